From an optimization exercise on the open Yosys and OpenROAD flow, aimed at small area, a short achievable clock period and few clock cycles per item; shortcuts taken in it are not production practice.
Function was checked by simulation only, so behaviour that the tests miss may differ from the original.
Runs are listed by start time; runs that overlapped did not see each other's results, and the first one shown may already differ from the original design.
The series may have gaps, and a smaller design here may also do less where the tests do not look.

## design/flow/design.v

```verilog
`timescale 1ns/1ps
module not_gate (input logic a, output logic y); assign y = ~a; endmodule
module and_gate_2 (input logic a,b, output logic y); assign y = a & b; endmodule
module or_gate_2 (input logic a,b, output logic y); assign y = a | b; endmodule
module xor_gate_2 (input logic a,b, output logic y); assign y = a ^ b; endmodule
module and_gate_3 (input logic a,b,c, output logic y); assign y = a & b & c; endmodule
module or_gate_3 (input logic a,b,c, output logic y); assign y = a | b | c; endmodule
module mux2 #(parameter int N = 1) (
    input  logic [N-1:0] d0, d1,
    input  logic         sel,
    output logic [N-1:0] y
);
    assign y = sel ? d1 : d0; 
endmodule
module zero_detect #(parameter int N = 8) (input logic [N-1:0] a, output logic is_zero);
    assign is_zero = ~(|a);
endmodule
module or_reduction_8  (input logic [7:0] a, output logic y); assign y = |a; endmodule
module or_reduction_23 (input logic [22:0] a, output logic y); assign y = |a; endmodule
module and_reduction_8 (input logic [7:0] a, output logic y); assign y = &a; endmodule
module cla_4bit_super (
    input  logic [3:0] a, b,
    input  logic       cin,  
    output logic [3:0] sum,
    output logic       group_p, group_g
);
    logic [3:0] p, g, c;
    assign p = a ^ b; 
    assign g = a & b;
    assign c[0] = cin;
    assign c[1] = g[0] | (p[0] & c[0]);
    assign c[2] = g[1] | (p[1] & g[0]) | (p[1] & p[0] & c[0]);
    assign c[3] = g[2] | (p[2] & g[1]) | (p[2] & p[1] & g[0]) | (p[2] & p[1] & p[0] & c[0]);
    assign sum  = p ^ c;
    assign group_p = &p; 
    assign group_g = g[3] | (p[3] & g[2]) | (p[3] & p[2] & g[1]) | (p[3] & p[2] & p[1] & g[0]);
endmodule
module lcu_7group_adder (
    input  logic [6:0] P, G,
    input  logic       cin_global,
    output logic [6:0] C
);
    assign C[0] = cin_global;
    assign C[1] = G[0] | (P[0] & cin_global);
    assign C[2] = G[1] | (P[1] & G[0]) | (P[1] & P[0] & cin_global);
    assign C[3] = G[2] | (P[2] & G[1]) | (P[2] & P[1] & G[0]) | (P[2] & P[1] & P[0] & cin_global);
    assign C[4] = G[3] | (P[3] & C[3]); 
    assign C[5] = G[4] | (P[4] & G[3]) | (P[4] & P[3] & C[3]);
    assign C[6] = G[5] | (P[5] & C[5]);
endmodule
(* flatten *)
module cla_adder_28bit_core (
    input  logic [27:0] a, b,
    input  logic        cin,  
    output logic [27:0] sum,
    output logic        cout
);
    logic [6:0] P_grp, G_grp, C_grp;
    lcu_7group_adder u_lcu (.P(P_grp), .G(G_grp), .cin_global(cin), .C(C_grp));
    cla_4bit_super u0 (a[3:0],   b[3:0],   C_grp[0], sum[3:0],   P_grp[0], G_grp[0]);
    cla_4bit_super u1 (a[7:4],   b[7:4],   C_grp[1], sum[7:4],   P_grp[1], G_grp[1]);
    cla_4bit_super u2 (a[11:8],  b[11:8],  C_grp[2], sum[11:8],  P_grp[2], G_grp[2]);
    cla_4bit_super u3 (a[15:12], b[15:12], C_grp[3], sum[15:12], P_grp[3], G_grp[3]);
    cla_4bit_super u4 (a[19:16], b[19:16], C_grp[4], sum[19:16], P_grp[4], G_grp[4]);
    cla_4bit_super u5 (a[23:20], b[23:20], C_grp[5], sum[23:20], P_grp[5], G_grp[5]);
    cla_4bit_super u6 (a[27:24], b[27:24], C_grp[6], sum[27:24], P_grp[6], G_grp[6]);
    assign cout = G_grp[6] | (P_grp[6] & C_grp[6]);
endmodule
module cla_4bit_manual (
    input  logic [3:0] a, b,
    input  logic       cin,  
    output logic [3:0] sum,
    output logic       cout
);
    logic gp, gg;
    cla_4bit_super u_core (.a(a), .b(b), .cin(cin), .sum(sum), .group_p(gp), .group_g(gg));
    assign cout = gg | (gp & cin);
endmodule
module adder_8bit_manual (
    input  logic [7:0] a, b,
    input  logic       cin,  
    output logic [7:0] sum,
    output logic       cout
);
    logic c_mid;
    logic [3:0] g0, p0, g1, p1;
    assign p0 = a[3:0] ^ b[3:0]; assign g0 = a[3:0] & b[3:0];
    assign c_mid = g0[3] | (p0[3] & g0[2]) | (p0[3] & p0[2] & g0[1]) | 
                   (p0[3] & p0[2] & p0[1] & g0[0]) | (p0[3] & p0[2] & p0[1] & p0[0] & cin);
    cla_4bit_super u0 (.a(a[3:0]), .b(b[3:0]), .cin(cin),   .sum(sum[3:0]), .group_p(), .group_g());
    cla_4bit_super u1 (.a(a[7:4]), .b(b[7:4]), .cin(c_mid), .sum(sum[7:4]), .group_p(), .group_g());
    assign p1 = a[7:4] ^ b[7:4]; assign g1 = a[7:4] & b[7:4];
    assign cout = g1[3] | 
                  (p1[3] & g1[2]) | (p1[3] & p1[2] & g1[1]) | (p1[3] & p1[2] & p1[1] & g1[0]) | 
                  (p1[3] & p1[2] & p1[1] & p1[0] & c_mid);
endmodule
module cla_adder_28bit_manual (
    input  logic [27:0] a, b,
    input  logic        cin,  
    output logic [27:0] sum,
    output logic        cout
);
    cla_adder_28bit_core u_core (.a(a), .b(b), .cin(cin), .sum(sum), .cout(cout));
endmodule
module ripple_adder_27bit (
    input  logic [26:0] a, b,
    input  logic        cin,
    output logic [26:0] s,
    output logic        cout
);
    logic [27:0] s_full;
    logic        cout_unused;
    cla_adder_28bit_core u_core (
        .a({1'b0, a}), .b({1'b0, b}), .cin(cin), 
        .sum(s_full), .cout(cout_unused)
    );
    assign s = s_full[26:0];
    assign cout = s_full[27];
endmodule
module ripple_sub_8bit (
    input  logic [7:0] a, b,
    output logic [7:0] diff,
    output logic       cout
);
    adder_8bit_manual u_core (.a(a), .b(~b), .cin(1'b1), .sum(diff), .cout(cout));
endmodule
module cmp_ge_24bit (
    input  logic [23:0] a, b,
    output logic        ge
);
    logic [27:0] s_full;
    logic        cout_full;
    cla_adder_28bit_core u_cmp (
        .a({4'd0, a}), .b({4'd0, ~b}), .cin(1'b1),
        .sum(s_full), .cout(cout_full) 
    );
    assign ge = s_full[24]; 
endmodule
(* flatten *)
module barrel_shifter_right_27 (
    input  logic [26:0] in_data,
    input  logic [4:0]  shift_amt,
    output logic [54:0] out_data
);
    logic [26:0] s0, s1, s2, s3, s4;
    assign s0 = shift_amt[0] ? {1'b0, in_data[26:1]} : in_data;
    assign s1 = shift_amt[1] ? {2'b00, s0[26:2]}     : s0;
    assign s2 = shift_amt[2] ? {4'h0, s1[26:4]}      : s1;
    assign s3 = shift_amt[3] ? {8'h00, s2[26:8]}     : s2;
    assign s4 = shift_amt[4] ? {16'h0000, s3[26:16]} : s3;
    assign out_data = {s4, 28'd0};
endmodule
(* flatten *)
module barrel_shifter_left_manual (
    input  logic [26:0] in_data,
    input  logic [4:0]  shift_amt,
    output logic [26:0] out_data
);
    logic [26:0] s0, s1, s2, s3, s4;
    assign s0 = shift_amt[0] ? {in_data[25:0], 1'b0} : in_data;
    assign s1 = shift_amt[1] ? {s0[24:0], 2'b00}     : s0;
    assign s2 = shift_amt[2] ? {s1[22:0], 4'h0}      : s1;
    assign s3 = shift_amt[3] ? {s2[18:0], 8'h00}     : s2;
    assign s4 = shift_amt[4] ? {s3[10:0], 16'h0000}  : s3;
    assign out_data = s4;
endmodule
module lzc_cell_2 (input logic [1:0] in, output logic v, p);
    assign v = in[1] | in[0]; assign p = in[1];
endmodule
module lzc_cell_4 (input logic [3:0] in, output logic v, output logic [1:0] p);
    logic v_hi, v_lo, p_hi, p_lo;
    lzc_cell_2 u_hi (.in(in[3:2]), .v(v_hi), .p(p_hi));
    lzc_cell_2 u_lo (.in(in[1:0]), .v(v_lo), .p(p_lo));
    assign v = v_hi | v_lo; assign p[1] = v_hi; assign p[0] = v_hi ? p_hi : p_lo; 
endmodule
module lzc_cell_8 (input logic [7:0] in, output logic v, output logic [2:0] p);
    logic v_hi, v_lo; logic [1:0] p_hi, p_lo;
    lzc_cell_4 u_hi (.in(in[7:4]), .v(v_hi), .p(p_hi));
    lzc_cell_4 u_lo (.in(in[3:0]), .v(v_lo), .p(p_lo));
    assign v = v_hi | v_lo; assign p[2] = v_hi; assign p[1:0] = v_hi ? p_hi : p_lo;
endmodule
module lzc_cell_16 (input logic [15:0] in, output logic v, output logic [3:0] p);
    logic v_hi, v_lo; logic [2:0] p_hi, p_lo;
    lzc_cell_8 u_hi (.in(in[15:8]), .v(v_hi), .p(p_hi));
    lzc_cell_8 u_lo (.in(in[7:0]),  .v(v_lo), .p(p_lo));
    assign v = v_hi | v_lo; assign p[3] = v_hi; assign p[2:0] = v_hi ? p_hi : p_lo;
endmodule
(* flatten *)
module lzc_32_tree (input logic [31:0] in, output logic [4:0] count);
    logic v_hi, v_lo, v_total; logic [3:0] p_hi, p_lo;
    logic [4:0] pos;
    lzc_cell_16 u_hi (.in(in[31:16]), .v(v_hi), .p(p_hi));
    lzc_cell_16 u_lo (.in(in[15:0]),  .v(v_lo), .p(p_lo));
    assign v_total = v_hi | v_lo;
    assign pos[4] = v_hi; assign pos[3:0] = v_hi ? p_hi : p_lo;
    assign count = v_total ? (~pos) : 5'b11000;
endmodule
(* flatten *)
module lzc_manual (
    input  logic [31:0] in_data,
    output logic [4:0]  count
);
    lzc_32_tree u_core (.in(in_data), .count(count));
endmodule
module incrementer_8bit (input [7:0] A, output [7:0] S, output Cout);
    assign S[0] = ~A[0];
    assign S[1] = A[1] ^ A[0];
    assign S[2] = A[2] ^ (A[1] & A[0]);
    assign S[3] = A[3] ^ (A[2] & A[1] & A[0]);
    assign S[4] = A[4] ^ (A[3] & A[2] & A[1] & A[0]);
    assign S[5] = A[5] ^ (A[4] & A[3] & A[2] & A[1] & A[0]);
    assign S[6] = A[6] ^ (A[5] & A[4] & A[3] & A[2] & A[1] & A[0]);
    assign S[7] = A[7] ^ (A[6] & A[5] & A[4] & A[3] & A[2] & A[1] & A[0]);
    assign Cout = &A;
endmodule
module incrementer_23bit (input [22:0] A, output [22:0] S);
    logic [23:0] c;
    assign c[0] = 1'b1;
    assign S[0] = A[0] ^ c[0];   assign c[1] = A[0] & c[0];
    assign S[1] = A[1] ^ c[1];   assign c[2] = A[1] & c[1];
    assign S[2] = A[2] ^ c[2];   assign c[3] = A[2] & c[2];
    assign S[3] = A[3] ^ c[3];   assign c[4] = A[3] & c[3];
    assign S[4] = A[4] ^ c[4];   assign c[5] = A[4] & c[4];
    assign S[5] = A[5] ^ c[5];   assign c[6] = A[5] & c[5];
    assign S[6] = A[6] ^ c[6];   assign c[7] = A[6] & c[6];
    assign S[7] = A[7] ^ c[7];   assign c[8] = A[7] & c[7];
    assign S[8] = A[8] ^ c[8];   assign c[9] = A[8] & c[8];
    assign S[9] = A[9] ^ c[9];   assign c[10] = A[9] & c[9];
    assign S[10] = A[10] ^ c[10]; assign c[11] = A[10] & c[10];
    assign S[11] = A[11] ^ c[11]; assign c[12] = A[11] & c[11];
    assign S[12] = A[12] ^ c[12]; assign c[13] = A[12] & c[12];
    assign S[13] = A[13] ^ c[13]; assign c[14] = A[13] & c[13];
    assign S[14] = A[14] ^ c[14]; assign c[15] = A[14] & c[14];
    assign S[15] = A[15] ^ c[15]; assign c[16] = A[15] & c[15];
    assign S[16] = A[16] ^ c[16]; assign c[17] = A[16] & c[16];
    assign S[17] = A[17] ^ c[17]; assign c[18] = A[17] & c[17];
    assign S[18] = A[18] ^ c[18]; assign c[19] = A[18] & c[18];
    assign S[19] = A[19] ^ c[19]; assign c[20] = A[19] & c[19];
    assign S[20] = A[20] ^ c[20]; assign c[21] = A[20] & c[20];
    assign S[21] = A[21] ^ c[21]; assign c[22] = A[21] & c[21];
    assign S[22] = A[22] ^ c[22]; 
endmodule
`timescale 1ns/1ps
module fpu_unpack_pretest (
    input  logic [31:0] raw_a, raw_b,
    output logic        sign_a, sign_b,
    output logic [7:0]  exp_a,  exp_b,
    output logic [22:0] frac_a, frac_b,
    output logic        is_zero_a, is_zero_b,
    output logic        is_inf_a,  is_inf_b,
    output logic        is_nan_a,  is_nan_b,
    output logic        is_subn_a, is_subn_b
);
    assign sign_a = raw_a[31];
    assign sign_b = raw_b[31];
    assign exp_a  = raw_a[30:23];
    assign exp_b  = raw_b[30:23];
    assign frac_a = raw_a[22:0];
    assign frac_b = raw_b[22:0];
    logic or_E_a, or_E_b;
    logic or_M_a, or_M_b;
    logic and_E_a, and_E_b;
    logic not_or_E_a, not_or_E_b;
    logic not_or_M_a, not_or_M_b;
    or_reduction_8  u_or_E_a (.a(exp_a),  .y(or_E_a));
    or_reduction_8  u_or_E_b (.a(exp_b),  .y(or_E_b));
    or_reduction_23 u_or_M_a (.a(frac_a), .y(or_M_a));
    or_reduction_23 u_or_M_b (.a(frac_b), .y(or_M_b));
    and_reduction_8 u_and_E_a (.a(exp_a), .y(and_E_a));
    and_reduction_8 u_and_E_b (.a(exp_b), .y(and_E_b));
    not_gate u_not_or_E_a (.a(or_E_a), .y(not_or_E_a));
    not_gate u_not_or_E_b (.a(or_E_b), .y(not_or_E_b));
    not_gate u_not_or_M_a (.a(or_M_a), .y(not_or_M_a));
    not_gate u_not_or_M_b (.a(or_M_b), .y(not_or_M_b));
    and_gate_2 u_is_zero_a (.a(not_or_E_a), .b(not_or_M_a), .y(is_zero_a));
    and_gate_2 u_is_zero_b (.a(not_or_E_b), .b(not_or_M_b), .y(is_zero_b));
    and_gate_2 u_is_subn_a (.a(not_or_E_a), .b(or_M_a), .y(is_subn_a));
    and_gate_2 u_is_subn_b (.a(not_or_E_b), .b(or_M_b), .y(is_subn_b));
    and_gate_2 u_is_inf_a (.a(and_E_a), .b(not_or_M_a), .y(is_inf_a));
    and_gate_2 u_is_inf_b (.a(and_E_b), .b(not_or_M_b), .y(is_inf_b));
    and_gate_2 u_is_nan_a (.a(and_E_a), .b(or_M_a), .y(is_nan_a));
    and_gate_2 u_is_nan_b (.a(and_E_b), .b(or_M_b), .y(is_nan_b));
endmodule
`timescale 1ns/1ps
module fpu_exponent_subtractor (
    input  logic [7:0] exp_a,
    input  logic [7:0] exp_b,
    output logic [7:0] exp_max,
    output logic [7:0] exp_min,
    output logic [4:0] exp_diff,   
    output logic       a_ge_b,
    output logic       ex_eq
);
    logic [7:0] diff_ab, diff_ba;
    logic       cout_ab, cout_ba;
    ripple_sub_8bit u_sub_ab (.a(exp_a), .b(exp_b), .diff(diff_ab), .cout(cout_ab));
    ripple_sub_8bit u_sub_ba (.a(exp_b), .b(exp_a), .diff(diff_ba), .cout(cout_ba));
    assign a_ge_b = cout_ab;
    mux2 #(.N(8)) u_mux_max (.d0(exp_b), .d1(exp_a), .sel(a_ge_b), .y(exp_max));
    mux2 #(.N(8)) u_mux_min (.d0(exp_a), .d1(exp_b), .sel(a_ge_b), .y(exp_min));
    logic [7:0] diff_abs;
    mux2 #(.N(8)) u_mux_diff (.d0(diff_ba), .d1(diff_ab), .sel(a_ge_b), .y(diff_abs));
    logic high_bits_nonzero;
    or_gate_3 u_check (.a(diff_abs[7]), .b(diff_abs[6]), .c(diff_abs[5]), .y(high_bits_nonzero));
    mux2 #(.N(5)) u_mux_sat (
        .d0 (diff_abs[4:0]),
        .d1 (5'd31),
        .sel(high_bits_nonzero),
        .y  (exp_diff)
    );
    logic diff_is_zero;
    zero_detect #(.N(8)) u_zdet (.a(diff_ab), .is_zero(diff_is_zero));
    assign ex_eq = diff_is_zero;
endmodule
`timescale 1ns/1ps
module fpu_swap_operands #(
    parameter int unsigned SIG_W = 24
) (
    input  logic [7:0]       exp_a, exp_b,
    input  logic [SIG_W-1:0] sig_a, sig_b,
    input  logic             a_ge_b_exp,
    input  logic             ex_eq,
    output logic [7:0]       exp_big, exp_small,
    output logic [SIG_W-1:0] sig_big, sig_small,
    output logic             a_is_big_mag
);
    logic sig_a_ge_b;
    cmp_ge_24bit u_cmp_sig (
        .a  (sig_a),
        .b  (sig_b),
        .ge (sig_a_ge_b)
    );
    logic a_big_final;
    mux2 #(.N(1)) u_mux_decision (
        .d0 (a_ge_b_exp),
        .d1 (sig_a_ge_b),
        .sel(ex_eq),
        .y  (a_big_final)
    );
    assign a_is_big_mag = a_big_final;
    mux2 #(.N(8))     u_mux_exp_big   (.d0(exp_b), .d1(exp_a), .sel(a_big_final), .y(exp_big));
    mux2 #(.N(8))     u_mux_exp_small (.d0(exp_a), .d1(exp_b), .sel(a_big_final), .y(exp_small));
    mux2 #(.N(SIG_W)) u_mux_sig_big   (.d0(sig_b), .d1(sig_a), .sel(a_big_final), .y(sig_big));
    mux2 #(.N(SIG_W)) u_mux_sig_small (.d0(sig_a), .d1(sig_b), .sel(a_big_final), .y(sig_small));
endmodule
`timescale 1ns/1ps
module fpu_sign_computation (
    input  logic sign_a,
    input  logic sign_b_eff, 
    input  logic a_is_big,   
    output logic sign_big,   
    output logic sign_small,   
    output logic add_path     
);
    mux2 #(.N(1)) u_mux_big (
        .d0 (sign_b_eff),
        .d1 (sign_a),
        .sel(a_is_big),
        .y  (sign_big)
    );
    mux2 #(.N(1)) u_mux_small (
        .d0 (sign_a),
        .d1 (sign_b_eff),
        .sel(a_is_big),
        .y  (sign_small)
    );
    logic xor_signs;
    xor_gate_2 u_xor (.a(sign_a), .b(sign_b_eff), .y(xor_signs));
    not_gate   u_not (.a(xor_signs), .y(add_path));
endmodule
`timescale 1ns/1ps
module fpu_align_shift_right #(
    parameter int SIG_W = 24
) (
    input  logic [SIG_W-1:0] sig_small_in,
    input  logic [4:0]       shift_amt,
    output logic [SIG_W+2:0] sig_small_out,
    output logic             guard,
    output logic             round,
    output logic             sticky
);
    logic [26:0] in_padded;
    logic [54:0] out_shifted_full;
    assign in_padded = {sig_small_in, 3'b000};
    barrel_shifter_right_27 u_shifter (
        .in_data   (in_padded),
        .shift_amt (shift_amt),
        .out_data  (out_shifted_full)
    );
    assign sig_small_out = out_shifted_full[54:28];
    assign guard = sig_small_out[2];
    assign round = sig_small_out[1];
    logic bits_shifted_out;
    or_reduction_23 u_or_sticky (.a(out_shifted_full[22:0]), .y(bits_shifted_out));
    assign sticky = sig_small_out[0] | (|out_shifted_full[27:0]);
endmodule
`timescale 1ns/1ps
module fpu_sig_add_sub (
    input  logic [26:0] mant_big,
    input  logic [26:0] mant_small,
    input  logic        add_path,  
    output logic [26:0] mant_res,
    output logic        carry_out
);
    logic [26:0] sum_add, diff_sub;
    logic        cout_add, cout_sub;
    ripple_adder_27bit u_add (
        .a   (mant_big),
        .b   (mant_small),
        .cin (1'b0),
        .s   (sum_add),
        .cout(cout_add)
    );
    ripple_adder_27bit u_sub (
        .a   (mant_big),
        .b   (~mant_small),  
        .cin (1'b1),         
        .s   (diff_sub),
        .cout(cout_sub) 
    );
    mux2 #(.N(27)) u_mux_res (
        .d0 (diff_sub),
        .d1 (sum_add),
        .sel(add_path),
        .y  (mant_res)
    );
    mux2 #(.N(1)) u_mux_cout (
        .d0 (cout_sub),
        .d1 (cout_add),
        .sel(add_path),
        .y  (carry_out)
    );
endmodule
`timescale 1ns/1ps
module fpu_normalization (
    input  logic        is_add_path,
    input  logic        carry_in,
    input  logic [26:0] mant_in,
    input  logic [7:0]  exp_in,
    output logic [7:0]  exp_out,
    output logic [22:0] frac_out,
    output logic        overflow,
    output logic        underflow,
    output logic        is_zero
);
    logic is_overflow_add;
    assign is_overflow_add = is_add_path & carry_in;
    logic [22:0] mant_right_res;
    logic [7:0]  exp_right;
    logic        ovf_right;
    logic r_guard, r_round, r_sticky, r_lsb, need_round_right;
    assign r_guard = mant_in[3]; assign r_round = mant_in[2];
    assign r_sticky = mant_in[1] | mant_in[0]; assign r_lsb = mant_in[4]; 
    assign need_round_right = r_guard & (r_round | r_sticky | r_lsb);
    logic [22:0] mant_right_rounded;
    incrementer_23bit u_round_r (.A(mant_in[26:4]), .S(mant_right_rounded));
    logic [7:0] exp_inc; logic exp_inc_ovf;
    incrementer_8bit u_exp_inc (.A(exp_in), .S(exp_inc), .Cout(exp_inc_ovf));
    logic exp_is_254; assign exp_is_254 = (exp_in == 8'hFE);
    assign ovf_right = exp_inc_ovf | (exp_inc == 8'hFF) | exp_is_254;
    assign exp_right = ovf_right ? 8'hFF : exp_inc;
    logic [22:0] mant_right_temp;
    assign mant_right_temp = need_round_right ? mant_right_rounded : mant_in[26:4];
    assign mant_right_res = ovf_right ? 23'd0 : mant_right_temp;
    logic [22:0] mant_left_res;
    logic [7:0]  exp_left;
    logic        unf_left;
    logic [23:0] mant_24_raw;
    assign mant_24_raw = mant_in[26:3];
    logic [4:0] shift_amt;
    lzc_manual u_lzc (.in_data({mant_24_raw, 8'h00}), .count(shift_amt));
    logic [26:0] shift_out_full;
    barrel_shifter_left_manual u_shifter_l (.in_data(mant_in), .shift_amt(shift_amt), .out_data(shift_out_full));
    assign mant_left_res = shift_out_full[25:3];
    logic [7:0] exp_sub_res; logic exp_sub_cout; 
    adder_8bit_manual u_exp_sub (.a(exp_in), .b(~{3'b000, shift_amt}), .cin(1'b1), .sum(exp_sub_res), .cout(exp_sub_cout));
    logic mant_is_zero_raw;
    zero_detect #(.N(24)) u_zd (.a(mant_24_raw), .is_zero(mant_is_zero_raw));
    assign unf_left = (~exp_sub_cout) & (~mant_is_zero_raw);
    assign exp_left = (exp_sub_cout) ? exp_sub_res : 8'b00;
    logic use_right_path; assign use_right_path = is_overflow_add;
    logic [7:0]  exp_pre_final; logic [22:0] frac_pre_final;
    logic        ovf_final, unf_final;
    assign exp_pre_final  = use_right_path ? exp_right : exp_left;
    assign frac_pre_final = use_right_path ? mant_right_res : mant_left_res;
    assign ovf_final      = use_right_path ? ovf_right : 1'b0;
    assign unf_final      = (!use_right_path) ? unf_left : 1'b0;
    logic frac_zero, exp_zero, result_cancellation;
    assign frac_zero = ~(|frac_pre_final);
    assign exp_zero  = ~(|exp_pre_final);
    assign result_cancellation = (!use_right_path) & mant_is_zero_raw;
    assign is_zero = (frac_zero & exp_zero) | result_cancellation;
    logic real_underflow;
    assign real_underflow = (unf_final | (exp_pre_final == 8'd0)) & (~is_zero);
    logic result_is_inf;
    assign result_is_inf = (exp_pre_final == 8'hFF);
    logic [22:0] frac_clean;
    assign frac_clean = result_is_inf ? 23'd0 : frac_pre_final;
    assign exp_out   = (is_zero | real_underflow) ? 8'b0 : exp_pre_final;
    assign frac_out  = (is_zero | real_underflow) ? 23'b0 : frac_clean;
    assign overflow  = (ovf_final | result_is_inf) & (~is_zero);
    assign underflow = real_underflow;
endmodule
`timescale 1ns/1ps
module fpu_special_case (
    input  logic        sign_a,
    input  logic        sign_b_eff,
    input  logic [7:0]  exp_a, exp_b,
    input  logic [22:0] frac_a, frac_b,
    input  logic        is_zero_a, is_zero_b,
    input  logic        is_inf_a,  is_inf_b,
    input  logic        is_nan_a,  is_nan_b,
    output logic        special_valid,
    output logic [31:0] special_res
);
    logic any_nan, inf_any, both_inf, xor_inf_sign, zero_zero;
    logic not_is_zero_a, not_is_zero_b;
    logic not_both_inf, not_xor_inf_sign, not_inf_any;
    logic a_zero_only_pre, b_zero_only_pre;
    or_gate_2  u_any_nan  (.a(is_nan_a), .b(is_nan_b), .y(any_nan));
    or_gate_2  u_inf_any  (.a(is_inf_a), .b(is_inf_b), .y(inf_any));
    and_gate_2 u_both_inf (.a(is_inf_a), .b(is_inf_b), .y(both_inf));
    xor_gate_2 u_xor_sign (.a(sign_a),   .b(sign_b_eff), .y(xor_inf_sign));
    and_gate_2 u_zero_zero(.a(is_zero_a), .b(is_zero_b),  .y(zero_zero));
    not_gate u_not_is_zero_a (.a(is_zero_a), .y(not_is_zero_a));
    not_gate u_not_is_zero_b (.a(is_zero_b), .y(not_is_zero_b));
    not_gate u_not_both_inf  (.a(both_inf),  .y(not_both_inf));
    not_gate u_not_xor_sign  (.a(xor_inf_sign), .y(not_xor_inf_sign));
    not_gate u_not_inf_any   (.a(inf_any),   .y(not_inf_any));
    and_gate_2 u_a_zero_only_pre (.a(is_zero_a),     .b(not_is_zero_b), .y(a_zero_only_pre));
    and_gate_2 u_b_zero_only_pre (.a(not_is_zero_a), .b(is_zero_b),     .y(b_zero_only_pre));
    logic cond_nan;
    logic cond_inf_pair_conflict, cond_inf_pair_same;
    logic cond_inf_a_only, cond_inf_b_only;
    logic cond_zero_zero_final, cond_a_zero_only, cond_b_zero_only;
    logic not_cond_nan;
    assign cond_nan = any_nan;
    not_gate u_not_cond_nan (.a(cond_nan), .y(not_cond_nan));
    and_gate_3 u_cond_inf_pair_conflict (
        .a(not_cond_nan), .b(both_inf),     .c(xor_inf_sign),
        .y(cond_inf_pair_conflict)
    );
    and_gate_3 u_cond_inf_pair_same (
        .a(not_cond_nan), .b(both_inf),     .c(not_xor_inf_sign),
        .y(cond_inf_pair_same)
    );
    and_gate_3 u_cond_inf_a_only (
        .a(not_cond_nan), .b(not_both_inf), .c(is_inf_a),
        .y(cond_inf_a_only)
    );
    and_gate_3 u_cond_inf_b_only (
        .a(not_cond_nan), .b(not_both_inf), .c(is_inf_b),
        .y(cond_inf_b_only)
    );
    and_gate_3 u_cond_zero_zero_final (
        .a(not_cond_nan), .b(not_inf_any), .c(zero_zero),
        .y(cond_zero_zero_final)
    );
    and_gate_3 u_cond_a_zero_only (
        .a(not_cond_nan), .b(not_inf_any), .c(a_zero_only_pre),
        .y(cond_a_zero_only)
    );
    and_gate_3 u_cond_b_zero_only (
        .a(not_cond_nan), .b(not_inf_any), .c(b_zero_only_pre),
        .y(cond_b_zero_only)
    );
    logic or1, or2, or3, or4, or5, or6;
    or_gate_2 u_or1 (.a(cond_nan),              .b(cond_inf_pair_conflict), .y(or1));
    or_gate_2 u_or2 (.a(or1),                   .b(cond_inf_pair_same),     .y(or2));
    or_gate_2 u_or3 (.a(or2),                   .b(cond_inf_a_only),        .y(or3));
    or_gate_2 u_or4 (.a(or3),                   .b(cond_inf_b_only),        .y(or4));
    or_gate_2 u_or5 (.a(or4),                   .b(cond_zero_zero_final),   .y(or5));
    or_gate_2 u_or6 (.a(or5),                   .b(cond_a_zero_only),       .y(or6));
    or_gate_2 u_or7 (.a(or6),                   .b(cond_b_zero_only),       .y(special_valid));
    logic [31:0] res_qnan, res_inf_a, res_inf_b_eff;
    logic [31:0] res_zero, res_from_b, res_from_a;
    assign res_qnan      = {1'b0, 8'hFF, 1'b1, 22'd0};    
    assign res_inf_a     = {sign_a,     8'hFF, 23'd0};
    assign res_inf_b_eff = {sign_b_eff, 8'hFF, 23'd0};
    assign res_zero      = 32'd0;
    assign res_from_b    = {sign_b_eff, exp_b, frac_b};
    assign res_from_a    = {sign_a,     exp_a, frac_a};
    assign special_res =
          ({32{cond_nan | cond_inf_pair_conflict}}   & res_qnan)
        | ({32{cond_inf_pair_same | cond_inf_a_only}} & res_inf_a)
        | ({32{cond_inf_b_only}}                      & res_inf_b_eff)
        | ({32{cond_zero_zero_final}}                 & res_zero)
        | ({32{cond_a_zero_only}}                     & res_from_b)
        | ({32{cond_b_zero_only}}                     & res_from_a);
endmodule
`timescale 1ns/1ps
module fpu_add_sub_top (
    input  logic [31:0] i_a,
    input  logic [31:0] i_b,
    input  logic        i_add_sub,    
    output logic [31:0] o_z,
    output logic        o_overflow,
    output logic        o_underflow,
    output logic        o_zero
);
    logic        sign_a, sign_b;
    logic [7:0]  exp_a_raw, exp_b_raw;
    logic [22:0] frac_a, frac_b;
    logic        is_zero_a, is_zero_b;
    logic        is_inf_a,  is_inf_b;
    logic        is_nan_a,  is_nan_b;
    logic        is_subn_a, is_subn_b;
    fpu_unpack_pretest u_unpack (
        .raw_a      (i_a),
        .raw_b      (i_b),
        .sign_a     (sign_a),
        .sign_b     (sign_b),
        .exp_a      (exp_a_raw),
        .exp_b      (exp_b_raw),
        .frac_a     (frac_a),
        .frac_b     (frac_b),
        .is_zero_a  (is_zero_a),
        .is_zero_b  (is_zero_b),
        .is_inf_a   (is_inf_a),
        .is_inf_b   (is_inf_b),
        .is_nan_a   (is_nan_a),
        .is_nan_b   (is_nan_b),
        .is_subn_a  (is_subn_a),
        .is_subn_b  (is_subn_b)
    );
    logic sign_b_eff;
    xor_gate_2 u_xor_b (
        .a (sign_b),
        .b (i_add_sub),
        .y (sign_b_eff)
    );
    logic        special_valid;
    logic [31:0] special_res;
    fpu_special_case u_special (
        .sign_a       (sign_a),
        .sign_b_eff   (sign_b_eff),
        .exp_a        (exp_a_raw),
        .exp_b        (exp_b_raw),
        .frac_a       (frac_a),
        .frac_b       (frac_b),
        .is_zero_a    (is_zero_a),
        .is_zero_b    (is_zero_b),
        .is_inf_a     (is_inf_a),
        .is_inf_b     (is_inf_b),
        .is_nan_a     (is_nan_a),
        .is_nan_b     (is_nan_b),
        .special_valid(special_valid),
        .special_res  (special_res)
    );
    logic [7:0]  exp_a_eff, exp_b_eff;
    logic [23:0] sig_a,     sig_b;        
    assign sig_a = {(~is_subn_a), frac_a};
    assign sig_b = {(~is_subn_b), frac_b};
    assign exp_a_eff = is_subn_a ? 8'd1 : exp_a_raw;
    assign exp_b_eff = is_subn_b ? 8'd1 : exp_b_raw;
    logic [7:0] exp_max, exp_min;
    logic [4:0] exp_diff;
    logic       a_ge_b_exp;
    logic       ex_eq;
    fpu_exponent_subtractor u_exp_sub (
        .exp_a   (exp_a_eff),
        .exp_b   (exp_b_eff),
        .exp_max (exp_max),
        .exp_min (exp_min),
        .exp_diff(exp_diff),
        .a_ge_b  (a_ge_b_exp),
        .ex_eq   (ex_eq)
    );
    logic [7:0]  exp_big, exp_small;
    logic [23:0] sig_big, sig_small;
    logic        a_is_big_mag;
    fpu_swap_operands #(.SIG_W(24)) u_swap (
        .exp_a       (exp_a_eff),
        .exp_b       (exp_b_eff),
        .sig_a       (sig_a),
        .sig_b       (sig_b),
        .a_ge_b_exp  (a_ge_b_exp),
        .ex_eq       (ex_eq),
        .exp_big     (exp_big),
        .exp_small   (exp_small),
        .sig_big     (sig_big),
        .sig_small   (sig_small),
        .a_is_big_mag(a_is_big_mag)
    );
    logic sign_big, sign_small;
    logic add_path;    
    fpu_sign_computation u_sign_comp (
        .sign_a     (sign_a),
        .sign_b_eff (sign_b_eff),
        .a_is_big   (a_is_big_mag),
        .sign_big   (sign_big),
        .sign_small (sign_small),
        .add_path   (add_path)
    );
    logic [26:0] sig_small_align;    
    logic        guard_bit, round_bit, sticky_bit;
    fpu_align_shift_right #(.SIG_W(24)) u_align (
        .sig_small_in (sig_small),
        .shift_amt    (exp_diff),
        .sig_small_out(sig_small_align),
        .guard        (guard_bit),
        .round        (round_bit),
        .sticky       (sticky_bit)
    );
    logic [26:0] mant_big, mant_small;
    logic [26:0] mant_res;
    logic        carry_addsub;
    assign mant_big   = {sig_big, 3'b000};
    assign mant_small = sig_small_align;
    fpu_sig_add_sub u_sig_addsub (
        .mant_big  (mant_big),
        .mant_small(mant_small),
        .add_path  (add_path),
        .mant_res  (mant_res),
        .carry_out (carry_addsub)
    );
    logic [7:0]  exp_norm;
    logic [22:0] frac_norm;
    logic        ovf_norm, unf_norm;
    logic        is_zero_norm;
    fpu_normalization u_norm_final (
        .is_add_path (add_path),
        .carry_in    (carry_addsub),
        .mant_in     (mant_res),
        .exp_in      (exp_big),
        .exp_out     (exp_norm),
        .frac_out    (frac_norm),
        .overflow    (ovf_norm),
        .underflow   (unf_norm),
        .is_zero     (is_zero_norm)
    );
    logic sign_z_normal;
    logic [31:0] normal_res;
    mux2 #(.N(1)) u_mux_sign_zero (
        .d0 (sign_big),
        .d1 (1'b0),
        .sel(is_zero_norm),
        .y  (sign_z_normal)
    );
    assign normal_res = {sign_z_normal, exp_norm, frac_norm};
    mux2 #(.N(32)) u_mux_result (
        .d0 (normal_res),
        .d1 (special_res),
        .sel(special_valid),
        .y  (o_z)
    );
    assign o_overflow  = (~special_valid) & ovf_norm;
    assign o_underflow = (~special_valid) & unf_norm;
    logic zero_norm_total;
    logic zero_special_exp, zero_special_frac, zero_special;
    assign zero_norm_total = is_zero_norm;
    assign zero_special_exp  = ~(|special_res[30:23]);
    assign zero_special_frac = ~(|special_res[22:0]);
    assign zero_special      = zero_special_exp & zero_special_frac;
    mux2 #(.N(1)) u_mux_zero (
        .d0 (zero_norm_total),
        .d1 (zero_special),
        .sel(special_valid),
        .y  (o_zero)
    );
endmodule
`timescale 1ns/1ps
module fpu_mult (
    input  logic        clk,
    input  logic        rst_n,
    input  logic        valid_in,
    input  logic [31:0] i_op_a,
    input  logic [31:0] i_op_b,
    output logic        valid_out,
    output logic [31:0] o_res,
    output logic        o_overflow,
    output logic        o_underflow,
    output logic        o_invalid
);
    logic        s1_valid;
    logic        s1_sign_res;
    logic [9:0]  s1_exp_temp;
    logic [47:0] s1_prod_raw;
    logic        s1_is_special;
    logic [31:0] s1_res_special;
    logic s_a, s_b;
    logic [7:0] e_a, e_b;
    logic [22:0] f_a, f_b;
    logic a_is_zero, b_is_zero, a_is_inf, b_is_inf, a_is_nan, b_is_nan;
    logic [23:0] m_a, m_b;
    always_ff @(posedge clk or negedge rst_n) begin
        if (!rst_n) begin
            s1_valid       <= 1'b0;
            s1_sign_res    <= 1'b0;
            s1_exp_temp    <= 10'd0;
            s1_prod_raw    <= 48'd0;
            s1_is_special  <= 1'b0;
            s1_res_special <= 32'd0;
        end else begin
            s1_valid <= valid_in;
            s_a = i_op_a[31]; e_a = i_op_a[30:23]; f_a = i_op_a[22:0];
            s_b = i_op_b[31]; e_b = i_op_b[30:23]; f_b = i_op_b[22:0];
            a_is_zero = (e_a == 8'd0); 
            b_is_zero = (e_b == 8'd0);
            a_is_inf  = (e_a == 8'hFF) && (f_a == 0); 
            b_is_inf  = (e_b == 8'hFF) && (f_b == 0);
            a_is_nan  = (e_a == 8'hFF) && (f_a != 0); 
            b_is_nan  = (e_b == 8'hFF) && (f_b != 0);
            s1_sign_res <= s_a ^ s_b;
            s1_exp_temp <= {2'b0, e_a} + {2'b0, e_b} - 10'd127;
            m_a = {~a_is_zero, f_a}; 
            m_b = {~b_is_zero, f_b};
            s1_prod_raw <= m_a * m_b;  
            s1_is_special <= 1'b0; 
            s1_res_special <= 32'd0;
            if (a_is_nan || b_is_nan) begin
                s1_is_special <= 1'b1; 
                s1_res_special <= {1'b0, 8'hFF, 1'b1, 22'd0}; 
            end else if ((a_is_inf && b_is_zero) || (a_is_zero && b_is_inf)) begin
                s1_is_special <= 1'b1; 
                s1_res_special <= {1'b1, 8'hFF, 1'b1, 22'd0}; 
            end else if (a_is_inf || b_is_inf) begin
                s1_is_special <= 1'b1; 
                s1_res_special <= {(s_a ^ s_b), 8'hFF, 23'd0}; 
            end else if (a_is_zero || b_is_zero) begin
                s1_is_special <= 1'b1; 
                s1_res_special <= {(s_a ^ s_b), 8'd0, 23'd0}; 
            end
        end
    end
    logic        norm_shift;
    logic [22:0] mant_norm;
    logic        guard, round, sticky, round_up;
    logic [23:0] mant_rounded;
    logic [9:0]  exp_final;
    logic        is_overflow, is_underflow;
    always_ff @(posedge clk or negedge rst_n) begin
        if (!rst_n) begin
            valid_out   <= 1'b0;
            o_res       <= 32'd0;
            o_overflow  <= 1'b0;
            o_underflow <= 1'b0;
            o_invalid   <= 1'b0;
        end else begin
            valid_out <= s1_valid;
            if (s1_is_special) begin
                o_res       <= s1_res_special;
                o_overflow  <= (s1_res_special[30:23] == 8'hFF) && (s1_res_special[22:0] == 0); 
                o_underflow <= 1'b0; 
                o_invalid   <= (s1_res_special[30:23] == 8'hFF) && (s1_res_special[22:0] != 0); 
            end else begin
                norm_shift = s1_prod_raw[47];
                if (norm_shift) begin
                    mant_norm = s1_prod_raw[46:24];
                    guard     = s1_prod_raw[23]; 
                    round     = s1_prod_raw[22]; 
                    sticky    = |s1_prod_raw[21:0];
                end else begin
                    mant_norm = s1_prod_raw[45:23];
                    guard     = s1_prod_raw[22]; 
                    round     = s1_prod_raw[21]; 
                    sticky    = |s1_prod_raw[20:0];
                end
                round_up = guard && (round || sticky || mant_norm[0]);
                mant_rounded = {1'b0, mant_norm} + {23'd0, round_up};
                exp_final = s1_exp_temp;
                if (norm_shift) exp_final = exp_final + 1;
                if (mant_rounded[23]) exp_final = exp_final + 1;
                is_overflow  = (exp_final[9] == 0) && (exp_final >= 10'd255);
                is_underflow = (exp_final[9] == 1) || (exp_final == 0);
                if (is_overflow) begin
                    o_res <= {s1_sign_res, 8'hFF, 23'd0};
                    o_overflow <= 1'b1; o_underflow <= 0;
                end else if (is_underflow) begin
                    o_res <= {s1_sign_res, 8'd0, 23'd0};
                    o_overflow <= 0; o_underflow <= 1'b1;
                end else begin
                    o_res <= {s1_sign_res, exp_final[7:0], mant_rounded[22:0]};
                    o_overflow <= 0; o_underflow <= 0;
                end
                o_invalid <= 0;
            end
        end
    end
endmodule
`timescale 1ns/1ps
module fpu_add_sub_pipe #(
    parameter int L_ADD = 2
)(
    input  logic        clk, rst_n,
    input  logic        valid_in,
    input  logic [31:0] i_a, i_b,
    input  logic        i_add_sub,  
    output logic        valid_out,
    output logic [31:0] o_z,
    output logic        o_overflow, o_underflow, o_zero
);
    logic [31:0] z_c; logic ovf_c, unf_c, zero_c;
    fpu_add_sub_top u_core(.i_a(i_a), .i_b(i_b), .i_add_sub(i_add_sub),
                           .o_z(z_c), .o_overflow(ovf_c),
                           .o_underflow(unf_c), .o_zero(zero_c));
    logic [L_ADD-1:0] v, ovf, unf, zf;
    logic [31:0] zr [L_ADD-1:0];
    integer i;
    always_ff @(posedge clk or negedge rst_n) begin
        if (!rst_n) begin
            v <= '0; ovf <= '0; unf <= '0; zf <= '0;
            for (i=0;i<L_ADD;i++) zr[i] <= 32'd0;
        end else begin
            v[0]   <= valid_in;
            ovf[0] <= ovf_c; unf[0] <= unf_c; zf[0] <= zero_c; zr[0] <= z_c;
            for (i=1;i<L_ADD;i++) begin
                v[i]   <= v[i-1];
                ovf[i] <= ovf[i-1];
                unf[i] <= unf[i-1];
                zf[i]  <= zf[i-1];
                zr[i]  <= zr[i-1];
            end
        end
    end
    assign valid_out   = v[L_ADD-1];
    assign o_z         = zr[L_ADD-1];
    assign o_overflow  = ovf[L_ADD-1];
    assign o_underflow = unf[L_ADD-1];
    assign o_zero      = zf[L_ADD-1];
endmodule
`timescale 1ns/1ps
module complex_mult_pipe #(
    parameter int L_MUL = 2,  
    parameter int L_ADD = 2   
)(
    input  logic        clk, rst_n,
    input  logic        valid_in,
    input  logic [31:0] a_re, a_im,
    input  logic [31:0] b_re, b_im,
    output logic        valid_out,
    output logic [31:0] p_re, p_im,
    output logic        o_overflow, o_underflow, o_invalid
);
    logic vm1, vm2, vm3, vm4;
    logic [31:0] ac, bd, ad, bc;
    logic [3:0] ovf_m, unf_m, inv_m;
    fpu_mult m1 (
        .clk(clk), .rst_n(rst_n), .valid_in(valid_in),
        .i_op_a(a_re), .i_op_b(b_re),
        .valid_out(vm1), .o_res(ac),
        .o_overflow(ovf_m[0]), .o_underflow(unf_m[0]), .o_invalid(inv_m[0])
    );
    fpu_mult m2 (
        .clk(clk), .rst_n(rst_n), .valid_in(valid_in),
        .i_op_a(a_im), .i_op_b(b_im),
        .valid_out(vm2), .o_res(bd),
        .o_overflow(ovf_m[1]), .o_underflow(unf_m[1]), .o_invalid(inv_m[1])
    );
    fpu_mult m3 (
        .clk(clk), .rst_n(rst_n), .valid_in(valid_in),
        .i_op_a(a_re), .i_op_b(b_im),
        .valid_out(vm3), .o_res(ad),
        .o_overflow(ovf_m[2]), .o_underflow(unf_m[2]), .o_invalid(inv_m[2])
    );
    fpu_mult m4 (
        .clk(clk), .rst_n(rst_n), .valid_in(valid_in),
        .i_op_a(a_im), .i_op_b(b_re),
        .valid_out(vm4), .o_res(bc),
        .o_overflow(ovf_m[3]), .o_underflow(unf_m[3]), .o_invalid(inv_m[3])
    );
    logic vm_all; 
    assign vm_all = vm1;  
    logic mul_ovf_comb, mul_unf_comb, mul_inv_comb;
    assign mul_ovf_comb = |ovf_m;
    assign mul_unf_comb = |unf_m;
    assign mul_inv_comb = |inv_m;
    logic va1, va2;
    logic ovf_a1, unf_a1, inv_a1;  
    logic ovf_a2, unf_a2, inv_a2;  
    fpu_add_sub_pipe #(.L_ADD(L_ADD)) sub_re (
        .clk(clk), .rst_n(rst_n), .valid_in(vm_all),
        .i_a(ac), .i_b(bd), .i_add_sub(1'b1),  
        .valid_out(va1), .o_z(p_re),
        .o_overflow(ovf_a1), .o_underflow(unf_a1), .o_zero()
    );
    fpu_add_sub_pipe #(.L_ADD(L_ADD)) add_im (
        .clk(clk), .rst_n(rst_n), .valid_in(vm_all),
        .i_a(ad), .i_b(bc), .i_add_sub(1'b0),  
        .valid_out(va2), .o_z(p_im),
        .o_overflow(ovf_a2), .o_underflow(unf_a2), .o_zero()
    );
    logic [L_ADD-1:0] dly_ovf, dly_unf, dly_inv;
    integer i;
    always_ff @(posedge clk or negedge rst_n) begin
        if (!rst_n) begin
            dly_ovf <= '0;
            dly_unf <= '0;
            dly_inv <= '0;
        end else begin
            dly_ovf[0] <= mul_ovf_comb;
            for (i=1; i<L_ADD; i++) dly_ovf[i] <= dly_ovf[i-1];
            dly_unf[0] <= mul_unf_comb;
            for (i=1; i<L_ADD; i++) dly_unf[i] <= dly_unf[i-1];
            dly_inv[0] <= mul_inv_comb;
            for (i=1; i<L_ADD; i++) dly_inv[i] <= dly_inv[i-1];
        end
    end
    assign valid_out   = va1;  
    assign o_overflow  = dly_ovf[L_ADD-1] | ovf_a1 | ovf_a2;
    assign o_underflow = dly_unf[L_ADD-1] | unf_a1 | unf_a2;
    assign o_invalid   = dly_inv[L_ADD-1];  
endmodule
`timescale 1ns/1ps
module rom_twiddle (
    input  logic [1:0] i_addr,
    output logic [31:0] o_wr, o_wi,
    output logic        o_is_mj  
);
    always_comb begin
        case (i_addr)
            2'd0: begin o_wr=32'h3f800000; o_wi=32'h00000000; o_is_mj=1'b0; end  
            2'd1: begin o_wr=32'h3f3504f3; o_wi=32'hbf3504f3; o_is_mj=1'b0; end  
            2'd2: begin o_wr=32'h00000000; o_wi=32'hbf800000; o_is_mj=1'b1;  end  
            2'd3: begin o_wr=32'hbf3504f3; o_wi=32'hbf3504f3; o_is_mj=1'b0; end  
            default: begin o_wr=32'h3f800000; o_wi=32'h00000000; o_is_mj=1'b0; end
        endcase
    end
endmodule
`timescale 1ns/1ps
module fft_control #(
    parameter int LAT = 6  
)(
    input  logic       i_clk,
    input  logic       i_rst_n,
    input  logic       i_start,
    input  logic       i_valid_in,
    output logic       o_load_en,
    output logic [2:0] o_load_addr,
    output logic [1:0] o_stage_sel,
    output logic [1:0] o_k_idx,
    output logic [1:0] o_twiddle_addr,
    output logic       o_issue,
    output logic       o_latch,  
    output logic       o_output_en,
    output logic [2:0] o_output_addr,
    output logic       o_done
);
    typedef enum logic [2:0] {
        IDLE,
        LOAD,
        CALC_ISSUE,  
        CALC_WAIT,   
        DONE
    } state_t;
    state_t cur, nxt;
    logic [2:0] load_cnt;
    logic [1:0] stage_cnt;   
    logic [2:0] group_cnt;   
    logic [7:0] lat_cnt;     
    always_ff @(posedge i_clk or negedge i_rst_n) begin
        if (!i_rst_n) cur <= IDLE;
        else          cur <= nxt;
    end
    always_comb begin
        nxt = cur;
        case (cur)
            IDLE: begin
                if (i_start) nxt = LOAD;
            end
            LOAD: begin
                if (i_valid_in && load_cnt == 3'd7) 
                    nxt = CALC_ISSUE;
            end
            CALC_ISSUE: begin
                if (group_cnt == 3'd7) begin
                    nxt = CALC_WAIT;
                end
            end
            CALC_WAIT: begin
                if (lat_cnt >= LAT - 1) begin  
                    if (stage_cnt == 2'd2) nxt = DONE;        
                    else                   nxt = CALC_ISSUE;  
                end
            end
            DONE: begin
                if (group_cnt == 3'd7) nxt = IDLE;
            end
        endcase
    end
    always_ff @(posedge i_clk or negedge i_rst_n) begin
        if (!i_rst_n) begin
            load_cnt <= 0; stage_cnt <= 0; group_cnt <= 0; lat_cnt <= 0;
            o_done <= 0;
        end else begin
            if (cur != DONE) o_done <= 0;
            case (cur)
                IDLE: begin
                    load_cnt <= 0;
                    stage_cnt <= 0;
                    group_cnt <= 0;
                    lat_cnt <= 0;
                end
                LOAD: begin
                    if (i_valid_in) load_cnt <= load_cnt + 1;
                end
                CALC_ISSUE: begin
                    lat_cnt <= 0;  
                    group_cnt <= group_cnt + 1;
                end
                CALC_WAIT: begin
                    lat_cnt <= lat_cnt + 1;
                    if (lat_cnt >= LAT - 1) begin
                        group_cnt <= 0;  
                        if (stage_cnt < 2) stage_cnt <= stage_cnt + 1;
                    end
                end
                DONE: begin
                    group_cnt <= group_cnt + 1;
                    if (group_cnt == 3'd7) o_done <= 1;  
                end
            endcase
        end
    end
    assign o_load_en   = (cur == LOAD) && i_valid_in;
    assign o_load_addr = load_cnt;
    assign o_issue     = (cur == CALC_ISSUE);
    assign o_stage_sel = stage_cnt;
    assign o_k_idx     = group_cnt[1:0];  
    always_comb begin
        o_twiddle_addr = 0;
        if (cur == CALC_ISSUE) begin
            unique case (stage_cnt)
                2'd0: o_twiddle_addr = 2'd0;
                2'd1: o_twiddle_addr = (group_cnt[0]) ? 2'd2 : 2'd0;
                2'd2: o_twiddle_addr = group_cnt[1:0];
                default: o_twiddle_addr = 0;
            endcase
        end
    end
    assign o_output_en   = (cur == DONE);
    assign o_output_addr = group_cnt;  
    assign o_latch = 0;  
endmodule
`timescale 1ns/1ps
module buf_bank (
    input  logic        clk,
    input  logic        rst_n,
    input  logic        load_en,
    input  logic [2:0]  load_addr,
    input  logic [31:0] load_re,
    input  logic [31:0] load_im,
    input  logic        wb_en_a,
    input  logic [2:0]  wb_addr_a,
    input  logic [31:0] wb_re_a,
    input  logic [31:0] wb_im_a,
    input  logic        wb_en_b,
    input  logic [2:0]  wb_addr_b,
    input  logic [31:0] wb_re_b,
    input  logic [31:0] wb_im_b,
    input  logic [2:0]  rd_addr_a,
    input  logic [2:0]  rd_addr_b,
    input  logic [2:0]  rd_addr_out,
    output logic [31:0] rd_re_a,
    output logic [31:0] rd_im_a,
    output logic [31:0] rd_re_b,
    output logic [31:0] rd_im_b,
    output logic [31:0] rd_re_out,
    output logic [31:0] rd_im_out
);
    logic [31:0] mem_re[0:7], mem_im[0:7];
    integer i;
    always_ff @(posedge clk or negedge rst_n) begin
        if (!rst_n) begin
            for (i=0;i<8;i++) begin mem_re[i] <= 32'd0; mem_im[i] <= 32'd0; end
        end else begin
            if (load_en) begin
                mem_re[load_addr] <= load_re;
                mem_im[load_addr] <= load_im;
            end
            if (wb_en_a) begin
                mem_re[wb_addr_a] <= wb_re_a;
                mem_im[wb_addr_a] <= wb_im_a;
            end
            if (wb_en_b) begin
                mem_re[wb_addr_b] <= wb_re_b;
                mem_im[wb_addr_b] <= wb_im_b;
            end
        end
    end
    assign rd_re_a   = mem_re[rd_addr_a];
    assign rd_im_a   = mem_im[rd_addr_a];
    assign rd_re_b   = mem_re[rd_addr_b];
    assign rd_im_b   = mem_im[rd_addr_b];
    assign rd_re_out = mem_re[rd_addr_out];
    assign rd_im_out = mem_im[rd_addr_out];
endmodule
`timescale 1ns/1ps
module bf_input_latch (
    input  logic        clk, rst_n, issue,
    input  logic [31:0] in_ar, in_ai, in_br, in_bi,
    input  logic [31:0] in_w_re, in_w_im,
    input  logic        in_is_mj,
    input  logic [2:0]  in_a_now, in_b_now,
    output logic [31:0] out_ar, out_ai, out_br, out_bi,
    output logic [31:0] out_w_re, out_w_im,
    output logic        out_is_mj,
    output logic [2:0]  out_a_now, out_b_now,
    output logic        out_valid
);
    always_ff @(posedge clk or negedge rst_n) begin
        if (!rst_n) begin
            out_valid <= 1'b0;
            out_ar <= '0; out_ai <= '0; out_br <= '0; out_bi <= '0;
            out_w_re <= '0; out_w_im <= '0; out_is_mj <= '0;
            out_a_now <= '0; out_b_now <= '0;
        end else begin
            out_valid <= issue;
            if (issue) begin
                out_ar <= in_ar; out_ai <= in_ai; 
                out_br <= in_br; out_bi <= in_bi;
                out_w_re <= in_w_re; out_w_im <= in_w_im;
                out_is_mj <= in_is_mj;
                out_a_now <= in_a_now; out_b_now <= in_b_now;
            end
        end
    end
endmodule
`timescale 1ns/1ps
module bf_compute #(
    parameter int L_MUL = 2,
    parameter int L_ADD = 2
)(
    input  logic        clk, rst_n,
    input  logic        valid_in,
    input  logic [31:0] ar, ai, br, bi,  
    input  logic [31:0] w_re, w_im,      
    input  logic        is_mj,           
    output logic        valid_out,
    output logic [31:0] xr, xi, yr, yi   
);
    logic v1;
    logic [31:0] bw_r, bw_i;  
    complex_mult_pipe #(.L_MUL(L_MUL), .L_ADD(L_ADD)) u_cmul (
        .clk(clk), .rst_n(rst_n),
        .valid_in(valid_in),
        .a_re(br), .a_im(bi),      
        .b_re(w_re), .b_im(w_im),  
        .valid_out(v1),
        .p_re(bw_r), .p_im(bw_i),
        .o_overflow(), .o_underflow(), .o_invalid()
    );
    localparam int MUL_LAT = L_MUL + L_ADD;
    logic [31:0] dly_ar[MUL_LAT-1:0];
    logic [31:0] dly_ai[MUL_LAT-1:0];
    always_ff @(posedge clk) begin
        dly_ar[0] <= ar;
        dly_ai[0] <= ai;
        for (int k=1; k<MUL_LAT; k++) begin
            dly_ar[k] <= dly_ar[k-1];
            dly_ai[k] <= dly_ai[k-1];
        end
    end
    logic [31:0] ar_delayed, ai_delayed;
    assign ar_delayed = dly_ar[MUL_LAT-1];
    assign ai_delayed = dly_ai[MUL_LAT-1];
    logic v2_x, v2_y;
    fpu_add_sub_pipe #(.L_ADD(L_ADD)) u_add_xr (
        .clk(clk), .rst_n(rst_n), .valid_in(v1),
        .i_a(ar_delayed), .i_b(bw_r), .i_add_sub(1'b0),  
        .valid_out(v2_x), .o_z(xr), 
        .o_overflow(), .o_underflow(), .o_zero()
    );
    fpu_add_sub_pipe #(.L_ADD(L_ADD)) u_add_xi (
        .clk(clk), .rst_n(rst_n), .valid_in(v1),
        .i_a(ai_delayed), .i_b(bw_i), .i_add_sub(1'b0),  
        .valid_out(), .o_z(xi), 
        .o_overflow(), .o_underflow(), .o_zero()
    );
    fpu_add_sub_pipe #(.L_ADD(L_ADD)) u_sub_yr (
        .clk(clk), .rst_n(rst_n), .valid_in(v1),
        .i_a(ar_delayed), .i_b(bw_r), .i_add_sub(1'b1),  
        .valid_out(v2_y), .o_z(yr), 
        .o_overflow(), .o_underflow(), .o_zero()
    );
    fpu_add_sub_pipe #(.L_ADD(L_ADD)) u_sub_yi (
        .clk(clk), .rst_n(rst_n), .valid_in(v1),
        .i_a(ai_delayed), .i_b(bw_i), .i_add_sub(1'b1),  
        .valid_out(), .o_z(yi), 
        .o_overflow(), .o_underflow(), .o_zero()
    );
    assign valid_out = v2_x;
endmodule
`timescale 1ns/1ps
module addr_pipe #(
    parameter int LAT = 7
)(
    input  logic       clk,
    input  logic       rst_n,
    input  logic       v_in,
    input  logic [2:0] a_in,
    input  logic [2:0] b_in,
    output logic       v_out,
    output logic [2:0] a_out,
    output logic [2:0] b_out
);
    logic [LAT-1:0] v;
    logic [2:0] a[LAT-1:0], b[LAT-1:0];
    genvar i;
    generate
        for (i=0; i<LAT; i++) begin : G_AP
            if (i==0) begin
                dffr #(.W(1))  dv (.clk(clk), .rst_n(rst_n), .d(v_in),   .q(v[i]));
                dffr #(.W(3))  da (.clk(clk), .rst_n(rst_n), .d(a_in),   .q(a[i]));
                dffr #(.W(3))  db (.clk(clk), .rst_n(rst_n), .d(b_in),   .q(b[i]));
            end else begin
                dffr #(.W(1))  dv (.clk(clk), .rst_n(rst_n), .d(v[i-1]), .q(v[i]));
                dffr #(.W(3))  da (.clk(clk), .rst_n(rst_n), .d(a[i-1]), .q(a[i]));
                dffr #(.W(3))  db (.clk(clk), .rst_n(rst_n), .d(b[i-1]), .q(b[i]));
            end
        end
    endgenerate
    assign v_out = v[LAT-1];
    assign a_out = a[LAT-1];
    assign b_out = b[LAT-1];
endmodule
`timescale 1ns/1ps
module bf_top_single #(
    parameter int L_MUL = 3,
    parameter int L_ADD = 2
)(
    input  logic        clk,
    input  logic        rst_n,
    input  logic        issue,
    input  logic [2:0]  a_now,
    input  logic [2:0]  b_now,
    input  logic [31:0] in_ar, in_ai, in_br, in_bi,
    input  logic [31:0] w_re, w_im,
    input  logic        is_mj,
    output logic        wb_valid,
    output logic [2:0]  wb_addr_a,
    output logic [2:0]  wb_addr_b,
    output logic [31:0] wb_re_a, wb_im_a,
    output logic [31:0] wb_re_b, wb_im_b
);
    logic li_valid;
    logic [31:0] li_ar, li_ai, li_br, li_bi;
    logic [31:0] li_w_re, li_w_im;
    logic        li_is_mj;
    logic [2:0]  li_a_now, li_b_now;
    bf_input_latch u_il (
        .clk(clk), .rst_n(rst_n), .issue(issue),
        .in_ar(in_ar), .in_ai(in_ai), .in_br(in_br), .in_bi(in_bi),
        .out_ar(li_ar), .out_ai(li_ai), .out_br(li_br), .out_bi(li_bi),
        .in_w_re(w_re), .in_w_im(w_im), .in_is_mj(is_mj),
        .out_w_re(li_w_re), .out_w_im(li_w_im), .out_is_mj(li_is_mj),
        .in_a_now(a_now), .in_b_now(b_now),
        .out_a_now(li_a_now), .out_b_now(li_b_now),
        .out_valid(li_valid)
    );
    logic v_cmp; logic [31:0] xr, xi, yr, yi;
    bf_compute #(.L_MUL(L_MUL), .L_ADD(L_ADD)) u_cmp (
        .clk(clk), .rst_n(rst_n), .valid_in(li_valid),
        .ar(li_ar), .ai(li_ai), .br(li_br), .bi(li_bi),
        .w_re(li_w_re), .w_im(li_w_im), .is_mj(li_is_mj),
        .valid_out(v_cmp), .xr(xr), .xi(xi), .yr(yr), .yi(yi)
    );
    localparam int PIPE_LAT = L_MUL + 2*L_ADD;
    logic v_addr; logic [2:0] a_wb, b_wb;
    addr_pipe #(.LAT(PIPE_LAT)) u_ap (
        .clk(clk), .rst_n(rst_n), 
        .v_in(li_valid),  
        .a_in(li_a_now),  
        .b_in(li_b_now),
        .v_out(v_addr), 
        .a_out(a_wb), 
        .b_out(b_wb)
    );
    assign wb_valid = v_cmp;  
    assign wb_addr_a = a_wb;
    assign wb_addr_b = b_wb;
    assign wb_re_a   = xr;
    assign wb_im_a   = xi;
    assign wb_re_b   = yr;
    assign wb_im_b   = yi;
endmodule
`timescale 1ns/1ps
module dffr #(parameter W=1) (
    input  logic         clk,
    input  logic         rst_n,
    input  logic [W-1:0] d,
    output logic [W-1:0] q
);
    always_ff @(posedge clk or negedge rst_n) begin
        if (!rst_n) q <= '0; else q <= d;
    end
endmodule
module idx_gen_8pt (
    input  logic [1:0] stage_sel,
    input  logic [1:0] k_idx,
    output logic [2:0] a_now,
    output logic [2:0] b_now
);
    always_comb begin
        unique case (stage_sel)
            2'd0: begin 
                a_now = {k_idx, 1'b0}; 
                b_now = {k_idx, 1'b0} + 3'd1; 
            end
            2'd1: begin 
                a_now = {k_idx[1], 1'b0, k_idx[0]}; 
                b_now = {k_idx[1], 1'b0, k_idx[0]} + 3'd2; 
            end
            default: begin 
                a_now = {1'b0, k_idx}; 
                b_now = {1'b0, k_idx} + 3'd4; 
            end
        endcase
    end
endmodule
module fft_8point_top #(
    parameter int L_MUL = 2,
    parameter int L_ADD = 2
)(
    input  logic        i_clk,
    input  logic        i_rst_n,
    input  logic        i_start,
    input  logic        i_valid,
    input  logic [31:0] i_re,
    input  logic [31:0] i_im,
    output logic        o_valid,
    output logic [31:0] o_re,
    output logic [31:0] o_im,
    output logic        o_done
);
    localparam int LAT = 1 + L_MUL + 2*L_ADD;
    logic load_en, issue, latch_unused, output_en;
    logic [2:0] load_addr, output_addr;
    logic [1:0] stage_sel, k_idx, tw_addr;
    fft_control #(.LAT(LAT)) u_ctrl (
        .i_clk(i_clk), .i_rst_n(i_rst_n), .i_start(i_start), .i_valid_in(i_valid),
        .o_load_en(load_en), .o_load_addr(load_addr),
        .o_stage_sel(stage_sel), .o_k_idx(k_idx), .o_twiddle_addr(tw_addr),
        .o_issue(issue), .o_latch(latch_unused),
        .o_output_en(output_en), .o_output_addr(output_addr),
        .o_done(o_done)
    );
    logic [31:0] W_re, W_im; logic is_mj;
    rom_twiddle u_tw(.i_addr(tw_addr), .o_wr(W_re), .o_wi(W_im), .o_is_mj(is_mj));
    logic [2:0] a_now, b_now;
    idx_gen_8pt u_idx (.stage_sel(stage_sel), .k_idx(k_idx), .a_now(a_now), .b_now(b_now));
    logic [31:0] rd_ar, rd_ai, rd_br, rd_bi;
    logic [31:0] rd_re_out, rd_im_out;
    logic        wb_valid;
    logic [2:0]  wb_addr_a, wb_addr_b;
    logic [31:0] wb_re_a, wb_im_a, wb_re_b, wb_im_b;
    function automatic [2:0] bitrev3(input [2:0] x);
        bitrev3 = {x[0], x[1], x[2]};
    endfunction
    buf_bank u_bank (
        .clk(i_clk), .rst_n(i_rst_n),
        .load_en(load_en), .load_addr(bitrev3(load_addr)), 
        .load_re(i_re), .load_im(i_im),
        .wb_en_a(wb_valid), .wb_addr_a(wb_addr_a), .wb_re_a(wb_re_a), .wb_im_a(wb_im_a),
        .wb_en_b(wb_valid && (wb_addr_b != wb_addr_a)), 
        .wb_addr_b(wb_addr_b), .wb_re_b(wb_re_b), .wb_im_b(wb_im_b),
        .rd_addr_a(a_now), .rd_addr_b(b_now),
        .rd_addr_out(output_addr),
        .rd_re_a(rd_ar), .rd_im_a(rd_ai),
        .rd_re_b(rd_br), .rd_im_b(rd_bi),
        .rd_re_out(rd_re_out), .rd_im_out(rd_im_out)
    );
    bf_top_single #(.L_MUL(L_MUL), .L_ADD(L_ADD)) u_bf (
        .clk(i_clk), .rst_n(i_rst_n), .issue(issue),
        .a_now(a_now), .b_now(b_now),
        .in_ar(rd_ar), .in_ai(rd_ai), .in_br(rd_br), .in_bi(rd_bi),
        .w_re(W_re), .w_im(W_im), .is_mj(is_mj),
        .wb_valid(wb_valid),
        .wb_addr_a(wb_addr_a), .wb_addr_b(wb_addr_b),
        .wb_re_a(wb_re_a), .wb_im_a(wb_im_a),
        .wb_re_b(wb_re_b), .wb_im_b(wb_im_b)
    );
    assign o_valid = output_en;
    assign o_re    = rd_re_out;
    assign o_im    = rd_im_out;
endmodule
```

## design/flow/run.sh

```bash
#!/bin/bash
# synth_recipe.tcl (not shown) runs the flow's synth.tcl, then flattens the netlist and writes it again
# the make line also repeats each setting of config.mk as NAME=value (left out here)
make -C /OpenROAD-flow-scripts/flow DESIGN_CONFIG=/design/flow/config.mk WORK_HOME=/design/flow/orfs CLKGATE_MAP_FILE= SYNTH_SCRIPT=/design/flow/synth_recipe.tcl finish
```

## design/flow/config.mk

```make
export PLATFORM = sky130hd
export DESIGN_NAME = fft_8point_top
export DESIGN_NICKNAME = fft_8point_top
export VERILOG_FILES = /design/flow/design.v
export SDC_FILE = /design/flow/constraint.sdc
export NUM_CORES = 4
export LEC_CHECK = 0
export CAP_MARGIN = 20
export CORE_MARGIN = 2
export CORE_UTILIZATION = 40
export SLEW_MARGIN = 20
```

## design/flow/constraint.sdc

```tcl
create_clock -name core_clock -period 14.0 [get_ports {i_clk}]
set_input_delay 2.8000 -clock core_clock [delete_from_list [all_inputs] [get_ports {i_clk}]]
set_output_delay 2.8000 -clock core_clock [all_outputs]
set_load 0.01 [all_outputs]
```

==> impl.org, run 1 <==
** Job
- Max-cap violations in this run came to 0.

** Floorplanning
- Count of boundary I/O pins :: 134
- DIE HEIGHT :: between 600 and 700 um
- The floorplan step set the die width to 639 um.
- In this run the standard cell core region covers 402000 um2.
- In this run the core area contains 233 standard-cell rows.
- Initial core utilization :: 40.1%
- The floorplan step defined a die boundary enclosing 409000 um2.

** Worst setup path
- Type of element capturing the critical path :: flop
- Critical path's largest stage delay :: 0.62 ns
- Most frequent cell on the critical path :: sky130_fd_sc_hd__buf_4
- For the worst setup path, the data arrival time is about 14 ns.
- Crit path max fanout :: 4
- The worst setup path is launched from a flop.
- Worst reg2reg path depth :: 58
- The critical path in this run is classified as reg -> reg.
- Required @ worst endpoint :: 14.76 ns
- Cell at the slowest stage of the critical path :: sky130_fd_sc_hd__or4_1

** STA
- Final setup skew :: ~0.079 ns
- Endpoints failing hold :: 0
- Slack of the critical path :: 0.496 ns
- Relative slew slack :: roughly 13%
- The final-report max-slew violation count came to 0.
- The worst path in the final design needs a cycle of 13.50 ns, including I/O delays and setup.
- Setup repair after global routing could not meet its margin everywhere.
- For this run, the top clock speed supported by timing is 74.0 MHz.
- In the finished design, the share of the clock period the worst path needs comes to between 90% and 100%.
- Final Setup Violations :: 0
- Transition at the pin with the smallest max-transition slack :: around 1.3 ns

** GRT
- Maximum number of pins on one net before global-route repair :: 158
- The first global-routing pass estimated 955000 um of wire.
- Initial antenna violation count :: 76
- Remaining Overflow, GRT :: 0
- The number of global-route vias before repair came to 144k.
- For this run, the total global-route usage over all layers was measured as 30.8%.

** Synth
- Main flop type after synthesis :: sky130_fd_sc_hd__dfrtp_1
- Post-synthesis instance area :: ~160000 um2
- Synthesis-stage register bit count :: roughly 1.7k
- In this run, distinct cell masters in the synthesized netlist total about 130.
- Synthesis produced a netlist whose cell count is between 15k and 20k.
- During synthesis, Yosys emitted a total of 20 warnings.
- Synthesis produced a netlist with a net count of 21.2k.
- Part of the Yosys area used for sequential elements :: 26.0%
- Number of synthesized flops with an enable pin :: 0
- For this run, asynchronously set or reset flops after synthesis account for approximately 85%.
- Avg Synthesized Cell Area :: 8.57 um2

** Route
- First-iteration detailed-routing DRC count :: between 15k and 20k
- DR WL/cell :: ~26 um
- Post-route DRC violation count :: 0
- Via/cell ratio :: between 6 and 7
- Via count :: about 150k
- Wire length after detailed routing :: 650000 um
- Antenna violation net count after detailed routing :: 0
- Number of detailed-route iterations in the first pass :: 14

** Placement
- Summed over all nets, the half-perimeter wirelength after detailed placement is 475000 um.
- Before CTS, the worst setup slack after placement is -0.807 ns.
- At the end of routability-driven placement, the weighted congestion stood at 1.01.
- The count of buffers added on input and output ports is 133.

** Cells and area
- Net total in the final layout :: ~22k
- Area overhead of the layout relative to synthesis :: 14.3%
- Number of filler instances in the final layout :: between 30k and 40k
- In the final layout, the share of cells above drive strength 1 is 12.8%.

** Worst hold path
- Min-delay worst type :: reg -> reg
- Counting instances, the worst hold path has a depth of 0.

** Clocking
- CTS placed an instance of sky130_fd_sc_hd__clkbuf_16 at the clock tree root.
- CTS H-tree lvls :: 4
- Buffers inserted during clock tree synthesis total 191.
- Clock transition at the registers of the reported paths :: about 0.080 ns
- Worst-skew pair later-pin latency :: around 0.93 ns
- Number of sinks handled by clock tree synthesis :: 1729
- The longest clock path from root to sink contains 4 buffers.
- CTS tree :: yes

** Status
- The flow ran to the end and the layout has no timing, DRC or antenna violations.
[layout make-up]
type	count	area, um2	share of cell area (%)
clock buffers	258	5490	2.97
inverters	1669	6270	3.40
repair buffers	1536	12100	6.58
well taps	5287	6620	3.58
diodes	49	123	0.0664
clock inverters	99	1250	0.675
multi-input cells	14200	111000	60.0
flip-flops and latches	1729	42000	22.8
[layout by cell type (no fill, tap or decap), drive strengths merged, types with 365 or more instances in the layout]
cell type and count:
nand2 2019, inv 1676, o21ai 1488, ha 1479, dfrtp 1473, buf 1404
nor2 1337, a21oi 1106, mux2i 939, fa 820, nand3 365
[path summary, 6_finish.rpt]
| kind | startpoint | endpoint | slack (ns) |
|---|---|---|---|
| min | u_bf.u_cmp.dly_ai[0][17] | u_bf.u_cmp.dly_ai[1][17] | 0.31 |
| max | u_bf.u_cmp.u_cmul.sub_re.zr[1][21] | u_bf.u_cmp.u_add_xr.zr[0][31] | 0.50 |
| max in group asynchronous | i_rst_n | u_bf.u_cmp.u_cmul.m1.o_res[23] | 9.45 |
| min in group asynchronous | i_rst_n | u_bf.u_cmp.u_cmul.m3.s1_prod_raw[7] | 1.84 |
| min reg2reg | u_bf.u_cmp.dly_ai[0][17] | u_bf.u_cmp.dly_ai[1][17] | 0.31 |
| max reg2reg | u_bf.u_cmp.u_cmul.sub_re.zr[1][21] | u_bf.u_cmp.u_add_xr.zr[0][31] | 0.50 |
[critical path: cells and delay by family (launching register included)]
kind / cells / cell delay, ns
XOR/XNOR: 1 / 0.16
AND/OR/NAND/NOR: 25 / 6.64
AO/OA/AOI/OAI: 18 / 3.10
flip-flops: 1 / 0.41
adder cells (fa/ha/maj): 5 / 1.61
buffers and inverters: 9 / 1.43
[through the flow]
stage / setup TNS, ns / hold slack (ns) / cell area (um2) / std cells / utilization (%)
after detailed placement: -1.04 / 0.312 / 176000 / 24400 / 43.6
after floorplan: -0.0170 / 0.310 / 162000 / 18800 / -
final: 0 / 0.311 / 185000 / 24900 / 45.9
after global routing: -0.282 / 0.318 / 185000 / 24800 / 45.9
after CTS: -0.00348 / 0.313 / 183000 / 24700 / 45.4
after global placement: -0.751 / 0.310 / 176000 / 24400 / 43.6
[state kept, by name, summed over array words and instances, names as in the netlist, 18 cells and up]
signal	cells
u_bank.mem_im	256
u_bank.mem_re	256
u_bf.u_ap.G_AP.genblk1.da.q	18
u_bf.u_ap.G_AP.genblk1.db.q	18
u_bf.u_cmp.dly_ai	128
u_bf.u_cmp.dly_ar	128
u_bf.u_cmp.u_add_xi.zr	64
u_bf.u_cmp.u_add_xr.zr	64
u_bf.u_cmp.u_cmul.add_im.zr	64
u_bf.u_cmp.u_cmul.m1.o_res	32
u_bf.u_cmp.u_cmul.m1.s1_prod_raw	48
u_bf.u_cmp.u_cmul.m2.o_res	32
u_bf.u_cmp.u_cmul.m2.s1_prod_raw	48
u_bf.u_cmp.u_cmul.m3.o_res	32
u_bf.u_cmp.u_cmul.m3.s1_prod_raw	44
u_bf.u_cmp.u_cmul.m4.o_res	32
u_bf.u_cmp.u_cmul.m4.s1_prod_raw	46
u_bf.u_cmp.u_cmul.sub_re.zr	64
u_bf.u_cmp.u_sub_yi.zr	64
u_bf.u_cmp.u_sub_yr.zr	64
u_bf.u_il.out_ai	32
u_bf.u_il.out_ar	32
u_bf.u_il.out_bi	32
u_bf.u_il.out_br	32
[synthesized netlist by cell type (87+ instances only)]
cell type	instances	area, um2
sky130_fd_sc_hd__o21bai_1	94	706
sky130_fd_sc_hd__inv_1	1647	6180
sky130_fd_sc_hd__a222oi_1	195	1950
sky130_fd_sc_hd__mux2_2	228	2570
sky130_fd_sc_hd__and3_1	98	613
sky130_fd_sc_hd__nor3_1	267	1340
sky130_fd_sc_hd__xor2_1	183	1600
sky130_fd_sc_hd__nor4_1	171	1070
sky130_fd_sc_hd__a21o_1	192	1440
sky130_fd_sc_hd__a221oi_1	143	1250
sky130_fd_sc_hd__dfxtp_1	256	5120
sky130_fd_sc_hd__buf_1	174	653
sky130_fd_sc_hd__a21oi_1	1101	5510
sky130_fd_sc_hd__o21ai_0	1457	7290
sky130_fd_sc_hd__nand3_1	364	1820
sky130_fd_sc_hd__and2_1	219	1370
sky130_fd_sc_hd__a31oi_1	225	1410
sky130_fd_sc_hd__o211ai_1	191	1430
sky130_fd_sc_hd__a211oi_1	231	1730
sky130_fd_sc_hd__nand2b_1	112	701
sky130_fd_sc_hd__nand4_1	123	769
sky130_fd_sc_hd__o22ai_1	135	845
sky130_fd_sc_hd__dfrtp_1	1473	36900
sky130_fd_sc_hd__xnor2_1	347	3040
sky130_fd_sc_hd__ha_1	1479	18500
sky130_fd_sc_hd__nand2_1	2017	7570
sky130_fd_sc_hd__fa_1	820	16400
sky130_fd_sc_hd__o21a_1	87	653
sky130_fd_sc_hd__mux2i_1	937	9380
sky130_fd_sc_hd__a22oi_1	316	2370
sky130_fd_sc_hd__clkbuf_1	949	3560
sky130_fd_sc_hd__nor2_1	1333	5000
[metal layers]
metal	vias up	share of wire [%]	global-route usage (%)
li1	67900	-	-
met5	-	0.054	0.0236
met3	1929	10	7.14
met4	52	6.1	15.4
met1	72600	41	41.0
met2	7887	43	46.8
[kinds of logic (layout without fill, tap and decap cells)]
logic type	Yosys count	after routing	synth area share [%]
adders and majority gates	2299	2299	21.6
AOI/OAI and AO/OA	5150	5150	20.8
and+or+nand+nor	5076	5076	14.2
DFF	1729	1729	26.0
other	0	49	0
muxes	1186	1186	7.67
buffers and inverters	2876	3562	6.79
xor gates and xnor gates	530	530	2.87
[timing repair]
item | 4_1_cts | 5_1_grt
cloned | 0 | 0
gates resized for setup | 42 | 278
setup buffers | 12 | 73
endpoints found under the setup margin | 3 | 144
pin swaps | 22 | 133
hold buffers | 0 | 0
Testbench counts, summed over its fixed seeds: cycles 15,880, items 256.
Power of run 1 is left out: the tool's default activity adds up to more than one toggle a clock period on the data nets, which glitch-free logic cannot reach.
==> inputs of run 2 (changes only) <==
==> design/flow/design.v (replaced) <==
`timescale 1ns/1ps
`timescale 1ns/1ps
`timescale 1ns/1ps
`timescale 1ns/1ps
`timescale 1ns/1ps
`timescale 1ns/1ps
`timescale 1ns/1ps
`timescale 1ns/1ps
`timescale 1ns/1ps
`timescale 1ns/1ps
module fpd_s1 (
    input  logic [31:0] a,
    input  logic [31:0] b,
    output logic [67:0] q
);
    logic        sa, sb;
    logic [7:0]  ea, eb;
    logic        za, zb, ia, ib, na, nb;
    assign sa = a[31];
    assign sb = b[31];
    assign ea = a[30:23];
    assign eb = b[30:23];
    assign za = (a[30:0] == 31'd0);
    assign zb = (b[30:0] == 31'd0);
    assign ia = (ea == 8'hff) && (a[22:0] == 23'd0);
    assign ib = (eb == 8'hff) && (b[22:0] == 23'd0);
    assign na = (ea == 8'hff) && (a[22:0] != 23'd0);
    assign nb = (eb == 8'hff) && (b[22:0] != 23'd0);
    logic        a_big;
    logic [30:0] big, sml;
    assign a_big = a[30:0] >= b[30:0];
    assign big   = a_big ? a[30:0] : b[30:0];
    assign sml   = a_big ? b[30:0] : a[30:0];
    logic [7:0] xa, xb;
    logic [8:0] dab, dba;
    logic [7:0] d;
    assign xa  = (ea == 8'd0) ? 8'd1 : ea;
    assign xb  = (eb == 8'd0) ? 8'd1 : eb;
    assign dab = {1'b0, xa} - {1'b0, xb};
    assign dba = {1'b0, xb} - {1'b0, xa};
    assign d   = a_big ? dab[7:0] : dba[7:0];
    logic [4:0] dsat;
    assign dsat = (d[7:5] != 3'd0) ? 5'd31 : d[4:0];
    logic nan_p, nan_m, subn_pass;
    assign nan_p = na | nb | (ia & ib & (sa ^ sb));
    assign nan_m = na | nb | (ia & ib & ~(sa ^ sb));
    assign subn_pass = (za ^ zb) & (big[30:23] == 8'd0);
    assign q = {nan_p, nan_m, ia | ib, subn_pass, sa, sb, a_big, dsat,
                (big[30:23] == 8'd0) ? 8'd1 : big[30:23],
                (big[30:23] != 8'd0), big[22:0],
                (sml[30:23] != 8'd0), sml[22:0]};
endmodule
module fpd_s2 (
    input  logic [67:0] q,
    output logic [69:0] r
);
    logic [4:0]  dsat;
    logic [7:0]  ebig;
    logic [23:0] sigb, sigs;
    assign dsat = q[60:56];
    assign ebig = q[55:48];
    assign sigb = q[47:24];
    assign sigs = q[23:0];
    logic [26:0] mbig, msml;
    logic [27:0] sum;
    logic [26:0] dif;
    assign mbig = {sigb, 3'b000};
    assign msml = {sigs, 3'b000} >> dsat;
    assign sum  = {1'b0, mbig} + {1'b0, msml};
    assign dif  = mbig - msml;
    assign r = {q[67:61], ebig, sum, dif};
endmodule
module fpd_s3 (
    input  logic [69:0] r,
    output logic [31:0] zp,
    output logic [31:0] zm
);
    logic        nan_p, nan_m, inf, subn_pass, sa, sb, a_big;
    logic [7:0]  ebig;
    logic [27:0] sum;
    logic [26:0] dif;
    assign {nan_p, nan_m, inf, subn_pass, sa, sb, a_big} = r[69:63];
    assign ebig = r[62:55];
    assign sum  = r[54:27];
    assign dif  = r[26:0];
    logic [31:0] add_r;    
    logic        add_pz;   
    logic        need, ovf;
    logic [22:0] frac_r;
    assign need   = sum[3] & (sum[2] | sum[1] | sum[0] | sum[4]);
    assign ovf    = (ebig >= 8'd254);
    assign frac_r = sum[26:4] + {22'd0, need};
    logic [22:0] lowb;
    logic        one_or_none;
    assign lowb = sum[25:3];
    assign one_or_none = ((lowb & (lowb - 23'd1)) == 23'd0);
    always_comb begin
        add_pz = 1'b0;
        if (sum[27]) begin
            add_r = ovf ? {1'b0, 8'hff, 23'd0} : {1'b0, ebig + 8'd1, frac_r};
        end else if (sum[26]) begin
            add_r = {1'b0, ebig, sum[25:3]};
        end else begin
            add_r  = 32'd0;
            add_pz = one_or_none;
        end
    end
    logic [26:0] m;
    assign m = dif;
    logic [4:0]  cnt;
    always_comb begin
        cnt = 5'd24;
        for (int i = 0; i < 24; i++)
            if (m[3 + i]) cnt = 5'(23 - i);
    end
    logic        mzero;
    assign mzero = (m[26:3] == 24'd0);
    logic [26:0] shl;
    logic [22:0] frac_l;
    logic [8:0]  esub;
    logic [7:0]  exp_l;
    assign shl    = m << cnt;
    assign frac_l = shl[25:3];
    assign esub   = {1'b0, ebig} - {4'd0, cnt};
    assign exp_l  = esub[8] ? 8'd0 : esub[7:0];
    logic sub_zero, sub_unf;
    assign sub_zero = ((frac_l == 23'd0) && (exp_l == 8'd0)) || mzero;
    assign sub_unf  = (esub[8] || (exp_l == 8'd0)) && !sub_zero;
    logic [31:0] sub_r;
    logic        sub_pz;
    assign sub_r  = (sub_zero || sub_unf) ? 32'd0 : {1'b0, exp_l, frac_l};
    assign sub_pz = sub_zero;
    logic addp;
    logic sgn_p, sgn_m;
    assign addp  = ~(sa ^ sb);
    assign sgn_p = a_big ? sa : sb;
    assign sgn_m = a_big ? sa : ~sb;
    logic [31:0] np, nm;
    logic        pzp, pzm;
    assign np  = addp ? add_r : sub_r;
    assign pzp = addp ? add_pz : sub_pz;
    assign nm  = addp ? sub_r : add_r;
    assign pzm = addp ? sub_pz : add_pz;
    always_comb begin
        if (nan_p)          zp = 32'h7fc00000;
        else if (inf)       zp = {sgn_p, 8'hff, 23'd0};
        else if (subn_pass) zp = {sgn_p, 8'd0, sum[25:3]};
        else                zp = {sgn_p & ~pzp, np[30:0]};
        if (nan_m)          zm = 32'h7fc00000;
        else if (inf)       zm = {sgn_m, 8'hff, 23'd0};
        else if (subn_pass) zm = {sgn_m, 8'd0, sum[25:3]};
        else                zm = {sgn_m & ~pzm, nm[30:0]};
    end
endmodule
`timescale 1ns/1ps
module fmc_s1 (
    input  logic [31:0] x,
    output logic [40:0] q
);
    logic [7:0]  ex;
    logic [22:0] fx;
    assign ex = x[30:23];
    assign fx = x[22:0];
    logic [47:0] p;
    assign p = {24'd0, 1'b1, fx} * 48'hB504F3;
    assign q = {x[31], (ex == 8'hff) && (fx != 23'd0), (ex == 8'hff) && (fx == 23'd0),
                (ex == 8'd0), ex, p[47:21], (fx[21:0] != 22'd0), (fx[20:0] != 21'd0)};
endmodule
module fmc_s2 (
    input  logic [40:0] q,
    output logic [31:0] z
);
    logic        sx, nan, inf, zero, st22, st21;
    logic [7:0]  ex;
    logic [26:0] p;    
    assign {sx, nan, inf, zero, ex, p, st22, st21} = q;
    logic        norm, g, r, s, up;
    logic [22:0] mant;
    assign norm = p[26];
    assign mant = norm ? p[25:3] : p[24:2];
    assign g    = norm ? p[2] : p[1];
    assign r    = norm ? p[1] : p[0];
    assign s    = norm ? st22 : st21;
    assign up   = g & (r | s | mant[0]);
    logic [23:0] mr;
    logic [8:0]  ef;
    assign mr = {1'b0, mant} + {23'd0, up};
    assign ef = {1'b0, ex} - 9'd1 + {8'd0, norm} + {8'd0, mr[23]};
    always_comb begin
        if (nan)                         z = 32'h7fc00000;
        else if (inf)                    z = {sx, 8'hff, 23'd0};
        else if (zero || ef[8] || (ef[7:0] == 8'd0)) z = {sx, 31'd0};
        else                             z = {sx, ef[7:0], mr[22:0]};
    end
endmodule
`timescale 1ns/1ps
`timescale 1ns/1ps
`timescale 1ns/1ps
`timescale 1ns/1ps
`timescale 1ns/1ps
`timescale 1ns/1ps
`timescale 1ns/1ps
`timescale 1ns/1ps
`timescale 1ns/1ps
`timescale 1ns/1ps
module fft_8point_top (
    input  logic        i_clk,
    input  logic        i_rst_n,
    input  logic        i_start,
    input  logic        i_valid,
    input  logic [31:0] i_re,
    input  logic [31:0] i_im,
    output logic        o_valid,
    output logic [31:0] o_re,
    output logic [31:0] o_im,
    output logic        o_done
);
    localparam logic [31:0] QNAN = 32'h7fc00000;
    logic       busy;       
    logic [3:0] ld;         
    logic       s0_go;      
    logic       run;        
    logic [4:0] tc;         
    logic       ov, od;     
    logic [2:0] oent;       
    logic       iss_bf, iss_top, top_w3;
    logic [2:0] ra, rb;     
    logic [1:0] twm;        
    logic [2:0] wa, wb;     
    logic [1:0] mul_sel;    
    logic start_acc, load_en;
    assign start_acc = i_start & (~busy | od);
    assign load_en   = busy & ~od & i_valid & ~ld[3];
    logic       n_bf, n_top, n_w3;
    logic [2:0] n_ra, n_rb, n_wa, n_wb;
    logic [1:0] n_twm, n_ms;
    logic       run_n;
    logic [4:0] tc_n;
    always_comb begin
        run_n = run;
        tc_n  = tc;
        if (run) tc_n = tc + 5'd1;
        if (s0_go && ra[1:0] == 2'd3) begin
            run_n = 1'b1;
            tc_n  = 5'd1;
        end
        if (od || start_acc) run_n = 1'b0;
        n_bf  = 1'b0;
        n_top = 1'b0;
        n_w3  = 1'b0;
        n_ra  = 3'd0;
        n_rb  = 3'd4;
        n_wa  = 3'd0;
        n_wb  = 3'd4;
        n_twm = 2'd0;
        n_ms  = 2'(tc_n - 5'd6);
        if (load_en && ld[2]) begin
            n_bf = 1'b1;
            n_ra = {1'b0, ld[1:0]};
            n_rb = {1'b1, ld[1:0]};
            n_wa = {1'b0, ld[1:0]};
            n_wb = {1'b1, ld[1:0]};
        end
        if (run_n) begin
            case (tc_n)
                5'd2:  begin n_bf = 1'b1; n_ra = 3'd0; n_rb = 3'd2; n_twm = 2'd0; n_wa = 3'd0; n_wb = 3'd2; end
                5'd3:  begin n_bf = 1'b1; n_ra = 3'd5; n_rb = 3'd7; n_twm = 2'd1; n_wa = 3'd5; n_wb = 3'd7; end
                5'd4:  begin n_bf = 1'b1; n_ra = 3'd4; n_rb = 3'd6; n_twm = 2'd1; n_wa = 3'd4; n_wb = 3'd1; end
                5'd5:  begin n_bf = 1'b1; n_ra = 3'd1; n_rb = 3'd3; n_twm = 2'd0; n_wa = 3'd3; n_wb = 3'd6; end
                5'd9:  begin n_top = 1'b1; n_wa = 3'd5; end
                5'd10: begin n_bf = 1'b1; n_ra = 3'd0; n_rb = 3'd3; n_twm = 2'd0; n_wa = 3'd0; n_wb = 3'd3; end
                5'd11: begin n_top = 1'b1; n_w3 = 1'b1; n_wb = 3'd7; end
                5'd12: begin n_bf = 1'b1; n_ra = 3'd4; n_rb = 3'd5; n_twm = 2'd2; n_wa = 3'd4; n_wb = 3'd5; end
                5'd13: begin n_bf = 1'b1; n_ra = 3'd2; n_rb = 3'd6; n_twm = 2'd1; n_wa = 3'd2; n_wb = 3'd6; end
                5'd14: begin n_bf = 1'b1; n_ra = 3'd1; n_rb = 3'd7; n_twm = 2'd2; n_wa = 3'd1; n_wb = 3'd7; end
                default: ;
            endcase
        end
    end
    function automatic logic [2:0] out_entry(input logic [4:0] t);
        case (3'(t - 5'd14))
            3'd0: out_entry = 3'd0;
            3'd1: out_entry = 3'd4;
            3'd2: out_entry = 3'd2;
            3'd3: out_entry = 3'd1;
            3'd4: out_entry = 3'd3;
            3'd5: out_entry = 3'd5;
            3'd6: out_entry = 3'd6;
            default: out_entry = 3'd7;
        endcase
    endfunction
    always_ff @(posedge i_clk or negedge i_rst_n) begin
        if (!i_rst_n) begin
            busy    <= 1'b0;
            ld      <= 4'd0;
            s0_go   <= 1'b0;
            run     <= 1'b0;
            tc      <= 5'd0;
            ov      <= 1'b0;
            od      <= 1'b0;
            oent    <= 3'd0;
            iss_bf  <= 1'b0;
            iss_top <= 1'b0;
            top_w3  <= 1'b0;
            ra      <= 3'd0;
            rb      <= 3'd4;
            wa      <= 3'd0;
            wb      <= 3'd4;
            twm     <= 2'd0;
            mul_sel <= 2'd0;
        end else begin
            s0_go <= load_en & ld[2];
            if (load_en) ld <= ld + 4'd1;
            run <= run_n;
            tc  <= tc_n;
            ov   <= run_n && (tc_n >= 5'd14) && (tc_n <= 5'd21);
            od   <= run_n && (tc_n == 5'd21);
            oent <= out_entry(tc_n);
            iss_bf  <= n_bf;
            iss_top <= n_top;
            top_w3  <= n_w3;
            ra      <= n_ra;
            rb      <= n_rb;
            wa      <= n_wa;
            wb      <= n_wb;
            twm     <= n_twm;
            mul_sel <= n_ms;
            if (od) busy <= 1'b0;
            if (start_acc) begin
                busy  <= 1'b1;
                ld    <= 4'd0;
                s0_go <= 1'b0;
            end
        end
    end
    assign o_valid = ov;
    assign o_done  = od;
    logic [31:0] fre [0:7];
    logic [31:0] fim [0:7];
    logic [31:0] ar, ai, br, bi;
    always_comb begin
        case (ra)
            3'd0: begin ar = fre[0]; ai = fim[0]; end
            3'd1: begin ar = fre[1]; ai = fim[1]; end
            3'd2: begin ar = fre[2]; ai = fim[2]; end
            3'd3: begin ar = fre[3]; ai = fim[3]; end
            3'd4: begin ar = fre[4]; ai = fim[4]; end
            default: begin ar = fre[5]; ai = fim[5]; end
        endcase
        case (rb)
            3'd2: begin br = fre[2]; bi = fim[2]; end
            3'd3: begin br = fre[3]; bi = fim[3]; end
            3'd4: begin br = fre[4]; bi = fim[4]; end
            3'd5: begin br = fre[5]; bi = fim[5]; end
            3'd6: begin br = fre[6]; bi = fim[6]; end
            default: begin br = fre[7]; bi = fim[7]; end
        endcase
    end
    logic nanr, nani, infr, infi, zr_, zi_;
    assign nanr = (br[30:23] == 8'hff) && (br[22:0] != 23'd0);
    assign nani = (bi[30:23] == 8'hff) && (bi[22:0] != 23'd0);
    assign infr = (br[30:23] == 8'hff) && (br[22:0] == 23'd0);
    assign infi = (bi[30:23] == 8'hff) && (bi[22:0] == 23'd0);
    assign zr_  = (br[30:23] == 8'd0);
    assign zi_  = (bi[30:23] == 8'd0);
    logic nA, nB;
    assign nA = nanr | nani | infi;
    assign nB = nanr | infr | nani;
    logic [31:0] tr, ti;
    always_comb begin
        case (twm)
            2'd0: begin    
                tr = nA ? QNAN : (zr_ ? 32'd0 : br);
                ti = nB ? QNAN : (zi_ ? 32'd0 : bi);
            end
            2'd1: begin    
                tr = nB ? QNAN : (zi_ ? 32'd0 : bi);
                ti = nA ? QNAN : (zr_ ? 32'd0 : {~br[31], br[30:0]});
            end
            default: begin
                tr = br;
                ti = bi;
            end
        endcase
    end
    logic [31:0] q0, q1;    
    logic [31:0] mx;
    always_comb begin
        case (mul_sel)
            2'd0: mx = fre[5];
            2'd1: mx = fim[5];
            2'd2: mx = fre[7];
            default: mx = fim[7];
        endcase
    end
    logic [40:0] mq_d, mq;
    logic [31:0] mz;
    fmc_s1 u_m1 (.x(mx), .q(mq_d));
    fmc_s2 u_m2 (.q(mq), .z(mz));
    always_ff @(posedge i_clk) begin
        mq <= mq_d;
        q0 <= mz;
        q1 <= q0;
    end
    logic [31:0] ra_in, rb_in, ia_in, ib_in;
    assign ra_in = iss_top ? q0 : ar;
    assign rb_in = iss_top ? q1 : tr;
    assign ia_in = iss_top ? {~q0[31], q0[30:0]} : ai;
    assign ib_in = iss_top ? q1 : ti;
    logic [67:0] rq_d, iq_d, rq, iq;
    logic [69:0] rr_d, ir_d, rr, ir;
    logic [31:0] rzp, rzm, izp, izm;
    fpd_s1 u_r1 (.a(ra_in), .b(rb_in), .q(rq_d));
    fpd_s1 u_i1 (.a(ia_in), .b(ib_in), .q(iq_d));
    fpd_s2 u_r2 (.q(rq), .r(rr_d));
    fpd_s2 u_i2 (.q(iq), .r(ir_d));
    fpd_s3 u_r3 (.r(rr), .zp(rzp), .zm(rzm));
    fpd_s3 u_i3 (.r(ir), .zp(izp), .zm(izm));
    always_ff @(posedge i_clk) begin
        rq <= rq_d;
        iq <= iq_d;
        rr <= rr_d;
        ir <= ir_d;
    end
    logic       wa1, wb1, sw1, wa2, wb2, sw2;
    logic [2:0] aa1, ab1, aa2, ab2;
    always_ff @(posedge i_clk or negedge i_rst_n) begin
        if (!i_rst_n) begin
            wa1 <= 1'b0; wb1 <= 1'b0; sw1 <= 1'b0;
            wa2 <= 1'b0; wb2 <= 1'b0; sw2 <= 1'b0;
            aa1 <= 3'd0; ab1 <= 3'd0; aa2 <= 3'd0; ab2 <= 3'd0;
        end else begin
            wa1 <= iss_bf | (iss_top & ~top_w3);
            wb1 <= iss_bf | (iss_top & top_w3);
            sw1 <= iss_top;
            aa1 <= wa;
            ab1 <= wb;
            wa2 <= wa1; wb2 <= wb1; sw2 <= sw1;
            aa2 <= aa1; ab2 <= ab1;
        end
    end
    always_ff @(posedge i_clk) begin
        if (load_en) begin
            fre[ld[2:0]] <= i_re;
            fim[ld[2:0]] <= i_im;
        end
        if (wa2) begin
            fre[aa2] <= rzp;
            fim[aa2] <= sw2 ? rzm : izp;
        end
        if (wb2) begin
            fre[ab2] <= rzm;
            fim[ab2] <= izm;
        end
    end
    assign o_re = fre[oent];
    assign o_im = fim[oent];
endmodule
--- a/design/flow/config.mk
+++ b/design/flow/config.mk
@@ -5,7 +5,8 @@
 export SDC_FILE = /design/flow/constraint.sdc
 export NUM_CORES = 4
 export LEC_CHECK = 0
-export CAP_MARGIN = 20
+export CAP_MARGIN = 40
 export CORE_MARGIN = 2
 export CORE_UTILIZATION = 40
+export SETUP_SLACK_MARGIN = 5
 export SLEW_MARGIN = 20
==> run 2 against run 1 <==
  * Still clean on timing, DRC and antenna
  * Sequential share of layout area grew 4.5 points
  * Routed wire length shrank 37%
  * Die area shrank 50%
  * Synthesized area shrank 50%
  * Non-clock buffer count shrank 1072
  * Count of clock-buffer cells in the layout shrank 121
==> impl.org, run 2 <==
** Status
- The run finished with no timing, DRC or antenna violations.

** Synth
- For this run, the number of Yosys warnings is 3.
- Nets in the synthesized netlist :: 10.0k
- Averaged over all synthesized cells, the footprint is 8.65 um2.
- Leading area contributor after synthesis :: sky130_fd_sc_hd__edfxtp_1
- Dominant cells by area after synthesis :: sky130_fd_sc_hd__edfxtp_1, sky130_fd_sc_hd__dfxtp_1, sky130_fd_sc_hd__ha_1
- Main flop type after synthesis :: sky130_fd_sc_hd__edfxtp_1
- Gate count of the mapped netlist :: slightly above 9k
- Sequential cells were found to cover 30.3% of the synthesized design area.
- Counting flops with an async set or reset pin after synthesis yields a share of about 5.6%.
- Fraction of synthesized cell area in xor and xnor cells :: 2.19%
- Most common cell in the synthesized netlist :: sky130_fd_sc_hd__nand2_1
- The commonest cells after synthesis are sky130_fd_sc_hd__nand2_1, sky130_fd_sc_hd__nor2_1, sky130_fd_sc_hd__a21oi_1, sky130_fd_sc_hd__o21ai_0, sky130_fd_sc_hd__inv_1.
- The synthesized design devotes to its leading area cell type 19.2% of total area.
- Of the total synthesized cell area, the portion taken by AND, OR, NAND and NOR gates is 15.8%.
- Mux cell area share after synthesis :: 11.2%
- The netlist uses 109 different library cells.
- By area, the combinational part of the netlist is dominated by compound AO/OA/AOI/OAI gates.
- Yosys mapped a number of flops with a built-in enable equal to 512.
- Post-synthesis instance area :: 80100 um2
- Compound-cell area share of the yosys netlist :: 21.6%
- Area share of fa/ha/maj cells after synthesis :: around an eighth
- Synthesis-stage register bit count :: 944

** Placement
- Routability-driven placement finished with a final weighted congestion of 1.10.
- I/O Buffers :: about 130
- Detailed-placement wirelength estimate :: 305000 um

** Floorplanning
- In this run the standard cell core region covers between 150000 and 200000 um2.
- Count of boundary I/O pins :: 134
- DIE HEIGHT :: 452 um
- After floorplanning, the core was divided into between 150 and 200 placement rows.
- The die covers 204000 um2.
- The floorplan step set the die width to around 450 um.
- For this configuration, the core starts out at a cell density of 40.2%.

** GRT
- Met2 usage :: 55.2%
- Remaining Overflow, GRT :: 0
- Maximum number of pins on one net before global-route repair :: 101
- Global-route wire length before repair :: 569000 um
- Initial antenna violation count :: 39
- Global routing used 50.6% of the available met1 tracks.
- Most Used Layer, Global Route :: met2
- Met3 usage :: 12.7%
- GRT Resource Usage Total :: 39.1%
- The number of global-route vias before repair came to ~73k.

** Worst setup path
- Data arrival at the endpoint of the critical path :: about 9 ns
- The worst setup path is launched from a flop.
- In this run the worst path has a maximum fanout of a little under 60.
- Counting stages on the worst path, the most repeated cell is sky130_fd_sc_hd__buf_4.
- For the worst setup path, the data required time is approximately 15 ns.
- Path type of the worst setup path :: reg -> reg
- Cell at the slowest stage of the critical path :: sky130_fd_sc_hd__dfstp_4
- Critical path's largest stage delay :: 0.77 ns
- STA classifies the critical path endpoint as a flop.

** Route
- The detailed router placed 79.2k vias in this run.
- Dividing the detail-routed wire length by the instance count gives 34.6 um.
- For this block, the initial DRC count from the detailed router was 12.8k.
- Wire length after detailed routing :: 412000 um
- Number of detailed-route iterations in the first pass :: 12
- Once detail routing completed, the nets flagged for antenna violations numbered 0.
- In the routed design, unresolved DRC markers number 0.
- Via/cell ratio :: around 6.6

** Cells and area
- Most used cells in the layout excluding fill and tap cells :: sky130_fd_sc_hd__nand2_1, sky130_fd_sc_hd__nor2_1, sky130_fd_sc_hd__a21oi_1
- Number of filler instances in the final layout :: between 15k and 20k
- Area overhead of the layout relative to synthesis :: 11.6%
- Leaving out fill and tap cells, the most frequent cell in the layout is sky130_fd_sc_hd__nand2_1.
- Largest registers :: fim x256, fre x256
- Multi-input logic area :: 51400 um2
- Register Area :: 24300 um2
- Cells with a size suffix above 1 make up 11.8% of the layout.
- At the end of the flow, the number of nets in the layout was between 9k and 10k.

** STA
- Endpoints failing hold :: 0
- Final setup TNS :: 0 ns
- In this run the tightest slew margin relative to its limit is 21.4%.
- Post-route minimum period :: 8.57 ns
- At the pin with the least slew margin, the transition time is 1.18 ns.
- Dividing the final minimum period by the clock period gives between 60 and 70%.
- Across the routed clock network, the largest skew measured is 0.0596 ns.
- Top achievable clock speed :: 117 MHz
- Setup repair after global routing could not meet its margin everywhere.
- Setup violations remaining at the end of the flow were counted as 0.
- Number of slew-limit violations in the final report :: 0

** Clocking
- Number of sinks handled by clock tree synthesis :: 944
- Clock transition at the registers of the reported paths :: 0.06 ns
- CTS tree :: yes
- CTS H-tree lvls :: 3
- Counting the buffers created by CTS gives between 100 and 150.
- Hold repair after CTS inserted 0 buffers.
- Clock tree synthesis selected as its root buffer the cell sky130_fd_sc_hd__clkbuf_16.
- Worst-skew pair later-pin latency :: 0.81 ns
- CTS Buffer Depth :: 3

** Job
- Max capacitance violation total :: 0

** Worst hold path
- Min-delay worst type :: reg -> reg
==> run 2: cell count changes in the layout (fill, tap and decap cells not counted), sizes merged, moves of 798 or more <==
cell / previous run / this run
dfrtp: 1473 / 51
buf: 1404 / 324
inv: 1676 / 616
nand2: 2019 / 973
ha: 1479 / 472
o21ai: 1488 / 690
==> run 2: kinds of logic (layout without fill, tap and decap cells) <==
kind of cell / Yosys count / after routing
AND/OR/NAND/NOR: 2820 / 2820
AO/OA/AOI/OAI: 2696 / 2696
buffers and inverters: 1312 / 1278
flip-flops: 944 / 944
adder cells (fa/ha/maj): 681 / 681
multiplexers: 606 / 606
XOR/XNOR: 200 / 200
other: 0 / 40
==> run 2: critical path: cells and delay by family (launching register included) <==
family / cells / cell delay (ns)
AO/OA/AOI/OAI: 16 / 3.70
XOR/XNOR: 1 / 0.19
flip-flops: 1 / 0.77
AND/OR/NAND/NOR: 5 / 1.23
adder cells (fa/ha/maj): 1 / 0.35
multiplexers: 1 / 0.41
buffers and inverters: 6 / 1.66
==> run 2: cell type report <==
type	count	share of cell area (%)
Multi-Input combinational cell	7003	57.5
Inverter	611	2.57
Clock buffer	137	3.33
Antenna cell	40	0.112
Sequential cell	944	27.2
Tap cell	2656	3.72
Clock inverter	66	0.712
Timing Repair Buffer	464	4.81
==> run 2: final timing paths <==
check                      endpoint  startpoint  slack [ns]  cells after the start
min in group asynchronous        ov     i_rst_n        2.14                      2
setup reg to reg             rq[60]       rb[2]        5.43                     30
hold / removal               ir[66]      iq[64]        0.33                      0
hold reg to reg              ir[66]      iq[64]        0.33                      0
setup / recovery             rq[60]       rb[2]        5.43                     30
max in group asynchronous   oent[1]     i_rst_n       11.26                      2
==> run 2: metrics by stage <==
step / setup WS, ns / cells / hold WS, ns / cell area [um2] / utilization, %
2_1_floorplan: 5.16 / 9259 / 0.310 / 80100 / -
5_1_grt: 5.00 / 11900 / 0.331 / 89300 / 44.8
3_5_place_dp: 4.42 / 11600 / 0.312 / 85000 / 42.6
4_1_cts: 5.02 / 11800 / 0.326 / 88800 / 44.5
6_report: 5.43 / 11900 / 0.326 / 89400 / 44.8
3_3_place_gp: 4.21 / 11500 / 0.311 / 84100 / 42.2
==> run 2: layer usage <==
metal	vias up	share of wire [%]
met1	38500	38
met5	-	0.066
met3	1441	13
met4	24	8.4
met2	5766	41
li1	33500	-
==> run 2: timing repair <==
item	4_1_cts	5_1_grt
resized for setup	14	21
endpoints found under the setup margin	15	14
pin swaps	4	4
endpoints found under the hold margin	0	0
setup buffers	10	14
Testbench counts for the RTL of run 2, summed over its fixed seeds: cycles 7,688, items 256.
Power of run 2 is left out for the same reason.
==> inputs of run 3 (changes only) <==
--- a/design/flow/design.v
+++ b/design/flow/design.v
@@ -11,6 +11,7 @@
 module fpd_s1 (
     input  logic [31:0] a,
     input  logic [31:0] b,
+    input  logic        fn,     
     output logic [67:0] q
 );
     logic        sa, sb;
@@ -27,28 +28,25 @@
     assign na = (ea == 8'hff) && (a[22:0] != 23'd0);
     assign nb = (eb == 8'hff) && (b[22:0] != 23'd0);
     logic        a_big;
-    logic [30:0] big, sml;
     assign a_big = a[30:0] >= b[30:0];
-    assign big   = a_big ? a[30:0] : b[30:0];
-    assign sml   = a_big ? b[30:0] : a[30:0];
     logic [7:0] xa, xb;
     logic [8:0] dab, dba;
-    logic [7:0] d;
     assign xa  = (ea == 8'd0) ? 8'd1 : ea;
     assign xb  = (eb == 8'd0) ? 8'd1 : eb;
     assign dab = {1'b0, xa} - {1'b0, xb};
     assign dba = {1'b0, xb} - {1'b0, xa};
-    assign d   = a_big ? dab[7:0] : dba[7:0];
-    logic [4:0] dsat;
-    assign dsat = (d[7:5] != 3'd0) ? 5'd31 : d[4:0];
+    logic [4:0] sab, sba, dsat;
+    assign sab  = (dab[7:5] != 3'd0) ? 5'd31 : dab[4:0];
+    assign sba  = (dba[7:5] != 3'd0) ? 5'd31 : dba[4:0];
+    assign dsat = a_big ? sab : sba;
     logic nan_p, nan_m, subn_pass;
-    assign nan_p = na | nb | (ia & ib & (sa ^ sb));
-    assign nan_m = na | nb | (ia & ib & ~(sa ^ sb));
-    assign subn_pass = (za ^ zb) & (big[30:23] == 8'd0);
+    assign nan_p = fn | na | nb | (ia & ib & (sa ^ sb));
+    assign nan_m = fn | na | nb | (ia & ib & ~(sa ^ sb));
+    assign subn_pass = a_big ? (zb & ~za & (ea == 8'd0)) : (za & ~zb & (eb == 8'd0));
     assign q = {nan_p, nan_m, ia | ib, subn_pass, sa, sb, a_big, dsat,
-                (big[30:23] == 8'd0) ? 8'd1 : big[30:23],
-                (big[30:23] != 8'd0), big[22:0],
-                (sml[30:23] != 8'd0), sml[22:0]};
+                a_big ? xa : xb,
+                (ea != 8'd0), a[22:0],
+                (eb != 8'd0), b[22:0]};
 endmodule
 module fpd_s2 (
     input  logic [67:0] q,
@@ -59,8 +57,8 @@
     logic [23:0] sigb, sigs;
     assign dsat = q[60:56];
     assign ebig = q[55:48];
-    assign sigb = q[47:24];
-    assign sigs = q[23:0];
+    assign sigb = q[61] ? q[47:24] : q[23:0];
+    assign sigs = q[61] ? q[23:0] : q[47:24];
     logic [26:0] mbig, msml;
     logic [27:0] sum;
     logic [26:0] dif;
@@ -161,8 +159,10 @@
     logic [22:0] fx;
     assign ex = x[30:23];
     assign fx = x[22:0];
-    logic [47:0] p;
-    assign p = {24'd0, 1'b1, fx} * 48'hB504F3;
+    logic [47:0] m, p;
+    assign m = {24'd0, 1'b1, fx};
+    assign p = (m << 24) - (m << 22) - (m << 20) + (m << 18) + (m << 16)
+             + (m << 10) + (m << 8) - (m << 4) + (m << 2) - m;
     assign q = {x[31], (ex == 8'hff) && (fx != 23'd0), (ex == 8'hff) && (fx == 23'd0),
                 (ex == 8'd0), ex, p[47:21], (fx[21:0] != 22'd0), (fx[20:0] != 21'd0)};
 endmodule
@@ -225,6 +225,7 @@
     logic [2:0] oent;       
     logic       iss_bf, iss_top, top_w3;
     logic [2:0] ra, rb;     
+    logic [5:0] ra_oh, rb_oh;    
     logic [1:0] twm;        
     logic [2:0] wa, wb;     
     logic [1:0] mul_sel;    
@@ -253,7 +254,7 @@
         n_wa  = 3'd0;
         n_wb  = 3'd4;
         n_twm = 2'd0;
-        n_ms  = 2'(tc_n - 5'd6);
+        n_ms  = 2'(tc_n - 5'd5);
         if (load_en && ld[2]) begin
             n_bf = 1'b1;
             n_ra = {1'b0, ld[1:0]};
@@ -304,6 +305,8 @@
             top_w3  <= 1'b0;
             ra      <= 3'd0;
             rb      <= 3'd4;
+            ra_oh   <= 6'd1;
+            rb_oh   <= 6'd4;
             wa      <= 3'd0;
             wb      <= 3'd4;
             twm     <= 2'd0;
@@ -321,6 +324,8 @@
             top_w3  <= n_w3;
             ra      <= n_ra;
             rb      <= n_rb;
+            ra_oh   <= 6'd1 << n_ra;
+            rb_oh   <= 6'd1 << (n_rb - 3'd2);
             wa      <= n_wa;
             wb      <= n_wb;
             twm     <= n_twm;
@@ -335,26 +340,18 @@
     end
     assign o_valid = ov;
     assign o_done  = od;
+    logic [31:0] rzp, rzm, izp, izm;    
     logic [31:0] fre [0:7];
     logic [31:0] fim [0:7];
     logic [31:0] ar, ai, br, bi;
     always_comb begin
-        case (ra)
-            3'd0: begin ar = fre[0]; ai = fim[0]; end
-            3'd1: begin ar = fre[1]; ai = fim[1]; end
-            3'd2: begin ar = fre[2]; ai = fim[2]; end
-            3'd3: begin ar = fre[3]; ai = fim[3]; end
-            3'd4: begin ar = fre[4]; ai = fim[4]; end
-            default: begin ar = fre[5]; ai = fim[5]; end
-        endcase
-        case (rb)
-            3'd2: begin br = fre[2]; bi = fim[2]; end
-            3'd3: begin br = fre[3]; bi = fim[3]; end
-            3'd4: begin br = fre[4]; bi = fim[4]; end
-            3'd5: begin br = fre[5]; bi = fim[5]; end
-            3'd6: begin br = fre[6]; bi = fim[6]; end
-            default: begin br = fre[7]; bi = fim[7]; end
-        endcase
+        ar = 32'd0; ai = 32'd0; br = 32'd0; bi = 32'd0;
+        for (int i = 0; i < 6; i++) begin
+            ar = ar | ({32{ra_oh[i]}} & fre[i]);
+            ai = ai | ({32{ra_oh[i]}} & fim[i]);
+            br = br | ({32{rb_oh[i]}} & fre[i + 2]);
+            bi = bi | ({32{rb_oh[i]}} & fim[i + 2]);
+        end
     end
     logic nanr, nani, infr, infi, zr_, zi_;
     assign nanr = (br[30:23] == 8'hff) && (br[22:0] != 23'd0);
@@ -367,37 +364,45 @@
     assign nA = nanr | nani | infi;
     assign nB = nanr | infr | nani;
     logic [31:0] tr, ti;
+    logic        fr, fi;
     always_comb begin
         case (twm)
             2'd0: begin    
-                tr = nA ? QNAN : (zr_ ? 32'd0 : br);
-                ti = nB ? QNAN : (zi_ ? 32'd0 : bi);
+                tr = zr_ ? 32'd0 : br;
+                ti = zi_ ? 32'd0 : bi;
+                fr = nA;
+                fi = nB;
             end
             2'd1: begin    
-                tr = nB ? QNAN : (zi_ ? 32'd0 : bi);
-                ti = nA ? QNAN : (zr_ ? 32'd0 : {~br[31], br[30:0]});
+                tr = zi_ ? 32'd0 : bi;
+                ti = zr_ ? 32'd0 : {~br[31], br[30:0]};
+                fr = nB;
+                fi = nA;
             end
             default: begin
                 tr = br;
                 ti = bi;
+                fr = 1'b0;
+                fi = 1'b0;
             end
         endcase
     end
     logic [31:0] q0, q1;    
-    logic [31:0] mx;
+    logic [31:0] mx, mx_d;
+    logic [40:0] mq_d, mq;
+    logic [31:0] mz;
     always_comb begin
         case (mul_sel)
-            2'd0: mx = fre[5];
-            2'd1: mx = fim[5];
-            2'd2: mx = fre[7];
-            default: mx = fim[7];
+            2'd0: mx_d = rzp;
+            2'd1: mx_d = fim[5];
+            2'd2: mx_d = fre[7];
+            default: mx_d = fim[7];
         endcase
     end
-    logic [40:0] mq_d, mq;
-    logic [31:0] mz;
     fmc_s1 u_m1 (.x(mx), .q(mq_d));
     fmc_s2 u_m2 (.q(mq), .z(mz));
     always_ff @(posedge i_clk) begin
+        mx <= mx_d;
         mq <= mq_d;
         q0 <= mz;
         q1 <= q0;
@@ -409,9 +414,8 @@
     assign ib_in = iss_top ? q1 : ti;
     logic [67:0] rq_d, iq_d, rq, iq;
     logic [69:0] rr_d, ir_d, rr, ir;
-    logic [31:0] rzp, rzm, izp, izm;
-    fpd_s1 u_r1 (.a(ra_in), .b(rb_in), .q(rq_d));
-    fpd_s1 u_i1 (.a(ia_in), .b(ib_in), .q(iq_d));
+    fpd_s1 u_r1 (.a(ra_in), .b(rb_in), .fn(fr & ~iss_top), .q(rq_d));
+    fpd_s1 u_i1 (.a(ia_in), .b(ib_in), .fn(fi & ~iss_top), .q(iq_d));
     fpd_s2 u_r2 (.q(rq), .r(rr_d));
     fpd_s2 u_i2 (.q(iq), .r(ir_d));
     fpd_s3 u_r3 (.r(rr), .zp(rzp), .zm(rzm));
--- a/design/flow/config.mk
+++ b/design/flow/config.mk
@@ -7,6 +7,6 @@
 export LEC_CHECK = 0
 export CAP_MARGIN = 40
 export CORE_MARGIN = 2
-export CORE_UTILIZATION = 40
+export CORE_UTILIZATION = 50
 export SETUP_SLACK_MARGIN = 5
 export SLEW_MARGIN = 20
==> run 3 against run 2 <==
  * Still clean
  * Maximum frequency grew 15%
  * Sequential cell count grew 41
  * Via count shrank 3.0%
  * Clock skew grew 0.0035 ns
  * Non-clock buffer count shrank 64
  * Synthesized area shrank 3.8%
  * Die area shrank 23%
==> impl.org, run 3 <==
** Clocking
- Number of sinks handled by clock tree synthesis :: 985
- Post_cts resized :: 0
- In this run the post-CTS setup repair buffer count came out at 0.
- In this run the clock root is driven by a sky130_fd_sc_hd__clkbuf_16.
- The H-tree was split into 3 levels.
- In this run, CTS created clock tree buffers numbering approximately 110.
- TritonCTS built the clock tree.
- Clock-pin slew was measured on the worst setup and hold paths at around 0.070 ns.
- CTS Buffer Depth :: 3
- Number of hold buffers added after cts :: 0
- For the worst-skew pair, the clock arrives at the later sink with an insertion delay of 0.80 ns.

** Synth
- The synthesized netlist devotes 10.7% of its cell area to adder and majority cells.
- Main flop type after synthesis :: sky130_fd_sc_hd__edfxtp_1
- Part of the Yosys area used for sequential elements :: 32.6%
- Synth warnings :: 3
- Top post-synthesis cells by count :: sky130_fd_sc_hd__nor2_1, sky130_fd_sc_hd__nand2_1, sky130_fd_sc_hd__o21ai_0, sky130_fd_sc_hd__inv_1, sky130_fd_sc_hd__a21oi_1
- Dominant cells by area after synthesis :: sky130_fd_sc_hd__edfxtp_1, sky130_fd_sc_hd__dfxtp_1, sky130_fd_sc_hd__mux4_2
- Combinational family with the most area after synthesis :: compound AO/OA/AOI/OAI gates
- Synthesis-stage register bit count :: 985
- In this run, synthesis inferred 512 flip-flops with an integrated enable.
- Most common cell in the synthesized netlist :: sky130_fd_sc_hd__nor2_1
- The number of nets handed over by synthesis was 9406.
- After synthesis, the share of flip-flops with an asynchronous set or reset is 6.29%.
- The synthesized netlist occupies a cell area of 77100 um2.
- Of the total synthesized cell area, the portion taken by XOR and XNOR cells is 2.23%.
- Simple-gate share of the synthesized area :: 15.2%
- The synthesized netlist contains 108 unique library cells.
- Compound-cell area share of the yosys netlist :: 22.5%
- Portion of synthesized cell area occupied by the leading cell type :: 19.9%
- Avg Synthesized Cell Area :: 8.78 um2
- Mux cell area share after synthesis :: a little over a tenth
- sky130_fd_sc_hd__edfxtp_1 takes more of the synthesized area than any other cell.
- Counting every instance in the synthesized netlist gives about 8.8k.

** Floorplanning
- Measured along the y axis, the die boundary spans 397 um.
- Full die area :: 157000 um2
- Die width :: 397 um
- Initial core utilization :: 50.2%
- Area of the placeable core :: between 150000 and 200000 um2
- 134 I/O pins were placed.
- In this run the core area contains 144 standard-cell rows.

** Worst setup path
- Data arrival at the endpoint of the critical path :: ~8.0 ns
- Path type of the worst setup path :: reg -> reg
- In this design, the largest share of critical-path delay is due to simple AND/OR/NAND/NOR gates.
- Crit path max fanout :: 30
- The worst setup path is captured at a flop.
- Worst Path Buf+Inv :: 2
- Category of the worst setup path launch point :: flop
- Critical path cell sequence :: nor3_1 > a211oi_1 > o21ai_0 > o21a_1 > nor2_4 > inv_2 > ha_1 > fa_1 > nor2b_1 > o21ai_0 > a21o_1 > and3b_1 > or4_1 > a211oi_1 > nor2_1 > inv_1 > nand4_1 > nor4_4 > a2111oi_0 > nand2b_1 > a221o_1 > a221o_1
- Among all stages on the critical path, the largest delay is contributed by sky130_fd_sc_hd__a221o_1.
- Required @ worst endpoint :: 14.56 ns
- Critical path's largest stage delay :: about 0.65 ns

** Cells and area
- Area overhead of the layout relative to synthesis :: 10.8%
- In the final design database the tool counted 9240 nets.
- In the layout the commonest cells are sky130_fd_sc_hd__nor2_1, sky130_fd_sc_hd__nand2_1, sky130_fd_sc_hd__o21ai_0.
- Largest registers :: fim x256, fre x256
- In the final layout, the share of cells above drive strength 1 is 11.6%.
- The multi-input combinational cells in the finished layout cover a total of about 48000 um2.
- Registers take 25200 um2.
- Leaving out fill and tap cells, the most frequent cell in the layout is sky130_fd_sc_hd__nor2_1.
- Fill cells in the final layout number 13.8k.

** Route
- After detailed routing, the number of remaining DRC violations is 0.
- In this run, the number of DRC markers left after iteration 0 of detailed routing was 13.1k.
- The first TritonRoute pass finished after 11 iterations.
- Summing over every cut layer, the via total after detailed routing is 76.9k.
- Wire length after detailed routing :: approximately 370000 um
- After detailed routing, the number of vias per cell comes to approximately 7.1.
- Once detail routing completed, the nets flagged for antenna violations numbered 0.
- DR WL/cell :: roughly 34 um

** STA
- Final setup TNS :: 0 ns
- Final Setup Violations :: 0
- Number of slew-limit violations in the final report :: 0
- For this run, the top clock speed supported by timing is 135 MHz.
- Post-route minimum period :: 7.43 ns
- Final setup skew :: about 0.063 ns
- In this run the tightest slew margin relative to its limit is 28.2%.
- The count of endpoints failing hold in the final timing report was 0.
- Unrepaired setup endpoints after global routing :: no
- In the finished design, the share of the clock period the worst path needs comes to between 50% and 60%.
- Transition at the pin with the smallest max-transition slack :: 1.08 ns

** GRT
- Global-route wire length before repair :: 522000 um
- Initial antenna violation count :: 35
- GRT Resource Usage Total :: 45.8%
- Entering global routing, the biggest net connects approximately 110 pins.
- The number of global-route vias before repair came to ~71k.
- Remaining Overflow, GRT :: 0

** Placement
- Global placement routability congestion :: about 1.1
- Detailed-placement wirelength estimate :: 262000 um
- Port buffering added 133 buffers.

** Status
- Result of the run :: complete, no violations

** Worst hold path
- The worst hold path belongs to the class reg -> reg.

** Job
- The tool flagged a number of max-cap violations equal to 0.
[run 3: final cells by class]
| type | instances | area share, % |
|---|---|---|
| Timing Repair Buffer | 400 | 4.35 |
| Multi-Input combinational cell | 6556 | 55.8 |
| Clock buffer | 162 | 4.00 |
| Tap cell | 2044 | 2.99 |
| Clock inverter | 52 | 0.830 |
| Antenna cell | 16 | 0.0469 |
| Sequential cell | 985 | 29.5 |
| Inverter | 554 | 2.43 |
[run 3: worst paths after layout]
path                            slack [ns]     from  cells past startpoint          to
worst min register to register        0.32   rq[64]                      0      rr[66]
max in group asynchronous            11.50  i_rst_n                      3    rb_oh[2]
min in group asynchronous             1.95  i_rst_n                      2        busy
worst max register to register        6.57   rr[14]                     22  fim[6][31]
worst min-delay path                  0.32   rq[64]                      0      rr[66]
worst max-delay path                  6.57   rr[14]                     22  fim[6][31]
[run 3: cells by family after synthesis]
kind of cell               count (synthesis)
muxes                                    487
DFF                                      985
buffers and inverters                   1235
xor gates and xnor gates                 196
adders and majority gates                570
AOI/OAI and AO/OA                       2658
and+or+nand+nor                         2645
[run 3: routing by layer]
| layer | vias to the layer above | global-route usage (%) | wire length [um] |
|---|---|---|---|
| met5 | - | 0 | 230 |
| met4 | 30 | 29.0 | 30100 |
| met3 | 1642 | 18.4 | 57300 |
| met2 | 6334 | 63.6 | 147000 |
| met1 | 36900 | 58.8 | 135000 |
| li1 | 32000 | - | - |
[run 3: worst register-to-register path: cells and delay by family, from the launching register on]
family                     cells  cell delay, ns
and+or+nand+nor                9            2.71
AOI/OAI and AO/OA              9            2.59
buffers and inverters          2            0.60
DFF                            1            0.51
adders and majority gates      2            0.79
[run 3: through the flow]
step	worst slack [ns]	hold slack, ns	instances	cell area [um2]	util (%)
final	6.57	0.324	10800	85400	55.7
after global routing	6.23	0.328	10800	85400	55.6
after CTS	6.72	0.326	10700	85000	55.4
after detailed placement	6.83	0.312	10500	80900	52.7
after global placement	6.57	0.311	10400	80100	52.2
after floorplan	5.21	0.310	8776	77100	-
Testbench counts for the RTL of run 3, summed over its fixed seeds: cycles 7,688, items 256.
Power of run 3 is left out for the same reason.
==> inputs of run 4 (changes only) <==
==> design/flow/flow/run.sh (new file) <==
#!/bin/bash
set -e
echo "export SETUP_SLACK_MARGIN = 8" >> config.mk
bash standard.sh > standard.log 2>&1
==> design/flow/standard.sh (new file) <==
#!/bin/bash
# synth_recipe.tcl (not shown) runs the flow's synth.tcl, then flattens the netlist and writes it again
# the make line also repeats each setting of config.mk as NAME=value (left out here)
make -C /OpenROAD-flow-scripts/flow DESIGN_CONFIG=/design/flow/config.mk WORK_HOME=/design/flow/orfs CLKGATE_MAP_FILE= SYNTH_SCRIPT=/design/flow/synth_recipe.tcl "${@:-finish}"
--- a/design/flow/config.mk
+++ b/design/flow/config.mk
@@ -8,5 +8,5 @@
 export CAP_MARGIN = 40
 export CORE_MARGIN = 2
 export CORE_UTILIZATION = 50
-export SETUP_SLACK_MARGIN = 5
 export SLEW_MARGIN = 20
+export SETUP_SLACK_MARGIN = 8
removed: design/flow/run.sh
==> run 4 against run 3 <==
  * Critical endpoint is now iq[58]
  * Sequential share of layout area decreased by 1.1 points
  * Register-to-register slack improved by 1.4 ns
  * Critical path type unchanged
  * Utilization grew 2.3 points
  * Via count up 2.7%
  * Count of clock-buffer cells in the layout down 9
  * Non-clock buffer count is 172 higher
  * Design area rose by 4.1%
==> impl.org, run 4 <==
** Synth
- Summing every instance area after synthesis gives ~77000 um2.
- Main flop type after synthesis :: sky130_fd_sc_hd__edfxtp_1
- Part of the Yosys area used for sequential elements :: 32.6%
- The Yosys step of the flow raised 3 warnings.
- By count the netlist is led by sky130_fd_sc_hd__nor2_1, sky130_fd_sc_hd__nand2_1, sky130_fd_sc_hd__o21ai_0, sky130_fd_sc_hd__inv_1, sky130_fd_sc_hd__a21oi_1.
- The netlist uses 108 different library cells.
- Portion of synthesized cell area occupied by the leading cell type :: 19.9%
- Nets in the synthesized netlist :: 9406
- In this run, synthesis produced a sequential element count of 985.
- The biggest area contributor in the post-synthesis netlist is sky130_fd_sc_hd__edfxtp_1.
- Each instance of the synthesized netlist takes up on average 8.78 um2.
- Dominant cells by area after synthesis :: sky130_fd_sc_hd__edfxtp_1, sky130_fd_sc_hd__dfxtp_1, sky130_fd_sc_hd__mux4_2
- For this run, asynchronously set or reset flops after synthesis account for 6.29%.
- Gate count of the mapped netlist :: 8776
- The synthesized design contains 512 enable-type register cells.
- In the post-synthesis netlist, the cell with the most instances is sky130_fd_sc_hd__nor2_1.

** STA
- Final setup TNS :: 0 ns
- Hold WS :: 0.282 ns
- Top achievable clock speed :: 165 MHz
- Unrepaired setup endpoints after global routing :: yes
- In this run the tightest slew margin relative to its limit is 25.1%.
- The final critical path takes up 43.3% of the cycle.
- The count of endpoints failing hold in the final timing report came to 0.
- Across all setup checks in the final design, the least slack found is approximately 7.9 ns.
- For the pin with the worst max-slew slack, the measured transition is 1.12 ns.
- Final Setup Violations :: 0
- The clock arrives with 0.0829 ns of skew.
- Number of slew-limit violations in the final report :: 0
- Post-route minimum period :: 6.06 ns

** Placement
- Detailed-placement wirelength estimate :: about 260000 um
- In this run the tool buffered the top-level ports with 133 buffer cells.
- Pre-CTS worst setup slack :: slightly below 7 ns
- Routability-driven placement finished with a final weighted congestion of 1.08.

** Cells and area
- Leading cell type in the layout, fill and taps excluded :: sky130_fd_sc_hd__nand2_1
- At the end of the flow, the number of nets in the layout was 9418.
- Multi-input logic area :: a little under 50000 um2
- Most used cells in the layout excluding fill and tap cells :: sky130_fd_sc_hd__nand2_1, sky130_fd_sc_hd__nor2_1, sky130_fd_sc_hd__o21ai_0
- Number of filler instances in the final layout :: 13.6k
- From synthesis to final layout, the design area changed by 15.4%.
- The largest registers in the layout are fim x256, fre x256.
- Share of cells above drive strength 1 :: 15.6%
- In the final layout, flip-flops and latches occupy roughly 25000 um2.

** Clocking
- Clock Root Buffer :: sky130_fd_sc_hd__clkbuf_16
- For this design, the sink count on the clock tree is 985.
- CTS H-tree lvls :: 3
- Number of buffers created by CTS :: approximately 110
- Worst-skew pair later-pin latency :: 0.82 ns
- CTS Buffer Depth :: 3
- After clock tree synthesis, the clock-pin slew on the worst setup and hold paths is ~0.060 ns.
- CTS tree :: yes

** Route
- The first TritonRoute pass finished after 12 iterations.
- Via/cell ratio :: 7.20
- Wire length after detailed routing :: slightly below 400000 um
- Post-route DRC violation count :: 0
- In the final routed layout, each cell accounts on average for 35.5 um.
- Once detail routing completed, the nets flagged for antenna violations numbered 0.
- The final route contains approximately 79k vias.
- First-iteration detailed-routing DRC count :: 13.8k

** Worst setup path
- Following the worst setup path forward leads to its endpoint at iq[58].
- STA classifies the critical path endpoint as a flop.
- Critical path's largest stage delay :: 0.59 ns
- In this run the critical register-to-register path is captured at iq[58].
- The number of cells on the worst reg-to-reg path is 29.
- STA puts the critical path data required time at 14.65 ns.
- STA puts the critical path data arrival time at 6.72 ns.
- Along the worst path, the maximum fanout reaches 8.
- Cell at the slowest stage of the critical path :: sky130_fd_sc_hd__dfrtp_4
- Across all register-to-register paths, the minimum setup slack is 7.94 ns.
- The worst setup path is launched from a flop.
- Startpoint of the worst-slack reg-to-reg timing path :: rb_oh[3]
- The most numerous cell type found on the critical path is sky130_fd_sc_hd__o21a_1.
- Timing startpoint of the critical path :: rb_oh[3]
- Path type of the worst setup path :: reg -> reg

** Job
- Max-cap violations in this run came to 0.

** Floorplanning
- The floorplan step set the die height to 397 um.
- The die is around 400 um wide.
- The floorplan step defined a die boundary enclosing 157000 um2.
- For this design the top-level I/O count stands at 134.
- Number of placement rows :: approximately 140
- The core region is around 150000 um2.
- The initial utilization of the core area, before any placement, comes to 50.2%.

** Worst hold path
- The worst hold path belongs to the class reg -> reg.

** Status
- The run finished with no timing, DRC or antenna violations.

** GRT
- Initial antenna violation count :: 46
- For this run the aggregate overflow at the end of global routing stands at 0.
- Global routing consumed, over all layers together, 47.4% of the routing resources.
- Maximum number of pins on one net before global-route repair :: 81
- Global-route wire length before repair :: 535000 um
- The number of global-route vias before repair was 71.1k.
[run 4: cell counts after synthesis]
No cell type changed its count.
[run 4: timing repair]
item                                    4_1_cts  5_1_grt
pin swaps                                     7       57
resized for setup                           154      249
hold buffers                                  0        0
gates cloned                                 10       19
endpoints found under the setup margin      698      586
setup buffers                                55       92
[run 4: per-layer routing]
layer / GRT usage (%) / up-vias / share of wire [%]
li1: - / 32400 / -
met1: 60.9 / 37700 / 36
met2: 64.6 / 7015 / 39
met3: 19.8 / 1796 / 17
met4: 31.3 / 36 / 8.7
met5: 0.0308 / - / 0.11
[run 4: per-stage QoR]
step	utilization, %	std cells	cell area, um2
4_1_cts	56.3	10800	86400
2_1_floorplan	-	8776	77100
3_5_place_dp	52.8	10500	81000
5_1_grt	57.9	10900	88900
6_report	57.9	11000	88900
3_3_place_gp	52.3	10400	80200
[run 4: cells by family (layout without fill, tap and decap cells)]
| kind of cell | Yosys count | count (layout) | share of synthesized area [%] |
|---|---|---|---|
| fa+ha+maj | 570 | 570 | 10.7 |
| simple gates | 2645 | 2649 | 15.2 |
| compound gates | 2658 | 2658 | 22.5 |
| flops | 985 | 985 | 32.6 |
| other cells | 0 | 37 | 0 |
| mux | 487 | 487 | 10.6 |
| buf+inv | 1235 | 1344 | 6.11 |
| xor+xnor | 196 | 196 | 2.23 |
[run 4: area by class of cell]
| class | instances | area share [%] |
|---|---|---|
| Multi-Input combinational cell | 6560 | 54.8 |
| Sequential cell | 985 | 28.5 |
| Timing Repair Buffer | 572 | 6.94 |
| Clock buffer | 153 | 3.65 |
| Tap cell | 2044 | 2.88 |
| Inverter | 554 | 2.41 |
| Clock inverter | 63 | 0.771 |
| Antenna cell | 37 | 0.104 |
| Timing Repair inverter | 2 | 0.0155 |
[run 4: worst min-delay path by stage]
stage               startpoint     end  slack, ns  cells after the start
global placement        iq[52]  ir[59]       0.31                      0
finish                  iq[66]  ir[68]       0.28                      0
floorplan               iq[48]  ir[55]       0.31                      0
detailed placement      rq[48]  rr[55]       0.31                      0
CTS                     iq[66]  ir[68]       0.28                      0
global route            iq[66]  ir[68]       0.28                      0
[run 4: worst max-delay path, delay by kind of cell, from the launching register on]
family,cells,cell delay [ns]
and+or+nand+nor,8,1.74
DFF,1,0.59
adders and majority gates,1,0.20
AOI/OAI and AO/OA,13,2.27
buffers and inverters,7,1.08
Power of run 4 is left out for the same reason.
==> inputs of run 5 (changes only) <==
--- a/design/flow/design.v
+++ b/design/flow/design.v
@@ -12,23 +12,24 @@
     input  logic [31:0] a,
     input  logic [31:0] b,
     input  logic        fn,     
+    input  logic        bz,     
     output logic [67:0] q
 );
     logic        sa, sb;
     logic [7:0]  ea, eb;
     logic        za, zb, ia, ib, na, nb;
     assign sa = a[31];
-    assign sb = b[31];
+    assign sb = b[31] & ~bz;
     assign ea = a[30:23];
     assign eb = b[30:23];
     assign za = (a[30:0] == 31'd0);
-    assign zb = (b[30:0] == 31'd0);
+    assign zb = (b[30:0] == 31'd0) | bz;
     assign ia = (ea == 8'hff) && (a[22:0] == 23'd0);
     assign ib = (eb == 8'hff) && (b[22:0] == 23'd0);
     assign na = (ea == 8'hff) && (a[22:0] != 23'd0);
     assign nb = (eb == 8'hff) && (b[22:0] != 23'd0);
     logic        a_big;
-    assign a_big = a[30:0] >= b[30:0];
+    assign a_big = bz | (a[30:0] >= b[30:0]);
     logic [7:0] xa, xb;
     logic [8:0] dab, dba;
     assign xa  = (ea == 8'd0) ? 8'd1 : ea;
@@ -46,7 +47,7 @@
     assign q = {nan_p, nan_m, ia | ib, subn_pass, sa, sb, a_big, dsat,
                 a_big ? xa : xb,
                 (ea != 8'd0), a[22:0],
-                (eb != 8'd0), b[22:0]};
+                (eb != 8'd0), b[22:0] & {23{~bz}}};
 endmodule
 module fpd_s2 (
     input  logic [67:0] q,
@@ -153,35 +154,48 @@
 `timescale 1ns/1ps
 module fmc_s1 (
     input  logic [31:0] x,
-    output logic [40:0] q
+    output logic [64:0] q
 );
     logic [7:0]  ex;
     logic [22:0] fx;
     assign ex = x[30:23];
     assign fx = x[22:0];
-    logic [47:0] m, p;
-    assign m = {24'd0, 1'b1, fx};
-    assign p = (m << 24) - (m << 22) - (m << 20) + (m << 18) + (m << 16)
-             + (m << 10) + (m << 8) - (m << 4) + (m << 2) - m;
+    logic [34:0] m, ph, pl;
+    assign m  = {11'd0, 1'b1, fx};
+    assign ph = (m << 8) - (m << 6) - (m << 4) + (m << 2) + m;       
+    assign pl = (m << 10) + (m << 8) - (m << 4) + (m << 2) - m;      
     assign q = {x[31], (ex == 8'hff) && (fx != 23'd0), (ex == 8'hff) && (fx == 23'd0),
-                (ex == 8'd0), ex, p[47:21], (fx[21:0] != 22'd0), (fx[20:0] != 21'd0)};
+                (ex == 8'd0), ex, ph[31:0], pl[34:16], (fx[21:0] != 22'd0), (fx[20:0] != 21'd0)};
 endmodule
 module fmc_s2 (
-    input  logic [40:0] q,
-    output logic [31:0] z
+    input  logic [64:0] q,
+    output logic [36:0] r
 );
     logic        sx, nan, inf, zero, st22, st21;
     logic [7:0]  ex;
-    logic [26:0] p;    
-    assign {sx, nan, inf, zero, ex, p, st22, st21} = q;
-    logic        norm, g, r, s, up;
+    logic [31:0] ph;
+    logic [18:0] pl;
+    assign {sx, nan, inf, zero, ex, ph, pl, st22, st21} = q;
+    logic [47:0] p;    
+    assign p = {ph + {13'd0, pl}, 16'd0};
+    logic        norm, g, rb, s, up;
     logic [22:0] mant;
-    assign norm = p[26];
-    assign mant = norm ? p[25:3] : p[24:2];
-    assign g    = norm ? p[2] : p[1];
-    assign r    = norm ? p[1] : p[0];
+    assign norm = p[47];
+    assign mant = norm ? p[46:24] : p[45:23];
+    assign g    = norm ? p[23] : p[22];
+    assign rb   = norm ? p[22] : p[21];
     assign s    = norm ? st22 : st21;
-    assign up   = g & (r | s | mant[0]);
+    assign up   = g & (rb | s | mant[0]);
+    assign r = {sx, nan, inf, zero, ex, norm, up, mant};
+endmodule
+module fmc_s3 (
+    input  logic [36:0] r,
+    output logic [31:0] z
+);
+    logic        sx, nan, inf, zero, norm, up;
+    logic [7:0]  ex;
+    logic [22:0] mant;
+    assign {sx, nan, inf, zero, ex, norm, up, mant} = r;
     logic [23:0] mr;
     logic [8:0]  ef;
     assign mr = {1'b0, mant} + {23'd0, up};
@@ -218,30 +232,36 @@
     localparam logic [31:0] QNAN = 32'h7fc00000;
     logic       busy;       
     logic [3:0] ld;         
-    logic       s0_go;      
     logic       run;        
     logic [4:0] tc;         
     logic       ov, od;     
     logic [2:0] oent;       
     logic       iss_bf, iss_top, top_w3;
     logic [2:0] ra, rb;     
-    logic [5:0] ra_oh, rb_oh;    
+    logic [6:0]  a_oh;
+    logic [12:0] br_oh, bi_oh;
+    logic        flush;     
+    logic        negib;     
+    logic        negia;     
     logic [1:0] twm;        
     logic [2:0] wa, wb;     
     logic [1:0] mul_sel;    
-    logic start_acc, load_en;
+    logic start_acc, load_en, s0ph, s0_iss;
     assign start_acc = i_start & (~busy | od);
     assign load_en   = busy & ~od & i_valid & ~ld[3];
+    assign s0ph      = busy & ~od & ld[2] & ~ld[3];
+    assign s0_iss    = load_en & ld[2];
     logic       n_bf, n_top, n_w3;
     logic [2:0] n_ra, n_rb, n_wa, n_wb;
     logic [1:0] n_twm, n_ms;
     logic       run_n;
     logic [4:0] tc_n;
+    logic [3:0] ld_n;
     always_comb begin
         run_n = run;
         tc_n  = tc;
         if (run) tc_n = tc + 5'd1;
-        if (s0_go && ra[1:0] == 2'd3) begin
+        if (s0_iss && ld[1:0] == 2'd3) begin
             run_n = 1'b1;
             tc_n  = 5'd1;
         end
@@ -255,31 +275,28 @@
         n_wb  = 3'd4;
         n_twm = 2'd0;
         n_ms  = 2'(tc_n - 5'd5);
-        if (load_en && ld[2]) begin
-            n_bf = 1'b1;
-            n_ra = {1'b0, ld[1:0]};
-            n_rb = {1'b1, ld[1:0]};
-            n_wa = {1'b0, ld[1:0]};
-            n_wb = {1'b1, ld[1:0]};
-        end
+        ld_n = start_acc ? 4'd0 : ld + {3'd0, load_en};
+        n_ra = {1'b0, ld_n[1:0]};
+        n_wa = {1'b0, ld_n[1:0]};
+        n_wb = {1'b1, ld_n[1:0]};
         if (run_n) begin
             case (tc_n)
                 5'd2:  begin n_bf = 1'b1; n_ra = 3'd0; n_rb = 3'd2; n_twm = 2'd0; n_wa = 3'd0; n_wb = 3'd2; end
                 5'd3:  begin n_bf = 1'b1; n_ra = 3'd5; n_rb = 3'd7; n_twm = 2'd1; n_wa = 3'd5; n_wb = 3'd7; end
                 5'd4:  begin n_bf = 1'b1; n_ra = 3'd4; n_rb = 3'd6; n_twm = 2'd1; n_wa = 3'd4; n_wb = 3'd1; end
                 5'd5:  begin n_bf = 1'b1; n_ra = 3'd1; n_rb = 3'd3; n_twm = 2'd0; n_wa = 3'd3; n_wb = 3'd6; end
-                5'd9:  begin n_top = 1'b1; n_wa = 3'd5; end
-                5'd10: begin n_bf = 1'b1; n_ra = 3'd0; n_rb = 3'd3; n_twm = 2'd0; n_wa = 3'd0; n_wb = 3'd3; end
-                5'd11: begin n_top = 1'b1; n_w3 = 1'b1; n_wb = 3'd7; end
-                5'd12: begin n_bf = 1'b1; n_ra = 3'd4; n_rb = 3'd5; n_twm = 2'd2; n_wa = 3'd4; n_wb = 3'd5; end
-                5'd13: begin n_bf = 1'b1; n_ra = 3'd2; n_rb = 3'd6; n_twm = 2'd1; n_wa = 3'd2; n_wb = 3'd6; end
-                5'd14: begin n_bf = 1'b1; n_ra = 3'd1; n_rb = 3'd7; n_twm = 2'd2; n_wa = 3'd1; n_wb = 3'd7; end
+                5'd10: begin n_top = 1'b1; n_wa = 3'd5; end
+                5'd11: begin n_bf = 1'b1; n_ra = 3'd0; n_rb = 3'd3; n_twm = 2'd0; n_wa = 3'd0; n_wb = 3'd3; end
+                5'd12: begin n_top = 1'b1; n_w3 = 1'b1; n_wb = 3'd7; end
+                5'd13: begin n_bf = 1'b1; n_ra = 3'd4; n_rb = 3'd5; n_twm = 2'd2; n_wa = 3'd4; n_wb = 3'd5; end
+                5'd14: begin n_bf = 1'b1; n_ra = 3'd2; n_rb = 3'd6; n_twm = 2'd1; n_wa = 3'd2; n_wb = 3'd6; end
+                5'd15: begin n_bf = 1'b1; n_ra = 3'd1; n_rb = 3'd7; n_twm = 2'd2; n_wa = 3'd1; n_wb = 3'd7; end
                 default: ;
             endcase
         end
     end
     function automatic logic [2:0] out_entry(input logic [4:0] t);
-        case (3'(t - 5'd14))
+        case (3'(t - 5'd15))
             3'd0: out_entry = 3'd0;
             3'd1: out_entry = 3'd4;
             3'd2: out_entry = 3'd2;
@@ -294,7 +311,6 @@
         if (!i_rst_n) begin
             busy    <= 1'b0;
             ld      <= 4'd0;
-            s0_go   <= 1'b0;
             run     <= 1'b0;
             tc      <= 5'd0;
             ov      <= 1'b0;
@@ -305,27 +321,34 @@
             top_w3  <= 1'b0;
             ra      <= 3'd0;
             rb      <= 3'd4;
-            ra_oh   <= 6'd1;
-            rb_oh   <= 6'd4;
+            a_oh    <= 7'd1;
+            br_oh   <= 13'd1;
+            bi_oh   <= 13'd1;
+            flush   <= 1'b1;
+            negib   <= 1'b0;
+            negia   <= 1'b0;
             wa      <= 3'd0;
             wb      <= 3'd4;
             twm     <= 2'd0;
             mul_sel <= 2'd0;
         end else begin
-            s0_go <= load_en & ld[2];
             if (load_en) ld <= ld + 4'd1;
             run <= run_n;
             tc  <= tc_n;
-            ov   <= run_n && (tc_n >= 5'd14) && (tc_n <= 5'd21);
-            od   <= run_n && (tc_n == 5'd21);
+            ov   <= run_n && (tc_n >= 5'd15) && (tc_n <= 5'd22);
+            od   <= run_n && (tc_n == 5'd22);
             oent <= out_entry(tc_n);
             iss_bf  <= n_bf;
             iss_top <= n_top;
             top_w3  <= n_w3;
             ra      <= n_ra;
             rb      <= n_rb;
-            ra_oh   <= 6'd1 << n_ra;
-            rb_oh   <= 6'd1 << (n_rb - 3'd2);
+            a_oh    <= n_top ? 7'h40 : (7'd1 << n_ra);
+            br_oh   <= n_top ? 13'h1000 : (13'd1 << (((n_twm == 2'd1) ? 4'd6 : 4'd0) + {1'b0, n_rb} - 4'd2));
+            bi_oh   <= n_top ? 13'h1000 : (13'd1 << (((n_twm == 2'd1) ? 4'd0 : 4'd6) + {1'b0, n_rb} - 4'd2));
+            flush   <= !n_top && n_twm != 2'd2;
+            negib   <= !n_top && n_twm == 2'd1;
+            negia   <= n_top;
             wa      <= n_wa;
             wb      <= n_wb;
             twm     <= n_twm;
@@ -334,7 +357,6 @@
             if (start_acc) begin
                 busy  <= 1'b1;
                 ld    <= 4'd0;
-                s0_go <= 1'b0;
             end
         end
     end
@@ -343,53 +365,42 @@
     logic [31:0] rzp, rzm, izp, izm;    
     logic [31:0] fre [0:7];
     logic [31:0] fim [0:7];
-    logic [31:0] ar, ai, br, bi;
+    logic [31:0] q0, q1;    
+    logic [31:0] ar, ai, vr, vi;
     always_comb begin
-        ar = 32'd0; ai = 32'd0; br = 32'd0; bi = 32'd0;
+        ar = {32{a_oh[6]}} & q0;
+        ai = {32{a_oh[6]}} & q0;
+        vr = {32{br_oh[12]}} & q1;
+        vi = {32{bi_oh[12]}} & q1;
         for (int i = 0; i < 6; i++) begin
-            ar = ar | ({32{ra_oh[i]}} & fre[i]);
-            ai = ai | ({32{ra_oh[i]}} & fim[i]);
-            br = br | ({32{rb_oh[i]}} & fre[i + 2]);
-            bi = bi | ({32{rb_oh[i]}} & fim[i + 2]);
+            ar = ar | ({32{a_oh[i]}} & fre[i]);
+            ai = ai | ({32{a_oh[i]}} & fim[i]);
+            vr = vr | ({32{br_oh[i]}} & fre[i + 2]) | ({32{br_oh[i + 6]}} & fim[i + 2]);
+            vi = vi | ({32{bi_oh[i]}} & fre[i + 2]) | ({32{bi_oh[i + 6]}} & fim[i + 2]);
+        end
+        if (s0ph) begin
+            vr = i_re;
+            vi = i_im;
         end
     end
-    logic nanr, nani, infr, infi, zr_, zi_;
-    assign nanr = (br[30:23] == 8'hff) && (br[22:0] != 23'd0);
-    assign nani = (bi[30:23] == 8'hff) && (bi[22:0] != 23'd0);
-    assign infr = (br[30:23] == 8'hff) && (br[22:0] == 23'd0);
-    assign infi = (bi[30:23] == 8'hff) && (bi[22:0] == 23'd0);
-    assign zr_  = (br[30:23] == 8'd0);
-    assign zi_  = (bi[30:23] == 8'd0);
-    logic nA, nB;
-    assign nA = nanr | nani | infi;
-    assign nB = nanr | infr | nani;
-    logic [31:0] tr, ti;
-    logic        fr, fi;
-    always_comb begin
-        case (twm)
-            2'd0: begin    
-                tr = zr_ ? 32'd0 : br;
-                ti = zi_ ? 32'd0 : bi;
-                fr = nA;
-                fi = nB;
-            end
-            2'd1: begin    
-                tr = zi_ ? 32'd0 : bi;
-                ti = zr_ ? 32'd0 : {~br[31], br[30:0]};
-                fr = nB;
-                fi = nA;
-            end
-            default: begin
-                tr = br;
-                ti = bi;
-                fr = 1'b0;
-                fi = 1'b0;
-            end
-        endcase
-    end
-    logic [31:0] q0, q1;    
+    logic nanr, nani, infr, infi;
+    assign nanr = (vr[30:23] == 8'hff) && (vr[22:0] != 23'd0);
+    assign nani = (vi[30:23] == 8'hff) && (vi[22:0] != 23'd0);
+    assign infr = (vr[30:23] == 8'hff) && (vr[22:0] == 23'd0);
+    assign infi = (vi[30:23] == 8'hff) && (vi[22:0] == 23'd0);
+    logic [31:0] ra_in, rb_in, ia_in, ib_in;
+    logic        fr, fi, bzr, bzi;
+    assign ra_in = ar;
+    assign rb_in = vr;
+    assign ia_in = {ai[31] ^ negia, ai[30:0]};
+    assign ib_in = {vi[31] ^ negib, vi[30:0]};
+    assign fr    = flush & (nanr | nani | infi);
+    assign fi    = flush & (nanr | nani | infr);
+    assign bzr   = flush & (vr[30:23] == 8'd0);
+    assign bzi   = flush & (vi[30:23] == 8'd0);
     logic [31:0] mx, mx_d;
-    logic [40:0] mq_d, mq;
+    logic [64:0] mq_d, mq;
+    logic [36:0] mr_d, mr;
     logic [31:0] mz;
     always_comb begin
         case (mul_sel)
@@ -400,22 +411,19 @@
         endcase
     end
     fmc_s1 u_m1 (.x(mx), .q(mq_d));
-    fmc_s2 u_m2 (.q(mq), .z(mz));
+    fmc_s2 u_m2 (.q(mq), .r(mr_d));
+    fmc_s3 u_m3 (.r(mr), .z(mz));
     always_ff @(posedge i_clk) begin
         mx <= mx_d;
         mq <= mq_d;
+        mr <= mr_d;
         q0 <= mz;
         q1 <= q0;
     end
-    logic [31:0] ra_in, rb_in, ia_in, ib_in;
-    assign ra_in = iss_top ? q0 : ar;
-    assign rb_in = iss_top ? q1 : tr;
-    assign ia_in = iss_top ? {~q0[31], q0[30:0]} : ai;
-    assign ib_in = iss_top ? q1 : ti;
     logic [67:0] rq_d, iq_d, rq, iq;
     logic [69:0] rr_d, ir_d, rr, ir;
-    fpd_s1 u_r1 (.a(ra_in), .b(rb_in), .fn(fr & ~iss_top), .q(rq_d));
-    fpd_s1 u_i1 (.a(ia_in), .b(ib_in), .fn(fi & ~iss_top), .q(iq_d));
+    fpd_s1 u_r1 (.a(ra_in), .b(rb_in), .fn(fr), .bz(bzr), .q(rq_d));
+    fpd_s1 u_i1 (.a(ia_in), .b(ib_in), .fn(fi), .bz(bzi), .q(iq_d));
     fpd_s2 u_r2 (.q(rq), .r(rr_d));
     fpd_s2 u_i2 (.q(iq), .r(ir_d));
     fpd_s3 u_r3 (.r(rr), .zp(rzp), .zm(rzm));
@@ -434,8 +442,8 @@
             wa2 <= 1'b0; wb2 <= 1'b0; sw2 <= 1'b0;
             aa1 <= 3'd0; ab1 <= 3'd0; aa2 <= 3'd0; ab2 <= 3'd0;
         end else begin
-            wa1 <= iss_bf | (iss_top & ~top_w3);
-            wb1 <= iss_bf | (iss_top & top_w3);
+            wa1 <= iss_bf | s0_iss | (iss_top & ~top_w3);
+            wb1 <= iss_bf | s0_iss | (iss_top & top_w3);
             sw1 <= iss_top;
             aa1 <= wa;
             ab1 <= wb;
@@ -444,9 +452,9 @@
         end
     end
     always_ff @(posedge i_clk) begin
-        if (load_en) begin
-            fre[ld[2:0]] <= i_re;
-            fim[ld[2:0]] <= i_im;
+        if (load_en && !ld[2]) begin
+            fre[ld[1:0]] <= i_re;
+            fim[ld[1:0]] <= i_im;
         end
         if (wa2) begin
             fre[aa2] <= rzp;
==> run 5 against run 4 <==
  * Still clean
  * Maximum frequency is 0.84% lower
  * Global-route usage grew 1.3 points
  * Sequential cell count increased by 79
  * Count of clock-buffer cells in the layout is 20 higher
  * Cell count decreased by 4.6%
  * Hold slack better by 0.043 ns
  * Die area fell by 0.41%
  * Non-clock buffer count decreased by 103
  * Via count shrank 1.6%
  * Worst setup slack worse by 0.051 ns
  * Routed wire length increased by 0.74%
  * Utilization down 0.58 points
  * Highest routed layer unchanged
==> impl.org, run 5 <==
** Status
- The flow ran to the end and the layout has no timing, DRC or antenna violations.

** Synth
- The most used flip-flop cell after synthesis is sky130_fd_sc_hd__edfxtp_1.
- The number of nets handed over by synthesis was 8805.
- Post-synthesis instance area :: 76800 um2
- Portion of synthesized cell area occupied by the leading cell type :: 20.0%
- The synthesized design contains 512 enable-type register cells.
- Gate count of the mapped netlist :: 8255
- The netlist uses 107 different library cells.
- Avg Synthesized Cell Area :: 9.30 um2
- Leading area contributor after synthesis :: sky130_fd_sc_hd__edfxtp_1
- By count the netlist is led by sky130_fd_sc_hd__nor2_1, sky130_fd_sc_hd__nand2_1, sky130_fd_sc_hd__o21ai_0, sky130_fd_sc_hd__edfxtp_1, sky130_fd_sc_hd__a21oi_1.
- Part of the Yosys area used for sequential elements :: 35.0%
- Synthesis-stage register bit count :: 1064
- Asr flop ratio synth :: 7.52%
- In the post-synthesis netlist, the biggest area contributors are sky130_fd_sc_hd__edfxtp_1, sky130_fd_sc_hd__dfxtp_1, sky130_fd_sc_hd__mux4_2.
- Most common cell in the synthesized netlist :: sky130_fd_sc_hd__nor2_1
- Synth warnings :: 3

** Clocking
- For the worst-skew pair, the clock arrives at the later sink with an insertion delay of 0.85 ns.
- After clock tree synthesis, the flow added hold-fix buffers numbering 0.
- CTS Buffer Depth :: 3
- CTS tree :: yes
- CTS built an H-tree with a depth of 3.
- Buffers inserted during clock tree synthesis total 121.
- Clock transition at the registers of the reported paths :: 0.06 ns
- The root buffer cell chosen for the clock tree is sky130_fd_sc_hd__clkbuf_16.
- The tree built by TritonCTS fans out to 1064 sinks.

** Worst setup path
- Path type of the worst setup path :: reg -> reg
- Crit path max fanout :: 23
- Worst reg2reg path depth :: 19
- The worst setup path is launched from a flop.
- The worst setup path is captured at a flop.
- Startpoint of the worst-slack reg-to-reg timing path :: a_oh[1]
- End of the worst register-to-register path :: rq[59]
- At the worst endpoint, the required time is approximately 15 ns.
- Data arrival at the endpoint of the critical path :: 6.78 ns
- Minimum setup slack among reg-to-reg paths :: approximately 8 ns

** Cells and area
- Share of cells above drive strength 1 :: approximately 15%
- Most used cells in the layout excluding fill and tap cells :: sky130_fd_sc_hd__nor2_1, sky130_fd_sc_hd__nand2_1, sky130_fd_sc_hd__o21ai_0
- Net total in the final layout :: a little under 9k
- Area overhead of the layout relative to synthesis :: 13.8%
- Number of filler instances in the final layout :: 13.5k
- Register Area :: 26900 um2
- Summing all multi-input logic gate instances after layout gives 47500 um2.
- Measured on the finished design, the core utilization comes to 57.4%.
- Largest registers :: fim x256, fre x256
- The library cell used most frequently in the layout, excluding fill and tap cells, is sky130_fd_sc_hd__nor2_1.

** GRT
- The first global-routing pass estimated 544000 um of wire.
- Entering global routing, the biggest net connects 89 pins.
- After global routing the overflow that remains totals 0.
- Vias in the first global route :: 70.5k
- Initial antenna violation count :: 54
- GRT Resource Usage Total :: 48.7%

** Worst hold path
- Worst Hold Path EP :: ir[69]
- Hold path startpoint :: iq[67]
- Min-delay worst type :: reg -> reg
- Counting instances, the worst hold path has a depth of 0.

** Floorplanning
- Full die area :: 157000 um2
- The total area inside the core boundary comes to 152000 um2.
- DIE HEIGHT :: roughly 400 um
- During I/O placement, the number of pins put on the boundary was approximately 130.
- The die is 396 um wide.
- Once the floorplan was initialized, standard cells occupied 50.4% of the core.
- Row generation in the floorplan step produced 143 rows.

** STA
- Number of slew-limit violations in the final report :: 0
- Setup violations remaining at the end of the flow were counted as 0.
- Setup repair after global routing could not meet its margin everywhere.
- At the pin with the least slew margin, the transition time is 1.06 ns.
- Final setup TNS :: 0 ns
- Relative slew slack :: 29.4%
- The count of endpoints failing hold in the final timing report is 0.
- For this run, the top clock speed supported by timing is between 150 and 200 MHz.
- Final setup skew :: around 0.091 ns
- After layout, the minimum clock period comes to a little over 6 ns.
- In the finished design, the share of the clock period the worst path needs comes to 43.7%.

** Placement
- Detailed-placement wirelength estimate :: 268000 um
- Global placement routability congestion :: 1.04
- I/O Buffers :: ~130

** Job
- The tool flagged a number of max-cap violations equal to 0.

** Route
- Via count :: 77.7k
- Dividing the detail-routed wire length by the instance count gives 37.5 um.
- Via/cell ratio :: 7.43
- Post-route DRC violation count :: 0
- Wires add up to 392000 um.
- Number of detailed-route iterations in the first pass :: 13
- Antenna violation net count after detailed routing :: 0
- First-iteration detailed-routing DRC count :: ~15k
run 5: changes by cell type after synthesis, moves of 50 or more:
cell and delta:
sky130_fd_sc_hd__nand2_1 -167, sky130_fd_sc_hd__clkbuf_1 -57, sky130_fd_sc_hd__a22o_1 +52, sky130_fd_sc_hd__dfxtp_1 +61, sky130_fd_sc_hd__nor2_1 -98, sky130_fd_sc_hd__mux2i_1 +50, sky130_fd_sc_hd__o21ai_0 +53, sky130_fd_sc_hd__a22oi_1 +85
sky130_fd_sc_hd__a222oi_1 +67, sky130_fd_sc_hd__inv_1 -254, sky130_fd_sc_hd__a31oi_1 -204, sky130_fd_sc_hd__nand4_1 +58
run 5: critical path, stage by stage (launching register included):
cell,delay [ns]
sky130_fd_sc_hd__dfrtp_2,0.95
sky130_fd_sc_hd__buf_4,0.65
sky130_fd_sc_hd__buf_4,0.61
sky130_fd_sc_hd__a22oi_1,0.19
sky130_fd_sc_hd__nand3_1,0.27
sky130_fd_sc_hd__ha_1,0.31
sky130_fd_sc_hd__nor2b_1,0.14
sky130_fd_sc_hd__o21a_1,0.16
sky130_fd_sc_hd__o21a_1,0.17
sky130_fd_sc_hd__o21a_1,0.16
sky130_fd_sc_hd__o21a_1,0.16
sky130_fd_sc_hd__o21a_1,0.16
sky130_fd_sc_hd__o21a_1,0.17
sky130_fd_sc_hd__o21a_1,0.15
sky130_fd_sc_hd__o21ai_0,0.23
sky130_fd_sc_hd__a211oi_1,0.17
sky130_fd_sc_hd__nor4bb_4,0.40
sky130_fd_sc_hd__nor2_4,0.17
sky130_fd_sc_hd__or4_1,0.54
sky130_fd_sc_hd__o311a_1,0.13
run 5: logic make-up after synthesis:
family	count (synthesis)	share of synthesized area [%]
multiplexers	566	11.9
AO/OA/AOI/OAI	2557	22.2
buffers and inverters	890	4.51
AND/OR/NAND/NOR	2461	14.8
XOR/XNOR	230	2.62
flip-flops	1064	35.0
adder cells (fa/ha/maj)	487	9.11
run 5: area by class of cell:
class	count	area share (%)
Timing Repair Buffer	469	5.49
Clock buffer	173	4.18
Multi-Input combinational cell	6305	54.4
Tap cell	2030	2.91
Inverter	297	1.31
Timing Repair inverter	1	0.00573
Clock inverter	59	0.719
Sequential cell	1064	30.8
Antenna cell	64	0.183
run 5: per-layer routing:
| layer | wire (um) | vias to the layer above | GRT usage [%] |
|---|---|---|---|
| li1 | - | 31300 | - |
| met1 | 140000 | 37100 | 61.0 |
| met2 | 151000 | 7174 | 65.3 |
| met3 | 64200 | 2064 | 22.8 |
| met4 | 36800 | 30 | 34.2 |
| met5 | 305 | - | 2.96 |
run 5: timing repair:
item	4_1_cts	5_1_grt
buffers inserted	29	39
setup endpoints to repair	352	473
pin swaps	9	7
gates resized for setup	145	134
cloned	9	4
run 5: metrics by stage:
step                hold slack [ns]  setup slack (ns)  area [um2]  cells
finish                        0.325              7.88       87300  10500
global route                  0.329              7.80       87200  10400
CTS                           0.321              7.96       86100  10300
detailed placement            0.312              6.54       80900  10100
global placement              0.311              6.52       80100  10000
floorplan                     0.310              8.02       76800   8255
run 5: worst max path at each step:
| stage | start | to | slack [ns] | cells past startpoint |
|---|---|---|---|---|
| floorplan | i_re[30] | rq[60] | 8.02 | 16 |
| global placement | i_re[30] | rq[58] | 6.52 | 11 |
| detailed placement | i_re[24] | rq[60] | 6.54 | 18 |
| CTS | oent[0] | o_re[4] | 7.96 | 7 |
| global route | i_im[30] | iq[58] | 7.80 | 18 |
| finish | a_oh[1] | rq[59] | 7.88 | 19 |
Testbench counts for the RTL of run 5, summed over its fixed seeds: cycles 7,688, items 256.
Power of run 5 is left out for the same reason.
==> inputs of run 6 (changes only) <==
--- a/design/flow/design.v
+++ b/design/flow/design.v
@@ -236,6 +236,7 @@
     logic [4:0] tc;         
     logic       ov, od;     
     logic [2:0] oent;       
+    logic       ofw;        
     logic       iss_bf, iss_top, top_w3;
     logic [2:0] ra, rb;     
     logic [6:0]  a_oh;
@@ -296,7 +297,7 @@
         end
     end
     function automatic logic [2:0] out_entry(input logic [4:0] t);
-        case (3'(t - 5'd15))
+        case (3'(t - 5'd14))
             3'd0: out_entry = 3'd0;
             3'd1: out_entry = 3'd4;
             3'd2: out_entry = 3'd2;
@@ -316,6 +317,7 @@
             ov      <= 1'b0;
             od      <= 1'b0;
             oent    <= 3'd0;
+            ofw     <= 1'b0;
             iss_bf  <= 1'b0;
             iss_top <= 1'b0;
             top_w3  <= 1'b0;
@@ -338,6 +340,7 @@
             ov   <= run_n && (tc_n >= 5'd15) && (tc_n <= 5'd22);
             od   <= run_n && (tc_n == 5'd22);
             oent <= out_entry(tc_n);
+            ofw  <= run_n && (tc_n >= 5'd15) && (tc_n <= 5'd17);
             iss_bf  <= n_bf;
             iss_top <= n_top;
             top_w3  <= n_w3;
@@ -465,6 +468,21 @@
             fim[ab2] <= izm;
         end
     end
-    assign o_re = fre[oent];
-    assign o_im = fim[oent];
+    logic [31:0] ore, oim;
+    always_ff @(posedge i_clk) begin
+        if (ofw) begin
+            ore <= rzp;
+            oim <= izp;
+        end else begin
+            case (oent)
+                3'd0: begin ore <= fre[0]; oim <= fim[0]; end
+                3'd3: begin ore <= fre[3]; oim <= fim[3]; end
+                3'd5: begin ore <= fre[5]; oim <= fim[5]; end
+                3'd6: begin ore <= fre[6]; oim <= fim[6]; end
+                default: begin ore <= fre[7]; oim <= fim[7]; end
+            endcase
+        end
+    end
+    assign o_re = ore;
+    assign o_im = oim;
 endmodule
==> design/flow/flow/run.sh (replaced) <==
#!/bin/bash
set -e
echo "export SETUP_SLACK_MARGIN = 8.5" >> config.mk
bash standard.sh > standard.log 2>&1
--- a/design/flow/config.mk
+++ b/design/flow/config.mk
@@ -7,6 +7,6 @@
 export LEC_CHECK = 0
 export CAP_MARGIN = 40
 export CORE_MARGIN = 2
-export CORE_UTILIZATION = 50
+export CORE_UTILIZATION = 45
 export SLEW_MARGIN = 20
-export SETUP_SLACK_MARGIN = 8
+export SETUP_SLACK_MARGIN = 8.5
==> run 6 against run 5 <==
  * Sequential cell count increased by 65
  * Synthesized area increased by 0.11%
  * Still clean
  * Synthesized cell count grew 3.7%
  * Critical path depth is 5 lower
  * First-iteration DRC count is 5.1% higher
  * Utilization fell by 4.9 points
  * Largest cell class unchanged
  * Global-route usage fell by 4.8 points
  * Routed wire length grew 1.4%
  * Count of clock-buffer cells in the layout increased by 11
  * Die area grew 11%
  * Design area is 1.8% higher
  * Worst setup slack gained 0.60 ns
==> impl.org, run 6 <==
** Status
- Result of the run :: complete, no violations

** Cells and area
- The top cell types in the final layout, fill and taps aside, are sky130_fd_sc_hd__nand2_1, sky130_fd_sc_hd__nor2_1, sky130_fd_sc_hd__o21ai_0.
- The library cell used most frequently in the layout, excluding fill and tap cells, is sky130_fd_sc_hd__nand2_1.
- Register Area :: 28300 um2
- Number of filler instances in the final layout :: 15.5k
- Compared with the post-synthesis result, the final layout area differs by 15.7%.
- Share of cells above drive strength 1 :: 14.8%
- Summing all multi-input logic gate instances after layout gives 46900 um2.
- In the final layout, the registers with the most flip-flops are fim x256, fre x256.
- Net total in the final layout :: 9187

** STA
- Unrepaired setup endpoints after global routing :: yes
- Dividing the final minimum period by the clock period gives 39.4%.
- Number of slew-limit violations in the final report :: 0
- The count of endpoints failing hold in the final timing report is 0.
- Post-route minimum period :: 5.51 ns
- Across the routed clock network, the largest skew measured is between 0.05 and 0.06 ns.
- Transition at the pin with the smallest max-transition slack :: about 1.0 ns
- After routing, the total negative slack on setup checks comes to 0 ns.
- Relative slew slack :: roughly a third
- Final Setup Violations :: 0
- Derived from the worst setup path, the maximum achievable clock frequency is around 180 MHz.

** Route
- Wire length after detailed routing :: 398000 um
- Via/cell ratio :: ~7.3
- Via count :: 80.1k
- The first detailed-routing pass ran for 17 iterations.
- After detailed routing, the average wire length per cell comes to 36.2 um.
- Antenna violation net count after detailed routing :: 0
- First-iteration detailed-routing DRC count :: 16.1k
- Post-route DRC violation count :: 0

** Worst setup path
- The kind of cell with the highest combined delay along the critical path is compound AO/OA/AOI/OAI gates.
- In this run the register-to-register setup slack is 8.49 ns.
- Category of the worst setup path launch point :: input pin
- In this run the worst path has a maximum fanout of 7.
- End of the worst register-to-register path :: iq[64]
- Data arrives at the worst endpoint at 6.23 ns.
- Critical path's largest stage delay :: 0.59 ns
- Cell at the slowest stage of the critical path :: sky130_fd_sc_hd__clkdlybuf4s50_1
- Among the stages of the critical path, the cell type that occurs most often is sky130_fd_sc_hd__a21o_1.
- Together, buffers and inverters on the worst path number 2.
- Critical path cell sequence :: clkdlybuf4s50_1 > o21ai_1 > ha_1 > a21o_1 > a21o_1 > a21oi_1 > o21ai_0 > nor3_1 > o211a_1 > nor3b_2 > buf_6 > or2_4 > nand3b_1 > a211oi_1
- By startpoint and endpoint, the worst setup path is classified as in -> reg.
- Required @ worst endpoint :: 14.72 ns
- Startpoint of the worst-slack reg-to-reg timing path :: a_oh[3]
- The worst register-to-register path has a depth of 19.
- Type of element capturing the critical path :: flop

** Worst hold path
- The worst hold path was traced through 0 stages.
- The worst hold path belongs to the class reg -> reg.
- Hold path startpoint :: iq[51]
- The worst hold path terminates at ir[58].

** Floorplanning
- The floorplan has 151 rows.
- Die width :: ~420 um
- The floorplan step defined a die boundary enclosing 174000 um2.
- 134 I/O pins were placed.
- From bottom edge to top edge, the die measures 417 um.
- The region available for standard cell placement spans 169000 um2.
- Initial core utilization :: 45.3%

** Synth
- After synthesis the netlist holds a flip-flop and latch count of 1129.
- Leading area contributor after synthesis :: sky130_fd_sc_hd__edfxtp_1
- After technology mapping, the gate count stands at 8558.
- Number of synthesized flops with an enable pin :: between 500 and 600
- Count of cell types in the netlist :: between 100 and 150
- Most common cell in the synthesized netlist :: sky130_fd_sc_hd__nand2_1
- Summing the sequential cell areas from Yosys gives 36.6% of the chip area.
- A synthesized cell averages roughly 9.0 um2.
- Asr flop ratio synth :: 7.17%
- Post-synthesis instance area :: 76800 um2
- After synthesis, the largest area contributor takes up 20.0% of total cell area.
- Dominant cells by area after synthesis :: sky130_fd_sc_hd__edfxtp_1, sky130_fd_sc_hd__dfxtp_1, sky130_fd_sc_hd__ha_1
- Main flop type after synthesis :: sky130_fd_sc_hd__dfxtp_1
- During synthesis, Yosys emitted a total of 3 warnings.
- After synthesis, the most frequently instantiated cells are sky130_fd_sc_hd__nand2_1, sky130_fd_sc_hd__nor2_1, sky130_fd_sc_hd__o21ai_0, sky130_fd_sc_hd__a21oi_1, sky130_fd_sc_hd__dfxtp_1.
- Nets in the synthesized netlist :: 9110

** GRT
- The number of global-route vias before repair is approximately 74k.
- Global routing used 43.9% of the available tracks across all layers.
- Global routing finished with a remaining overflow of 0.
- The number of antenna violations at the first check in global routing is 34.
- Maximum number of pins on one net before global-route repair :: 100
- Global-route wire length before repair :: 551000 um

** Clocking
- After clock tree synthesis, the flow added hold-fix buffers numbering 0.
- CTS tree :: yes
- Number of sinks handled by clock tree synthesis :: 1129
- After clock tree synthesis, the clock-pin slew on the worst setup and hold paths is 0.06 ns.
- Clock Root Buffer :: sky130_fd_sc_hd__clkbuf_16
- Counting the buffers created by CTS gives 134.
- In this run the number of H-tree levels came out at 4.
- The later pin in the worst-skew pair is clocked with a latency of 0.84 ns.
- CTS Buffer Depth :: 3

** Placement
- Detailed placement finished with a half-perimeter wire length of 271000 um.
- Port buffering added 133 buffers.
- Global placement routability congestion :: 1.03

** Job
- Max capacitance violation total :: 0
## run 6: area by class of cell
cell class	count	share of cell area (%)
diodes	24	0.0676
clock buffers	184	4.29
clock inverters	64	0.700
inverters	304	1.38
multi-input cells	6495	52.7
flip-flops and latches	1129	31.8
well taps	2218	3.12
repair buffers	567	5.88
repair inverters	4	0.0253
## run 6: logic make-up after synthesis
logic type / share of synthesized area (%)
and+or+nand+nor: 15.2
muxes: 5.55
AOI/OAI and AO/OA: 26.2
adders and majority gates: 9.18
DFF: 36.6
xor gates and xnor gates: 2.54
buffers and inverters: 4.72
## run 6: what timing repair did
| item | in CTS | in global routing |
|---|---|---|
| gates resized for setup | 228 | 222 |
| setup buffers | 45 | 104 |
| pin swaps | 46 | 72 |
| endpoints found under the setup margin | 631 | 518 |
| gates cloned | 9 | 6 |
## run 6: worst max path at each step
| stage | from | end | cells after the start | slack (ns) |
|---|---|---|---|---|
| detailed placement | i_im[30] | iq[58] | 17 | 7.04 |
| CTS | rq[61] | rr[54] | 26 | 8.45 |
| global placement | i_re[0] | rq[59] | 19 | 6.96 |
| floorplan | i_im[28] | iq[59] | 18 | 8.27 |
| finish | i_im[20] | iq[64] | 14 | 8.49 |
| global route | rr[25] | fim[2][31] | 25 | 8.44 |
## run 6: through the flow
| stage | setup WS, ns | hold slack [ns] | std cells | cell area [um2] | utilization (%) |
|---|---|---|---|---|---|
| floorplan | 8.27 | 0.310 | 8558 | 77200 | - |
| global placement | 6.96 | 0.310 | 10500 | 80700 | 47.6 |
| detailed placement | 7.04 | 0.312 | 10500 | 81400 | 48.0 |
| CTS | 8.45 | 0.324 | 10800 | 87100 | 51.4 |
| global route | 8.44 | 0.328 | 11000 | 88800 | 52.4 |
| finish | 8.49 | 0.323 | 11000 | 88900 | 52.4 |
## run 6: layer usage
metal | global-route usage (%) | vias up | wire, um
met5 | 0.750 | - | 270
met4 | 29.6 | 18 | 34700
met3 | 17.9 | 1964 | 64600
met2 | 59.3 | 7322 | 154000
met1 | 56.9 | 38200 | 144000
li1 | - | 32600 | -
Testbench counts for the RTL of run 6, summed over its fixed seeds: cycles 7,688, items 256.
Power of run 6 is left out for the same reason.
==> inputs of run 7 (changes only) <==
--- a/design/flow/config.mk
+++ b/design/flow/config.mk
@@ -8,5 +8,6 @@
 export CAP_MARGIN = 40
 export CORE_MARGIN = 2
 export CORE_UTILIZATION = 45
+export CTS_BUF_LIST = sky130_fd_sc_hd__clkbuf_8
 export SLEW_MARGIN = 20
 export SETUP_SLACK_MARGIN = 8.5
==> run 7 against run 6 <==
  * Count of clock-buffer cells in the layout grew 50
  * Cell count grew 0.77%
  * Critical path type is now reg -> reg
  * Utilization down 0.27 points
  * Synthesized area stayed put
  * Still clean
  * First-iteration DRC count barely moved
  * Design area down 0.52%
  * Sequential share of layout area rose by 0.17 points
  * Routed wire length hardly changed
==> impl.org, run 7 <==
** Status
- Result of the run :: complete, no violations

** Floorplanning
- Count of boundary I/O pins :: 134
- Row generation in the floorplan step produced roughly 150 rows.
- Measured along the y axis, the die boundary spans 417 um.
- In this run the standard cell core region covers 169000 um2.
- Full die area :: 174000 um2
- Initial core utilization :: a little under half
- Die width :: around 420 um

** Worst setup path
- Path type of the worst setup path :: reg -> reg
- Critical path's largest stage delay :: between 0.7 and 0.8 ns
- Most frequent cell on the critical path :: sky130_fd_sc_hd__o21a_1
- Critical path cell sequence :: buf_4 > buf_4 > a22oi_1 > nand3_1 > ha_1 > o21a_1 > o21a_1 > o21a_1 > o21a_1 > o21a_1 > o21a_1 > o21ai_1 > a211o_1 > o211a_1 > nor3b_2 > buf_4 > or2_4 > nand3b_1 > a211oi_1
- STA classifies the critical path endpoint as a flop.
- The worst setup path is launched from a flop.
- Data arrives at the worst endpoint at 6.47 ns.
- For the worst setup path, the data required time is 14.92 ns.
- Among all stages on the critical path, the largest delay is contributed by sky130_fd_sc_hd__buf_4.
- Crit path max fanout :: 39

** Synth
- Sorting the synthesized cells by area gives the leading types as sky130_fd_sc_hd__edfxtp_1, sky130_fd_sc_hd__dfxtp_1, sky130_fd_sc_hd__ha_1.
- Number of synthesized flops with an enable pin :: 512
- When the netlist entered floorplanning its net count stood at about 9.1k.
- Synthesis-stage register bit count :: 1129
- Synth warnings :: 3
- Most common cell in the synthesized netlist :: sky130_fd_sc_hd__nand2_1
- In this run the cell area of the synthesized design comes to 76800 um2.
- Count of cell types in the netlist :: about 110
- Top post-synthesis cells by count :: sky130_fd_sc_hd__nand2_1, sky130_fd_sc_hd__nor2_1, sky130_fd_sc_hd__o21ai_0, sky130_fd_sc_hd__a21oi_1, sky130_fd_sc_hd__dfxtp_1
- The cell count after synthesis came out at 8558.
- Main flop type after synthesis :: sky130_fd_sc_hd__dfxtp_1
- Sequential cells were found to cover 36.6% of the synthesized design area.
- Avg Synthesized Cell Area :: 8.98 um2
- The synthesized design spends more area on one cell type than any other, namely sky130_fd_sc_hd__edfxtp_1.
- Portion of synthesized cell area occupied by the leading cell type :: 20.0%
- Asr flop ratio synth :: 7.17%

** Placement
- Detailed-placement wirelength estimate :: approximately 270000 um
- After detailed placement, the design holds a cell count of 10.5k.
- Routability-driven placement finished with a final weighted congestion of 1.03.
- In this run the tool buffered the top-level ports with 133 buffer cells.

** GRT
- Vias in the first global route :: 75.0k
- The first global-routing pass estimated 553000 um of wire.
- For this run the aggregate overflow at the end of global routing stands at 0.
- GRT Resource Usage Total :: approximately 44%
- Entering global routing, the biggest net connects 100 pins.
- Initial antenna violation count :: 34

** Clocking
- Number of sinks handled by clock tree synthesis :: 1129
- The H-tree was split into 4 levels.
- Clock-pin slew was measured on the worst setup and hold paths at 0.06 ns.
- CTS Buffer Depth :: 3
- TritonCTS built the clock tree.
- The cell sitting at the root of the clock tree is a sky130_fd_sc_hd__clkbuf_8.
- At the later pin of the worst-skew pair, clock insertion delay measures 1.06 ns.
- In this run, CTS created clock tree buffers numbering 201.

** Cells and area
- Summing all flip-flop and latch instances after layout gives 28300 um2.
- After filler insertion, the fill cell instance count of the layout stands at 15.6k.
- For this run, the share of the core covered by cells in the final layout is between 50% and 60%.
- Compared with the post-synthesis result, the final layout area differs by 15.1%.
- Net total in the final layout :: 9210
- In the layout the commonest cells are sky130_fd_sc_hd__nand2_1, sky130_fd_sc_hd__nor2_1, sky130_fd_sc_hd__o21ai_0.
- Largest registers :: fim x256, fre x256
- Leading cell type in the layout, fill and taps excluded :: sky130_fd_sc_hd__nand2_1
- Summing all multi-input logic gate instances after layout gives around 47000 um2.
- Final Instance Count excl. Fillers :: between 10k and 15k
- Share of cells above drive strength 1 :: between 15 and 20%

** Route
- For this block, the initial DRC count from the detailed router was 16.1k.
- The routed design has 398000 um of wire.
- Via/cell ratio :: between 7 and 8
- Post-route DRC violation count :: 0
- Antenna violation net count after detailed routing :: 0
- DR WL/cell :: 35.9 um
- Across all layers, the routed design uses about 80k vias.
- The first detailed-routing pass took 14 iterations.

** STA
- The count of endpoints failing hold in the final timing report came to 0.
- Headroom to the max-slew limit came out at 29.0%.
- In the finished design, the share of the clock period the worst path needs comes to 39.6%.
- Final setup TNS :: 0 ns
- Number of slew-limit violations in the final report :: 0
- The clock period could shrink to 5.55 ns.
- Setup repair after global routing could not meet its margin everywhere.
- For this run, the top clock speed supported by timing is 180 MHz.
- Final setup skew :: 0.0763 ns
- Transition at the pin with the smallest max-transition slack :: between 1 and 1.5 ns
- Setup violations remaining at the end of the flow were counted as 0.

** Job
- The tool flagged a number of max-cap violations equal to 0.

** Worst hold path
- The min-delay analysis places its worst path in the category reg -> reg.
run 7: changes by cell type in the layout (fill, tap and decap cells not counted), sizes merged, moves of 5 or more:
cell           delta
clkinv           +21
inv              +44
dlymetal6s2s      +9
buf              -45
bufinv            +5
clkbuf           +33
clkinvlp          +5
clkdlybuf4s50     +8
run 7: what timing repair did:
item / CTS / global route
endpoints found under the setup margin: 625 / 507
pin swaps: 40 / 56
setup buffers: 43 / 62
hold buffers: 0 / 0
resized for setup: 195 / 194
cloned: 8 / 7
run 7: cell families (layout without fill, tap and decap cells):
group                      count (synthesis)  count (layout)  share of synthesized area [%]
AOI/OAI and AO/OA                       2940            2940                           26.2
and+or+nand+nor                         2543            2544                           15.2
DFF                                     1129            1129                           36.6
buffers and inverters                    935            1204                           4.72
adders and majority gates                492             492                           9.18
muxes                                    296             296                           5.55
xor gates and xnor gates                 223             223                           2.54
other                                      0              28                              0
run 7: per-layer routing:
layer,GRT usage [%],wire (um)
met5,0.889,172
met3,18.1,64000
met4,29.8,35200
met2,59.6,155000
met1,56.8,144000
run 7: final timing paths:
check,startpoint,endpoint,depth (start not counted),slack (ns)
max reg2reg,a_oh[3],iq[64],19,8.45
max in group asynchronous,i_rst_n,bi_oh[0],2,11.53
min reg2reg,rq[50],rr[57],0,0.31
max,a_oh[3],iq[64],19,8.45
min,rq[50],rr[57],0,0.31
min in group asynchronous,i_rst_n,wa2,1,1.81
run 7: stage by stage:
stage	cell area [um2]	hold WS [ns]	setup slack, ns
after floorplan	77200	0.310	8.27
after CTS	86900	0.310	8.45
after global placement	80700	0.310	6.96
after detailed placement	81400	0.312	7.04
final	88400	0.307	8.45
after global routing	88400	0.318	8.46
run 7: cell type report:
class,instances,share of cell area [%]
Sequential cell,1129,32.0
Clock inverter,139,1.17
Timing Repair inverter,4,0.0255
Tap cell,2218,3.14
Clock buffer,234,3.64
Timing Repair Buffer,523,5.63
Multi-Input combinational cell,6495,53.0
Inverter,304,1.39
Antenna cell,28,0.0792
run 7: worst max-delay path, delay by kind of cell, from the launching register on:
kind | cells | cell delay, ns
AOI/OAI and AO/OA | 11 | 1.89
buffers and inverters | 3 | 1.59
and+or+nand+nor | 4 | 1.20
adders and majority gates | 1 | 0.38
DFF | 1 | 0.34
Power of run 7 is left out for the same reason.

[port drivers added, routing unchanged]
The results above use ideal ports. As a check the final layouts listed here were re-extracted and re-timed, cells and wires unchanged.
Step 1: set_driving_cell puts a clkbuf_16 on i_clk and a buf_2 on each other input, an assumption about the parent block.
Step 2 also shifts input and output timing later by t, the mid clock arrival at the registers, as if the neighbouring blocks saw the same clock.
Slacks: no drivers / after step 1 / after step 2; pairs: no drivers / after step 1.
run	t, ns	setup slack, ns	slew at the worst register clock pin (ns)
run 1	0.989	0.496 / 0.496 / 0.496	0.08 / 0.08
run 2	0.883	5.434 / 5.434 / 5.434	0.07 / 0.07
run 3	0.867	6.572 / 6.572 / 6.572	0.07 / 0.07
run 4	0.865	7.935 / 7.881 / 7.272	0.07 / 0.07
run 5	0.895	7.884 / 7.804 / 6.909	0.08 / 0.08
run 6	0.909	8.488 / 8.484 / 7.575	0.07 / 0.07
run 7	1.111	8.452 / 8.452 / 7.416	0.07 / 0.07
After both steps every run listed still meets setup and hold. For run 7, which loses most, drivers alone change the setup slack by 0.000 ns; drivers and shift together by -1.036 ns.
